What follows belongs to an exercise in optimizing a design on an open flow for small area; a production flow would make more cautious choices. Only simulation tests tie the RTL to the original design; equivalence was not proved. The runs stand in the order in which they began. Some may have run side by side, so a run need not build on the results above it, and the first need not be the original design. The series may have gaps, and a smaller design here may also do less where the tests do not look. Power is estimated from default activity; no workload was simulated.

File: flow/design.v
`timescale 1ns / 1ps
module clock_divider(
    input clk,
	input [26:0] freq,
	input reset,
    output clk_out
    );
reg [26:0] counter;
assign clk_out = (counter == 0)? 1'b1 : 1'b0;
always @ (posedge clk)
begin
	if (reset) begin
		counter <= 0;
	end
	else if (counter == freq - 1)
		counter <= 0;
	else
		counter <= (counter + 1); 
end
endmodule
`timescale 1ns / 1ps
module seven_seg_display(
	input clk,
	input rst,
	input tick,
	input [31:0] digit_values,
	output [6:0] ssd_digit,
	output [3:0] ssd_select
	);
reg [1:0] idx;
reg [7:0] ch;
reg [6:0] seg;  
always @(posedge clk) begin
	if (rst)
		idx <= 2'd0;
	else if (tick)
		idx <= idx + 2'd1;
end
always @(*) begin
	case (idx)
	2'd0: ch = digit_values[7:0];
	2'd1: ch = digit_values[15:8];
	2'd2: ch = digit_values[23:16];
	default: ch = digit_values[31:24];
	endcase
	case (ch)
	"0": seg = 7'b0111111;
	"1": seg = 7'b0000110;
	"2": seg = 7'b1011011;
	"3": seg = 7'b1001111;
	"4": seg = 7'b1100110;
	"5": seg = 7'b1101101;
	"6": seg = 7'b1111101;
	"7": seg = 7'b0000111;
	"8": seg = 7'b1111111;
	"9": seg = 7'b1101111;
	"-": seg = 7'b1000000;
	"r": seg = 7'b1010000;
	"d": seg = 7'b1011110;
	"l": seg = 7'b0111000;
	"u": seg = 7'b0011100;
	"c": seg = 7'b1011000;
	"n": seg = 7'b1010100;
	"o": seg = 7'b1011100;
	default: seg = 7'b0000000;
	endcase
end
assign ssd_digit = ~seg;
assign ssd_select = ~(4'b0001 << idx);
endmodule
`timescale 1ns / 1ps
module RN_JESUS (
	clk, 
	i_en,
	rst,
	o_rand
);
input clk;
input rst; 
input i_en; 
output reg o_rand;
parameter REG_LEN = 32;
reg [REG_LEN-1:0] shift_reg;
reg flag;
reg [REG_LEN-1:0] seed;  
wire feedback;
assign feedback = (shift_reg[31] ^ shift_reg[21] ^ shift_reg[1] ^ shift_reg[0]);
always@(posedge clk)
begin
	if (rst)
		seed <= 1;
	else if(!flag) begin
		if (seed == 32'hFFFF)
			seed <= 1;
		else
			seed <= seed+1;
	end
end
always @(posedge clk)
begin
	if (rst) begin
		shift_reg <= 1;
		flag <= 0;
		o_rand <= 0;
	end
	else if (i_en) begin
		if (!flag) begin
			shift_reg <= seed;
			flag <= 1;
			o_rand <= feedback;
		end
		else begin
			shift_reg <= {shift_reg[REG_LEN-2:0], feedback};
			o_rand <= feedback;
		end
	end 
end
endmodule
`timescale 1ns / 1ps
module move_to_ssd(
	input clk,
	input rst,
	input start,
    input [4:0] move,
    output reg [31:0] ssd_digits,
	output reg ready
    );
reg [2:0] disp_st_counter;
reg [4:0] move_reg;
always @(posedge clk) begin
	if (rst) begin
		disp_st_counter <= 3'b0;
		ready <= 1'b0;
		move_reg <= 0;
		ssd_digits <= 0;
	end
	else if (start) begin
		disp_st_counter <= 3'b0;
		ready <= 1'b0;
		move_reg <= move;
		ssd_digits <= 0;
	end
	else begin
		if (move_reg[4]) begin
			move_reg[4] <= 1'b0;
			ssd_digits <= {"r", ssd_digits[31:8]};
		end
		else if (move_reg[3]) begin
			move_reg[3] <= 1'b0;
			ssd_digits <= {"d", ssd_digits[31:8]};
		end
		else if (move_reg[2]) begin
			move_reg[2] <= 1'b0;
			ssd_digits <= {"l", ssd_digits[31:8]};
		end
		else if (move_reg[1]) begin
			move_reg[1] <= 1'b0;
			ssd_digits <= {"u", ssd_digits[31:8]};
		end
		else if (move_reg[0]) begin
			move_reg[0] <= 1'b0;
			ssd_digits <= {"c", ssd_digits[31:8]};
		end
		else
			ssd_digits <= ssd_digits;
		if (disp_st_counter == 5) begin
			ready <= 1'b1;
		end
		else
			disp_st_counter <= disp_st_counter + 1;
	end
end
endmodule
`timescale 1ns / 1ps
module rng_to_move(
    input [31:0] rng,
    input [3:0] num_play,
	input [2:0] num_elements,
    output reg [12:0] move,
    input clk,
    input rst,
    output reg ready,
    input start
    );
wire clk_slow;
reg [31:0] rng_reg;
reg [2:0] move_elements;
reg [3:0] play_elements;
reg a;
reg b;
clock_divider clk_div(
	.clk(clk),
	.freq(32),
	.reset(rst),
    .clk_out(clk_slow));
	always@(posedge clk) begin
		if (rst) begin
			rng_reg <= 0;
			move_elements <= 1;
			play_elements <= 5;
			ready <= 0;
			b <= 0;
		end
		else begin
		if(start)begin
			rng_reg <= rng;
			move_elements <= num_elements;
			play_elements <= num_play;
			ready <= 0;
			b <= a;
		end	
		if (b == ~a) 
			ready <= 1;
		end
	end
	always@(posedge clk)begin
		if (rst) begin
			move <= 0;
			a <= 1;
		end
		else if (clk_slow) begin
		case (move_elements)
		1:  begin
			move <= 1 << (rng_reg % play_elements);
			end
		2:  begin
			move <= (1 << ((rng_reg) % play_elements))
				  | (1 << ((rng_reg >> 4) % play_elements));
			end
		3:  begin
			move <= (1 << ((rng_reg) % play_elements))
				  | (1 << ((rng_reg >> 4) % play_elements))
				  | (1 << ((rng_reg >> 8) % play_elements));
			end
		4:  begin
			move <= (1 << ((rng_reg) % play_elements))
				  | (1 << ((rng_reg >> 4) % play_elements))
				  | (1 << ((rng_reg >> 8) % play_elements))
				  | (1 << ((rng_reg >> 16) % play_elements));
			end
		default:
			move <= 1 << (rng_reg % play_elements);
		endcase
		a <= ~a;
		end
	end
endmodule
`timescale 1ns / 1ps
module check_move(
    input [28:0] play_freq,
    input clk,
    input rst,
    input start,
	input [12:0] move,
	input [7:0] sw,
	input [4:0] btn,
    output reg halfway,
    output reg ready,
    output reg correct
    );
reg [31:0] counter;
reg [7:0] sw_prev;
reg [4:0] btn_press;
reg [12:0] move_reg;
always@(posedge clk) begin
	if (rst) begin
		sw_prev <= 0;
		counter <= 0;
		btn_press <= 0;
		ready <= 1'b0;
		correct <= 1'b0;
        halfway <= 1'b0;
        move_reg <= 0;
	end
	else if (start) begin
		sw_prev <= sw;
		counter <= 0;
		btn_press <= 0;
		ready <= 1'b0;
		correct <= 1'b0;
        halfway <= 1'b0;
        move_reg <= move;
	end
	else if (counter == play_freq) begin
		ready <= 1;
		if (((sw ^ sw_prev) == move_reg[12:5]) && (move_reg[4:0] == btn_press)) begin
			correct <= 1'b1;
		end
		else begin
			correct <= 1'b0;
		end
	end
	else begin  
		ready <= 0;
		counter <= counter + 28'b1;
		btn_press <= btn_press | btn;
        if (counter == play_freq >> 1)
            halfway <= 1'b1;
	end
end
endmodule
`timescale 1ns / 1ps
module level_up(
	input clk,
	input rst,
    input [3:0] level,
    output reg [28:0] play_freq,
    output reg [3:0] play_elements,
    output reg [2:0] move_elements,
    output reg [31:0] max_points
    );
always @(posedge clk)
begin
	if (rst) begin
		play_freq <= 4000;
		play_elements <= 5;
		move_elements <= 1;
		max_points <= 8;
	end
	else
	case (level) 
	1: begin
		play_freq <= 4000;
		play_elements <= 5;
		move_elements <= 1;
		max_points <= 8;
	end
	2: begin
		play_freq <= 4000;
		play_elements <= 5;
		move_elements <= 2;
		max_points <= 16;
	end
	3: begin
		play_freq <= 4000;
		play_elements <= 9;
		move_elements <= 2;
		max_points <= 24;
	end
	4: begin
		play_freq <= 4000;
		play_elements <= 9;
		move_elements <= 3;
		max_points <= 32;
	end
	5: begin
		play_freq <= 3000;
		play_elements <= 9;
		move_elements <= 3;
		max_points <= 40;
	end
	6: begin
		play_freq <= 3000;
		play_elements <= 13;
		move_elements <= 3;
		max_points <= 48;
	end
	7: begin
		play_freq <= 2000;
		play_elements <= 13;
		move_elements <= 4;
		max_points <= 56;
	end
	8: begin
		play_freq <= 2000;
		play_elements <= 13;
		move_elements <= 4;
		max_points <= 64;
	end
	default: begin
		play_freq <= 4000;
		play_elements <= 5;
		move_elements <= 1;
		max_points <= 8;
	end
	endcase
end
endmodule
`timescale 1ns / 1ps
module bop_it(
	input clk,
	input rst,
	input [7:0] sw,
	input [4:0] btns,
	output [7:0] leds,
	output [6:0] ssd_digit,
	output [3:0] ssd_select
    );
parameter 
	INIT_ST = 0,
	IDLE_ST = 1,
	RNG_ST =  2,
	PLAY_ST = 3,
	DISP_ST = 4,
	CHK_ST =  5,
	LVLUP_ST = 6,
	DISP_LVLUP_ST = 7,
	LOSE_ST = 8,
	WIN_ST = 9;
reg [3:0] state;
reg [3:0] level;
wire [3:0] play_elements;
wire [2:0] move_elements;
reg [31:0] points_won;
wire [31:0] max_points;
wire [28:0] play_freq;
reg [31:0] ssd_digits;
reg [4:0] rng_counter;
reg [31:0] rng_reg;
reg rng_en;
reg [12:0] move;
reg [4:0] btn_req;
reg [4:0] btn_press;
reg [2:0] disp_st_counter;
reg [7:0] sw_prev;
reg [27:0] timeout_cntr;
wire clk_ssd;
wire clk_slow;
wire rng_rst;
wire rng_num;
wire [4:0] btns_d;
reg mts_start;
wire mts_ready;
wire [31:0] mts_ssd_digits;
reg rtm_start;
wire rtm_ready;
wire [12:0] rtm_move;
reg cm_start;
wire cm_ready;
wire cm_correct;
wire cm_half;
reg [28:0] timer;
reg [3:0] points_100;
reg [3:0] points_10;
reg [3:0] points_1;
assign leds = move[12:5];
clock_divider ssd_clk (
    .clk(clk),
	.freq(16),
	.reset(rst),
    .clk_out(clk_ssd)
    );
clock_divider slow_clk (
    .clk(clk),
	.freq(64),
	.reset(rst),
    .clk_out(clk_slow)
    );
seven_seg_display ssd (
	.clk(clk),
	.rst(rst),
	.tick(clk_ssd),
	.digit_values(ssd_digits),
    .ssd_digit(ssd_digit),
    .ssd_select(ssd_select)
	);
RN_JESUS rng (
	.clk(clk), 
	.i_en(rng_en), 
	.rst(rng_rst), 
	.o_rand(rng_num)
);
move_to_ssd mts(
	.clk(clk),
	.rst(rst),
	.start(mts_start),
    .move(move[4:0]),
    .ssd_digits(mts_ssd_digits),
	.ready(mts_ready)
    );
rng_to_move rtm(
    .rng(rng_reg),
    .num_play(play_elements),
	.num_elements(move_elements),
    .move(rtm_move),
    .clk(clk),
    .rst(rst),
    .ready(rtm_ready),
    .start(rtm_start)
    );
check_move cm(
    .play_freq(play_freq),
    .clk(clk),
    .rst(rst),
    .start(cm_start),
	.move(move),
	.sw(sw),
	.btn(btns_d),
	.halfway(cm_half),	
    .ready(cm_ready),
    .correct(cm_correct)
    );
level_up lu(
	.clk(clk),
	.rst(rst),
    .level(level),
    .play_freq(play_freq),
    .play_elements(play_elements),
    .move_elements(move_elements),
    .max_points(max_points)
    );
assign btns_d = btns;
assign rng_rst = rst;
always @(posedge clk)
begin
	if (rst) begin
		state <= INIT_ST;
		level <= 0;
		points_won <= 0;
		ssd_digits <= 0;
		rng_counter <= 0;
		rng_reg <= 0;
		rng_en <= 0;
		move <= 0;
		sw_prev <= 0;
		timer <= 0;
		points_100 <= 0;
		points_10 <= 0;
		points_1 <= 0;
		mts_start <= 0;
		rtm_start <= 0;
		cm_start <= 0;
	end
	else if (clk_slow)
	case(state)
	INIT_ST: begin
			state <= IDLE_ST;
			sw_prev <= sw;
			ssd_digits <= "----";
		end
	IDLE_ST: begin
		if (sw[7] == ~sw_prev[7]) begin
			rng_en <= 1; 
			state <= RNG_ST;
		end
		sw_prev <= sw;
        level <= 1;
        points_won <= 0;
        points_1 <= 0;
        points_10 <= 0;
        points_100 <= 0;
		move <= 0;
	end
	RNG_ST:
	begin
		rng_reg[rng_counter] <= rng_num;
		if (rng_counter == 5'b11111)
		begin
			rng_en <= 0;
			state <= PLAY_ST;
			rng_counter <= 0;
			rtm_start <= 1;
		end
		else
			rng_counter <= rng_counter + 1;
	end
	PLAY_ST:
	begin
		rtm_start <= 1'b0;
		if (rtm_ready) begin
			mts_start <= 1'b1;
			sw_prev <= sw;
			ssd_digits <= 32'b0;
			state <= DISP_ST;
			move <= rtm_move;
		end
	end
	DISP_ST:
	begin
		if (mts_start)
			mts_start <= 1'b0;
		else if (mts_ready) begin
			ssd_digits <= mts_ssd_digits;
			state <= CHK_ST;
			cm_start <= 1'b1;
		end
	end
	CHK_ST: begin
		if (cm_start)
			cm_start <= 1'b0;
		else if (cm_ready)
		begin
			sw_prev <= sw;
			if (cm_correct) begin
                points_won <= points_won + 1;
                if (points_1 == 9) begin
                    points_1 <= 0;
                    if (points_10 == 9) begin
                        points_100 <= points_100 + 1;
                        points_10 <= 0;
                    end
                    else
                        points_10 <= points_10 + 1;
                end
                else
                    points_1 <= points_1 + 1;
				if (points_won == max_points - 1) begin
				level <= level + 1;
				state <= LVLUP_ST;
                timer <= 0;
				end
				else begin
					state <= RNG_ST;
					rng_en <= 1;
					rng_reg <= 0;
				end
			end
			else begin
				state <= LOSE_ST;
			end
		end
		else begin
			state <= CHK_ST;
            if (cm_half) begin
                ssd_digits <= 0;
                move <= 0;
            end
        end
	end
	LVLUP_ST:
	begin
		if (level == 9) begin
			state <= WIN_ST;
            timer <= 0;
            move[12:5] <= 8'hFF;
        end
		else
			state <= DISP_LVLUP_ST;
	end
	DISP_LVLUP_ST:
	begin
		if (timer == 200) begin
			state <= RNG_ST;
		end
        else if (timer == 0)
		begin
			ssd_digits <= {"lul", ("0" + level)};
			move[12:5] <= (1 << level) - 1;
            timer <= timer + 1;
		end
        else
            timer <= timer + 1;
	end
	LOSE_ST:
	begin
		ssd_digits[31:24] <= 8'b0;
        ssd_digits[23:16] <= 8'b0;
        ssd_digits[15:8] <= (points_10 + "0");
        ssd_digits[7:0] <= (points_1 + "0");
        sw_prev <= sw;
		state <= IDLE_ST;  
	end
	WIN_ST: 
	begin
        timer <= timer + 1;
        ssd_digits[31:24] <= 8'b0;
        ssd_digits[23:16] <= 8'b0;
        ssd_digits[15:8] <= (points_10 + "0");
        ssd_digits[7:0] <= (points_1 + "0");
		if (timer == 30 || timer == 60 || timer == 90 ||
            timer == 120 || timer == 150 || timer == 180)
            move[12:5] <= ~move[12:5];
        else if (timer == 200) begin
            state <= IDLE_ST;  
            sw_prev <= sw;
        end
	end
	default: begin
		ssd_digits <= "nooo";
		end
	endcase
end
endmodule
File: flow/run.sh
#!/bin/bash
# synth_recipe.tcl (not shown) runs the flow's synth.tcl, then flattens the netlist and writes it again
# the make line also repeats each setting of config.mk as NAME=value (left out here)
make -C /OpenROAD-flow-scripts/flow DESIGN_CONFIG=/design/flow/config.mk WORK_HOME=/design/flow/orfs CLKGATE_MAP_FILE= SYNTH_SCRIPT=/design/flow/synth_recipe.tcl finish
File: flow/config.mk
export PLATFORM = sky130hd
export DESIGN_NAME = bop_it
export DESIGN_NICKNAME = bop_it
export VERILOG_FILES = /design/flow/design.v
export SDC_FILE = /design/flow/constraint.sdc
export NUM_CORES = 4
export LEC_CHECK = 0
export CAP_MARGIN = 20
export CORE_MARGIN = 2
export CORE_UTILIZATION = 40
export SLEW_MARGIN = 20
File: flow/constraint.sdc
create_clock -name core_clock -period 80.0 [get_ports {clk}]
set_input_delay 16.0000 -clock core_clock [delete_from_list [all_inputs] [get_ports {clk}]]
set_output_delay 16.0000 -clock core_clock [all_outputs]
set_load 0.01 [all_outputs]
==> results of run 1 <==
==> cell families (layout without fill, tap and decap cells) <==
kind of cell | after synthesis | after routing | synth area share [%]
XOR/XNOR | 926 | 926 | 11.0
flip-flops | 469 | 469 | 12.5
AO/OA/AOI/OAI | 2892 | 2892 | 28.3
adder cells (fa/ha/maj) | 257 | 257 | 4.26
multiplexers | 315 | 315 | 4.41
AND/OR/NAND/NOR | 4910 | 4910 | 35.0
buffers and inverters | 682 | 523 | 4.47
other | 1 | 6 | 0.00500
==> path summary, 6_finish.rpt <==
check / depth (start not counted) / slack [ns] / to / startpoint
worst max-delay path: 254 / 11.03 / rtm.move[12] / rtm.play_elements[3]
worst min-delay path: 2 / 0.45 / rtm.move_elements[0] / lu.move_elements[0]
worst max register to register: 254 / 11.03 / rtm.move[12] / rtm.play_elements[3]
worst min register to register: 2 / 0.45 / rtm.move_elements[0] / lu.move_elements[0]
==> per-layer routing <==
layer	share of wire [%]	GRT usage (%)	up-vias
li1	-	-	38939
met1	46	34.4	38352
met2	46	42.8	2307
met3	4.8	2.00	382
met4	2.3	6.02	0
met5	0	0	-
==> tightest hold or removal path, stage by stage (launching register included) <==
cell and delay [ns]:
dfxtp_1 0.30, mux2i_1 0.06, nand2_1 0.06
==> through the flow <==
stage               setup slack [ns]  hold WS, ns  instance area, µm²
floorplan                      20.78        0.422               75100
global placement               13.91        0.430               77100
detailed placement             12.18        0.437               77100
CTS                            11.96        0.451               78900
global route                    5.03        0.466               78900
finish                         11.03        0.451               78900
==> synthesized netlist by cell type, types with 37 or more instances <==
cell type / n
nor2_1: 1304
nand2_1: 966
a21oi_1: 593
xnor2_1: 536
dfxtp_1: 469
nand3_1: 455
o21ai_0: 444
nor3_1: 392
xor2_1: 371
inv_1: 291
ha_1: 247
mux2i_1: 219
and3_1: 206
clkbuf_1: 203
nand4_1: 198
a211oi_1: 167
nor4_1: 162
a31oi_1: 158
and2_1: 151
or3_1: 134
o21a_1: 124
a21o_1: 104
o211ai_1: 100
o31ai_1: 94
or2_2: 94
mux2_2: 81
nand2b_1: 81
nor2b_1: 80
o21ai_1: 72
and4_1: 63
or4_1: 63
a22oi_1: 54
buf_2: 50
o31a_1: 47
o2111ai_1: 46
nor3b_1: 44
a21boi_0: 43
o22ai_1: 41
a211o_1: 39
a41oi_1: 38
buf_6: 37
==> area by class of cell <==
class	count	area [µm²]	share of cell area, %
multi-input cells	9306	62400	79.1
flip-flops and latches	469	9390	11.9
well taps	2495	3120	3.96
clock buffers	67	1460	1.85
inverters	307	1180	1.49
repair buffers	123	1000	1.27
clock inverters	26	330	0.419
==> metrics.cfg, run 1 <==
[timing]
tightest_slew_ns = 1.15
worst_clock_skew_ns = 0.0211
tns_ns = 0
fmax_mhz = 14.5
final_hold_viol_count = 0
post-route-min-period_ns = 68.97
setup_violations = 0
slew_headroom_pct = 21.0
slew_viol_final = 0
rsz0062_at_grt = false
fin_crit_sh_pct = 86.2

[cts]
cts_buffer_depth = 3
clk_latency_ns = 0.60
cts-resized-gates = 0
numCtsBuffers = 51
clock-sinks = 469
root_buffer = clkbuf_16
htree_levels = 2
cts_tree = yes
path_clk_slew_ns = 0.06
holdBufCountCts = 0
cts_setup_buffers = 0

[synthesis]
synth_top_cell_by_area = dfxtp_1
ys_seq_area_share_pct = 12.5
synth_area_um2 = 75100
synth_cells = 10452
ys_ff_latch = 469
ys_async_sr_fraction_pct = 0
synth.top_cell.area_share_pct = 12.5
synth_edf_count = 0
synth.distinct_cells = 215
ys.flop_type = dfxtp_1
syn_area_per_cell_um2 = 7.18
ys_top_cells_by_area = dfxtp_1 (13%), nor2_1 (6.5%), xnor2_1 (6.3%)
yosys_warnings = 11

[global_route]
grt_pass1_vias = 74508
grt_max_degree = 71
grt_pass1_wl_mm = 407
grt-ovfl-total = 0
grt_antenna_before_repair = 0
grt_usage_pct = 25.2

[setup_path]
crit_family = simple AND/OR/NAND/NOR gates
worstPathArrival_ns = 69.47
required_ns = 80.51
end_kind = flop
crit_path_top_delay_cell = mux2i_1
crit_buf_inv = 16
cp-start-kind = flop
setup.worst_path.class = flop to flop
crit_path_frequent_cell = ha_1
critPathMaxStageDelay_ns = 0.80
crit_fanout = 22

[final_layout]
nets = 10520
fillers = 19317
final_layout_size_suffix_gt1_share_pct = 10.0
syn_to_final_growth_pct = 5.08
antenna_cells = 0
final_cell_mix = nor2_1 (1304), nand2_1 (966), a21oi_1 (593)
utilization_pct = 42.1
final_common_cell = nor2_1
fin_cells = 12793

[placement]
io_buffers = 33
place_hpwl_mm = 204
dpl.cell_count = 12698
place_congestion = 0.985

[floorplan]
coreArea_um2 = 187000
fp.dieH_um = 437
die_w_um = 437
die-area_um2 = 191000
start_util_pct = 40.1
ios = 34
rows = 159

[hold_path]
hp-class = flop to flop

[drt]
vias = 79980
routed_wl_mm = 254
vias_per_cell = 6.25
drt_iter0_markers = 6445
ant_nets = 0
dr.pass1.iters = 7
wl_per_cell_um = 19.9
post-route-drc-count = 0

[run_status]
status = timing/DRC/antenna clean

[run]
maxCapViolations = 0

Power of run 1 is not shown: default switching activity piles up to over one toggle a cycle in this logic, so the estimate is an artifact.
==> inputs of run 2 (changes only) <==
==> flow/design.v (replaced) <==
`timescale 1ns / 1ps
module bop_it(
	input clk,
	input rst,
	input [7:0] sw,
	input [4:0] btns,
	output [7:0] leds,
	output [6:0] ssd_digit,
	output [3:0] ssd_select
	);
localparam S_INIT = 3'd0, S_IDLE = 3'd1, S_RNG = 3'd2, S_CHK = 3'd3,
           S_LVL = 3'd4, S_DLVL = 3'd5, S_LOSE = 3'd6, S_WIN = 3'd7;
localparam D_BLANK = 3'd0, D_LET = 3'd1, D_LUL = 3'd2, D_DASH = 3'd4, D_SCORE = 3'd5;
reg [5:0] e;
reg [2:0] state;
reg [7:0] cnt;
reg [2:0] dm;
reg [12:0] move;
reg [7:0] sw_prev;
reg [4:0] btn_press;
reg corr;
reg [6:0] points;
reg [31:0] R;
reg flag;
reg [32:0] ring;
reg [3:0] acc;
wire tick = (e == 6'd63);
wire [1:0] idx = e[5:4] + 2'd1;
wire newgame = (state == S_RNG) && dm[2];
wire [2:0] lv = newgame ? 3'd0 : points[5:3];
wire [3:0] m = (lv <= 3'd1) ? 4'd5 : (lv <= 3'd4) ? 4'd9 : 4'd13;
wire [2:0] nel = (lv == 3'd0) ? 3'd1 : (lv <= 3'd2) ? 3'd2 : (lv <= 3'd5) ? 3'd3 : 3'd4;
wire [7:0] cj = lv[2] ? (lv[1] ? 8'd31 : 8'd46) : 8'd62;
wire [7:0] ch = lv[2] ? (lv[1] ? 8'd15 : 8'd23) : 8'd31;
wire [5:0] pe = lv[2] ? (lv[1] ? 6'd15 : 6'd55) : 6'd31;
wire [7:0] bar = ~(8'hFE << lv);
wire en = (state == S_RNG) && (cnt <= 8'd31) && (dm != D_LUL);
wire fb = R[31] ^ R[21] ^ R[1] ^ R[0];
wire [15:0] inc = R[15:0] + 16'd1;
wire sample = en ? R[0] : R[31];
wire [4:0] h2 = {acc, ring[32]};
wire [3:0] hn = (h2 >= {1'b0, m}) ? h2 - {1'b0, m} : h2[3:0];
wire hwin = ((state == S_RNG) && ((cnt == 8'd32 && e[5]) || (cnt == 8'd33 && !e[5]))) && !e[0];
wire [5:0] hk = e - 6'd32;  
wire cap = hwin && ((e == 6'd30) || (e == 6'd22 && nel >= 3'd2) ||
                    (e == 6'd14 && nel >= 3'd3) || (e == 6'd62 && nel >= 3'd4));
always @(posedge clk) begin
	if (rst) e <= 6'd63; else e <= e + 6'd1;
	if (rst) begin
		R[15:0] <= 16'd1;
		flag <= 1'b0;
	end else if (!flag) begin
		if (!en) R[15:0] <= (R[15:0] == 16'hFFFF) ? 16'd1 : inc;
		flag <= en;
	end else
		R[15:0] <= {R[14:0], en ? fb : R[31]};
	R[31:16] <= {R[30:16], R[15] & flag};
	ring <= {ring[31:0], (tick && state == S_RNG && cnt <= 8'd31) ? sample : ring[32]};
	if (hwin) acc <= hn;
	if (cap) move <= move | (13'd1 << hn);
	if (state == S_CHK && (cnt != cj || e <= pe))
		btn_press <= btn_press | btns;
	corr <= (sw == sw_prev) && (btn_press == move[4:0]);
	if (tick && state != S_CHK)
		sw_prev <= sw ^ ((state == S_RNG) ? move[12:5] : 8'd0);
	if (rst) begin
		state <= S_INIT;
		dm <= D_BLANK;
		move[12:5] <= 8'd0;
	end else if (tick) begin
		case (state)
		S_INIT: begin
			state <= S_IDLE;
			dm <= D_DASH;
		end
		S_IDLE: begin
			if (sw[7] != sw_prev[7]) begin
				state <= S_RNG;
				cnt <= 8'd0;
			end
			move[12:5] <= 8'd0;
		end
		S_RNG: begin
			cnt <= cnt + 8'd1;
			if (cnt == 8'd31) begin
				move <= 13'd0;
				acc <= 4'd0;
			end
			if (cnt == 8'd33) begin
				dm <= D_BLANK;
				if (newgame) points <= 7'd0;
			end
			if (cnt == 8'd35)
				dm <= D_LET;
			if (cnt == 8'd36) begin
				state <= S_CHK;
				cnt <= 8'd0;
				btn_press <= 5'd0;
			end
		end
		S_CHK: begin
			if (cnt == cj) begin
				cnt <= 8'd0;
				if (corr) begin
					points <= points + 7'd1;
					state <= (points[2:0] == 3'd7) ? S_LVL : S_RNG;
				end else
					state <= S_LOSE;
			end else begin
				cnt <= cnt + 8'd1;
				if (cnt == ch) begin
					dm <= D_BLANK;
					move[12:5] <= 8'd0;
				end
			end
		end
		S_LVL: begin
			if (points[6]) begin
				state <= S_WIN;
				move[12:5] <= 8'hFF;
			end else
				state <= S_DLVL;
		end
		S_DLVL: begin
			cnt <= cnt + 8'd1;
			if (cnt == 8'd0)
				dm <= D_LUL;
			if (cnt == 8'd200) begin
				state <= S_RNG;
				cnt <= 8'd0;
			end
		end
		S_LOSE: begin
			dm <= D_SCORE;
			state <= S_IDLE;
		end
		S_WIN: begin
			cnt <= cnt + 8'd1;
			dm <= D_SCORE;
			if (cnt == 8'd30 || cnt == 8'd60 || cnt == 8'd90 ||
			    cnt == 8'd120 || cnt == 8'd150 || cnt == 8'd180)
				move[12:5] <= ~move[12:5];
			else if (cnt == 8'd200)
				state <= S_IDLE;
		end
		endcase
	end
end
wire ovr = (state == S_DLVL) || (state == S_RNG && cnt <= 8'd33);
assign leds = ovr ? ((dm == D_LUL) ? bar : 8'd0) : move[12:5];
function [6:0] dseg(input [3:0] d);
	case (d)
	4'd0: dseg = 7'b0111111;
	4'd1: dseg = 7'b0000110;
	4'd2: dseg = 7'b1011011;
	4'd3: dseg = 7'b1001111;
	4'd4: dseg = 7'b1100110;
	4'd5: dseg = 7'b1101101;
	4'd6: dseg = 7'b1111101;
	4'd7: dseg = 7'b0000111;
	4'd8: dseg = 7'b1111111;
	4'd9: dseg = 7'b1101111;
	default: dseg = 7'b0000000;
	endcase
endfunction
localparam [6:0] G_R = 7'b1010000, G_D = 7'b1011110, G_L = 7'b0111000,
                 G_U = 7'b0011100, G_C = 7'b1011000, G_DASH = 7'b1000000;
reg [6:0] let_seg;
integer i, n;
always @(*) begin
	let_seg = 7'd0;
	n = 0;
	for (i = 0; i < 5; i = i + 1)
		if (move[i]) begin
			if (n == 3 - idx)
				case (i)
				0: let_seg = G_C;
				1: let_seg = G_U;
				2: let_seg = G_L;
				3: let_seg = G_D;
				default: let_seg = G_R;
				endcase
			n = n + 1;
		end
end
wire [3:0] p10 = points / 7'd10;
wire [3:0] p1 = points % 7'd10;
reg [6:0] seg;
always @(*) begin
	case (dm)
	D_LET: seg = let_seg;
	D_LUL: seg = (idx == 2'd0) ? dseg({1'b0, lv} + 4'd1) : (idx == 2'd2) ? G_U : G_L;
	D_DASH: seg = G_DASH;
	D_SCORE: seg = (idx == 2'd0) ? dseg(p1) : (idx == 2'd1) ? dseg(p10) : 7'd0;
	default: seg = 7'd0;
	endcase
end
assign ssd_digit = ~seg;
assign ssd_select = ~(4'b0001 << idx);
endmodule
--- a/flow/config.mk
+++ b/flow/config.mk
@@ -6,4 +6,5 @@
 export NUM_CORES = 4
 export LEC_CHECK = 0
+export ABC_AREA = 1
 export CAP_MARGIN = 20
 export CORE_MARGIN = 2
==> metrics.cfg, run 2 <==
[timing]
fmax_mhz = 50.1  ; was 14.5 MHz
setup_violations = 0  ; unchanged
worst_slack_ns = 60.04  ; was 11.03 ns
tightest_slew_ns = 0.964  ; was 1.15 ns
post-route-min-period_ns = 19.96  ; was 68.97 ns
tns_ns = 0  ; unchanged
rsz0062_at_grt = false  ; unchanged
final_hold_viol_count = 0  ; unchanged
worst_clock_skew_ns = 0.00803  ; was 0.0211 ns
fin_crit_sh_pct = 25.0  ; was 86.2%
slew_headroom_pct = 35.4  ; was 21.0%
slew_viol_final = 0  ; unchanged

[floorplan]
ios = 34  ; unchanged
rows = 48  ; was 159
die-area_um2 = 18900  ; was 191000 µm²
die_w_um = 137  ; was 437 µm
start_util_pct = 41.0  ; was 40.1%
fp.dieH_um = 137  ; was 437 µm
coreArea_um2 = 17400  ; was 187000 µm²

[drt]
vias_per_cell = 5.08  ; was 6.25
ant_nets = 0  ; unchanged
vias = 6278  ; was 79980
post-route-drc-count = 0  ; unchanged
drt_iter0_markers = 404  ; was 6445
dr.pass1.iters = 6  ; was 7
routed_wl_mm = 17.4  ; was 254 mm
wl_per_cell_um = 14.1  ; was 19.9 µm

[setup_path]
crit_fanout = 8  ; was 22
setup.worst_path.class = flop to primary output  ; was flop to flop
end_kind = primary output  ; was flop
ff2ff_path_depth = 23  ; was 254
cp-start-kind = flop  ; unchanged
rr_startpoint = state[2]  ; was rtm.play_elements[3]
rrSetupSlack_ns = 75.56  ; was 11.03 ns
timing.rr.end = move[10]  ; was rtm.move[12]
required_ns = 64.00  ; was 80.51 ns
worstPathArrival_ns = 3.96  ; was 69.47 ns

[cts]
clk_latency_ns = 0.42  ; was 0.60 ns
clock-sinks = 124  ; was 469
path_clk_slew_ns = 0.06  ; about the same
root_buffer = clkbuf_16  ; unchanged
cts_buffer_depth = 2  ; was 3
numCtsBuffers = 17  ; was 51
holdBufCountCts = 0  ; unchanged
cts-resized-gates = 0  ; unchanged
htree_levels = 4  ; was 2
cts_tree = yes  ; unchanged
cts_setup_buffers = 0  ; unchanged

[hold_path]
hold_start = R[28]  ; was lu.move_elements[0]
hp-class = flop to flop  ; unchanged
min_to = R[29]  ; was rtm.move_elements[0]
hold_depth = 0  ; was 2

[pwr]
p_sw_share_pct = 32.1
power_frac_seq_pct = 37.2
switching_power_mw = 0.0616
ir_drop_mv = 0.0166
p_per_area_nw_per_um2 = 23.1
intPower_mw = 0.130
clkPwrFrac_pct = 41.3
comb_power_share_pct = 21.4
finalPower_mw = 0.192
power.leakage_nw = 3.59

[global_route]
grt_pass1_wl_mm = 29.0  ; was 407 mm
grt-ovfl-total = 0  ; unchanged
grt_antenna_before_repair = 0  ; unchanged
grt_max_degree = 26  ; was 71
grt_usage_pct = 19.5  ; was 25.2%
grt_pass1_vias = 5945  ; was 74508

[final_layout]
largest_register_ffs = 33
final-seq-area_um2 = 2710  ; was 9390 µm²
largest-register = ring
antenna_cells = 0  ; unchanged
final_common_cell = nand2_1  ; was nor2_1
final_cell_mix = nand2_1 (192), inv_1 (141), dfxtp_1 (101)  ; was nor2_1 (1304), nand2_1 (966), a21oi_1 (593)
multi_input_area_um2 = 3780  ; was 62400 µm²
final_layout_size_suffix_gt1_share_pct = 8.61  ; was 10.0%
largestRegisters = ring: 33 flops, R: 32 flops, move: 13 flops
syn_to_final_growth_pct = 16.8  ; was 5.08%
fin_area_um2 = 8310  ; was 78900 µm²
nets = 1058  ; was 10520
fin_cells = 1236  ; was 12793
fillers = 1755  ; was 19317

[placement]
dpl-instance-area_um2 = 7700  ; was 77100 µm²
dp_slack_ns = 60.47  ; was 12.18 ns
io_buffers = 33  ; unchanged
dpl.cell_count = 1204  ; was 12698
place_congestion = 0.886  ; was 0.985
place_hpwl_mm = 13.0  ; was 204 mm

[synthesis]
synth_top_cell_by_area = dfxtp_1  ; unchanged
synth_cells = 956  ; was 10452
ys_top_cells_by_area = dfxtp_1 (28%), nand2_1 (10%), edfxtp_1 (9.7%)  ; was dfxtp_1 (13%), nor2_1 (6.5%), xnor2_1 (6.3%)
ys.flop_type = dfxtp_1  ; unchanged
yosys-top-cells-count = nand2_1 (192), inv_1 (141), dfxtp_1 (101)  ; was nor2_1 (1304), nand2_1 (966), a21oi_1 (593)
synth.top_cell.area_share_pct = 28.4  ; was 12.5%
ys_ff_latch = 124  ; was 469
yosysMostFrequentCell = nand2_1  ; was nor2_1
synth_area_um2 = 7120  ; was 75100 µm²
syn_area_per_cell_um2 = 7.44  ; was 7.18 µm²
yosys_warnings = 1  ; was 11
synth_edf_count = 23  ; was 0
synth.distinct_cells = 48  ; was 215
ys_async_sr_fraction_pct = 0  ; unchanged
ys_seq_area_share_pct = 38.1  ; was 12.5%

[run]
maxCapViolations = 0  ; unchanged

[run_status]
status = timing/DRC/antenna clean  ; unchanged

-- run 2: changes by cell type after synthesis, moves of 351 or more --
cell     before  now
nand2_1     966  192
xnor2_1     536   15
nor3_1      392   15
nand3_1     455   54
o21ai_0     444   57
nor2_1     1304   91
dfxtp_1     469  101
xor2_1      371   20
a21oi_1     593   48
-- run 2: routing by layer --
| metal | wire [µm] | track usage, % | up-vias | share of wire [%] |
|---|---|---|---|---|
| met5 | 0 | 0 | - | 0 |
| met4 | 312 | 5.56 | 0 | 1.8 |
| met3 | 903 | 3.97 | 31 | 5.2 |
| met2 | 7980 | 32.1 | 183 | 46 |
| met1 | 8180 | 25.8 | 2828 | 47 |
| li1 | - | - | 3236 | - |
-- run 2: kinds of logic (layout without fill, tap and decap cells) --
kind of cell / after synthesis / in the layout / synth area share (%)
buffers and inverters: 166 / 221 / 8.79
AND/OR/NAND/NOR: 416 / 416 / 27.1
AO/OA/AOI/OAI: 170 / 170 / 13.8
XOR/XNOR: 35 / 35 / 4.31
adder cells (fa/ha/maj): 45 / 45 / 7.91
flip-flops: 124 / 124 / 38.1
-- run 2: stage by stage --
stage / utilization (%) / hold WS [ns]
global placement: 44.4 / 0.310
CTS: 47.9 / 0.322
floorplan: - / 0.310
detailed placement: 44.4 / 0.312
finish: 47.9 / 0.322
global route: 47.9 / 0.328
-- run 2: worst max path at each step --
stage | endpoint | cells after the start | start
after floorplan | ssd_digit[1] | 23 | points[4]
after global placement | ssd_digit[1] | 24 | points[4]
after detailed placement | ssd_digit[1] | 24 | points[4]
after CTS | ssd_digit[1] | 24 | points[4]
after global routing | ssd_digit[1] | 25 | points[4]
final | ssd_digit[1] | 24 | points[4]
-- run 2: critical path, cell delays in order, from the launching register on --
cell and delay (ns):
edfxtp_1 0.43, inv_2 0.17, nand2_2 0.08, nor2_1 0.21, inv_2 0.10, nand2_4 0.09
nand2_1 0.05, nand2_1 0.08, inv_2 0.05, nand2_4 0.08, nand3_1 0.10, nand2_1 0.10
inv_2 0.04, ha_1 0.16, inv_1 0.10, nand3_4 0.12, nand3_4 0.11, nand2_1 0.06
nand2_1 0.10, ha_1 0.23, or2_1 0.25, o21ai_1 0.12, nor2_1 0.06, nor2_1 0.09
clkdlybuf4s50_1 0.54
-- run 2: final cells by class --
class / instances / area share, %
clock buffer: 18 / 5.42
multi-input combinational: 666 / 45.5
inverter: 153 / 6.91
sequential: 124 / 32.6
timing repair buffer: 36 / 4.25
tap: 225 / 3.39
clock inverter: 14 / 1.88
-- run 2: power by group through the flow --
| stage | Combinational [mW] | Clock [mW] | Sequential (mW) |
|---|---|---|---|
| detailed placement | 0.0405 | 0 | 0.0727 |
| floorplan | 0.0298 | 0 | 0.0715 |
| global route | 0.0467 | 0.0831 | 0.0721 |
| global placement | 0.0403 | 0 | 0.0727 |
| finish | 0.0411 | 0.0793 | 0.0714 |
| CTS | 0.0407 | 0.0802 | 0.0714 |
==> inputs of run 3 (changes only) <==
==> flow/flow/run.sh (new file) <==
#!/bin/bash
# Standard ORFS layout with smaller port buffers and clock buffers and no CTS dummy loads.
set -euo pipefail
export BUFFER_PORTS_ARGS="-buffer_cell sky130_fd_sc_hd__buf_1"
export CTS_ARGS="-sink_clustering_enable -repair_clock_nets -buf_list sky130_fd_sc_hd__clkbuf_4 -root_buf sky130_fd_sc_hd__clkbuf_4 -sink_clustering_size 40 -sink_clustering_max_diameter 200 -dont_use_dummy_load"
bash standard.sh > standard.log 2>&1
==> flow/standard.sh (new file) <==
#!/bin/bash
# synth_recipe.tcl (not shown) runs the flow's synth.tcl, then flattens the netlist and writes it again
# the make line also repeats each setting of config.mk as NAME=value (left out here)
make -C /OpenROAD-flow-scripts/flow DESIGN_CONFIG=/design/flow/config.mk WORK_HOME=/design/flow/orfs CLKGATE_MAP_FILE= SYNTH_SCRIPT=/design/flow/synth_recipe.tcl "${@:-finish}"
removed: flow/run.sh
==> metrics.cfg, run 3 <==
[run_status]
status = timing/DRC/antenna clean  ; unchanged

[pwr]
intPower_mw = 0.0895  ; was 0.130 mW
power_frac_seq_pct = 51.4  ; was 37.2%
power.leakage_nw = 3.28  ; was 3.59 nW
p_sw_share_pct = 35.5  ; was 32.1%
p_per_area_nw_per_um2 = 18.2  ; was 23.1 nW/µm²
ir_drop_mv = 0.0113  ; was 0.0166 mV
comb_power_share_pct = 28.1  ; was 21.4%
clkPwrFrac_pct = 20.6  ; was 41.3%
switching_power_mw = 0.0493  ; was 0.0616 mW

[drt]
dr.pass1.iters = 4  ; was 6
drt_iter0_markers = 361  ; was 404
routed_wl_mm = 16.7  ; was 17.4 mm
vias = 6162  ; was 6278
post-route-drc-count = 0  ; unchanged
ant_nets = 0  ; unchanged
vias_per_cell = 5.04  ; was 5.08
wl_per_cell_um = 13.6  ; was 14.1 µm

[synthesis]
synth_cells = 956  ; unchanged
ys_async_sr_fraction_pct = 0  ; unchanged
ys.flop_type = dfxtp_1  ; unchanged
synth.distinct_cells = 48  ; unchanged
yosys-top-cells-count = nand2_1 (192), inv_1 (141), dfxtp_1 (101)  ; unchanged
synth_top_cell_by_area = dfxtp_1  ; unchanged
ys_top_cells_by_area = dfxtp_1 (28%), nand2_1 (10%), edfxtp_1 (9.7%)  ; unchanged
synth_area_um2 = 7120  ; unchanged
syn_area_per_cell_um2 = 7.44  ; unchanged
synth_edf_count = 23  ; unchanged
ys_ff_latch = 124  ; unchanged
synth.top_cell.area_share_pct = 28.4  ; unchanged
yosys_warnings = 1  ; unchanged
yosysMostFrequentCell = nand2_1  ; unchanged
ys_seq_area_share_pct = 38.1  ; unchanged

[placement]
dpl.cell_count = 1205  ; was 1204
io_buffers = 33  ; unchanged
place_hpwl_mm = 12.8  ; was 13.0 mm
place_congestion = 0.895  ; was 0.886

[setup_path]
rrSetupSlack_ns = 75.61  ; was 75.56 ns
crit_path_top_delay_cell = edfxtp_1  ; was clkdlybuf4s50_1
critPathMaxStageDelay_ns = 0.45  ; was 0.54 ns
worstPathArrival_ns = 3.67  ; was 3.96 ns
crit_fanout = 8  ; unchanged
crit_chain = inv_2 -> nand2_2 -> nor2_1 -> inv_2 -> nand3_2 -> nand2_4 -> nand2_4 -> nand2_4 -> nand2_4 -> nand2_2 -> nand2_1 -> inv_2 -> ha_1 -> inv_1 -> nand3_4 -> nand3_4 -> nand2_1 -> nand2_1 -> ha_1 -> or2_1 -> o21ai_1 -> nor2_1 -> nor2_1 -> buf_1  ; was inv_2 -> nand2_2 -> nor2_1 -> inv_2 -> nand2_4 -> nand2_1 -> nand2_1 -> inv_2 -> nand2_4 -> nand3_1 -> nand2_1 -> inv_2 -> ha_1 -> inv_1 -> nand3_4 -> nand3_4 -> nand2_1 -> nand2_1 -> ha_1 -> or2_1 -> o21ai_1 -> nor2_1 -> nor2_1 -> clkdlybuf4s50_1
setup.worst_path.class = flop to primary output  ; unchanged
cp-start-kind = flop  ; unchanged
crit_path_frequent_cell = nand2_4  ; was nand2_1
required_ns = 64.00  ; about the same
rr_startpoint = state[2]  ; unchanged
worstSetupStartpoint = points[4]  ; unchanged
path_depth = 24  ; unchanged
crit_buf_inv = 5  ; was 6
end_kind = primary output  ; unchanged
ff2ff_path_depth = 23  ; unchanged
timing.rr.end = move[11]  ; was move[10]
worstSetupEndpoint = ssd_digit[1]  ; unchanged
crit_family = simple AND/OR/NAND/NOR gates  ; unchanged

[cts]
htree_levels = 4  ; unchanged
cts_buffer_depth = 2  ; unchanged
root_buffer = clkbuf_4  ; was clkbuf_16
clock-sinks = 124  ; unchanged
clk_latency_ns = 0.52  ; was 0.42 ns
cts-resized-gates = 0  ; unchanged
holdBufCountCts = 0  ; unchanged
path_clk_slew_ns = 0.11  ; was 0.06 ns
cts_tree = yes  ; unchanged
numCtsBuffers = 17  ; unchanged
cts_setup_buffers = 0  ; unchanged

[final_layout]
final_common_cell = nand2_1  ; unchanged
largestRegisters = ring: 33 flops, R: 32 flops, move: 13 flops  ; unchanged
fillers = 1821  ; was 1755
fin_cells = 1222  ; was 1236
largest-register = ring  ; unchanged
final_layout_size_suffix_gt1_share_pct = 7.22  ; was 8.61%
utilization_pct = 44.0  ; was 47.9%
final_cell_mix = nand2_1 (192), inv_1 (141), dfxtp_1 (101)  ; unchanged
syn_to_final_growth_pct = 7.21  ; was 16.8%
largest_register_ffs = 33  ; unchanged
multi_input_area_um2 = 3780  ; about the same
final-seq-area_um2 = 2710  ; unchanged
antenna_cells = 0  ; unchanged
nets = 1059  ; was 1058

[floorplan]
fp.dieH_um = 137  ; unchanged
die_w_um = 137  ; unchanged
rows = 48  ; unchanged
ios = 34  ; unchanged
die-area_um2 = 18900  ; unchanged
coreArea_um2 = 17400  ; unchanged
start_util_pct = 41.0  ; unchanged

[run]
maxCapViolations = 0  ; unchanged

[timing]
whs_ns = 0.313  ; was 0.322 ns
slew_headroom_pct = 39.5  ; was 35.4%
worst_clock_skew_ns = 0.0363  ; was 0.00803 ns
rsz0062_at_grt = false  ; unchanged
setup_violations = 0  ; unchanged
fin_crit_sh_pct = 24.6  ; was 25.0%
tns_ns = 0  ; unchanged
tightest_slew_ns = 0.904  ; was 0.964 ns
slew_viol_final = 0  ; unchanged
final_hold_viol_count = 0  ; unchanged
post-route-min-period_ns = 19.67  ; was 19.96 ns
fmax_mhz = 50.8  ; was 50.1 MHz

[global_route]
grt_pass1_wl_mm = 27.5  ; was 29.0 mm
grt-ovfl-total = 0  ; unchanged
grt_antenna_before_repair = 0  ; unchanged
grt_usage_pct = 18.5  ; was 19.5%
grt_max_degree = 29  ; was 26
grt_pass1_vias = 5690  ; was 5945

[hold_path]
hp-class = flop to flop  ; unchanged

==> run 3: worst min-delay path by stage <==
stage	start	end	slack (ns)	depth (start not counted)
2_1_floorplan	R[16]	R[17]	0.31	0
3_3_place_gp	R[27]	R[28]	0.31	0
3_5_place_dp	ring[18]	ring[19]	0.31	0
4_1_cts	R[26]	R[27]	0.32	0
5_1_grt	ring[8]	ring[9]	0.32	0
6_report	R[26]	R[27]	0.31	0
==> run 3: power by group through the flow <==
stage / logic [mW] / clock network, mW / registers [mW]
6_report: 0.0389 / 0.0285 / 0.0714
5_1_grt: 0.0440 / 0.0325 / 0.0720
3_5_place_dp: 0.0385 / 0 / 0.0727
4_1_cts: 0.0387 / 0.0300 / 0.0713
3_3_place_gp: 0.0382 / 0 / 0.0727
2_1_floorplan: 0.0298 / 0 / 0.0715
==> run 3: stage by stage <==
stage               cell area (µm²)  power, mW  setup WS [ns]
finish                         7630      0.139          60.33
global placement               7500      0.111          60.96
global route                   7630      0.148          59.91
floorplan                      7120      0.101          61.22
detailed placement             7500      0.111          60.88
CTS                            7630      0.140          60.27
==> run 3: cell type report <==
type                    count  area share, %
inverters                 153           7.53
clock buffers              17           1.67
repair buffers             37           2.02
flip-flops and latches    124           35.6
multi-input cells         666           49.5
well taps                 225           3.69
==> run 3: layer usage <==
| layer | vias up | share of wire [%] | wire length, µm | track usage, % |
|---|---|---|---|---|
| met5 | - | 0 | 0 | 0 |
| met4 | 0 | 2.1 | 357 | 6.76 |
| met3 | 31 | 4.2 | 703 | 3.35 |
| met2 | 133 | 45 | 7460 | 29.5 |
| met1 | 2781 | 49 | 8140 | 24.9 |
| li1 | 3217 | - | - | - |
==> run 3: cells by family (layout without fill, tap and decap cells) <==
kind of cell	after synthesis	count (layout)	share of synthesized area [%]
AND/OR/NAND/NOR	416	416	27.1
buffers and inverters	166	207	8.79
flip-flops	124	124	38.1
XOR/XNOR	35	35	4.31
AO/OA/AOI/OAI	170	170	13.8
adder cells (fa/ha/maj)	45	45	7.91
==> run 3: worst reg2reg max path, delay by kind of cell, from the launching register on <==
family / cells / cell delay (ns)
buf+inv: 6 / 0.67
flops: 1 / 0.40
compound gates: 4 / 0.85
fa+ha+maj: 2 / 0.55
simple gates: 11 / 1.87
==> inputs of run 4 (changes only) <==
==> flow/flow/run.sh (replaced) <==
#!/bin/bash
# Standard ORFS layout with smaller port buffers and clock buffers and no CTS dummy loads.
set -euo pipefail
export BUFFER_PORTS_ARGS="-buffer_cell sky130_fd_sc_hd__buf_1"
export CTS_ARGS="-sink_clustering_enable -repair_clock_nets -buf_list sky130_fd_sc_hd__clkbuf_8 -root_buf sky130_fd_sc_hd__clkbuf_8 -dont_use_dummy_load"
bash standard.sh > standard.log 2>&1
==> metrics.cfg, run 4 <==
[pwr]
p_per_area_nw_per_um2 = 19.3  ; was 18.2 nW/µm²
power.leakage_nw = 3.33  ; was 3.28 nW
finalPower_mw = 0.149  ; was 0.139 mW
ir_drop_mv = 0.0121  ; was 0.0113 mV

[final_layout]
final_common_cell = nand2_1  ; unchanged
syn_to_final_growth_pct = 8.70  ; was 7.21%
fin_area_um2 = 7740  ; was 7630 µm²
largest-register = ring  ; unchanged
fin_cells = 1222  ; unchanged
antenna_cells = 0  ; unchanged
largestRegisters = ring: 33 flops, R: 32 flops, move: 13 flops  ; unchanged
final_cell_mix = nand2_1 (192), inv_1 (141), dfxtp_1 (101)  ; unchanged
fillers = 1808  ; was 1821
largest_register_ffs = 33  ; unchanged
final_layout_size_suffix_gt1_share_pct = 7.22  ; unchanged
nets = 1059  ; unchanged

[drt]
vias = 6136  ; was 6162
ant_nets = 0  ; unchanged
post-route-drc-count = 0  ; unchanged
vias_per_cell = 5.02  ; was 5.04
routed_wl_mm = 16.7  ; about the same
drt_iter0_markers = 352  ; was 361
wl_per_cell_um = 13.6  ; about the same
dr.pass1.iters = 5  ; was 4

[timing]
fmax_mhz = 51.1  ; was 50.8 MHz
post-route-min-period_ns = 19.57  ; was 19.67 ns
setup_violations = 0  ; unchanged
slew_viol_final = 0  ; unchanged
slew_headroom_pct = 38.5  ; was 39.5%
final_hold_viol_count = 0  ; unchanged
whs_ns = 0.314  ; was 0.313 ns
fin_crit_sh_pct = 24.5  ; was 24.6%
tns_ns = 0  ; unchanged
rsz0062_at_grt = false  ; unchanged
tightest_slew_ns = 0.918  ; was 0.904 ns
worst_clock_skew_ns = 0.0259  ; was 0.0363 ns

[setup_path]
critPathMaxStageDelay_ns = 0.44  ; was 0.45 ns
crit_chain = inv_2 -> nand2_2 -> nor2_1 -> inv_2 -> nand2_4 -> nand2_1 -> nand2_1 -> inv_2 -> nand2_4 -> nand3_1 -> nand2_1 -> inv_2 -> ha_1 -> inv_1 -> nand3_4 -> nand3_4 -> nand2_1 -> nand2_1 -> ha_1 -> or2_1 -> o21ai_1 -> nor2_1 -> nor2_1 -> buf_1  ; was inv_2 -> nand2_2 -> nor2_1 -> inv_2 -> nand3_2 -> nand2_4 -> nand2_4 -> nand2_4 -> nand2_4 -> nand2_2 -> nand2_1 -> inv_2 -> ha_1 -> inv_1 -> nand3_4 -> nand3_4 -> nand2_1 -> nand2_1 -> ha_1 -> or2_1 -> o21ai_1 -> nor2_1 -> nor2_1 -> buf_1
setup.worst_path.class = flop to primary output  ; unchanged
rrSetupSlack_ns = 75.61  ; about the same
ff2ff_path_depth = 23  ; unchanged
rr_startpoint = state[2]  ; unchanged
crit_path_top_delay_cell = edfxtp_1  ; unchanged
end_kind = primary output  ; unchanged
crit_path_frequent_cell = nand2_1  ; was nand2_4
worstPathArrival_ns = 3.57  ; was 3.67 ns
cp-start-kind = flop  ; unchanged
crit_fanout = 8  ; unchanged
timing.rr.end = move[11]  ; unchanged
required_ns = 64.00  ; about the same

[synthesis]
yosys_warnings = 1  ; unchanged
ys_seq_area_share_pct = 38.1  ; unchanged
synth_top_cell_by_area = dfxtp_1  ; unchanged
ys_async_sr_fraction_pct = 0  ; unchanged
synth_area_um2 = 7120  ; unchanged
syn_area_per_cell_um2 = 7.44  ; unchanged
ys_ff_latch = 124  ; unchanged
ys_top_cells_by_area = dfxtp_1 (28%), nand2_1 (10%), edfxtp_1 (9.7%)  ; unchanged
synth.distinct_cells = 48  ; unchanged
synth.top_cell.area_share_pct = 28.4  ; unchanged
synth_edf_count = 23  ; unchanged
yosys-top-cells-count = nand2_1 (192), inv_1 (141), dfxtp_1 (101)  ; unchanged
yosysMostFrequentCell = nand2_1  ; unchanged
ys.flop_type = dfxtp_1  ; unchanged
synth_cells = 956  ; unchanged

[floorplan]
start_util_pct = 41.0  ; unchanged
die-area_um2 = 18900  ; unchanged
coreArea_um2 = 17400  ; unchanged
ios = 34  ; unchanged
die_w_um = 137  ; unchanged
rows = 48  ; unchanged
fp.dieH_um = 137  ; unchanged

[global_route]
grt_usage_pct = 18.4  ; was 18.5%
grt_max_degree = 29  ; unchanged
grt_pass1_wl_mm = 27.4  ; was 27.5 mm
grt-ovfl-total = 0  ; unchanged
grt_antenna_before_repair = 0  ; unchanged
grt_pass1_vias = 5681  ; was 5690

[cts]
cts_tree = yes  ; unchanged
cts_buffer_depth = 2  ; unchanged
holdBufCountCts = 0  ; unchanged
cts_setup_buffers = 0  ; unchanged
cts-resized-gates = 0  ; unchanged
htree_levels = 4  ; unchanged
clock-sinks = 124  ; unchanged
path_clk_slew_ns = 0.07  ; was 0.11 ns
numCtsBuffers = 17  ; unchanged
root_buffer = clkbuf_8  ; was clkbuf_4
clk_latency_ns = 0.43  ; was 0.52 ns

[placement]
io_buffers = 33  ; unchanged
dpl-instance-area_um2 = 7500  ; unchanged
dpl.cell_count = 1205  ; unchanged
place_congestion = 0.895  ; unchanged
place_hpwl_mm = 12.8  ; unchanged

[hold_path]
hold_start = R[26]  ; unchanged
min_to = R[27]  ; unchanged
hp-class = flop to flop  ; unchanged
hold_depth = 0  ; unchanged

[run_status]
status = timing/DRC/antenna clean  ; unchanged

[run]
maxCapViolations = 0  ; unchanged

[run 4: power breakdown]
part | internal, mW | switching (mW) | total, mW
logic | 0.0121 | 0.0267 | 0.0389
registers | 0.0678 | 0.00368 | 0.0715
clock network | 0.0186 | 0.0203 | 0.0390
total | 0.0986 | 0.0507 | 0.149
[run 4: final cells by class]
class | count | area (µm²) | share of cell area [%]
multi-input cells | 666 | 3780 | 48.9
well taps | 225 | 282 | 3.64
flip-flops and latches | 124 | 2710 | 35.1
inverters | 153 | 574 | 7.42
repair buffers | 37 | 154 | 1.99
clock buffers | 17 | 234 | 3.02
[run 4: critical path: cells and delay by family (launching register included)]
kind	cells	cell delay (ns)
flip-flops	1	0.44
buffers and inverters	6	0.60
AND/OR/NAND/NOR	15	1.54
adder cells (fa/ha/maj)	2	0.41
AO/OA/AOI/OAI	1	0.13
[run 4: logic make-up after synthesis]
kind of cell / synth area share, %
buffers and inverters: 8.79
XOR/XNOR: 4.31
AO/OA/AOI/OAI: 13.8
flip-flops: 38.1
AND/OR/NAND/NOR: 27.1
adder cells (fa/ha/maj): 7.91
[run 4: metal layers]
| layer | wire length, µm | global-route usage (%) | share of wire [%] | up-vias |
|---|---|---|---|---|
| li1 | - | - | - | 3221 |
| met1 | 8170 | 24.9 | 49 | 2759 |
| met2 | 7420 | 29.4 | 45 | 133 |
| met3 | 725 | 3.24 | 4.4 | 23 |
| met4 | 350 | 6.53 | 2.1 | 0 |
| met5 | 0 | 0 | 0 | - |
[run 4: how the worst max path moves through the flow]
stage | startpoint | to | cells past startpoint
2_1_floorplan | points[4] | ssd_digit[1] | 23
3_3_place_gp | points[4] | ssd_digit[1] | 24
3_5_place_dp | points[4] | ssd_digit[1] | 24
4_1_cts | points[4] | ssd_digit[1] | 24
5_1_grt | points[4] | ssd_digit[6] | 25
6_report | points[4] | ssd_digit[1] | 24
[run 4: metrics by stage]
stage / util, % / setup WS, ns
6_report: 44.6 / 60.43
5_1_grt: 44.6 / 60.04
4_1_cts: 44.6 / 60.39
3_5_place_dp: 43.2 / 60.88
3_3_place_gp: 43.2 / 60.96
2_1_floorplan: - / 61.22
==> inputs of run 5 (changes only) <==
==> flow/design.v (replaced) <==
`timescale 1ns / 1ps
module bop_it(
	input clk,
	input rst,
	input [7:0] sw,
	input [4:0] btns,
	output [7:0] leds,
	output [6:0] ssd_digit,
	output [3:0] ssd_select
	);
localparam S_INIT = 3'd0, S_IDLE = 3'd1, S_RNG = 3'd2, S_CHK = 3'd3,
           S_LVL = 3'd4, S_DLVL = 3'd5, S_LOSE = 3'd6, S_WIN = 3'd7;
localparam D_BLANK = 3'd0, D_LET = 3'd1, D_LUL = 3'd2, D_DASH = 3'd4, D_SCORE = 3'd5;
reg [5:0] e;
reg [2:0] state;
reg [7:0] cnt;
reg [2:0] dm;
reg [12:0] move;
reg [7:0] sw_prev;
reg [4:0] btn_press;
reg corr;
reg [2:0] pa;      
reg [3:0] pb;      
reg [31:0] R;
reg flag;
reg [32:0] ring;
reg [3:0] acc;
wire tick = &e;
wire [1:0] idx = {e[5] ^ e[4], ~e[4]};
wire st_rng = (state == S_RNG);
wire st_chk = (state == S_CHK);
wire [6:0] ce;
assign ce[0] = 1'b1;
genvar gi;
generate for (gi = 1; gi < 7; gi = gi + 1) begin : g_ce
	assign ce[gi] = ce[gi-1] & e[gi-1];
end endgenerate
wire [5:0] e_inc = e ^ ce[5:0];
wire [8:0] cc;
assign cc[0] = 1'b1;
generate for (gi = 1; gi < 9; gi = gi + 1) begin : g_cc
	assign cc[gi] = cc[gi-1] & cnt[gi-1];
end endgenerate
wire [7:0] cnt_inc = cnt ^ cc[7:0];
reg [2:0] lvr;
always @(*) begin
	case (pa)
	3'd0: lvr = {2'b00, pb[3]};
	3'd1: lvr = (pb >= 4'd6) ? 3'd2 : 3'd1;
	3'd2: lvr = (pb >= 4'd4) ? 3'd3 : 3'd2;
	3'd3: lvr = (pb >= 4'd2) ? 3'd4 : 3'd3;
	3'd4: lvr = pb[3] ? 3'd6 : 3'd5;
	3'd5: lvr = (pb >= 4'd6) ? 3'd7 : 3'd6;
	default: lvr = 3'd7;
	endcase
end
wire [2:0] s3 = {pa[1:0], 1'b0} + pb[2:0];
wire l7 = &s3;
wire is64 = pa[2] & pa[1] & pb[2];
wire newgame = st_rng & dm[2];
wire ng = ~newgame;
wire m9 = ng & (lvr == 3'd2 || lvr == 3'd3 || lvr == 3'd4);
wire m13 = ng & (lvr[2] & (lvr[1] | lvr[0]));
wire n2 = ng & (lvr != 3'd0);
wire n3 = ng & (lvr >= 3'd3);
wire n4 = ng & (lvr[2] & lvr[1]);
wire g3 = lvr[2] & ~lvr[1];
wire g2 = lvr[2] & lvr[1];
wire [7:0] bar = {&lvr, lvr[2] & lvr[1], lvr[2] & (lvr[1] | lvr[0]), lvr[2],
                  lvr[2] | (lvr[1] & lvr[0]), lvr[2] | lvr[1], |lvr, 1'b1};
wire en = st_rng & ~cnt[5] & (dm != D_LUL);
wire fb = R[31] ^ R[21] ^ R[1] ^ R[0];
wire [16:0] cr;
assign cr[0] = ~en;
generate for (gi = 1; gi < 17; gi = gi + 1) begin : g_cr
	assign cr[gi] = cr[gi-1] & R[gi-1];
end endgenerate
wire [15:0] r_inc = (R[15:0] ^ cr[15:0]) | {15'd0, cr[16]};
wire sample = en ? R[0] : R[31];
wire [4:0] h2 = {acc, ring[32]};
reg [3:0] hn;
always @(*) begin
	if (m13)
		hn = (h2 >= 5'd13) ? h2 - 5'd13 : h2[3:0];
	else if (m9)
		hn = (h2 >= 5'd9) ? h2 - 5'd9 : h2[3:0];
	else
		hn = (h2 >= 5'd5) ? h2 - 5'd5 : h2[3:0];
end
wire c32 = cnt[5] & ~cnt[2] & ~cnt[1] & ~cnt[0];
wire c33 = cnt[5] & ~cnt[1] & cnt[0];
wire hwin = st_rng & ((c32 & e[5]) | (c33 & ~e[5])) & ~e[0];
wire cap = hwin & ((e == 6'd30) | (e == 6'd22 & n2) | (e == 6'd14 & n3) | (e == 6'd62 & n4));
wire fin = g2 ? &cnt[4:0] : g3 ? (cnt[5] & cnt[3] & cnt[2] & cnt[1]) : &cnt[5:1];
wire half = g2 ? (~cnt[4] & (&cnt[3:0])) :
            g3 ? (~cnt[5] & cnt[4] & ~cnt[3] & (&cnt[2:0])) : (~cnt[5] & (&cnt[4:0]));
wire bwin = ~fin | (g2 ? ~(e[5] | e[4]) : g3 ? ~(e[5] & e[4] & e[3]) : ~e[5]);
wire c0 = ~|cnt;
wire c200 = cnt[7] & cnt[6] & cnt[3];
wire ctog = (cnt == 8'd30) | (cnt == 8'd60) | (cnt == 8'd90) |
            (cnt == 8'd120) | (cnt == 8'd150) | (cnt == 8'd180);
always @(posedge clk) begin
	e <= rst ? 6'd63 : e_inc;
	if (rst) begin
		R[15:0] <= 16'd1;
		flag <= 1'b0;
	end else begin
		R[15:0] <= flag ? {R[14:0], en ? fb : R[31]} : r_inc;
		if (!flag) flag <= en;
	end
	R[31:16] <= {R[30:16], R[15] & flag};
	ring <= {ring[31:0], (tick & st_rng & ~cnt[5]) ? sample : ring[32]};
	if (hwin) acc <= hn;
	if (cap) move <= move | (13'd1 << hn);
	if (st_chk & bwin)
		btn_press <= btn_press | btns;
	corr <= (sw == sw_prev) && (btn_press == move[4:0]);
	if (tick & ~st_chk)
		sw_prev <= sw ^ {move[12] & st_rng, move[11:5]};
	if (rst) begin
		state <= S_INIT;
		dm <= D_BLANK;
		move[12:5] <= 8'd0;
	end else if (tick) begin
		case (state)
		S_INIT: begin
			state <= S_IDLE;
			dm <= D_DASH;
		end
		S_IDLE: begin
			if (sw[7] != sw_prev[7]) begin
				state <= S_RNG;
				cnt <= 8'd0;
			end
			move[12:5] <= 8'd0;
		end
		S_RNG: begin
			cnt <= cnt_inc;
			if (&cnt[4:0]) begin
				move <= 13'd0;
				acc <= 4'd0;
			end
			if (c33) begin
				dm <= D_BLANK;
				if (newgame) begin
					pa <= 3'd0;
					pb <= 4'd0;
				end
			end
			if (cnt[5] & cnt[1] & cnt[0])
				dm <= D_LET;
			if (cnt[5] & cnt[2]) begin
				state <= S_CHK;
				cnt <= 8'd0;
				btn_press <= 5'd0;
			end
		end
		S_CHK: begin
			if (fin) begin
				cnt <= 8'd0;
				if (corr) begin
					if (pb[3] & pb[0]) begin
						pb <= 4'd0;
						pa <= pa + 3'd1;
					end else
						pb <= pb + 4'd1;
					state <= l7 ? S_LVL : S_RNG;
				end else
					state <= S_LOSE;
			end else begin
				cnt <= cnt_inc;
				if (half) begin
					dm <= D_BLANK;
					move[12:5] <= 8'd0;
				end
			end
		end
		S_LVL: begin
			if (is64) begin
				state <= S_WIN;
				move[12:5] <= 8'hFF;
			end else
				state <= S_DLVL;
		end
		S_DLVL: begin
			cnt <= cnt_inc;
			if (c0)
				dm <= D_LUL;
			if (c200) begin
				state <= S_RNG;
				cnt <= 8'd0;
			end
		end
		S_LOSE: begin
			dm <= D_SCORE;
			state <= S_IDLE;
		end
		S_WIN: begin
			cnt <= cnt_inc;
			dm <= D_SCORE;
			if (ctog)
				move[12:5] <= ~move[12:5];
			else if (c200)
				state <= S_IDLE;
		end
		endcase
	end
end
wire ovr = (state == S_DLVL) | (st_rng & (~cnt[5] | ~(cnt[2] | cnt[1])));
assign leds = ovr ? ((dm == D_LUL) ? bar : 8'd0) : move[12:5];
function [6:0] dseg(input [3:0] d);
	case (d)
	4'd0: dseg = 7'b0111111;
	4'd1: dseg = 7'b0000110;
	4'd2: dseg = 7'b1011011;
	4'd3: dseg = 7'b1001111;
	4'd4: dseg = 7'b1100110;
	4'd5: dseg = 7'b1101101;
	4'd6: dseg = 7'b1111101;
	4'd7: dseg = 7'b0000111;
	4'd8: dseg = 7'b1111111;
	4'd9: dseg = 7'b1101111;
	default: dseg = 7'b0000000;
	endcase
endfunction
localparam [6:0] G_R = 7'b1010000, G_D = 7'b1011110, G_L = 7'b0111000,
                 G_U = 7'b0011100, G_C = 7'b1011000, G_DASH = 7'b1000000;
reg [6:0] let_seg;
integer i, n;
always @(*) begin
	let_seg = 7'd0;
	n = 0;
	for (i = 0; i < 5; i = i + 1)
		if (move[i]) begin
			if (n == 3 - idx)
				case (i)
				0: let_seg = G_C;
				1: let_seg = G_U;
				2: let_seg = G_L;
				3: let_seg = G_D;
				default: let_seg = G_R;
				endcase
			n = n + 1;
		end
end
wire lul = (dm == D_LUL);
wire [3:0] dval = lul ? {1'b0, lvr} + 4'd1 : idx[0] ? {1'b0, pa} : pb;
wire [6:0] dsg = dseg(dval);
reg [6:0] seg;
always @(*) begin
	case (dm)
	D_LET: seg = let_seg;
	D_LUL: seg = (idx == 2'd0) ? dsg : (idx == 2'd2) ? G_U : G_L;
	D_DASH: seg = G_DASH;
	D_SCORE: seg = idx[1] ? 7'd0 : dsg;
	default: seg = 7'd0;
	endcase
end
assign ssd_digit = ~seg;
assign ssd_select = ~(4'b0001 << idx);
endmodule
==> flow/flow/run.sh (replaced) <==
#!/bin/bash
# The standard ORFS layout (standard.sh), with three changes that only affect area:
#  * ABC maps the combinational logic for area only (no buffering or upsizing;
#    the clock period is 80 ns), from a copy of ORFS's scripts folder;
#  * port buffers are sky130_fd_sc_hd__buf_1;
#  * CTS uses clkbuf_4 buffers and no dummy loads.
# Registers are untouched: synthesis is synth_recipe.tcl / ORFS synth.tcl up to
# the same dfflibmap, only the ABC script differs.
set -euo pipefail
cp -r "$FLOW_HOME/scripts" ./scripts_area
printf 'strash\ndch -f\namap\ntopo\nstime -c\n' > ./scripts_area/abc_area.script
export BUFFER_PORTS_ARGS="-buffer_cell sky130_fd_sc_hd__buf_1"
export CTS_ARGS="-sink_clustering_enable -repair_clock_nets -buf_list sky130_fd_sc_hd__clkbuf_4 -root_buf sky130_fd_sc_hd__clkbuf_4 -dont_use_dummy_load"
bash standard.sh SCRIPTS_DIR="$PWD/scripts_area" finish > standard.log 2>&1
==> metrics.cfg, run 5 <==
[synthesis]
ys_async_sr_fraction_pct = 0  ; unchanged
synth_top_family_by_area = compound AO/OA/AOI/OAI gates  ; was simple AND/OR/NAND/NOR gates
synth_cells = 686  ; was 956
synth_area_um2 = 6070  ; was 7120 µm²
synth_edf_count = 23  ; unchanged
muxShareOfSynthArea_pct = 0  ; unchanged
synth-compound-area-share_pct = 21.2  ; was 13.8%
synth_top_cell_by_area = dfxtp_1  ; unchanged
syn_area_per_cell_um2 = 8.85  ; was 7.44 µm²
yosys_warnings = 1  ; unchanged
ys.flop_type = dfxtp_1  ; unchanged
synth.top_cell.area_share_pct = 33.3  ; was 28.4%
synthSimpleGateAreaFrac_pct = 16.1  ; was 27.1%
yosys-top-cells-count = nor2_1 (116), clkinv_1 (102), dfxtp_1 (101)  ; was nand2_1 (192), inv_1 (141), dfxtp_1 (101)
synth.distinct_cells = 43  ; was 48
synth_xor_area_share_pct = 0  ; was 4.31%
yosysMostFrequentCell = nor2_1  ; was nand2_1
ys_seq_area_share_pct = 44.7  ; was 38.1%
ys_top_cells_by_area = dfxtp_1 (33%), ha_1 (12%), edfxtp_1 (11%)  ; was dfxtp_1 (28%), nand2_1 (10%), edfxtp_1 (9.7%)
ys_ff_latch = 124  ; unchanged
synthAdderAreaFrac_pct = 11.7  ; was 7.91%

[final_layout]
final_common_cell = nor2_1  ; was nand2_1
nets = 813  ; was 1059
syn_to_final_growth_pct = 8.47  ; was 8.70%
final-seq-area_um2 = 2710  ; unchanged
final_layout_size_suffix_gt1_share_pct = 2.84  ; was 7.22%
final_cell_mix = nor2_1 (116), clkinv_1 (102), dfxtp_1 (101)  ; was nand2_1 (192), inv_1 (141), dfxtp_1 (101)
largest-register = ring  ; unchanged
multi_input_area_um2 = 2980  ; was 3780 µm²
fillers = 1475  ; was 1808
largestRegisters = ring: 33 flops, R: 32 flops, move: 13 flops  ; unchanged
largest_register_ffs = 33  ; unchanged
antenna_cells = 0  ; unchanged

[drt]
post-route-drc-count = 0  ; unchanged
vias_per_cell = 5.56  ; was 5.02
dr.pass1.iters = 5  ; unchanged
routed_wl_mm = 14.4  ; was 16.7 mm
vias = 5158  ; was 6136
wl_per_cell_um = 15.5  ; was 13.6 µm
drt_iter0_markers = 294  ; was 352
ant_nets = 0  ; unchanged

[cts]
clock-sinks = 124  ; unchanged
numCtsBuffers = 17  ; unchanged
cts-resized-gates = 0  ; unchanged
htree_levels = 4  ; unchanged
path_clk_slew_ns = 0.12  ; was 0.07 ns
cts_buffer_depth = 2  ; unchanged
root_buffer = clkbuf_4  ; was clkbuf_8
cts_setup_buffers = 0  ; unchanged
holdBufCountCts = 0  ; unchanged
cts_tree = yes  ; unchanged
clk_latency_ns = 0.52  ; was 0.43 ns

[setup_path]
crit_family = compound AO/OA/AOI/OAI gates  ; was simple AND/OR/NAND/NOR gates
crit_path_top_delay_cell = o22ai_1  ; was edfxtp_1
cp-start-kind = flop  ; unchanged
crit_fanout = 8  ; unchanged
required_ns = 64.00  ; about the same
end_kind = primary output  ; unchanged
crit_chain = nor2_1 -> clkinv_1 -> o21ai_0 -> clkinv_1 -> a221oi_1 -> o2111ai_1 -> ha_1 -> clkinv_1 -> ha_1 -> o22ai_1 -> clkinv_1 -> nor2_1 -> nor2_1 -> nor2_1 -> o21a_1 -> a21oi_1 -> buf_1  ; was inv_2 -> nand2_2 -> nor2_1 -> inv_2 -> nand2_4 -> nand2_1 -> nand2_1 -> inv_2 -> nand2_4 -> nand3_1 -> nand2_1 -> inv_2 -> ha_1 -> inv_1 -> nand3_4 -> nand3_4 -> nand2_1 -> nand2_1 -> ha_1 -> or2_1 -> o21ai_1 -> nor2_1 -> nor2_1 -> buf_1
critPathMaxStageDelay_ns = 0.47  ; was 0.44 ns
setup.worst_path.class = flop to primary output  ; unchanged
worstPathArrival_ns = 4.32  ; was 3.57 ns
crit_buf_inv = 5  ; was 6

[pwr]
p_sw_share_pct = 33.5  ; was 34.0%
clkPwrFrac_pct = 20.1  ; was 26.1%
finalPower_mw = 0.139  ; was 0.149 mW
comb_power_share_pct = 25.5  ; was 26.0%
power_frac_seq_pct = 54.4  ; was 47.9%
intPower_mw = 0.0927  ; was 0.0986 mW
switching_power_mw = 0.0467  ; was 0.0507 mW
ir_drop_mv = 0.0100  ; was 0.0121 mV
p_per_area_nw_per_um2 = 21.2  ; was 19.3 nW/µm²
power.leakage_nw = 2.45  ; was 3.33 nW

[run]
maxCapViolations = 0  ; unchanged

[timing]
fin_crit_sh_pct = 25.4  ; was 24.5%
tightest_slew_ns = 0.836  ; was 0.918 ns
worst_clock_skew_ns = 0.0534  ; was 0.0259 ns
slew_headroom_pct = 43.8  ; was 38.5%
post-route-min-period_ns = 20.32  ; was 19.57 ns
worst_slack_ns = 59.68  ; was 60.43 ns
fmax_mhz = 49.2  ; was 51.1 MHz
setup_violations = 0  ; unchanged
slew_viol_final = 0  ; unchanged
tns_ns = 0  ; unchanged
rsz0062_at_grt = false  ; unchanged
final_hold_viol_count = 0  ; unchanged

[placement]
dp_slack_ns = 60.25  ; was 60.88 ns
place_congestion = 0.952  ; was 0.895
io_buffers = 33  ; unchanged
place_hpwl_mm = 11.1  ; was 12.8 mm

[floorplan]
coreArea_um2 = 15000  ; was 17400 µm²
die_w_um = 127  ; was 137 µm
rows = 45  ; was 48
die-area_um2 = 16200  ; was 18900 µm²
fp.dieH_um = 127  ; was 137 µm
ios = 34  ; unchanged
start_util_pct = 40.4  ; was 41.0%

[global_route]
grt_pass1_vias = 4886  ; was 5681
grt_pass1_wl_mm = 24.0  ; was 27.4 mm
grt_antenna_before_repair = 0  ; unchanged
grt-ovfl-total = 0  ; unchanged
grt_max_degree = 28  ; was 29
grt_usage_pct = 18.6  ; was 18.4%

[run_status]
status = timing/DRC/antenna clean  ; unchanged

[hold_path]
hp-class = flop to flop  ; unchanged

==> run 5: changes by cell type in the layout (fill, tap and decap cells not counted), moves of 25 or more <==
cell,delta
clkinv_1,+102
inv_1,-141
nand2_1,-163
nand3_1,-47
nor2_1,+25
o21ai_0,-25
==> run 5: cell type report <==
class                      count  share of cell area (%)
multi-input combinational    460                    45.3
inverter                     102                    5.81
clock buffer                  17                    1.94
timing repair buffer          36                    2.22
sequential                   124                    41.2
tap                          188                    3.57
==> run 5: power by group through the flow <==
stage / Sequential, mW / Clock (mW) / Combinational, mW
global route: 0.0767 / 0.0321 / 0.0410
global placement: 0.0770 / 0 / 0.0343
CTS: 0.0758 / 0.0296 / 0.0355
floorplan: 0.0754 / 0 / 0.0271
finish: 0.0759 / 0.0280 / 0.0356
detailed placement: 0.0771 / 0 / 0.0353
==> run 5: final timing paths <==
path | from | endpoint | slack [ns] | cells after the start
setup reg to reg | state[1] | R[15] | 74.59 | 24
hold / removal | ring[14] | ring[15] | 0.29 | 0
setup / recovery | pb[2] | ssd_digit[1] | 59.68 | 17
hold reg to reg | ring[14] | ring[15] | 0.29 | 0
==> run 5: per-stage QoR <==
stage / cells / utilization, % / hold WS [ns] / instance area, µm²
2_1_floorplan: 686 / - / 0.310 / 6070
3_3_place_gp: 910 / 42.9 / 0.311 / 6450
3_5_place_dp: 910 / 43.0 / 0.312 / 6460
4_1_cts: 927 / 43.8 / 0.291 / 6590
5_1_grt: 927 / 43.8 / 0.299 / 6590
6_report: 927 / 43.8 / 0.288 / 6590
==> run 5: logic make-up after synthesis <==
group / after synthesis
AOI/OAI and AO/OA: 184
adders and majority gates: 57
buffers and inverters: 102
DFF: 124
and+or+nand+nor: 219
==> run 5: per-layer routing <==
metal  share of wire (%)  global-route usage (%)  vias up
met2                  45                    29.1      171
met1                  48                    24.7     2377
met4                 2.4                    8.47        0
met3                 5.2                    4.36       26
met5                   0                       0        -
li1                    -                       -     2584
==> inputs of run 6 (changes only) <==
--- a/flow/design.v
+++ b/flow/design.v
@@ -9,6 +9,6 @@
 	output [3:0] ssd_select
 	);
-localparam S_INIT = 3'd0, S_IDLE = 3'd1, S_RNG = 3'd2, S_CHK = 3'd3,
-           S_LVL = 3'd4, S_DLVL = 3'd5, S_LOSE = 3'd6, S_WIN = 3'd7;
+localparam S_INIT = 3'd0, S_IDLE = 3'd1, S_LVL = 3'd2, S_LOSE = 3'd3,
+           S_RNG = 3'd4, S_CHK = 3'd5, S_DLVL = 3'd6, S_WIN = 3'd7;
 localparam D_BLANK = 3'd0, D_LET = 3'd1, D_LUL = 3'd2, D_DASH = 3'd4, D_SCORE = 3'd5;
 reg [5:0] e;
@@ -25,5 +25,4 @@
 reg flag;
 reg [32:0] ring;
-reg [3:0] acc;
 wire tick = &e;
 wire [1:0] idx = {e[5] ^ e[4], ~e[4]};
@@ -38,5 +37,5 @@
 wire [5:0] e_inc = e ^ ce[5:0];
 wire [8:0] cc;
-assign cc[0] = 1'b1;
+assign cc[0] = tick;
 generate for (gi = 1; gi < 9; gi = gi + 1) begin : g_cc
 	assign cc[gi] = cc[gi-1] & cnt[gi-1];
@@ -47,14 +46,13 @@
 	case (pa)
 	3'd0: lvr = {2'b00, pb[3]};
-	3'd1: lvr = (pb >= 4'd6) ? 3'd2 : 3'd1;
-	3'd2: lvr = (pb >= 4'd4) ? 3'd3 : 3'd2;
-	3'd3: lvr = (pb >= 4'd2) ? 3'd4 : 3'd3;
+	3'd1: lvr = (pb[3] | (pb[2] & pb[1])) ? 3'd2 : 3'd1;
+	3'd2: lvr = (pb[3] | pb[2]) ? 3'd3 : 3'd2;
+	3'd3: lvr = (pb[3] | pb[2] | pb[1]) ? 3'd4 : 3'd3;
 	3'd4: lvr = pb[3] ? 3'd6 : 3'd5;
-	3'd5: lvr = (pb >= 4'd6) ? 3'd7 : 3'd6;
+	3'd5: lvr = (pb[3] | (pb[2] & pb[1])) ? 3'd7 : 3'd6;
 	default: lvr = 3'd7;
 	endcase
 end
-wire [2:0] s3 = {pa[1:0], 1'b0} + pb[2:0];
-wire l7 = &s3;
+wire l7 = pb[0] & (pa[0] ^ pb[1]) & (pa[1] ^ pb[2] ^ (pa[0] & pb[1]));
 wire is64 = pa[2] & pa[1] & pb[2];
 wire newgame = st_rng & dm[2];
@@ -63,5 +61,5 @@
 wire m13 = ng & (lvr[2] & (lvr[1] | lvr[0]));
 wire n2 = ng & (lvr != 3'd0);
-wire n3 = ng & (lvr >= 3'd3);
+wire n3 = ng & (lvr[2] | (lvr[1] & lvr[0]));
 wire n4 = ng & (lvr[2] & lvr[1]);
 wire g3 = lvr[2] & ~lvr[1];
@@ -78,18 +76,22 @@
 wire [15:0] r_inc = (R[15:0] ^ cr[15:0]) | {15'd0, cr[16]};
 wire sample = en ? R[0] : R[31];
-wire [4:0] h2 = {acc, ring[32]};
-reg [3:0] hn;
-always @(*) begin
-	if (m13)
-		hn = (h2 >= 5'd13) ? h2 - 5'd13 : h2[3:0];
-	else if (m9)
-		hn = (h2 >= 5'd9) ? h2 - 5'd9 : h2[3:0];
-	else
-		hn = (h2 >= 5'd5) ? h2 - 5'd5 : h2[3:0];
-end
+wire [3:0] acc = btn_press[3:0];
+wire hb = ring[32];
+wire [3:0] hs;
+assign hs[0] = acc[0] ^ hb;
+assign hs[1] = acc[1] ^ (acc[0] & hb);
+assign hs[2] = acc[2] ^ (acc[1] & acc[0] & hb);
+assign hs[3] = acc[3] | (acc[2] & acc[1] & acc[0] & hb);
+wire ge3 = hs[3] | hs[2] | (hs[1] & hs[0]);
+wire ge5 = hs[3] | (hs[2] & (hs[1] | hs[0]));
+wire ge7 = hs[3] | (hs[2] & hs[1] & hs[0]);
+wire hwrap = m13 ? ge7 : m9 ? ge5 : ge3;
+wire [2:0] hd = m13 ? hs[2:0] + 3'd1 : m9 ? hs[2:0] - 3'd5 : hs[2:0] - 3'd3;
+wire [3:0] hn = {hwrap ? hd : acc[2:0], hb ^ hwrap};
 wire c32 = cnt[5] & ~cnt[2] & ~cnt[1] & ~cnt[0];
 wire c33 = cnt[5] & ~cnt[1] & cnt[0];
 wire hwin = st_rng & ((c32 & e[5]) | (c33 & ~e[5])) & ~e[0];
-wire cap = hwin & ((e == 6'd30) | (e == 6'd22 & n2) | (e == 6'd14 & n3) | (e == 6'd62 & n4));
+wire cap = st_rng & ((c32 & (e == 6'd63) & n4) |
+                     (c33 & ((e == 6'd31) | (e == 6'd23 & n2) | (e == 6'd15 & n3))));
 wire fin = g2 ? &cnt[4:0] : g3 ? (cnt[5] & cnt[3] & cnt[2] & cnt[1]) : &cnt[5:1];
 wire half = g2 ? (~cnt[4] & (&cnt[3:0])) :
@@ -111,15 +113,17 @@
 	R[31:16] <= {R[30:16], R[15] & flag};
 	ring <= {ring[31:0], (tick & st_rng & ~cnt[5]) ? sample : ring[32]};
-	if (hwin) acc <= hn;
-	if (cap) move <= move | (13'd1 << hn);
-	if (st_chk & bwin)
+	if (cap) move <= move | (13'd1 << acc);
+	if (hwin) btn_press[3:0] <= hn;
+	else if (tick & st_rng & ~c32) btn_press <= 5'd0;
+	else if (st_chk & bwin)
 		btn_press <= btn_press | btns;
 	corr <= (sw == sw_prev) && (btn_press == move[4:0]);
 	if (tick & ~st_chk)
 		sw_prev <= sw ^ {move[12] & st_rng, move[11:5]};
+	cnt <= (tick & (~state[2] | (st_rng & cnt[5] & cnt[2]) | (st_chk & fin) |
+	                 (state == S_DLVL & c200))) ? 8'd0 : cnt_inc;
 	if (rst) begin
 		state <= S_INIT;
 		dm <= D_BLANK;
-		move[12:5] <= 8'd0;
 	end else if (tick) begin
 		case (state)
@@ -127,18 +131,14 @@
 			state <= S_IDLE;
 			dm <= D_DASH;
+			move[12:5] <= 8'd0;
 		end
 		S_IDLE: begin
-			if (sw[7] != sw_prev[7]) begin
+			if (sw[7] != sw_prev[7])
 				state <= S_RNG;
-				cnt <= 8'd0;
-			end
 			move[12:5] <= 8'd0;
 		end
 		S_RNG: begin
-			cnt <= cnt_inc;
-			if (&cnt[4:0]) begin
+			if (&cnt[4:0])
 				move <= 13'd0;
-				acc <= 4'd0;
-			end
 			if (c33) begin
 				dm <= D_BLANK;
@@ -152,22 +152,18 @@
 			if (cnt[5] & cnt[2]) begin
 				state <= S_CHK;
-				cnt <= 8'd0;
-				btn_press <= 5'd0;
 			end
 		end
 		S_CHK: begin
 			if (fin) begin
-				cnt <= 8'd0;
 				if (corr) begin
 					if (pb[3] & pb[0]) begin
 						pb <= 4'd0;
-						pa <= pa + 3'd1;
+						pa <= {pa[2] ^ (pa[1] & pa[0]), pa[1] ^ pa[0], ~pa[0]};
 					end else
-						pb <= pb + 4'd1;
+						pb <= {pb[3] ^ (pb[2] & pb[1] & pb[0]), pb[2] ^ (pb[1] & pb[0]), pb[1] ^ pb[0], ~pb[0]};
 					state <= l7 ? S_LVL : S_RNG;
 				end else
 					state <= S_LOSE;
 			end else begin
-				cnt <= cnt_inc;
 				if (half) begin
 					dm <= D_BLANK;
@@ -184,11 +180,8 @@
 		end
 		S_DLVL: begin
-			cnt <= cnt_inc;
 			if (c0)
 				dm <= D_LUL;
-			if (c200) begin
+			if (c200)
 				state <= S_RNG;
-				cnt <= 8'd0;
-			end
 		end
 		S_LOSE: begin
@@ -197,5 +190,4 @@
 		end
 		S_WIN: begin
-			cnt <= cnt_inc;
 			dm <= D_SCORE;
 			if (ctog)
@@ -207,41 +199,31 @@
 	end
 end
-wire ovr = (state == S_DLVL) | (st_rng & (~cnt[5] | ~(cnt[2] | cnt[1])));
+wire ovr = (state == S_DLVL) | (state == S_INIT) | (st_rng & (~cnt[5] | ~(cnt[2] | cnt[1])));
 assign leds = ovr ? ((dm == D_LUL) ? bar : 8'd0) : move[12:5];
 function [6:0] dseg(input [3:0] d);
-	case (d)
-	4'd0: dseg = 7'b0111111;
-	4'd1: dseg = 7'b0000110;
-	4'd2: dseg = 7'b1011011;
-	4'd3: dseg = 7'b1001111;
-	4'd4: dseg = 7'b1100110;
-	4'd5: dseg = 7'b1101101;
-	4'd6: dseg = 7'b1111101;
-	4'd7: dseg = 7'b0000111;
-	4'd8: dseg = 7'b1111111;
-	4'd9: dseg = 7'b1101111;
-	default: dseg = 7'b0000000;
-	endcase
+	reg A, B, C, D;
+	begin
+		{A, B, C, D} = d;
+		dseg[0] = A | C | (B & D) | (~B & ~D);
+		dseg[1] = ~B | (~C & ~D) | (C & D);
+		dseg[2] = B | ~C | D;
+		dseg[3] = A | (~B & ~D) | (~B & C) | (C & ~D) | (B & ~C & D);
+		dseg[4] = (~B & ~D) | (C & ~D);
+		dseg[5] = A | (~C & ~D) | (B & ~C) | (B & ~D);
+		dseg[6] = A | (~B & C) | (B & ~C) | (C & ~D);
+	end
 endfunction
 localparam [6:0] G_R = 7'b1010000, G_D = 7'b1011110, G_L = 7'b0111000,
                  G_U = 7'b0011100, G_C = 7'b1011000, G_DASH = 7'b1000000;
-reg [6:0] let_seg;
-integer i, n;
-always @(*) begin
-	let_seg = 7'd0;
-	n = 0;
-	for (i = 0; i < 5; i = i + 1)
-		if (move[i]) begin
-			if (n == 3 - idx)
-				case (i)
-				0: let_seg = G_C;
-				1: let_seg = G_U;
-				2: let_seg = G_L;
-				3: let_seg = G_D;
-				default: let_seg = G_R;
-				endcase
-			n = n + 1;
-		end
-end
+wire [1:0] lk = ~idx;
+wire [1:0] lc2 = {move[0] & move[1], move[0] ^ move[1]};
+wire [1:0] lc3 = {lc2[1] | (lc2[0] & move[2]), lc2[0] ^ move[2]};
+wire [1:0] lc4 = {lc3[1] ^ (lc3[0] & move[3]), lc3[0] ^ move[3]};
+wire sC = move[0] & (lk == 2'd0);
+wire sU = move[1] & (lk == {1'b0, move[0]});
+wire sL = move[2] & (lk == lc2);
+wire sD = move[3] & (lk == lc3);
+wire sR = move[4] & (lk == lc4);
+wire [6:0] let_seg = {sC | sD | sR, sL, sC | sU | sL | sD | sR, sC | sU | sL | sD, sU | sD, sD, 1'b0};
 wire lul = (dm == D_LUL);
 wire [3:0] dval = lul ? {1'b0, lvr} + 4'd1 : idx[0] ? {1'b0, pa} : pb;
==> flow/flow/run.sh (replaced) <==
#!/bin/bash
# The standard ORFS layout (standard.sh), with three changes that only affect area:
#  * ABC restructures the combinational logic with &deepsyn and maps it for
#    area only (no buffering or upsizing; the clock period is 80 ns), from a
#    copy of ORFS's scripts folder;
#  * port buffers are sky130_fd_sc_hd__buf_1;
#  * CTS uses clkbuf_4 buffers and no dummy loads.
# Registers are untouched: synthesis is synth_recipe.tcl / ORFS synth.tcl up to
# the same dfflibmap, only the ABC script differs.
set -euo pipefail
cp -r "$FLOW_HOME/scripts" ./scripts_area
printf 'strash\n&get -n\n&st\n&deepsyn -T 30\n&put\ndch -f\namap\ntopo\nstime -c\n' > ./scripts_area/abc_area.script
export BUFFER_PORTS_ARGS="-buffer_cell sky130_fd_sc_hd__buf_1"
export CTS_ARGS="-sink_clustering_enable -repair_clock_nets -buf_list sky130_fd_sc_hd__clkbuf_4 -root_buf sky130_fd_sc_hd__clkbuf_4 -dont_use_dummy_load"
bash standard.sh SCRIPTS_DIR="$PWD/scripts_area" finish > standard.log 2>&1
==> metrics.cfg, run 6 <==
[setup_path]
worstPathArrival_ns = 4.74  ; was 4.32 ns
required_ns = 64.00  ; about the same
cp-start-kind = flop  ; unchanged
ff2ff_path_depth = 24  ; unchanged
end_kind = primary output  ; unchanged
setup.worst_path.class = flop to primary output  ; unchanged
crit_fanout = 8  ; unchanged

[pwr]
comb_power_share_pct = 25.5  ; about the same
clkPwrFrac_pct = 19.9  ; was 20.1%
power.leakage_nw = 2.21  ; was 2.45 nW
power_frac_seq_pct = 54.6  ; was 54.4%
switching_power_mw = 0.0474  ; was 0.0467 mW
intPower_mw = 0.0923  ; was 0.0927 mW
p_per_area_nw_per_um2 = 23.3  ; was 21.2 nW/µm²
ir_drop_mv = 0.0160  ; was 0.0100 mV
p_sw_share_pct = 33.9  ; was 33.5%

[synthesis]
synth_edf_count = 20  ; was 23
synth.top_cell.area_share_pct = 36.4  ; was 33.3%
yosys-top-cells-count = dfxtp_1 (100), clkinv_1 (77), nor2_1 (75)  ; was nor2_1 (116), clkinv_1 (102), dfxtp_1 (101)
ys_seq_area_share_pct = 47.3  ; was 44.7%
ys_async_sr_fraction_pct = 0  ; unchanged
yosys_warnings = 1  ; unchanged
ys_top_cells_by_area = dfxtp_1 (36%), ha_1 (11%), edfxtp_1 (11%)  ; was dfxtp_1 (33%), ha_1 (12%), edfxtp_1 (11%)
synth_top_cell_by_area = dfxtp_1  ; unchanged
synth_area_um2 = 5500  ; was 6070 µm²
ys_ff_latch = 120  ; was 124
ys.flop_type = dfxtp_1  ; unchanged
yosysMostFrequentCell = dfxtp_1  ; was nor2_1
synth_cells = 591  ; was 686
synth.distinct_cells = 42  ; was 43
syn_area_per_cell_um2 = 9.31  ; was 8.85 µm²

[hold_path]
hold_depth = 0  ; unchanged
hp-class = flop to flop  ; unchanged

[final_layout]
final-seq-area_um2 = 2600  ; was 2710 µm²
final_cell_mix = dfxtp_1 (100), clkinv_1 (77), nor2_1 (75)  ; was nor2_1 (116), clkinv_1 (102), dfxtp_1 (101)
fillers = 1357  ; was 1475
nets = 711  ; was 813
largest-register = ring  ; unchanged
multi_input_area_um2 = 2610  ; was 2980 µm²
utilization_pct = 44.9  ; was 43.8%
antenna_cells = 0  ; unchanged
largest_register_ffs = 33  ; unchanged
syn_to_final_growth_pct = 8.89  ; was 8.47%
final_layout_size_suffix_gt1_share_pct = 2.95  ; was 2.84%
fin_area_um2 = 5990  ; was 6590 µm²
final_common_cell = dfxtp_1  ; was nor2_1
largestRegisters = ring: 33 flops, R: 32 flops, move: 13 flops  ; unchanged

[cts]
cts_setup_buffers = 0  ; unchanged
path_clk_slew_ns = 0.09  ; was 0.12 ns
root_buffer = clkbuf_4  ; unchanged
holdBufCountCts = 0  ; unchanged
cts-resized-gates = 0  ; unchanged
htree_levels = 4  ; unchanged
cts_tree = yes  ; unchanged
numCtsBuffers = 17  ; unchanged
clk_latency_ns = 0.51  ; was 0.52 ns
cts_buffer_depth = 2  ; unchanged
clock-sinks = 120  ; was 124

[run_status]
status = timing/DRC/antenna clean  ; unchanged

[timing]
setup_violations = 0  ; unchanged
slew_headroom_pct = 26.8  ; was 43.8%
fin_crit_sh_pct = 25.9  ; was 25.4%
final_hold_viol_count = 0  ; unchanged
whs_ns = 0.324  ; was 0.288 ns
rsz0062_at_grt = false  ; unchanged
fmax_mhz = 48.2  ; was 49.2 MHz
tightest_slew_ns = 1.09  ; was 0.836 ns
slew_viol_final = 0  ; unchanged
worst_clock_skew_ns = 0.0307  ; was 0.0534 ns
post-route-min-period_ns = 20.74  ; was 20.32 ns
tns_ns = 0  ; unchanged

[placement]
place_hpwl_mm = 9.74  ; was 11.1 mm
dpl-instance-area_um2 = 5860  ; was 6460 µm²
io_buffers = 33  ; unchanged
place_congestion = 0.904  ; was 0.952

[drt]
vias_per_cell = 5.57  ; was 5.56
drt_iter0_markers = 274  ; was 294
routed_wl_mm = 12.9  ; was 14.4 mm
wl_per_cell_um = 15.7  ; was 15.5 µm
dr.pass1.iters = 5  ; unchanged
vias = 4563  ; was 5158
post-route-drc-count = 0  ; unchanged
ant_nets = 0  ; unchanged

[global_route]
grt_pass1_vias = 4345  ; was 4886
grt_antenna_before_repair = 0  ; unchanged
grt_max_degree = 20  ; was 28
grt-ovfl-total = 0  ; unchanged
grt_pass1_wl_mm = 21.2  ; was 24.0 mm
grt_usage_pct = 18.5  ; was 18.6%

[floorplan]
rows = 42  ; was 45
ios = 34  ; unchanged
fp.dieH_um = 121  ; was 127 µm
die-area_um2 = 14700  ; was 16200 µm²
start_util_pct = 41.2  ; was 40.4%
die_w_um = 121  ; was 127 µm
coreArea_um2 = 13300  ; was 15000 µm²

[run]
maxCapViolations = 0  ; unchanged

-- run 6: cell count changes after synthesis, moves of 4 or more --
| cell | before | now |
|---|---|---|
| a31oi_1 | 7 | 3 |
| nor3_1 | 25 | 19 |
| nor2_1 | 116 | 75 |
| o22ai_1 | 27 | 33 |
| o21bai_1 | 0 | 8 |
| a32o_1 | 1 | 15 |
| clkinv_1 | 102 | 77 |
| nand2_1 | 29 | 37 |
| a221oi_1 | 10 | 2 |
| ha_1 | 57 | 49 |
| o221a_1 | 20 | 0 |
| o21ai_0 | 33 | 25 |
| a211oi_1 | 10 | 4 |
| a21oi_1 | 39 | 23 |
-- run 6: stage by stage --
step	total power [mW]	setup slack, ns	cells
global route	0.150	58.75	819
global placement	0.112	60.00	802
CTS	0.141	59.02	819
finish	0.140	59.26	819
detailed placement	0.113	59.59	802
floorplan	0.102	60.35	591
-- run 6: cells by family after synthesis --
family	after synthesis	synth area share, %
compound gates	157	20.0
fa+ha+maj	51	11.9
buf+inv	77	5.25
flops	120	47.3
simple gates	186	15.6
-- run 6: final cells by class --
class | count | area share (%)
Sequential cell | 120 | 43.4
Timing Repair Buffer | 35 | 2.32
Clock buffer | 17 | 2.13
Inverter | 77 | 4.82
Tap cell | 176 | 3.68
Multi-Input combinational cell | 394 | 43.6
-- run 6: worst paths after layout --
kind,startpoint,to,slack [ns]
setup reg to reg,state[0],R[0],74.97
setup / recovery,pa[1],ssd_digit[6],59.26
hold / removal,R[19],R[20],0.32
hold reg to reg,R[19],R[20],0.32
-- run 6: critical path: stages (launching register included) --
cell       delay [ns]
edfxtp_1         0.50
clkinv_1         0.18
ha_1             0.24
nor2b_1          0.16
a21oi_1          0.15
nor2_1           0.05
a2111oi_1        0.81
clkinv_1         0.22
ha_1             0.28
clkinv_1         0.06
ha_1             0.22
a21oi_1          0.31
nor2_1           0.13
nor2_1           0.23
nor2_1           0.08
o31a_1           0.25
nor4_1           0.20
buf_1            0.19
-- run 6: power by group through the flow --
| stage | combinational, mW | clock [mW] | sequential (mW) |
|---|---|---|---|
| 2_1_floorplan | 0.0268 | 0 | 0.0754 |
| 6_report | 0.0356 | 0.0279 | 0.0763 |
| 4_1_cts | 0.0355 | 0.0290 | 0.0764 |
| 3_5_place_dp | 0.0352 | 0 | 0.0777 |
| 5_1_grt | 0.0410 | 0.0315 | 0.0775 |
| 3_3_place_gp | 0.0342 | 0 | 0.0776 |
-- run 6: metal layers --
metal	global-route usage, %	routed length, µm
met1	23.8	6050
met2	29.7	5840
met3	5.17	723
met4	6.54	231
met5	0	0
==> inputs of run 7 (changes only) <==
--- a/flow/config.mk
+++ b/flow/config.mk
@@ -9,4 +9,5 @@
 export CAP_MARGIN = 20
 export CORE_MARGIN = 2
-export CORE_UTILIZATION = 40
+export CORE_UTILIZATION = 70
+export PLACE_DENSITY = 0.8
 export SLEW_MARGIN = 20
==> metrics.cfg, run 7 <==
[setup_path]
timing.rr.end = R[0]  ; unchanged
worstSetupStartpoint = pa[1]  ; unchanged
ff2ff_path_depth = 24  ; unchanged
worstSetupEndpoint = ssd_digit[6]  ; unchanged
worstPathArrival_ns = 4.33  ; was 4.74 ns
crit_chain = clkinv_1 -> ha_1 -> nor2b_1 -> a21oi_1 -> nor2_1 -> a2111oi_0 -> buf_4 -> clkinv_1 -> ha_1 -> clkinv_1 -> ha_1 -> a21oi_1 -> nor2_1 -> nor2_1 -> nor2_1 -> o31a_1 -> nor4_1 -> buf_1  ; was clkinv_1 -> ha_1 -> nor2b_1 -> a21oi_1 -> nor2_1 -> a2111oi_1 -> clkinv_1 -> ha_1 -> clkinv_1 -> ha_1 -> a21oi_1 -> nor2_1 -> nor2_1 -> nor2_1 -> o31a_1 -> nor4_1 -> buf_1
crit_fanout = 8  ; unchanged
path_depth = 18  ; was 17
rr_startpoint = state[0]  ; unchanged
crit_path_top_delay_cell = edfxtp_1  ; was a2111oi_1
crit_path_frequent_cell = nor2_1  ; unchanged
crit_buf_inv = 5  ; was 4
required_ns = 64.00  ; about the same
crit_family = compound AO/OA/AOI/OAI gates  ; unchanged
critPathMaxStageDelay_ns = 0.50  ; was 0.81 ns
rrSetupSlack_ns = 74.31  ; was 74.97 ns
end_kind = primary output  ; unchanged
setup.worst_path.class = flop to primary output  ; unchanged
cp-start-kind = flop  ; unchanged

[cts]
root_buffer = clkbuf_4  ; unchanged
cts_tree = yes  ; unchanged
cts_setup_buffers = 0  ; unchanged
cts_buffer_depth = 2  ; unchanged
clock-sinks = 120  ; unchanged
path_clk_slew_ns = 0.12  ; was 0.09 ns
clk_latency_ns = 0.52  ; was 0.51 ns
holdBufCountCts = 0  ; unchanged
numCtsBuffers = 17  ; unchanged
cts-resized-gates = 0  ; unchanged
htree_levels = 4  ; unchanged

[floorplan]
ios = 34  ; unchanged
coreArea_um2 = 7690  ; was 13300 µm²
rows = 32  ; was 42
fp.dieH_um = 92.7  ; was 121 µm
die_w_um = 92.7  ; was 121 µm
start_util_pct = 71.6  ; was 41.2%
die-area_um2 = 8590  ; was 14700 µm²

[final_layout]
final_common_cell = dfxtp_1  ; unchanged
largest-register = ring  ; unchanged
antenna_cells = 0  ; unchanged
largestRegisters = ring: 33 flops, R: 32 flops, move: 13 flops  ; unchanged
syn_to_final_growth_pct = 7.32  ; was 8.89%
final_layout_size_suffix_gt1_share_pct = 3.11  ; was 2.95%
largest_register_ffs = 33  ; unchanged
nets = 712  ; was 711
final_cell_mix = dfxtp_1 (100), clkinv_1 (77), nor2_1 (75)  ; unchanged

[pwr]
finalPower_mw = 0.144  ; was 0.140 mW
ir_drop_mv = 0.0196  ; was 0.0160 mV
power.leakage_nw = 2.21  ; about the same
p_per_area_nw_per_um2 = 24.4  ; was 23.3 nW/µm²

[synthesis]
yosysMostFrequentCell = dfxtp_1  ; unchanged
ys_ff_latch = 120  ; unchanged
yosys_warnings = 1  ; unchanged
ys_seq_area_share_pct = 47.3  ; unchanged
synthAdderAreaFrac_pct = 11.9  ; unchanged
synth-compound-area-share_pct = 20.0  ; unchanged
synth_xor_area_share_pct = 0  ; unchanged
synth_area_um2 = 5500  ; unchanged
ys_top_cells_by_area = dfxtp_1 (36%), ha_1 (11%), edfxtp_1 (11%)  ; unchanged
muxShareOfSynthArea_pct = 0  ; unchanged
synth.distinct_cells = 42  ; unchanged
ys_async_sr_fraction_pct = 0  ; unchanged
synth.top_cell.area_share_pct = 36.4  ; unchanged
synth_cells = 591  ; unchanged
syn_area_per_cell_um2 = 9.31  ; unchanged
ys.flop_type = dfxtp_1  ; unchanged
yosys-top-cells-count = dfxtp_1 (100), clkinv_1 (77), nor2_1 (75)  ; unchanged
synthSimpleGateAreaFrac_pct = 15.6  ; unchanged
synth_edf_count = 20  ; unchanged
synth_top_family_by_area = compound AO/OA/AOI/OAI gates  ; unchanged
synth_top_cell_by_area = dfxtp_1  ; unchanged

[run_status]
status = timing/DRC/antenna clean  ; unchanged

[global_route]
grt-ovfl-total = 0  ; unchanged
grt_pass1_vias = 4721  ; was 4345
grt_pass1_wl_mm = 23.8  ; was 21.2 mm
grt_usage_pct = 36.2  ; was 18.5%
grt_antenna_before_repair = 0  ; unchanged
grt_max_degree = 20  ; unchanged

[hold_path]
hp-class = flop to flop  ; unchanged
hold_depth = 0  ; unchanged

[placement]
io_buffers = 33  ; unchanged
place_hpwl_mm = 10.2  ; was 9.74 mm
dp_slack_ns = 60.20  ; was 59.59 ns
place_congestion = 0.965  ; was 0.904

[drt]
ant_nets = 0  ; unchanged
drt_iter0_markers = 557  ; was 274
vias = 4926  ; was 4563
vias_per_cell = 6.60  ; was 5.57
routed_wl_mm = 14.8  ; was 12.9 mm
post-route-drc-count = 0  ; unchanged
dr.pass1.iters = 10  ; was 5
wl_per_cell_um = 19.8  ; was 15.7 µm

[timing]
slew_headroom_pct = 29.1  ; was 26.8%
final_hold_viol_count = 0  ; unchanged
fin_crit_sh_pct = 25.4  ; was 25.9%
tns_ns = 0  ; unchanged
worst_clock_skew_ns = 0.0443  ; was 0.0307 ns
post-route-min-period_ns = 20.33  ; was 20.74 ns
worst_slack_ns = 59.67  ; was 59.26 ns
whs_ns = 0.309  ; was 0.324 ns
slew_viol_final = 0  ; unchanged
fmax_mhz = 49.2  ; was 48.2 MHz
tightest_slew_ns = 1.06  ; was 1.09 ns
rsz0062_at_grt = false  ; unchanged
setup_violations = 0  ; unchanged

[run]
maxCapViolations = 0  ; unchanged

## run 7: cell count changes in the layout (fill, tap and decap cells not counted), sizes merged
cell and change:
buf +1
## run 7: final cells by class
class                           instances  area, µm²
Fill cell                             516       1780
Timing Repair Buffer                   36        146
Clock buffer                           17        128
Multi-Input combinational cell        394       2610
Tap cell                              102        128
Sequential cell                       120       2600
Inverter                               77        289
## run 7: worst min-delay path by stage
stage / from / end / slack, ns
after CTS: ring[6] / ring[7] / 0.31
after detailed placement: ring[20] / ring[21] / 0.31
final: ring[9] / ring[10] / 0.31
after global placement: R[20] / R[21] / 0.31
after floorplan: R[16] / R[17] / 0.31
after global routing: ring[6] / ring[7] / 0.31
## run 7: report_power, final
| group | leakage [nW] | internal (mW) | switching [mW] |
|---|---|---|---|
| sequential | 0.997 | 0.0692 | 0.00789 |
| combinational | 1.14 | 0.0137 | 0.0246 |
| clock | 0.0782 | 0.00970 | 0.0188 |
| total | 2.21 | 0.0927 | 0.0513 |
## run 7: cells by family (layout without fill, tap and decap cells)
family	after synthesis	after routing
and+or+nand+nor	186	186
AOI/OAI and AO/OA	157	157
DFF	120	120
buffers and inverters	77	130
adders and majority gates	51	51
## run 7: layer usage
layer  wire length (µm)  vias to the layer above  share of wire, %  track usage [%]
li1                   -                     2256                 -                -
met1               5730                     2220                39             45.8
met2               6970                      349                47             60.2
met3               1320                      101               8.9             7.00
met4                780                        0               5.3             16.9
met5                  0                        -                 0                0
## run 7: stage by stage
| step | instance area, µm² | util [%] | std cells |
|---|---|---|---|
| finish | 5910 | 76.8 | 746 |
| global route | 5910 | 76.8 | 746 |
| CTS | 5910 | 76.8 | 746 |
| detailed placement | 5780 | 75.2 | 729 |
| global placement | 5780 | 75.2 | 729 |
| floorplan | 5500 | - | 591 |
==> inputs of run 8 (changes only) <==
--- a/flow/design.v
+++ b/flow/design.v
@@ -77,16 +77,8 @@
 wire sample = en ? R[0] : R[31];
 wire [3:0] acc = btn_press[3:0];
-wire hb = ring[32];
-wire [3:0] hs;
-assign hs[0] = acc[0] ^ hb;
-assign hs[1] = acc[1] ^ (acc[0] & hb);
-assign hs[2] = acc[2] ^ (acc[1] & acc[0] & hb);
-assign hs[3] = acc[3] | (acc[2] & acc[1] & acc[0] & hb);
-wire ge3 = hs[3] | hs[2] | (hs[1] & hs[0]);
-wire ge5 = hs[3] | (hs[2] & (hs[1] | hs[0]));
-wire ge7 = hs[3] | (hs[2] & hs[1] & hs[0]);
-wire hwrap = m13 ? ge7 : m9 ? ge5 : ge3;
-wire [2:0] hd = m13 ? hs[2:0] + 3'd1 : m9 ? hs[2:0] - 3'd5 : hs[2:0] - 3'd3;
-wire [3:0] hn = {hwrap ? hd : acc[2:0], hb ^ hwrap};
+wire [4:0] h2 = {acc, ring[32]};
+wire [4:0] hm = {1'b0, m9 | m13, ~m9, 1'b0, 1'b1};    
+wire [5:0] hd = {1'b0, h2} - {1'b0, hm};
+wire [3:0] hn = hd[5] ? h2[3:0] : hd[3:0];
 wire c32 = cnt[5] & ~cnt[2] & ~cnt[1] & ~cnt[0];
 wire c33 = cnt[5] & ~cnt[1] & cnt[0];
@@ -227,5 +219,17 @@
 wire [6:0] let_seg = {sC | sD | sR, sL, sC | sU | sL | sD | sR, sC | sU | sL | sD, sU | sD, sD, 1'b0};
 wire lul = (dm == D_LUL);
-wire [3:0] dval = lul ? {1'b0, lvr} + 4'd1 : idx[0] ? {1'b0, pa} : pb;
+reg [3:0] lvp;
+always @(*) begin
+	case (pa)
+	3'd0: lvp = pb[3] ? 4'd2 : 4'd1;
+	3'd1: lvp = (pb[3] | (pb[2] & pb[1])) ? 4'd3 : 4'd2;
+	3'd2: lvp = (pb[3] | pb[2]) ? 4'd4 : 4'd3;
+	3'd3: lvp = (pb[3] | pb[2] | pb[1]) ? 4'd5 : 4'd4;
+	3'd4: lvp = pb[3] ? 4'd7 : 4'd6;
+	3'd5: lvp = (pb[3] | (pb[2] & pb[1])) ? 4'd8 : 4'd7;
+	default: lvp = 4'd8;
+	endcase
+end
+wire [3:0] dval = lul ? lvp : idx[0] ? {1'b0, pa} : pb;
 wire [6:0] dsg = dseg(dval);
 reg [6:0] seg;
--- a/flow/config.mk
+++ b/flow/config.mk
@@ -9,5 +9,4 @@
 export CAP_MARGIN = 20
 export CORE_MARGIN = 2
-export CORE_UTILIZATION = 70
-export PLACE_DENSITY = 0.8
+export CORE_UTILIZATION = 40
 export SLEW_MARGIN = 20
==> metrics.cfg, run 8 <==
[setup_path]
crit_fanout = 13  ; was 8
required_ns = 64.00  ; about the same
end_kind = primary output  ; unchanged
worstPathArrival_ns = 3.87  ; was 4.33 ns
cp-start-kind = flop  ; unchanged
setup.worst_path.class = flop to primary output  ; unchanged

[floorplan]
die-area_um2 = 14400  ; was 8590 µm²
fp.dieH_um = 120  ; was 92.7 µm
ios = 34  ; unchanged
die_w_um = 120  ; was 92.7 µm
rows = 42  ; was 32
coreArea_um2 = 13200  ; was 7690 µm²
start_util_pct = 40.9  ; was 71.6%

[synthesis]
yosysMostFrequentCell = dfxtp_1  ; unchanged
yosys-top-cells-count = dfxtp_1 (100), nor2_1 (93), clkinv_1 (69)  ; was dfxtp_1 (100), clkinv_1 (77), nor2_1 (75)
synth.distinct_cells = 43  ; was 42
ys_seq_area_share_pct = 48.2  ; was 47.3%
syn_area_per_cell_um2 = 9.12  ; was 9.31 µm²
synth_top_cell_by_area = dfxtp_1  ; unchanged
ys_async_sr_fraction_pct = 0  ; unchanged
ys_top_cells_by_area = dfxtp_1 (37%), edfxtp_1 (11%), ha_1 (10%)  ; was dfxtp_1 (36%), ha_1 (11%), edfxtp_1 (11%)
synth_edf_count = 20  ; unchanged
ys.flop_type = dfxtp_1  ; unchanged
yosys_warnings = 1  ; unchanged
ys_ff_latch = 120  ; unchanged
synth_area_um2 = 5400  ; was 5500 µm²
synth_cells = 592  ; was 591
synth.top_cell.area_share_pct = 37.1  ; was 36.4%

[cts]
numCtsBuffers = 17  ; unchanged
cts_setup_buffers = 0  ; unchanged
path_clk_slew_ns = 0.11  ; was 0.12 ns
holdBufCountCts = 0  ; unchanged
clock-sinks = 120  ; unchanged
cts_tree = yes  ; unchanged
htree_levels = 4  ; unchanged
clk_latency_ns = 0.51  ; was 0.52 ns
cts-resized-gates = 0  ; unchanged
root_buffer = clkbuf_4  ; unchanged
cts_buffer_depth = 2  ; unchanged

[global_route]
grt_usage_pct = 18.9  ; was 36.2%
grt_pass1_vias = 4405  ; was 4721
grt_max_degree = 21  ; was 20
grt_antenna_before_repair = 0  ; unchanged
grt-ovfl-total = 0  ; unchanged
grt_pass1_wl_mm = 21.5  ; was 23.8 mm

[final_layout]
syn_to_final_growth_pct = 8.90  ; was 7.32%
largest-register = ring  ; unchanged
antenna_cells = 0  ; unchanged
largest_register_ffs = 33  ; unchanged
utilization_pct = 44.6  ; was 76.8%
fillers = 1325  ; was 516
final_layout_size_suffix_gt1_share_pct = 2.80  ; was 3.11%
final_common_cell = dfxtp_1  ; unchanged
fin_cells = 819  ; was 746
final_cell_mix = dfxtp_1 (100), nor2_1 (93), clkinv_1 (69)  ; was dfxtp_1 (100), clkinv_1 (77), nor2_1 (75)
largestRegisters = ring: 33 flops, R: 32 flops, move: 13 flops  ; unchanged
nets = 706  ; was 712

[pwr]
ir_drop_mv = 0.0136  ; was 0.0196 mV
p_per_area_nw_per_um2 = 22.3  ; was 24.4 nW/µm²
finalPower_mw = 0.131  ; was 0.144 mW
power.leakage_nw = 2.27  ; was 2.21 nW

[drt]
routed_wl_mm = 12.7  ; was 14.8 mm
post-route-drc-count = 0  ; unchanged
vias_per_cell = 5.57  ; was 6.60
dr.pass1.iters = 5  ; was 10
vias = 4560  ; was 4926
drt_iter0_markers = 296  ; was 557
ant_nets = 0  ; unchanged
wl_per_cell_um = 15.6  ; was 19.8 µm

[run]
maxCapViolations = 0  ; unchanged

[hold_path]
hp-class = flop to flop  ; unchanged

[timing]
tightest_slew_ns = 1.02  ; was 1.06 ns
worst_slack_ns = 60.13  ; was 59.67 ns
post-route-min-period_ns = 19.87  ; was 20.33 ns
rsz0062_at_grt = false  ; unchanged
setup_violations = 0  ; unchanged
slew_headroom_pct = 31.8  ; was 29.1%
fmax_mhz = 50.3  ; was 49.2 MHz
tns_ns = 0  ; unchanged
worst_clock_skew_ns = 0.0449  ; was 0.0443 ns
final_hold_viol_count = 0  ; unchanged
fin_crit_sh_pct = 24.8  ; was 25.4%
slew_viol_final = 0  ; unchanged

[placement]
io_buffers = 33  ; unchanged
dp_slack_ns = 60.76  ; was 60.20 ns
dpl.cell_count = 802  ; was 729
place_hpwl_mm = 9.84  ; was 10.2 mm
place_congestion = 0.959  ; was 0.965

[run_status]
status = timing/DRC/antenna clean  ; unchanged

## run 8: changes by cell type after synthesis, sizes merged, moves of 4 or more
cell	before	now
o21ai	25	38
a22oi	5	1
nand3	8	12
clkinv	77	69
nor3	19	14
and3	1	5
nor2	75	93
ha	49	45
a221oi	2	7
nand2	37	44
o22ai	33	22
nor2b	16	11
a31oi	3	7
o21bai	8	1
## run 8: kinds of logic (layout without fill, tap and decap cells)
logic type               after synthesis  count (layout)  share of synthesized area (%)
buffers and inverters                 69             120                           4.80
flip-flops                           120             120                           48.2
AO/OA/AOI/OAI                        152             152                           19.2
XOR/XNOR                               1               1                          0.162
AND/OR/NAND/NOR                      204             204                           16.9
adder cells (fa/ha/maj)               46              46                           10.8
## run 8: path summary, 6_finish.rpt
path | depth (start not counted) | start | endpoint | slack [ns]
setup / recovery | 10 | e[4] | ssd_digit[4] | 60.13
hold / removal | 0 | ring[9] | ring[10] | 0.29
setup reg to reg | 22 | state[1] | R[0] | 75.41
hold reg to reg | 0 | ring[9] | ring[10] | 0.29
## run 8: stage by stage
stage	cell area, µm²	hold WS (ns)
4_1_cts	5880	0.295
3_3_place_gp	5750	0.312
2_1_floorplan	5400	0.310
6_report	5880	0.294
3_5_place_dp	5750	0.312
5_1_grt	5880	0.298
## run 8: layout make-up
type	count	area, µm²	area share (%)
well taps	176	220	3.75
flip-flops and latches	120	2600	44.3
multi-input cells	403	2540	43.2
inverters	69	259	4.41
clock buffers	17	128	2.17
repair buffers	34	131	2.24
## run 8: worst max-delay path: stages (launching register included)
cell       delay [ns]
dfxtp_1          0.61
clkinv_1         0.50
ha_1             0.51
clkinv_1         0.14
nor2_1           0.13
a21oi_1          0.06
a2111oi_0        0.74
o21bai_1         0.25
nor4_1           0.09
nor3b_1          0.18
buf_1            0.16
## run 8: power breakdown
part / switching (mW) / internal (mW)
Clock: 0.0181 / 0.00970
Sequential: 0.00429 / 0.0657
Combinational: 0.0214 / 0.0120
Total: 0.0438 / 0.0874
## run 8: metal layers
metal  global-route usage [%]  wire length, µm  vias to the layer above
met5                        0                0                        -
met4                     7.72              294                        0
met3                     4.33              806                       25
met2                     30.8             5900                      161
met1                     24.2             5750                     2130
li1                         -                -                     2244
==> inputs of run 9 (changes only) <==
==> flow/flow/run.sh (replaced) <==
#!/bin/bash
# The standard ORFS layout (standard.sh), with four changes that only affect area:
#  * no ADDER_MAP_FILE, so Yosys does not turn XOR/AND pairs into half-adder
#    cells ahead of ABC and ABC maps all the combinational logic;
#  * ABC restructures the combinational logic with &deepsyn and maps it for
#    area only (no buffering or upsizing; the clock period is 80 ns), from a
#    copy of ORFS's scripts folder;
#  * port buffers are sky130_fd_sc_hd__buf_1;
#  * CTS uses clkbuf_4 buffers and no dummy loads.
# Registers are untouched: synthesis is synth_recipe.tcl / ORFS synth.tcl up to
# the same dfflibmap; only the adder step and the ABC script differ.
set -euo pipefail
cp -r "$FLOW_HOME/scripts" ./scripts_area
printf 'strash\n&get -n\n&st\n&deepsyn -T 30\n&put\ndch -f\namap\ntopo\nstime -c\n' > ./scripts_area/abc_area.script
export BUFFER_PORTS_ARGS="-buffer_cell sky130_fd_sc_hd__buf_1"
export CTS_ARGS="-sink_clustering_enable -repair_clock_nets -buf_list sky130_fd_sc_hd__clkbuf_4 -root_buf sky130_fd_sc_hd__clkbuf_4 -dont_use_dummy_load"
bash standard.sh SCRIPTS_DIR="$PWD/scripts_area" ADDER_MAP_FILE= finish > standard.log 2>&1
==> metrics.cfg, run 9 <==
[setup_path]
end_kind = primary output  ; unchanged
rr_startpoint = dm[1]  ; was state[1]
cp-start-kind = flop  ; unchanged
rrSetupSlack_ns = 75.91  ; was 75.41 ns
worstPathArrival_ns = 3.77  ; was 3.87 ns
ff2ff_path_depth = 20  ; was 22
crit_family = compound AO/OA/AOI/OAI gates  ; unchanged
crit_path_frequent_cell = o21ai_0  ; was clkinv_1
critPathMaxStageDelay_ns = 0.49  ; was 0.74 ns
timing.rr.end = R[0]  ; unchanged
crit_buf_inv = 3  ; unchanged
setup.worst_path.class = flop to primary output  ; unchanged
crit_path_top_delay_cell = edfxtp_1  ; was a2111oi_0
crit_fanout = 6  ; was 13
required_ns = 64.00  ; about the same
crit_chain = clkinv_1 -> nor2_1 -> nor2_1 -> a31oi_1 -> clkinv_1 -> nand3_1 -> a21oi_1 -> a21oi_1 -> o21ai_0 -> o21ai_0 -> nand2_1 -> o21ai_0 -> nor4bb_1 -> buf_1  ; was clkinv_1 -> ha_1 -> clkinv_1 -> nor2_1 -> a21oi_1 -> a2111oi_0 -> o21bai_1 -> nor4_1 -> nor3b_1 -> buf_1

[drt]
vias = 4552  ; was 4560
routed_wl_mm = 12.5  ; was 12.7 mm
post-route-drc-count = 0  ; unchanged
drt_iter0_markers = 398  ; was 296
vias_per_cell = 5.36  ; was 5.57
wl_per_cell_um = 14.7  ; was 15.6 µm
ant_nets = 0  ; unchanged
dr.pass1.iters = 7  ; was 5

[final_layout]
largestRegisters = ring: 33 flops, R: 32 flops, move: 13 flops  ; unchanged
nets = 694  ; was 706
final_layout_size_suffix_gt1_share_pct = 2.81  ; was 2.80%
utilization_pct = 44.3  ; was 44.6%
fin_area_um2 = 5530  ; was 5880 µm²
final_common_cell = nor2_1  ; was dfxtp_1
fillers = 1252  ; was 1325
fin_cells = 850  ; was 819
final_cell_mix = nor2_1 (135), dfxtp_1 (100), clkinv_1 (98)  ; was dfxtp_1 (100), nor2_1 (93), clkinv_1 (69)
largest-register = ring  ; unchanged
final-seq-area_um2 = 2600  ; unchanged
largest_register_ffs = 33  ; unchanged
multi_input_area_um2 = 2070  ; was 2540 µm²
syn_to_final_growth_pct = 9.61  ; was 8.90%

[synthesis]
synth_edf_count = 20  ; unchanged
ys.flop_type = dfxtp_1  ; unchanged
synth_cells = 625  ; was 592
ys_ff_latch = 120  ; unchanged
yosysMostFrequentCell = nor2_1  ; was dfxtp_1
synth_top_cell_by_area = dfxtp_1  ; unchanged
ys_top_cells_by_area = dfxtp_1 (40%), edfxtp_1 (12%), nor2_1 (10%)  ; was dfxtp_1 (37%), edfxtp_1 (11%), ha_1 (10%)
yosys_warnings = 1  ; unchanged
syn_area_per_cell_um2 = 8.07  ; was 9.12 µm²
ys_seq_area_share_pct = 51.6  ; was 48.2%
synth_area_um2 = 5040  ; was 5400 µm²
ys_async_sr_fraction_pct = 0  ; unchanged
yosys-top-cells-count = nor2_1 (135), dfxtp_1 (100), clkinv_1 (98)  ; was dfxtp_1 (100), nor2_1 (93), clkinv_1 (69)
synth.distinct_cells = 35  ; was 43
synth.top_cell.area_share_pct = 39.7  ; was 37.1%

[floorplan]
die-area_um2 = 13500  ; was 14400 µm²
coreArea_um2 = 12500  ; was 13200 µm²
die_w_um = 116  ; was 120 µm
start_util_pct = 40.4  ; was 40.9%
rows = 41  ; was 42
fp.dieH_um = 116  ; was 120 µm
ios = 34  ; unchanged

[timing]
tns_ns = 0  ; unchanged
worst_clock_skew_ns = 0.0305  ; was 0.0449 ns
fmax_mhz = 50.6  ; was 50.3 MHz
slew_headroom_pct = 26.2  ; was 31.8%
slew_viol_final = 0  ; unchanged
final_hold_viol_count = 0  ; unchanged
setup_violations = 0  ; unchanged
post-route-min-period_ns = 19.77  ; was 19.87 ns
rsz0062_at_grt = false  ; unchanged
tightest_slew_ns = 1.10  ; was 1.02 ns
fin_crit_sh_pct = 24.7  ; was 24.8%

[placement]
dpl.cell_count = 832  ; was 802
place_hpwl_mm = 9.49  ; was 9.84 mm
place_congestion = 0.903  ; was 0.959
io_buffers = 33  ; unchanged
dpl-instance-area_um2 = 5400  ; was 5750 µm²

[pwr]
finalPower_mw = 0.119  ; was 0.131 mW
p_sw_share_pct = 30.6  ; was 33.4%
intPower_mw = 0.0827  ; was 0.0874 mW
clkPwrFrac_pct = 23.3  ; was 21.2%
ir_drop_mv = 0.0130  ; was 0.0136 mV
p_per_area_nw_per_um2 = 21.6  ; was 22.3 nW/µm²
power.leakage_nw = 1.81  ; was 2.27 nW
power_frac_seq_pct = 59.1  ; was 53.3%
comb_power_share_pct = 17.5  ; was 25.5%
switching_power_mw = 0.0364  ; was 0.0438 mW

[global_route]
grt_antenna_before_repair = 0  ; unchanged
grt-ovfl-total = 0  ; unchanged
grt_pass1_wl_mm = 20.7  ; was 21.5 mm
grt_pass1_vias = 4282  ; was 4405
grt_max_degree = 24  ; was 21
grt_usage_pct = 20.1  ; was 18.9%

[cts]
cts_buffer_depth = 2  ; unchanged
clock-sinks = 120  ; unchanged
clk_latency_ns = 0.53  ; was 0.51 ns
path_clk_slew_ns = 0.10  ; was 0.11 ns
htree_levels = 4  ; unchanged
root_buffer = clkbuf_4  ; unchanged
cts-resized-gates = 0  ; unchanged
cts_tree = yes  ; unchanged
cts_setup_buffers = 0  ; unchanged
numCtsBuffers = 17  ; unchanged
holdBufCountCts = 0  ; unchanged

[run]
maxCapViolations = 0  ; unchanged

[run_status]
status = timing/DRC/antenna clean  ; unchanged

[hold_path]
hp-class = flop to flop  ; unchanged
hold_start = ring[29]  ; was ring[9]
min_to = ring[30]  ; was ring[10]
hold_depth = 0  ; unchanged

## run 9: cell count changes after synthesis, moves of 6 or more
cell / delta
ha_1: -45
a21oi_1: +15
nand3_1: -6
a32o_1: -15
nor3_1: +16
o32ai_1: +15
nor2b_1: -9
clkinv_1: +29
o21ai_0: +6
nor2_1: +42
## run 9: metal layers
metal | GRT usage (%) | vias to the layer above | share of wire [%]
li1 | - | 2296 | -
met1 | 26.1 | 2058 | 45
met2 | 31.6 | 164 | 45
met3 | 4.72 | 34 | 6.5
met4 | 9.52 | 0 | 3.0
met5 | 0 | - | 0
## run 9: cell type report
cell class | instances | area share (%)
flip-flops and latches | 120 | 47.1
inverters | 98 | 6.66
well taps | 172 | 3.89
diodes | 1 | 0.0453
multi-input cells | 407 | 37.5
clock buffers | 17 | 2.31
repair buffers | 35 | 2.51
## run 9: power by group through the flow
stage | Sequential, mW | Clock (mW) | Combinational [mW]
after floorplan | 0.0705 | 0 | 0.0149
after global placement | 0.0716 | 0 | 0.0202
after detailed placement | 0.0717 | 0 | 0.0206
after CTS | 0.0703 | 0.0293 | 0.0208
after global routing | 0.0711 | 0.0314 | 0.0237
final | 0.0704 | 0.0278 | 0.0209
## run 9: how the worst max path moves through the flow
stage | startpoint | endpoint | slack [ns] | cells past startpoint
4_1_cts | pa[0] | ssd_digit[6] | 60.26 | 14
3_5_place_dp | pa[0] | ssd_digit[6] | 60.90 | 14
2_1_floorplan | pa[2] | ssd_digit[6] | 61.41 | 14
3_3_place_gp | dm[1] | ssd_digit[0] | 61.04 | 11
6_report | pa[0] | ssd_digit[6] | 60.23 | 14
5_1_grt | pa[0] | ssd_digit[6] | 59.83 | 14
## run 9: through the flow
step	hold slack, ns	setup WS [ns]
6_report	0.304	60.23
4_1_cts	0.303	60.26
3_5_place_dp	0.312	60.90
2_1_floorplan	0.310	61.41
3_3_place_gp	0.312	61.04
5_1_grt	0.305	59.83
## run 9: kinds of logic after synthesis
kind of cell	count (synthesis)	share of synthesized area, %
buf+inv	98	7.30
flops	120	51.6
simple gates	232	19.0
compound gates	175	22.0
==> inputs of run 10 (changes only) <==
--- a/flow/design.v
+++ b/flow/design.v
@@ -70,5 +70,5 @@
 wire fb = R[31] ^ R[21] ^ R[1] ^ R[0];
 wire [16:0] cr;
-assign cr[0] = ~en;
+assign cr[0] = 1'b1;
 generate for (gi = 1; gi < 17; gi = gi + 1) begin : g_cr
 	assign cr[gi] = cr[gi-1] & R[gi-1];
@@ -97,5 +97,5 @@
 	e <= rst ? 6'd63 : e_inc;
 	if (rst) begin
-		R[15:0] <= 16'd1;
+		R[15:0] <= 16'd0;
 		flag <= 1'b0;
 	end else begin
==> metrics.cfg, run 10 <==
[run_status]
status = timing/DRC/antenna clean  ; unchanged

[global_route]
grt_max_degree = 26  ; was 24
grt_pass1_wl_mm = 20.0  ; was 20.7 mm
grt_use_met3_pct = 6.18  ; was 4.72%
gr-usage-met2_pct = 30.7  ; was 31.6%
grt_pass1_vias = 4183  ; was 4282
grt_antenna_before_repair = 0  ; unchanged
grt_usage_pct = 19.4  ; was 20.1%
grt_busiest_layer = met2  ; unchanged
grt-ovfl-total = 0  ; unchanged
grtUsageMet1_pct = 24.1  ; was 26.1%

[synthesis]
synth_edf_count = 20  ; unchanged
ys_seq_area_share_pct = 51.6  ; unchanged
yosys_warnings = 1  ; unchanged
ys_ff_latch = 120  ; unchanged
yosysMostFrequentCell = nor2_1  ; unchanged
synth_area_um2 = 5040  ; unchanged
yosys-top-cells-count = nor2_1 (132), dfxtp_1 (100), clkinv_1 (84)  ; was nor2_1 (135), dfxtp_1 (100), clkinv_1 (98)
synth.distinct_cells = 40  ; was 35
synth_top_cell_by_area = dfxtp_1  ; unchanged
syn_area_per_cell_um2 = 8.14  ; was 8.07 µm²
ys_async_sr_fraction_pct = 0  ; unchanged
synth.top_cell.area_share_pct = 39.7  ; unchanged
ys_top_cells_by_area = dfxtp_1 (40%), edfxtp_1 (12%), nor2_1 (9.8%)  ; was dfxtp_1 (40%), edfxtp_1 (12%), nor2_1 (10%)
ys.flop_type = dfxtp_1  ; unchanged
synth_cells = 619  ; was 625

[cts]
htree_levels = 4  ; unchanged
cts_buffer_depth = 2  ; unchanged
cts_tree = yes  ; unchanged
clock-sinks = 120  ; unchanged
cts-resized-gates = 0  ; unchanged
clk_latency_ns = 0.53  ; about the same
numCtsBuffers = 17  ; unchanged
path_clk_slew_ns = 0.09  ; was 0.10 ns
root_buffer = clkbuf_4  ; unchanged
cts_setup_buffers = 0  ; unchanged
holdBufCountCts = 0  ; unchanged

[run]
maxCapViolations = 0  ; unchanged

[final_layout]
syn_to_final_growth_pct = 9.51  ; was 9.61%
antenna_cells = 0  ; was 1
final_cell_mix = nor2_1 (132), dfxtp_1 (100), clkinv_1 (84)  ; was nor2_1 (135), dfxtp_1 (100), clkinv_1 (98)
final_common_cell = nor2_1  ; unchanged
final_layout_size_suffix_gt1_share_pct = 2.84  ; was 2.81%
largestRegisters = ring: 33 flops, R: 32 flops, move: 13 flops  ; unchanged
final-seq-area_um2 = 2600  ; unchanged
largest-register = ring  ; unchanged
fillers = 1253  ; was 1252
nets = 687  ; was 694
multi_input_area_um2 = 2130  ; was 2070 µm²
largest_register_ffs = 33  ; unchanged

[timing]
setup_violations = 0  ; unchanged
slew_viol_final = 0  ; unchanged
slew_headroom_pct = 35.3  ; was 26.2%
tightest_slew_ns = 0.962  ; was 1.10 ns
worst_clock_skew_ns = 0.0325  ; was 0.0305 ns
rsz0062_at_grt = false  ; unchanged
fmax_mhz = 50.1  ; was 50.6 MHz
whs_ns = 0.326  ; was 0.304 ns
tns_ns = 0  ; unchanged
final_hold_viol_count = 0  ; unchanged
post-route-min-period_ns = 19.95  ; was 19.77 ns
fin_crit_sh_pct = 24.9  ; was 24.7%

[setup_path]
setup.worst_path.class = flop to primary output  ; unchanged
rr_startpoint = e[0]  ; was dm[1]
crit_fanout = 7  ; was 6
required_ns = 64.00  ; about the same
worstPathArrival_ns = 3.95  ; was 3.77 ns
end_kind = primary output  ; unchanged
crit_chain = clkinv_1 -> nor3_1 -> clkinv_1 -> nand2_1 -> nor2_1 -> a221oi_1 -> nand2_1 -> a21oi_1 -> o21ai_0 -> a2111oi_0 -> nor2b_1 -> buf_1  ; was clkinv_1 -> nor2_1 -> nor2_1 -> a31oi_1 -> clkinv_1 -> nand3_1 -> a21oi_1 -> a21oi_1 -> o21ai_0 -> o21ai_0 -> nand2_1 -> o21ai_0 -> nor4bb_1 -> buf_1
cp-start-kind = flop  ; unchanged
crit_path_top_delay_cell = nor3_1  ; was edfxtp_1
rrSetupSlack_ns = 76.64  ; was 75.91 ns
worstSetupStartpoint = dm[1]  ; was pa[0]
critPathMaxStageDelay_ns = 0.68  ; was 0.49 ns

[floorplan]
coreArea_um2 = 12500  ; unchanged
die-area_um2 = 13500  ; unchanged
fp.dieH_um = 116  ; unchanged
ios = 34  ; unchanged
rows = 41  ; unchanged
die_w_um = 116  ; unchanged
start_util_pct = 40.4  ; unchanged

[pwr]
power.leakage_nw = 1.86  ; was 1.81 nW
ir_drop_mv = 0.0103  ; was 0.0130 mV
p_per_area_nw_per_um2 = 20.1  ; was 21.6 nW/µm²

[drt]
vias = 4564  ; was 4552
wl_per_cell_um = 15.0  ; was 14.7 µm
ant_nets = 0  ; unchanged
dr.pass1.iters = 7  ; unchanged
post-route-drc-count = 0  ; unchanged
drt_iter0_markers = 446  ; was 398
routed_wl_mm = 12.6  ; was 12.5 mm
vias_per_cell = 5.42  ; was 5.36

[placement]
io_buffers = 33  ; unchanged
place_hpwl_mm = 9.37  ; was 9.49 mm
place_congestion = 0.952  ; was 0.903

[hold_path]
hp-class = flop to flop  ; unchanged
hold_start = ring[17]  ; was ring[29]

==> run 10: changes by cell type after synthesis, sizes merged, moves of 3 or more <==
cell    delta
nor3       +6
o21a       +5
o32ai     -15
nor4       +3
nand2      +3
a221oi     +3
a21oi      -8
a31oi      -8
nor2       -3
o31ai      -5
or3        +3
clkinv    -14
==> run 10: power breakdown <==
| part | switching [mW] | total (mW) | internal (mW) |
|---|---|---|---|
| Sequential | 0.00329 | 0.0677 | 0.0644 |
| Combinational | 0.0105 | 0.0155 | 0.00497 |
| Clock | 0.0183 | 0.0279 | 0.00967 |
==> run 10: kinds of logic after synthesis <==
group           after synthesis  synth area share [%]
simple gates                252                  21.3
compound gates              163                  20.8
flops                       120                  51.6
buf+inv                      84                  6.25
==> run 10: final timing paths <==
kind / depth (start not counted) / endpoint
max reg2reg: 8 / pa[1]
min reg2reg: 0 / ring[18]
max: 12 / ssd_digit[4]
min: 0 / ring[18]
==> run 10: layout make-up <==
type | count | share of cell area (%)
flip-flops and latches | 120 | 47.1
inverters | 84 | 5.71
well taps | 172 | 3.90
clock buffers | 17 | 2.31
repair buffers | 34 | 2.38
multi-input cells | 415 | 38.6
==> run 10: routing by layer <==
layer	vias up	wire length [µm]
met5	-	0
met3	39	749
met4	0	375
met1	2069	5830
li1	2290	-
met2	166	5650
==> run 10: stage by stage <==
step	utilization [%]	setup slack (ns)	cells	area [µm²]	total power [mW]
4_1_cts	44.2	60.06	842	5520	0.112
3_5_place_dp	43.2	60.65	825	5390	0.0840
3_3_place_gp	43.2	61.01	825	5390	0.0839
6_report	44.3	60.05	842	5520	0.111
5_1_grt	44.3	59.56	842	5520	0.117
2_1_floorplan	-	61.44	619	5040	0.0788
==> run 10: worst max-delay path, delay by kind of cell (launching register included) <==
kind / cells / cell delay, ns
DFF: 1 / 0.33
buffers and inverters: 3 / 0.65
and+or+nand+nor: 5 / 1.33
AOI/OAI and AO/OA: 4 / 1.12
==> inputs of run 11 (changes only) <==
--- a/flow/flow/run.sh
+++ b/flow/flow/run.sh
@@ -14,4 +14,4 @@
 printf 'strash\n&get -n\n&st\n&deepsyn -T 30\n&put\ndch -f\namap\ntopo\nstime -c\n' > ./scripts_area/abc_area.script
 export BUFFER_PORTS_ARGS="-buffer_cell sky130_fd_sc_hd__buf_1"
-export CTS_ARGS="-sink_clustering_enable -repair_clock_nets -buf_list sky130_fd_sc_hd__clkbuf_4 -root_buf sky130_fd_sc_hd__clkbuf_4 -dont_use_dummy_load"
+export CTS_ARGS="-sink_clustering_enable -repair_clock_nets -buf_list sky130_fd_sc_hd__clkbuf_4 -root_buf sky130_fd_sc_hd__clkbuf_4 -sink_clustering_size 30 -sink_clustering_max_diameter 80 -sink_clustering_levels 1 -dont_use_dummy_load"
 bash standard.sh SCRIPTS_DIR="$PWD/scripts_area" ADDER_MAP_FILE= finish > standard.log 2>&1
==> metrics.cfg, run 11 <==
[run_status]
status = timing/DRC/antenna clean  ; unchanged

[final_layout]
largest-register = ring  ; unchanged
antenna_cells = 0  ; unchanged
final_common_cell = nor2_1  ; unchanged
nets = 688  ; was 687
fillers = 1260  ; was 1253
largest_register_ffs = 33  ; unchanged
final_cell_mix = nor2_1 (133), dfxtp_1 (100), clkinv_1 (87)  ; was nor2_1 (132), dfxtp_1 (100), clkinv_1 (84)
syn_to_final_growth_pct = 9.61  ; was 9.51%
fin_area_um2 = 5540  ; was 5520 µm²
largestRegisters = ring: 33 flops, R: 32 flops, move: 13 flops  ; unchanged
final_layout_size_suffix_gt1_share_pct = 2.98  ; was 2.84%

[synthesis]
synth.top_cell.area_share_pct = 39.6  ; was 39.7%
ys_top_cells_by_area = dfxtp_1 (40%), edfxtp_1 (12%), nor2_1 (9.9%)  ; was dfxtp_1 (40%), edfxtp_1 (12%), nor2_1 (9.8%)
synth_cells = 620  ; was 619
ys_ff_latch = 120  ; unchanged
synth_top_cell_by_area = dfxtp_1  ; unchanged
synth.distinct_cells = 36  ; was 40
yosys-top-cells-count = nor2_1 (133), dfxtp_1 (100), clkinv_1 (87)  ; was nor2_1 (132), dfxtp_1 (100), clkinv_1 (84)
synth_area_um2 = 5050  ; was 5040 µm²
yosysMostFrequentCell = nor2_1  ; unchanged
syn_area_per_cell_um2 = 8.15  ; was 8.14 µm²
ys_seq_area_share_pct = 51.5  ; was 51.6%
synth_edf_count = 20  ; unchanged
ys.flop_type = dfxtp_1  ; unchanged
yosys_warnings = 1  ; unchanged
ys_async_sr_fraction_pct = 0  ; unchanged

[global_route]
grt_pass1_vias = 4102  ; was 4183
grt_max_degree = 24  ; was 26
grt_antenna_before_repair = 0  ; unchanged
grt-ovfl-total = 0  ; unchanged
grt_pass1_wl_mm = 20.3  ; was 20.0 mm
grt_usage_pct = 19.3  ; was 19.4%

[timing]
setup_violations = 0  ; unchanged
tns_ns = 0  ; unchanged
post-route-min-period_ns = 19.94  ; was 19.95 ns
tightest_slew_ns = 0.936  ; was 0.962 ns
worst_slack_ns = 60.06  ; was 60.05 ns
fin_crit_sh_pct = 24.9  ; about the same
fmax_mhz = 50.1  ; about the same
worst_clock_skew_ns = 0.0339  ; was 0.0325 ns
slew_headroom_pct = 37.1  ; was 35.3%
rsz0062_at_grt = false  ; unchanged
slew_viol_final = 0  ; unchanged
final_hold_viol_count = 0  ; unchanged

[pwr]
switching_power_mw = 0.0398  ; was 0.0320 mW
comb_power_share_pct = 20.6  ; was 13.9%
ir_drop_mv = 0.0117  ; was 0.0103 mV
p_sw_share_pct = 32.3  ; was 28.8%
power_frac_seq_pct = 56.5  ; was 61.0%
power.leakage_nw = 1.81  ; was 1.86 nW
p_per_area_nw_per_um2 = 22.3  ; was 20.1 nW/µm²
clkPwrFrac_pct = 23.0  ; was 25.1%
intPower_mw = 0.0835  ; was 0.0791 mW

[setup_path]
crit_fanout = 8  ; was 7
setup.worst_path.class = flop to primary output  ; unchanged
end_kind = primary output  ; unchanged
crit_path_frequent_cell = clkinv_1
worstPathArrival_ns = 3.94  ; was 3.95 ns
cp-start-kind = flop  ; unchanged
required_ns = 64.00  ; about the same
crit_path_top_delay_cell = nor3_1  ; unchanged
crit_chain = clkinv_1 -> nor3_1 -> clkinv_1 -> nor2_1 -> nand2_1 -> o2111ai_1 -> clkinv_1 -> a221oi_1 -> clkinv_1 -> o21ai_0 -> nor2_1 -> nor2_1 -> buf_1  ; was clkinv_1 -> nor3_1 -> clkinv_1 -> nand2_1 -> nor2_1 -> a221oi_1 -> nand2_1 -> a21oi_1 -> o21ai_0 -> a2111oi_0 -> nor2b_1 -> buf_1
critPathMaxStageDelay_ns = 0.66  ; was 0.68 ns

[placement]
dpl-instance-area_um2 = 5400  ; was 5390 µm²
dp_slack_ns = 60.67  ; was 60.65 ns
place_congestion = 0.937  ; was 0.952
io_buffers = 33  ; unchanged
place_hpwl_mm = 9.35  ; was 9.37 mm

[floorplan]
die_w_um = 116  ; about the same
ios = 34  ; unchanged
fp.dieH_um = 116  ; about the same
coreArea_um2 = 12500  ; unchanged
die-area_um2 = 13500  ; about the same
start_util_pct = 40.5  ; was 40.4%
rows = 41  ; unchanged

[drt]
dr.pass1.iters = 5  ; was 7
post-route-drc-count = 0  ; unchanged
drt_iter0_markers = 457  ; was 446
vias_per_cell = 5.49  ; was 5.42
wl_per_cell_um = 14.9  ; was 15.0 µm
vias = 4627  ; was 4564
routed_wl_mm = 12.6  ; about the same
ant_nets = 0  ; unchanged

[cts]
holdBufCountCts = 0  ; unchanged
clk_latency_ns = 0.51  ; was 0.53 ns
cts_buffer_depth = 2  ; unchanged
numCtsBuffers = 17  ; unchanged
cts-resized-gates = 0  ; unchanged
cts_tree = yes  ; unchanged
clock-sinks = 120  ; unchanged
cts_setup_buffers = 0  ; unchanged
path_clk_slew_ns = 0.10  ; was 0.09 ns
htree_levels = 4  ; unchanged
root_buffer = clkbuf_4  ; unchanged

[run]
maxCapViolations = 0  ; unchanged

[hold_path]
hp-class = flop to flop  ; unchanged

## run 11: worst paths after layout
kind	end	from	depth (start not counted)	slack, ns
setup / recovery	ssd_digit[3]	dm[1]	13	60.06
hold / removal	ring[18]	ring[17]	0	0.32
setup reg to reg	dm[0]	pa[1]	14	76.60
hold reg to reg	ring[18]	ring[17]	0	0.32
## run 11: layout make-up
| cell class | instances | area [µm²] | area share, % |
|---|---|---|---|
| well taps | 172 | 215 | 3.89 |
| flip-flops and latches | 120 | 2600 | 47.0 |
| inverters | 87 | 327 | 5.90 |
| multi-input cells | 413 | 2130 | 38.5 |
| repair buffers | 34 | 131 | 2.37 |
| clock buffers | 17 | 128 | 2.30 |
## run 11: per-layer routing
metal / global-route usage, % / wire length [µm] / up-vias
li1: - / - / 2299
met1: 25.8 / 5750 / 2139
met2: 29.6 / 5600 / 163
met3: 5.45 / 867 / 26
met4: 7.54 / 362 / 0
met5: 0 / 0 / -
## run 11: cell families (layout without fill, tap and decap cells)
logic type             Yosys count  in the layout  synth area share [%]
and+or+nand+nor                243            243                  20.6
DFF                            120            120                  51.5
AOI/OAI and AO/OA              170            170                  21.4
buffers and inverters           87            138                  6.46
## run 11: through the flow
stage	hold WS [ns]	instances	utilization, %	power [mW]
2_1_floorplan	0.310	620	-	0.0876
5_1_grt	0.328	843	44.4	0.131
3_3_place_gp	0.310	826	43.3	0.0953
6_report	0.321	843	44.4	0.123
4_1_cts	0.317	843	44.3	0.124
3_5_place_dp	0.312	826	43.3	0.0956
## run 11: critical path: cells and delay by family (launching register included)
family	cells	cell delay, ns
AND/OR/NAND/NOR	5	1.23
buffers and inverters	5	0.96
AO/OA/AOI/OAI	3	0.92
flip-flops	1	0.34
## run 11: power by group through the flow
| stage | clock [mW] | sequential (mW) | combinational (mW) |
|---|---|---|---|
| 2_1_floorplan | 0 | 0.0697 | 0.0179 |
| 3_3_place_gp | 0 | 0.0708 | 0.0245 |
| 3_5_place_dp | 0 | 0.0709 | 0.0248 |
| 4_1_cts | 0.0294 | 0.0695 | 0.0248 |
| 5_1_grt | 0.0319 | 0.0703 | 0.0284 |
| 6_report | 0.0283 | 0.0696 | 0.0253 |
==> inputs of run 12 (changes only) <==
--- a/flow/design.v
+++ b/flow/design.v
@@ -23,5 +23,4 @@
 reg [3:0] pb;      
 reg [31:0] R;
-reg flag;
 reg [32:0] ring;
 wire tick = &e;
@@ -75,5 +74,6 @@
 end endgenerate
 wire [15:0] r_inc = (R[15:0] ^ cr[15:0]) | {15'd0, cr[16]};
-wire sample = en ? R[0] : R[31];
+wire seeding = ~state[2] & ~state[1] & (~state[0] | (dm == D_DASH));
+wire sample = en ? R[1] : R[0];
 wire [3:0] acc = btn_press[3:0];
 wire [4:0] h2 = {acc, ring[32]};
@@ -96,12 +96,9 @@
 always @(posedge clk) begin
 	e <= rst ? 6'd63 : e_inc;
-	if (rst) begin
-		R[15:0] <= 16'd0;
-		flag <= 1'b0;
-	end else begin
-		R[15:0] <= flag ? {R[14:0], en ? fb : R[31]} : r_inc;
-		if (!flag) flag <= en;
-	end
-	R[31:16] <= {R[30:16], R[15] & flag};
+	if (rst)
+		R[15:0] <= 16'd1;
+	else
+		R[15:0] <= seeding ? r_inc : {R[14:0], en ? fb : R[31]};
+	R[31:16] <= {R[30:16], R[15] & ~seeding};
 	ring <= {ring[31:0], (tick & st_rng & ~cnt[5]) ? sample : ring[32]};
 	if (cap) move <= move | (13'd1 << acc);
--- a/flow/flow/run.sh
+++ b/flow/flow/run.sh
@@ -14,4 +14,4 @@
 printf 'strash\n&get -n\n&st\n&deepsyn -T 30\n&put\ndch -f\namap\ntopo\nstime -c\n' > ./scripts_area/abc_area.script
 export BUFFER_PORTS_ARGS="-buffer_cell sky130_fd_sc_hd__buf_1"
-export CTS_ARGS="-sink_clustering_enable -repair_clock_nets -buf_list sky130_fd_sc_hd__clkbuf_4 -root_buf sky130_fd_sc_hd__clkbuf_4 -sink_clustering_size 30 -sink_clustering_max_diameter 80 -sink_clustering_levels 1 -dont_use_dummy_load"
+export CTS_ARGS="-sink_clustering_enable -repair_clock_nets -buf_list sky130_fd_sc_hd__clkbuf_4 -root_buf sky130_fd_sc_hd__clkbuf_4 -dont_use_dummy_load"
 bash standard.sh SCRIPTS_DIR="$PWD/scripts_area" ADDER_MAP_FILE= finish > standard.log 2>&1
==> metrics.cfg, run 12 <==
[pwr]
clkPwrFrac_pct = 24.7  ; was 23.0%
comb_power_share_pct = 16.5  ; was 20.6%
power.leakage_nw = 1.83  ; was 1.81 nW
switching_power_mw = 0.0327  ; was 0.0398 mW
intPower_mw = 0.0786  ; was 0.0835 mW
ir_drop_mv = 0.0124  ; was 0.0117 mV
p_sw_share_pct = 29.4  ; was 32.3%
power_frac_seq_pct = 58.7  ; was 56.5%
p_per_area_nw_per_um2 = 20.2  ; was 22.3 nW/µm²

[drt]
vias_per_cell = 5.45  ; was 5.49
vias = 4604  ; was 4627
post-route-drc-count = 0  ; unchanged
dr.pass1.iters = 6  ; was 5
wl_per_cell_um = 15.3  ; was 14.9 µm
drt_iter0_markers = 338  ; was 457
routed_wl_mm = 12.9  ; was 12.6 mm
ant_nets = 0  ; unchanged

[setup_path]
end_kind = primary output  ; unchanged
required_ns = 64.00  ; about the same
cp-start-kind = flop  ; unchanged
setup.worst_path.class = flop to primary output  ; unchanged
worstPathArrival_ns = 3.68  ; was 3.94 ns
crit_fanout = 6  ; was 8

[synthesis]
yosysMostFrequentCell = nor2_1  ; unchanged
synth.top_cell.area_share_pct = 39.4  ; was 39.6%
ys_seq_area_share_pct = 51.4  ; was 51.5%
ys.flop_type = dfxtp_1  ; unchanged
synth_cells = 625  ; was 620
synth_top_cell_by_area = dfxtp_1  ; unchanged
yosys-top-cells-count = nor2_1 (145), dfxtp_1 (99), clkinv_1 (83)  ; was nor2_1 (133), dfxtp_1 (100), clkinv_1 (87)
synth_edf_count = 20  ; unchanged
synth.distinct_cells = 39  ; was 36
syn_area_per_cell_um2 = 8.04  ; was 8.15 µm²
synth_area_um2 = 5030  ; was 5050 µm²
ys_async_sr_fraction_pct = 0  ; unchanged
ys_ff_latch = 119  ; was 120
ys_top_cells_by_area = dfxtp_1 (39%), edfxtp_1 (12%), nor2_1 (11%)  ; was dfxtp_1 (40%), edfxtp_1 (12%), nor2_1 (9.9%)
yosys_warnings = 1  ; unchanged

[cts]
cts-resized-gates = 0  ; unchanged
path_clk_slew_ns = 0.10  ; about the same
cts_buffer_depth = 2  ; unchanged
holdBufCountCts = 0  ; unchanged
cts_tree = yes  ; unchanged
htree_levels = 4  ; unchanged
clk_latency_ns = 0.52  ; was 0.51 ns
numCtsBuffers = 17  ; unchanged
clock-sinks = 119  ; was 120
cts_setup_buffers = 0  ; unchanged
root_buffer = clkbuf_4  ; unchanged

[floorplan]
die-area_um2 = 13500  ; about the same
die_w_um = 116  ; about the same
coreArea_um2 = 12200  ; was 12500 µm²
start_util_pct = 41.3  ; was 40.5%
fp.dieH_um = 116  ; about the same
rows = 40  ; was 41
ios = 34  ; unchanged

[timing]
slew_headroom_pct = 30.1  ; was 37.1%
fmax_mhz = 50.8  ; was 50.1 MHz
slew_viol_final = 0  ; unchanged
tns_ns = 0  ; unchanged
tightest_slew_ns = 1.04  ; was 0.936 ns
setup_violations = 0  ; unchanged
worst_clock_skew_ns = 0.0306  ; was 0.0339 ns
whs_ns = 0.311  ; was 0.321 ns
fin_crit_sh_pct = 24.6  ; was 24.9%
final_hold_viol_count = 0  ; unchanged
post-route-min-period_ns = 19.68  ; was 19.94 ns
rsz0062_at_grt = false  ; unchanged

[final_layout]
largest-register = ring  ; unchanged
largest_register_ffs = 33  ; unchanged
nets = 694  ; was 688
final_common_cell = nor2_1  ; unchanged
syn_to_final_growth_pct = 9.48  ; was 9.61%
largestRegisters = ring: 33 flops, R: 32 flops, move: 13 flops  ; unchanged
antenna_cells = 0  ; unchanged
utilization_pct = 45.2  ; was 44.4%
final_cell_mix = nor2_1 (145), dfxtp_1 (99), clkinv_1 (83)  ; was nor2_1 (133), dfxtp_1 (100), clkinv_1 (87)
final_layout_size_suffix_gt1_share_pct = 2.81  ; was 2.98%

[global_route]
grt_usage_pct = 20.3  ; was 19.3%
grt_pass1_wl_mm = 21.1  ; was 20.3 mm
grt_pass1_vias = 4339  ; was 4102
grt_max_degree = 23  ; was 24
grt_antenna_before_repair = 0  ; unchanged
grt-ovfl-total = 0  ; unchanged

[placement]
io_buffers = 33  ; unchanged
place_congestion = 0.938  ; was 0.937
place_hpwl_mm = 9.84  ; was 9.35 mm

[run]
maxCapViolations = 0  ; unchanged

[run_status]
status = timing/DRC/antenna clean  ; unchanged

[hold_path]
hp-class = flop to flop  ; unchanged

[run 12: per-stage QoR]
| stage | cells | power (mW) | area, µm² | setup WS [ns] |
|---|---|---|---|---|
| final | 845 | 0.111 | 5500 | 60.32 |
| after global routing | 845 | 0.118 | 5500 | 59.94 |
| after CTS | 845 | 0.112 | 5500 | 60.42 |
| after detailed placement | 828 | 0.0848 | 5380 | 61.03 |
| after global placement | 828 | 0.0844 | 5380 | 61.19 |
| after floorplan | 625 | 0.0788 | 5030 | 61.49 |
[run 12: power groups by stage]
stage / combinational, mW / sequential (mW) / clock, mW
floorplan: 0.0128 / 0.0660 / 0
global placement: 0.0178 / 0.0666 / 0
detailed placement: 0.0180 / 0.0667 / 0
CTS: 0.0182 / 0.0653 / 0.0290
global route: 0.0207 / 0.0657 / 0.0314
finish: 0.0184 / 0.0654 / 0.0275
[run 12: final cells by class]
type	instances	area, µm²
multi-input cells	423	2130
flip-flops and latches	119	2580
inverters	83	312
well taps	168	210
clock buffers	17	128
repair buffers	35	139
fillers	1252	6660
[run 12: path summary, 6_finish.rpt]
kind | endpoint | slack [ns] | start | depth (start not counted)
min | ring[10] | 0.31 | ring[9] | 0
max reg2reg | move[8] | 76.04 | e[0] | 16
min reg2reg | ring[10] | 0.31 | ring[9] | 0
max | ssd_digit[6] | 60.32 | pa[1] | 11
[run 12: per-layer routing]
layer,vias up,GRT usage (%),wire length (µm)
met1,2083,26.0,5930
met2,198,31.9,5560
li1,2290,-,-
met5,-,0,0
met4,0,8.02,342
met3,33,6.64,1110
[run 12: logic make-up after synthesis]
logic type | share of synthesized area [%]
and+or+nand+nor | 21.2
DFF | 51.4
xor gates and xnor gates | 0.174
buffers and inverters | 6.20
AOI/OAI and AO/OA | 21.1
[run 12: critical path, cell delays in order (launching register included)]
cell       delay (ns)
edfxtp_1         0.49
clkinv_1         0.13
nor2_1           0.09
nor3_1           0.23
nor2_1           0.11
nor3_1           0.56
nor3_1           0.22
o21ai_0          0.36
o221a_1          0.26
a31oi_1          0.10
a2111oi_0        0.41
buf_1            0.20
==> inputs of run 13 (changes only) <==
--- a/flow/design.v
+++ b/flow/design.v
@@ -23,5 +23,5 @@
 reg [3:0] pb;      
 reg [31:0] R;
-reg [32:0] ring;
+reg [20:0] ring;
 wire tick = &e;
 wire [1:0] idx = {e[5] ^ e[4], ~e[4]};
@@ -77,13 +77,20 @@
 wire sample = en ? R[1] : R[0];
 wire [3:0] acc = btn_press[3:0];
-wire [4:0] h2 = {acc, ring[32]};
-wire [4:0] hm = {1'b0, m9 | m13, ~m9, 1'b0, 1'b1};    
-wire [5:0] hd = {1'b0, h2} - {1'b0, hm};
-wire [3:0] hn = hd[5] ? h2[3:0] : hd[3:0];
+wire [3:0] hm1 = {m9 | m13, ~m9, 1'b0, 1'b0};    
+wire [2:0] ht = {m9 | m13, ~m9, 1'b1};           
 wire c32 = cnt[5] & ~cnt[2] & ~cnt[1] & ~cnt[0];
 wire c33 = cnt[5] & ~cnt[1] & cnt[0];
-wire hwin = st_rng & ((c32 & e[5]) | (c33 & ~e[5])) & ~e[0];
-wire cap = st_rng & ((c32 & (e == 6'd63) & n4) |
-                     (c33 & ((e == 6'd31) | (e == 6'd23 & n2) | (e == 6'd15 & n3))));
+wire play1 = st_rng & c32;
+wire fwd = tick & st_rng & ~cnt[5];
+wire hz = play1 & ~e[5] & e[4];
+wire hund = play1 & e[5] & ~e[4];
+wire hb = fwd ? sample : hund ? ~ring[0] : (~e[3] & e[2] & ~e[1] & ~e[0]);
+wire [3:0] hx = (fwd & ~cnt[4] & ~cnt[3] & ~cnt[2] & ~cnt[1] & ~cnt[0]) ? 4'd0 : acc;
+wire [3:0] hinc = (hx == hm1) ? 4'd0 : {hx[3] ^ (hx[2] & hx[1] & hx[0]), hx[2] ^ (hx[1] & hx[0]), hx[1] ^ hx[0], ~hx[0]};
+wire [3:0] hpre = hb ? hinc : hx;
+wire [3:0] hn = {1'b0, hpre[3:1]} + (hpre[0] ? {1'b0, ht} : 4'd0);
+wire hop = fwd | hz | hund;
+wire [3:0] accm1 = (acc == 4'd0) ? hm1 : acc - 4'd1;
+wire cap = play1 & ((e == 6'd32) | (e == 6'd36 & n2) | (e == 6'd40 & n3) | (e == 6'd48 & n4));
 wire fin = g2 ? &cnt[4:0] : g3 ? (cnt[5] & cnt[3] & cnt[2] & cnt[1]) : &cnt[5:1];
 wire half = g2 ? (~cnt[4] & (&cnt[3:0])) :
@@ -101,8 +108,8 @@
 		R[15:0] <= seeding ? r_inc : {R[14:0], en ? fb : R[31]};
 	R[31:16] <= {R[30:16], R[15] & ~seeding};
-	ring <= {ring[31:0], (tick & st_rng & ~cnt[5]) ? sample : ring[32]};
-	if (cap) move <= move | (13'd1 << acc);
-	if (hwin) btn_press[3:0] <= hn;
-	else if (tick & st_rng & ~c32) btn_press <= 5'd0;
+	ring <= {ring[19:0], (tick & st_rng & ~cnt[5] & ~cnt[4]) ? sample : ring[20]};
+	if (cap) move <= move | (13'd1 << accm1);
+	if (hop) btn_press[3:0] <= hn;
+	else if (tick & st_rng & cnt[5] & cnt[2]) btn_press <= 5'd0;
 	else if (st_chk & bwin)
 		btn_press <= btn_press | btns;
--- a/flow/flow/run.sh
+++ b/flow/flow/run.sh
@@ -14,4 +14,4 @@
 printf 'strash\n&get -n\n&st\n&deepsyn -T 30\n&put\ndch -f\namap\ntopo\nstime -c\n' > ./scripts_area/abc_area.script
 export BUFFER_PORTS_ARGS="-buffer_cell sky130_fd_sc_hd__buf_1"
-export CTS_ARGS="-sink_clustering_enable -repair_clock_nets -buf_list sky130_fd_sc_hd__clkbuf_4 -root_buf sky130_fd_sc_hd__clkbuf_4 -dont_use_dummy_load"
+export CTS_ARGS="-sink_clustering_enable -repair_clock_nets -buf_list sky130_fd_sc_hd__clkbuf_8 -root_buf sky130_fd_sc_hd__clkbuf_8 -dont_use_dummy_load"
 bash standard.sh SCRIPTS_DIR="$PWD/scripts_area" ADDER_MAP_FILE= finish > standard.log 2>&1
==> metrics.cfg, run 13 <==
[drt]
drt_iter0_markers = 387  ; was 338
vias_per_cell = 5.72  ; was 5.45
route.met2.wl_mm = 5.70  ; was 5.56 mm
routed_wl_mm = 13.0  ; was 12.9 mm
wl_met1_mm = 6.33  ; was 5.93 mm
dr.pass1.iters = 5  ; was 6
highest_layer = met4  ; unchanged
vias = 4683  ; was 4604
dr_wl_met3_um = 644  ; was 1.11 mm
wl_per_cell_um = 15.9  ; was 15.3 µm
ant_nets = 0  ; unchanged
post-route-drc-count = 0  ; unchanged

[cts]
cts_setup_buffers = 0  ; unchanged
numCtsBuffers = 9  ; was 17
root_buffer = clkbuf_8  ; was clkbuf_4
clock-sinks = 107  ; was 119
path_clk_slew_ns = 0.10  ; about the same
holdBufCountCts = 0  ; unchanged
cts_tree = yes  ; unchanged
cts_buffer_depth = 2  ; unchanged
htree_levels = 3  ; was 4
clk_latency_ns = 0.39  ; was 0.52 ns
cts-resized-gates = 0  ; unchanged

[final_layout]
final_common_cell = nor2_1  ; unchanged
utilization_pct = 44.6  ; was 45.2%
final_layout_size_suffix_gt1_share_pct = 1.64  ; was 2.81%
final_cell_mix = nor2_1 (132), dfxtp_1 (87), clkinv_1 (85)  ; was nor2_1 (145), dfxtp_1 (99), clkinv_1 (83)
nets = 688  ; was 694
largestRegisters = R: 32 flops, ring: 21 flops, move: 13 flops  ; was ring: 33 flops, R: 32 flops, move: 13 flops
largest-register = R  ; was ring
largest_register_ffs = 32  ; was 33
antenna_cells = 0  ; unchanged
syn_to_final_growth_pct = 9.09  ; was 9.48%
fillers = 1258  ; was 1252

[floorplan]
rows = 40  ; unchanged
ios = 34  ; unchanged
fp.dieH_um = 115  ; was 116 µm
coreArea_um2 = 12000  ; was 12200 µm²
start_util_pct = 40.9  ; was 41.3%
die_w_um = 115  ; was 116 µm
die-area_um2 = 13200  ; was 13500 µm²

[setup_path]
worstSetupStartpoint = pa[0]  ; was pa[1]
end_kind = primary output  ; unchanged
cp-start-kind = flop  ; unchanged
crit_fanout = 7  ; was 6
worstPathArrival_ns = 3.69  ; was 3.68 ns
required_ns = 64.00  ; about the same
setup.worst_path.class = flop to primary output  ; unchanged
rr_startpoint = pb[3]  ; was e[0]

[pwr]
clkPwrFrac_pct = 21.9  ; was 24.7%
p_sw_share_pct = 33.9  ; was 29.4%
power.leakage_nw = 1.75  ; was 1.83 nW
p_per_area_nw_per_um2 = 22.4  ; was 20.2 nW/µm²
power_frac_seq_pct = 53.8  ; was 58.7%
switching_power_mw = 0.0407  ; was 0.0327 mW
intPower_mw = 0.0793  ; was 0.0786 mW
comb_power_share_pct = 24.3  ; was 16.5%
ir_drop_mv = 0.0131  ; was 0.0124 mV

[synthesis]
syn_area_per_cell_um2 = 7.84  ; was 8.04 µm²
synth.distinct_cells = 40  ; was 39
synth_cells = 627  ; was 625
yosys-top-cells-count = nor2_1 (132), dfxtp_1 (87), clkinv_1 (85)  ; was nor2_1 (145), dfxtp_1 (99), clkinv_1 (83)
synth_edf_count = 20  ; unchanged
synth_top_cell_by_area = dfxtp_1  ; unchanged
synth.top_cell.area_share_pct = 35.4  ; was 39.4%
ys_seq_area_share_pct = 47.7  ; was 51.4%
synth_area_um2 = 4910  ; was 5030 µm²
yosys_warnings = 1  ; unchanged
ys_ff_latch = 107  ; was 119
ys.flop_type = dfxtp_1  ; unchanged
yosysMostFrequentCell = nor2_1  ; unchanged
ys_async_sr_fraction_pct = 0  ; unchanged
ys_top_cells_by_area = dfxtp_1 (35%), edfxtp_1 (12%), nor2_1 (10%)  ; was dfxtp_1 (39%), edfxtp_1 (12%), nor2_1 (11%)

[run]
maxCapViolations = 0  ; unchanged

[placement]
io_buffers = 33  ; unchanged
place_hpwl_mm = 9.96  ; was 9.84 mm
place_congestion = 1.01  ; was 0.938

[timing]
tns_ns = 0  ; unchanged
fmax_mhz = 50.8  ; about the same
setup_violations = 0  ; unchanged
final_hold_viol_count = 0  ; unchanged
slew_headroom_pct = 33.4  ; was 30.1%
worst_clock_skew_ns = 0.0177  ; was 0.0306 ns
fin_crit_sh_pct = 24.6  ; about the same
tightest_slew_ns = 0.991  ; was 1.04 ns
rsz0062_at_grt = false  ; unchanged
slew_viol_final = 0  ; unchanged
post-route-min-period_ns = 19.69  ; was 19.68 ns

[global_route]
grt_max_degree = 18  ; was 23
grt_antenna_before_repair = 0  ; unchanged
grt_usage_pct = 20.3  ; about the same
grt_pass1_vias = 4236  ; was 4339
grt-ovfl-total = 0  ; unchanged
grt_pass1_wl_mm = 20.9  ; was 21.1 mm

[hold_path]
hp-class = flop to flop  ; unchanged
hold_start = ring[15]  ; was ring[9]

[run_status]
status = timing/DRC/antenna clean  ; unchanged

run 13: power groups by stage:
stage	sequential (mW)	combinational (mW)	clock (mW)
2_1_floorplan	0.0642	0.0207	0
3_3_place_gp	0.0656	0.0280	0
3_5_place_dp	0.0657	0.0286	0
4_1_cts	0.0644	0.0287	0.0274
5_1_grt	0.0651	0.0326	0.0295
6_report	0.0646	0.0292	0.0263
run 13: worst max-delay path: stages, from the launching register on:
cell,delay (ns)
edfxtp_1,0.48
clkinv_1,0.17
nor2_1,0.20
nor2_1,0.08
a21oi_1,0.21
clkinv_1,0.19
a31oi_1,0.23
and3_1,0.23
nor4_1,0.07
a211oi_1,0.55
nor2_1,0.11
o22ai_1,0.18
nor2_1,0.09
nand2_1,0.10
o31ai_1,0.08
or2_0,0.20
buf_1,0.13
run 13: logic make-up (layout without fill, tap and decap cells):
kind of cell	after synthesis	in the layout	synth area share, %
buf+inv	85	129	6.49
flops	107	107	47.7
simple gates	249	249	21.7
compound gates	186	186	24.1
run 13: worst paths after layout:
| check | depth (start not counted) | slack (ns) | endpoint |
|---|---|---|---|
| worst max-delay path | 16 | 60.31 | ssd_digit[0] |
| worst min-delay path | 0 | 0.33 | ring[16] |
| worst max register to register | 19 | 75.80 | btn_press[3] |
| worst min register to register | 0 | 0.33 | ring[16] |
run 13: per-layer routing:
metal	vias to the layer above	GRT usage (%)
met5	-	0
met4	0	9.00
met3	27	4.96
met2	121	31.0
met1	2194	27.5
li1	2341	-
run 13: area by class of cell:
cell class                 instances  area (µm²)  area share [%]
sequential                       107        2340            43.7
timing repair buffer              35         139            2.59
clock buffer                       9         124            2.31
tap                              147         184            3.43
multi-input combinational        435        2250            42.0
inverter                          85         319            5.95
run 13: per-stage QoR:
stage | total power [mW] | worst slack, ns | hold slack, ns | cells | cell area (µm²)
5_1_grt | 0.127 | 59.93 | 0.339 | 818 | 5360
2_1_floorplan | 0.0849 | 61.39 | 0.310 | 627 | 4910
6_report | 0.120 | 60.31 | 0.330 | 818 | 5360
3_3_place_gp | 0.0936 | 60.98 | 0.312 | 809 | 5240
3_5_place_dp | 0.0943 | 60.80 | 0.312 | 809 | 5240
4_1_cts | 0.121 | 60.35 | 0.332 | 818 | 5360
==> inputs of run 14 (changes only) <==
--- a/flow/flow/run.sh
+++ b/flow/flow/run.sh
@@ -7,5 +7,5 @@
 #    copy of ORFS's scripts folder;
 #  * port buffers are sky130_fd_sc_hd__buf_1;
-#  * CTS uses clkbuf_4 buffers and no dummy loads.
+#  * CTS uses clkbuf_8 buffers and no dummy loads.
 # Registers are untouched: synthesis is synth_recipe.tcl / ORFS synth.tcl up to
 # the same dfflibmap; only the adder step and the ABC script differ.
==> metrics.cfg, run 14 <==
[run_status]
status = timing/DRC/antenna clean  ; unchanged

[cts]
cts-resized-gates = 0  ; unchanged
htree_levels = 3  ; unchanged
path_clk_slew_ns = 0.10  ; about the same
numCtsBuffers = 9  ; unchanged
root_buffer = clkbuf_8  ; unchanged
clk_latency_ns = 0.39  ; about the same
cts_tree = yes  ; unchanged
holdBufCountCts = 0  ; unchanged
cts_setup_buffers = 0  ; unchanged
cts_buffer_depth = 2  ; unchanged
clock-sinks = 107  ; unchanged

[synthesis]
ys_ff_latch = 107  ; unchanged
synth.distinct_cells = 40  ; unchanged
ys_top_cells_by_area = dfxtp_1 (35%), edfxtp_1 (12%), nor2_1 (10%)  ; unchanged
yosys_warnings = 1  ; unchanged
synth_edf_count = 20  ; unchanged
yosysMostFrequentCell = nor2_1  ; unchanged
synth_cells = 627  ; unchanged
yosys-top-cells-count = nor2_1 (132), dfxtp_1 (87), clkinv_1 (85)  ; unchanged
ys.flop_type = dfxtp_1  ; unchanged
synth_top_cell_by_area = dfxtp_1  ; unchanged
ys_seq_area_share_pct = 47.7  ; unchanged
syn_area_per_cell_um2 = 7.84  ; unchanged
synth_area_um2 = 4910  ; unchanged
ys_async_sr_fraction_pct = 0  ; unchanged
synth.top_cell.area_share_pct = 35.4  ; unchanged

[final_layout]
final_layout_size_suffix_gt1_share_pct = 1.64  ; unchanged
fillers = 1258  ; unchanged
fin_area_um2 = 5360  ; unchanged
final_cell_mix = nor2_1 (132), dfxtp_1 (87), clkinv_1 (85)  ; unchanged
largestRegisters = R: 32 flops, ring: 21 flops, move: 13 flops  ; unchanged
antenna_cells = 0  ; unchanged
syn_to_final_growth_pct = 9.09  ; unchanged
nets = 688  ; unchanged
final_common_cell = nor2_1  ; unchanged
largest_register_ffs = 32  ; unchanged
largest-register = R  ; unchanged

[timing]
fmax_mhz = 50.8  ; unchanged
worst_clock_skew_ns = 0.0177  ; unchanged
tightest_slew_ns = 0.991  ; unchanged
slew_viol_final = 0  ; unchanged
tns_ns = 0  ; unchanged
fin_crit_sh_pct = 24.6  ; unchanged
setup_violations = 0  ; unchanged
whs_ns = 0.330  ; unchanged
final_hold_viol_count = 0  ; unchanged
slew_headroom_pct = 33.4  ; unchanged
rsz0062_at_grt = false  ; unchanged
post-route-min-period_ns = 19.69  ; unchanged

[drt]
wl_per_cell_um = 15.9  ; unchanged
routed_wl_mm = 13.0  ; unchanged
ant_nets = 0  ; unchanged
post-route-drc-count = 0  ; unchanged
drt_iter0_markers = 387  ; unchanged
dr.pass1.iters = 5  ; unchanged
vias_per_cell = 5.72  ; unchanged
vias = 4683  ; unchanged

[setup_path]
cp-start-kind = flop  ; unchanged
rrSetupSlack_ns = 75.80  ; about the same
worstPathArrival_ns = 3.69  ; about the same
required_ns = 64.00  ; about the same
end_kind = primary output  ; unchanged
timing.rr.end = btn_press[3]  ; unchanged
setup.worst_path.class = flop to primary output  ; unchanged
crit_fanout = 7  ; unchanged
rr_startpoint = pb[3]  ; unchanged
ff2ff_path_depth = 19  ; unchanged

[pwr]
p_sw_share_pct = 33.9  ; unchanged
power.leakage_nw = 1.75  ; unchanged
p_per_area_nw_per_um2 = 22.4  ; unchanged
finalPower_mw = 0.120  ; unchanged
intPower_mw = 0.0793  ; unchanged
comb_power_share_pct = 24.3  ; about the same
clkPwrFrac_pct = 21.9  ; about the same
ir_drop_mv = 0.0131  ; unchanged
switching_power_mw = 0.0407  ; unchanged
power_frac_seq_pct = 53.8  ; about the same

[hold_path]
hp-class = flop to flop  ; unchanged
hold_start = ring[15]  ; unchanged
min_to = ring[16]  ; unchanged
hold_depth = 0  ; unchanged

[global_route]
grt-ovfl-total = 0  ; unchanged
grt_pass1_wl_mm = 20.9  ; unchanged
grt_usage_pct = 20.3  ; unchanged
grt_antenna_before_repair = 0  ; unchanged
grt_max_degree = 18  ; unchanged
grt_pass1_vias = 4236  ; unchanged

[floorplan]
ios = 34  ; unchanged
start_util_pct = 40.9  ; unchanged
fp.dieH_um = 115  ; unchanged
die-area_um2 = 13200  ; unchanged
die_w_um = 115  ; unchanged
coreArea_um2 = 12000  ; unchanged
rows = 40  ; unchanged

[placement]
place_hpwl_mm = 9.96  ; unchanged
dpl-instance-area_um2 = 5240  ; unchanged
place_congestion = 1.01  ; unchanged
io_buffers = 33  ; unchanged

[run]
maxCapViolations = 0  ; unchanged

## run 14: cell counts after synthesis
No cell type changed its count.
## run 14: kinds of logic (layout without fill, tap and decap cells)
logic type,Yosys count,count (layout),synth area share (%)
flops,107,107,47.7
simple gates,249,249,21.7
compound gates,186,186,24.1
buf+inv,85,129,6.49
## run 14: area by class of cell
cell class	instances	area, µm²	area share, %
timing repair buffer	35	139	2.59
sequential	107	2340	43.7
tap	147	184	3.43
clock buffer	9	124	2.31
multi-input combinational	435	2250	42.0
inverter	85	319	5.95
## run 14: layer usage
metal | track usage [%] | routed length [µm] | vias up
met2 | 31.0 | 5700 | 121
met1 | 27.5 | 6330 | 2194
met4 | 9.00 | 371 | 0
met5 | 0 | 0 | -
li1 | - | - | 2341
met3 | 4.96 | 644 | 27
## run 14: worst max-delay path by stage
stage	startpoint	to	slack, ns	cells past startpoint
after global routing	pa[0]	ssd_digit[5]	59.93	15
after CTS	pa[0]	ssd_digit[0]	60.35	16
after detailed placement	pa[0]	ssd_digit[0]	60.80	16
final	pa[0]	ssd_digit[0]	60.31	16
after global placement	pa[0]	ssd_digit[0]	60.98	16
after floorplan	pa[0]	ssd_digit[0]	61.39	15
## run 14: stage by stage
stage / utilization [%] / instances / setup slack, ns
after floorplan: - / 627 / 61.39
after global placement: 43.6 / 809 / 60.98
after detailed placement: 43.6 / 809 / 60.80
after CTS: 44.6 / 818 / 60.35
after global routing: 44.6 / 818 / 59.93
final: 44.6 / 818 / 60.31
## run 14: power by group through the flow
stage               clock (mW)  sequential [mW]  combinational (mW)
floorplan                    0           0.0642              0.0207
global placement             0           0.0656              0.0280
detailed placement           0           0.0657              0.0286
CTS                     0.0274           0.0644              0.0287
global route            0.0295           0.0651              0.0326
finish                  0.0263           0.0646              0.0292
## run 14: worst max-delay path, cell delays in order, from the launching register on
cell	delay [ns]
edfxtp_1	0.48
clkinv_1	0.17
nor2_1	0.20
nor2_1	0.08
a21oi_1	0.21
clkinv_1	0.19
a31oi_1	0.23
and3_1	0.23
nor4_1	0.07
a211oi_1	0.55
nor2_1	0.11
o22ai_1	0.18
nor2_1	0.09
nand2_1	0.10
o31ai_1	0.08
or2_0	0.20
buf_1	0.13
==> inputs of run 15 (changes only) <==
--- a/flow/config.mk
+++ b/flow/config.mk
@@ -10,3 +10,4 @@
 export CORE_MARGIN = 2
 export CORE_UTILIZATION = 40
+export GPL_TIMING_DRIVEN = 0
 export SLEW_MARGIN = 20
==> metrics.cfg, run 15 <==
[synthesis]
ys_async_sr_fraction_pct = 0  ; unchanged
syn_area_per_cell_um2 = 7.84  ; unchanged
synth_area_um2 = 4910  ; unchanged
yosys-top-cells-count = nor2_1 (132), dfxtp_1 (87), clkinv_1 (85)  ; unchanged
synth.top_cell.area_share_pct = 35.4  ; unchanged
synth_edf_count = 20  ; unchanged
ys_seq_area_share_pct = 47.7  ; unchanged
yosysMostFrequentCell = nor2_1  ; unchanged
ys_ff_latch = 107  ; unchanged
synth.distinct_cells = 40  ; unchanged
yosys_warnings = 1  ; unchanged
synth_top_cell_by_area = dfxtp_1  ; unchanged
ys_top_cells_by_area = dfxtp_1 (35%), edfxtp_1 (12%), nor2_1 (10%)  ; unchanged
synth_cells = 627  ; unchanged
ys.flop_type = dfxtp_1  ; unchanged

[cts]
clock-sinks = 107  ; unchanged
root_buffer = clkbuf_8  ; unchanged
path_clk_slew_ns = 0.11  ; was 0.10 ns
clk_latency_ns = 0.38  ; was 0.39 ns
htree_levels = 3  ; unchanged
numCtsBuffers = 9  ; unchanged
cts_tree = yes  ; unchanged
holdBufCountCts = 0  ; unchanged
cts_setup_buffers = 0  ; unchanged
cts-resized-gates = 0  ; unchanged
cts_buffer_depth = 2  ; unchanged

[pwr]
comb_power_share_pct = 24.1  ; was 24.3%
power.leakage_nw = 1.74  ; was 1.75 nW
ir_drop_mv = 0.0102  ; was 0.0131 mV
clkPwrFrac_pct = 21.8  ; was 21.9%
power_frac_seq_pct = 54.1  ; was 53.8%
p_sw_share_pct = 33.6  ; was 33.9%
intPower_mw = 0.0793  ; about the same
p_per_area_nw_per_um2 = 22.3  ; was 22.4 nW/µm²
switching_power_mw = 0.0401  ; was 0.0407 mW

[setup_path]
crit_chain = clkinv_1 -> nor2_1 -> nor2_1 -> a21oi_1 -> clkinv_1 -> a31oi_1 -> and3_1 -> nor4_1 -> a211oi_1 -> nor2_1 -> o22ai_1 -> nor2_1 -> nand2_1 -> o31ai_1 -> or2_0 -> buf_1  ; unchanged
crit_fanout = 7  ; unchanged
critPathMaxStageDelay_ns = 0.52  ; was 0.55 ns
setup.worst_path.class = flop to primary output  ; unchanged
end_kind = primary output  ; unchanged
cp-start-kind = flop  ; unchanged
required_ns = 64.00  ; about the same
worstPathArrival_ns = 3.95  ; was 3.69 ns
crit_family = compound AO/OA/AOI/OAI gates  ; unchanged
crit_buf_inv = 3  ; unchanged
crit_path_top_delay_cell = a211oi_1  ; unchanged
crit_path_frequent_cell = nor2_1  ; unchanged

[floorplan]
die_w_um = 115  ; unchanged
rows = 40  ; unchanged
start_util_pct = 40.9  ; unchanged
fp.dieH_um = 115  ; unchanged
coreArea_um2 = 12000  ; unchanged
die-area_um2 = 13200  ; unchanged
ios = 34  ; unchanged

[drt]
vias = 4650  ; was 4683
post-route-drc-count = 0  ; unchanged
ant_nets = 0  ; unchanged
routed_wl_mm = 12.8  ; was 13.0 mm
wl_per_cell_um = 15.6  ; was 15.9 µm
dr.pass1.iters = 5  ; unchanged
vias_per_cell = 5.69  ; was 5.72
drt_iter0_markers = 382  ; was 387

[timing]
post-route-min-period_ns = 19.95  ; was 19.69 ns
whs_ns = 0.318  ; was 0.330 ns
rsz0062_at_grt = false  ; unchanged
slew_headroom_pct = 34.4  ; was 33.4%
setup_violations = 0  ; unchanged
tns_ns = 0  ; unchanged
slew_viol_final = 0  ; unchanged
tightest_slew_ns = 0.977  ; was 0.991 ns
fmax_mhz = 50.1  ; was 50.8 MHz
fin_crit_sh_pct = 24.9  ; was 24.6%
final_hold_viol_count = 0  ; unchanged
worst_clock_skew_ns = 0.0306  ; was 0.0177 ns

[global_route]
grt-ovfl-total = 0  ; unchanged
grt_pass1_vias = 4201  ; was 4236
grt_pass1_wl_mm = 21.1  ; was 20.9 mm
grt_usage_pct = 20.4  ; was 20.3%
grt_antenna_before_repair = 0  ; unchanged
grt_max_degree = 21  ; was 18

[placement]
dpl-instance-area_um2 = 5230  ; was 5240 µm²
io_buffers = 33  ; unchanged
place_congestion = 1.01  ; about the same
place_hpwl_mm = 9.79  ; was 9.96 mm

[final_layout]
nets = 687  ; was 688
largest-register = R  ; unchanged
final_cell_mix = nor2_1 (132), dfxtp_1 (87), clkinv_1 (85)  ; unchanged
fin_area_um2 = 5350  ; was 5360 µm²
final_layout_size_suffix_gt1_share_pct = 1.49  ; was 1.64%
syn_to_final_growth_pct = 8.94  ; was 9.09%
final_common_cell = nor2_1  ; unchanged
antenna_cells = 0  ; unchanged
largestRegisters = R: 32 flops, ring: 21 flops, move: 13 flops  ; unchanged
largest_register_ffs = 32  ; unchanged

[run_status]
status = timing/DRC/antenna clean  ; unchanged

[hold_path]
hp-class = flop to flop  ; unchanged

[run]
maxCapViolations = 0  ; unchanged

## run 15: logic make-up (layout without fill, tap and decap cells)
group / after synthesis / after routing / share of synthesized area, %
buf+inv: 85 / 128 / 6.49
simple gates: 249 / 249 / 21.7
flops: 107 / 107 / 47.7
compound gates: 186 / 186 / 24.1
## run 15: final cells by class
cell class	instances	area, µm²
inverters	85	319
flip-flops and latches	107	2340
repair buffers	34	131
well taps	147	184
multi-input cells	435	2250
clock buffers	9	124
fillers	1221	6660
## run 15: stage by stage
step	total power, mW	worst slack (ns)	util (%)	std cells
final	0.119	60.05	44.6	817
after global placement	0.0933	60.59	43.5	807
after detailed placement	0.0941	60.45	43.5	808
after global routing	0.128	59.69	44.6	817
after floorplan	0.0849	61.39	-	627
after CTS	0.120	60.04	44.6	817
## run 15: per-layer routing
layer / wire [µm] / track usage [%]
met1: 5980 / 27.7
met2: 5590 / 31.6
met3: 876 / 4.06
met4: 307 / 8.84
met5: 0 / 0
## run 15: final timing paths
kind,depth (start not counted),from,slack (ns),endpoint
worst min-delay path,0,R[19],0.32,R[20]
worst max register to register,17,e[4],75.83,btn_press[3]
worst min register to register,0,R[19],0.32,R[20]
worst max-delay path,16,pa[0],60.05,ssd_digit[0]
## run 15: power by group through the flow
stage	combinational, mW	clock (mW)	sequential (mW)
2_1_floorplan	0.0207	0	0.0642
3_3_place_gp	0.0277	0	0.0656
3_5_place_dp	0.0284	0	0.0658
4_1_cts	0.0285	0.0270	0.0645
5_1_grt	0.0329	0.0294	0.0653
6_report	0.0288	0.0260	0.0646

## what the ideal ports hide
How much do the figures lean on ideal ports? The routed layouts below were timed once more, with nothing changed but the port constraints. Step 1: set_driving_cell puts a clkbuf_16 on clk and a buf_2 on each other input, an assumption about the parent block. Step 2 adds t to the input delays and takes it off the output delays; t is the mean of the earliest and latest rising clock arrival at the registers after step 1. Input paths then give back, and output paths get back, about the clock's delay inside the block. Three values: ideal ports, drivers, drivers and shift; two values: the first two.
run | t (ns) | slack for setup (ns) | worst setup path at the end
run 1 | 0.654 | 11.035 / 11.035 / 11.035 | register to register
run 2 | 0.465 | 60.038 / 59.993 / 60.458 | register to output
run 3 | 0.535 | 60.333 / 60.301 / 60.836 | register to output
run 4 | 0.456 | 60.433 / 60.397 / 60.853 | register to output
run 5 | 0.528 | 59.682 / 59.648 / 60.176 | register to output
run 6 | 0.532 | 59.258 / 59.226 / 59.757 | register to output
run 7 | 0.532 | 59.669 / 59.639 / 60.170 | register to output
run 8 | 0.520 | 60.129 / 60.094 / 60.614 | register to output
run 9 | 0.544 | 60.232 / 60.201 / 60.745 | register to output
run 10 | 0.544 | 60.051 / 60.018 / 60.563 | register to output
run 11 | 0.522 | 60.056 / 60.029 / 60.551 | register to output
run 12 | 0.538 | 60.316 / 60.283 / 60.821 | register to output
run 13 | 0.413 | 60.312 / 60.276 / 60.690 | register to output
run 14 | 0.413 | 60.312 / 60.276 / 60.690 | register to output
run 15 | 0.402 | 60.047 / 60.010 / 60.413 | register to output
After both steps every run listed still meets setup and hold.
